Background: an optimization exercise with open tools, aiming at small area. Do not read the settings as production practice.
At most, simulation tests tie the RTL to the original design; equivalence was not proved.
Runs are listed by start time; runs that overlapped did not see each other's results, and the first one shown may already differ from the original design.
The series may have gaps, and a smaller design here may also do less where the tests do not look.
The RTL of run 5 was laid out without a check of its function.

**design/flow/design.v**
```verilog
module counter
#(
	parameter 
		COUNTER_SIZE	= 40,
		DATA_WIDTH		= 32
)
(
	input wire 								clock_i,
	input wire 								reset_i,
	input wire 								enable_i,
	input wire 								clear_i,				 
	input wire 								loadLo_i,				 
	input wire 								loadHi_i,				 
	input wire [DATA_WIDTH-1:0]		loadData_i,
	output wire	[COUNTER_SIZE-1:0]	counterOut_o		 
);
	reg [COUNTER_SIZE-1:0] counterReg;
	always @ (posedge clock_i, posedge reset_i) begin
		if (reset_i) begin
			counterReg <= 0;
		end
		else if (clear_i) begin
			counterReg <= 0;
		end
		else if (loadLo_i | loadHi_i) begin
			if (loadLo_i) begin
				counterReg[DATA_WIDTH-1:0] <= loadData_i;
			end
			if (loadHi_i) begin
				counterReg[COUNTER_SIZE-1:DATA_WIDTH] <= loadData_i[COUNTER_SIZE-DATA_WIDTH-1:0];
			end
		end
		else if (enable_i) begin
			counterReg <= counterReg + 1;
		end
	end
	assign counterOut_o = counterReg;				 
endmodule
module ept
#(
	parameter
		COUNTER_SIZE 		= 40,
		DATA_WIDTH 			= 32,
		RAM_SIZE				= 7,									
		TASK_ID_SIZE		= RAM_SIZE + 1,
		OFFSET_SIZE			= 8
)
(
	input wire 								clock_i,
	input wire 								reset_i,
	input wire 								softReset_i,			 
	input wire 								counterLoadLo_i,
	input wire 								counterLoadHi_i,
	input wire [DATA_WIDTH-1:0]		counterLoadData_i,
	output wire [RAM_SIZE-1:0] 		ramAddress_o,
	output wire [DATA_WIDTH-1:0] 		ramWriteData_o,
	input wire [DATA_WIDTH-1:0] 		ramReadData_i,
	output wire								ramWrite_o,
	output wire								ramRead_o,
	input wire 								start_i,
	input wire 								stop_i,
	input wire [TASK_ID_SIZE-1:0]		taskID_i,				 
	input wire [OFFSET_SIZE-1:0]		offset_i,				 
	input wire 								irqAssert_i,			 
	input wire 								isrHandling_i,			 
	input wire 								contextSave_i,  		 
	input wire 								contextRestore_i,		 
	output wire [COUNTER_SIZE-1:0]	counterData_o,
	output reg 								ready_o,
	output reg								doneTick_o
);
	localparam COUNTER_ZEROS = {(COUNTER_SIZE-DATA_WIDTH){1'b0}};
	localparam RESERVED_PARAMETER_SIZE = 4;												
	localparam [RAM_SIZE-1:0] 
		RAM_ADDRESS_MAX 			= ~('b0),															 
		RAM_ADDRESS_RESERVED		= RAM_ADDRESS_MAX - RESERVED_PARAMETER_SIZE + 1;		 
	localparam FSM_SIZE = 3;
	localparam [FSM_SIZE-1:0]
		STATE_IDLE 							= 3'b000,
		STATE_WATCH							= 3'b001,
		STATE_EXCEPTION 					= 3'b010,
		STATE_SUMMARIZE					= 3'b011,
		STATE_DONE							= 3'b100,
		STATE_STORE							= 3'b101;
	reg [FSM_SIZE-1:0] stateReg, stateNextReg;
	reg [TASK_ID_SIZE-1:0] taskIDReg, taskIDNextReg;
	reg [RAM_SIZE-1:0] ramAddressReg, ramAddressNextReg, taskAddressReg;
	wire counterEnable, counterReset;
	reg counterResetReg;
	reg [COUNTER_SIZE-1:0] startTimestampReg, startTimestampNextReg, taskPartTimeReg, taskPartTimeNextReg, elapsedReg, elapsedNextReg, elapsedSumReg, elapsedSumNextReg;
	reg irqReg, irqNextReg, isrReg, isrNextReg, contextSaveReg, contextSaveNextReg, contextRestoreReg, contextRestoreNextReg, exceptionFlagReg, exceptionFlagNextReg;
	reg taskStartCCR, taskStartNextCCR, taskStopCCR, taskStopNextCCR;
	reg irqStartCCR, irqStartNextCCR, isrStartCCR, isrStartNextCCR, isrStopCCR, isrStopNextCCR, contextSaveStartCCR, contextSaveStartNextCCR,
		 contextSaveStopCCR, contextSaveStopNextCCR, contextRestoreStartCCR, contextRestoreStartNextCCR, contextRestoreStopCCR, contextRestoreStopNextCCR;
	wire taskStartTick, taskStopTick;
	wire irqStartTick, isrStartTick, isrStopTick, contextSaveStartTick, contextSaveStopTick, contextRestoreStartTick, contextRestoreStopTick;
	wire taskEnableRamAddress;
	always @ (posedge clock_i, posedge reset_i) begin
		if (reset_i) begin
			stateReg 									<= STATE_IDLE;
			taskIDReg 									<= 0;
			ramAddressReg								<= 0;
			taskAddressReg								<= 0;
			taskStartCCR								<= 0;
			taskStopCCR									<= 0;
			irqStartCCR									<= 0;
			isrStartCCR									<= 0;
			isrStopCCR									<= 0;
			contextSaveStartCCR						<= 0;
			contextSaveStopCCR						<= 0;
			contextRestoreStartCCR					<= 0;
			contextRestoreStopCCR					<= 0;
			irqReg										<= 0;
			isrReg										<= 0;
			contextSaveReg								<= 0;
			contextRestoreReg							<= 0;
			startTimestampReg							<= 0;
			taskPartTimeReg							<= 0;
			elapsedReg									<= 0;
			elapsedSumReg								<= 0;
			exceptionFlagReg							<= 0;
		end
		else if (softReset_i) begin
			stateReg 									<= STATE_IDLE;
			taskIDReg 									<= 0;
			ramAddressReg								<= 0;
			taskAddressReg								<= 0;
			taskStartCCR								<= 0;
			taskStopCCR									<= 0;
			irqStartCCR									<= 0;
			isrStartCCR									<= 0;
			isrStopCCR									<= 0;
			contextSaveStartCCR						<= 0;
			contextSaveStopCCR						<= 0;
			contextRestoreStartCCR					<= 0;
			contextRestoreStopCCR					<= 0;
			irqReg										<= 0;
			isrReg										<= 0;
			contextSaveReg								<= 0;
			contextRestoreReg							<= 0;
			startTimestampReg							<= 0;
			taskPartTimeReg							<= 0;
			elapsedReg									<= 0;
			elapsedSumReg								<= 0;
			exceptionFlagReg							<= 0;
		end
		else begin
			stateReg 									<= stateNextReg;
			taskIDReg									<= taskIDNextReg;
			ramAddressReg								<= ramAddressNextReg;
			if (taskStartTick) begin
				taskStartCCR							<= 1'b1;
				taskAddressReg							<= taskID_i[TASK_ID_SIZE-2:0];	 
			end
			else begin
				taskStartCCR							<= taskStartNextCCR;
			end
			if (taskStopTick) begin
				taskStopCCR								<= 1'b1;
			end
			else begin
				taskStopCCR								<= taskStopNextCCR;
			end
			if (irqStartTick) begin
				irqStartCCR								<= 1'b1;
			end
			else begin
				irqStartCCR								<= irqStartNextCCR;
			end
			if (isrStartTick) begin
				isrStartCCR								<= 1'b1;
			end
			else begin
				isrStartCCR								<= isrStartNextCCR;
			end
			if (isrStopTick) begin
				isrStopCCR								<= 1'b1;
			end
			else begin
				isrStopCCR								<= isrStopNextCCR;
			end
			if (contextSaveStartTick) begin
				contextSaveStartCCR					<= 1'b1;
			end
			else begin
				contextSaveStartCCR					<= contextSaveStartNextCCR;
			end
			if (contextSaveStopTick) begin
				contextSaveStopCCR					<= 1'b1;
			end
			else begin
				contextSaveStopCCR					<= contextSaveStopNextCCR;
			end
			if (contextRestoreStartTick) begin
				contextRestoreStartCCR				<= 1'b1;
			end
			else begin
				contextRestoreStartCCR				<= contextRestoreStartNextCCR;
			end
			if (contextRestoreStopTick) begin
				contextRestoreStopCCR				<= 1'b1;
			end
			else begin
				contextRestoreStopCCR				<= contextRestoreStopNextCCR;
			end
			irqReg										<= irqNextReg;
			isrReg										<= isrNextReg;
			contextSaveReg								<= contextSaveNextReg;
			contextRestoreReg							<= contextRestoreNextReg;
			startTimestampReg							<= startTimestampNextReg;
			taskPartTimeReg							<= taskPartTimeNextReg;
			elapsedReg									<= elapsedNextReg;
			elapsedSumReg								<= elapsedSumNextReg;
			exceptionFlagReg							<= exceptionFlagNextReg;
		end
	end
	always @* begin
		stateNextReg 								= stateReg;
		taskIDNextReg								= taskID_i;
		ramAddressNextReg							= ramAddressReg;
		taskStartNextCCR							= taskStopCCR;
		taskStopNextCCR							= taskStopCCR;
		irqStartNextCCR							= irqStartCCR;
		isrStartNextCCR							= isrStartCCR;
		isrStopNextCCR								= isrStopCCR;
		contextSaveStartNextCCR					= contextSaveStartCCR;
		contextSaveStopNextCCR					= contextSaveStopCCR;
		contextRestoreStartNextCCR				= contextRestoreStartCCR;
		contextRestoreStopNextCCR				= contextRestoreStopCCR;
		irqNextReg									= irqAssert_i;
		isrNextReg									= isrHandling_i;
		contextSaveNextReg						= contextSave_i;
		contextRestoreNextReg					= contextRestore_i;
		exceptionFlagNextReg						= exceptionFlagReg;
		startTimestampNextReg					= startTimestampReg;
		taskPartTimeNextReg						= taskPartTimeReg;
		elapsedNextReg								= elapsedReg;
		elapsedSumNextReg							= elapsedSumReg;
		counterResetReg								= 1'b0;
		ready_o 										= 1'b0;
		doneTick_o 									= 1'b0;
		case (stateReg)
			STATE_IDLE: begin
				ready_o 								= 1'b1;
				if (start_i) begin
					counterResetReg					= 1'b1;
					stateNextReg					= STATE_WATCH;
				end
			end
			STATE_WATCH: begin
				if (stop_i) begin
					stateNextReg		 		= STATE_DONE;					 
				end
				else begin
					if (irqStartCCR) begin
						irqStartNextCCR				= 0;																			 
						startTimestampNextReg		= counterData_o;															 
						exceptionFlagNextReg			= 1'b1;																		 
						taskPartTimeNextReg			= taskPartTimeReg + (counterData_o - startTimestampReg);		 
						stateNextReg					= STATE_EXCEPTION;														 
					end
					else begin					
						if (taskStartCCR) begin
							taskStartNextCCR			= 0;												 
							startTimestampNextReg 	= counterData_o;								 
							taskPartTimeNextReg		= 0;											 
						end
						if (taskStopCCR) begin
							taskStopNextCCR				= 0;																												 
							elapsedNextReg 				= (counterData_o - startTimestampReg) + taskPartTimeReg - {COUNTER_ZEROS, offset_i};	 
							if (taskEnableRamAddress) begin
								ramAddressNextReg 	= taskAddressReg;											
							end
							else begin
								ramAddressNextReg		= RAM_ADDRESS_RESERVED - 1;			 
							end
							stateNextReg = STATE_SUMMARIZE;
						end
					end
				end
			end
			STATE_EXCEPTION: begin
				if (contextSaveStartCCR) begin
					contextSaveStartNextCCR				= 0;																						 
					elapsedNextReg							= (counterData_o - startTimestampReg) - {COUNTER_ZEROS, offset_i};	 
					startTimestampNextReg				= counterData_o;																		 
					ramAddressNextReg						= RAM_ADDRESS_RESERVED;																 
					stateNextReg							= STATE_SUMMARIZE;
				end
				if (contextSaveStopCCR) begin
					contextSaveStopNextCCR				= 0;																						 
					taskPartTimeNextReg					= taskPartTimeReg + elapsedReg;													 
					elapsedNextReg							= (counterData_o - startTimestampReg) - {COUNTER_ZEROS, offset_i};	 
					ramAddressNextReg						= RAM_ADDRESS_RESERVED + 1;														 
					stateNextReg							= STATE_SUMMARIZE;
				end
				if (isrStartCCR) begin
					isrStartNextCCR						= 0;																						 
					startTimestampNextReg				= counterData_o;
				end
				if (isrStopCCR) begin
					isrStopNextCCR							= 0;																						 
					elapsedNextReg							= (counterData_o - startTimestampReg) - {COUNTER_ZEROS, offset_i};	 
					ramAddressNextReg						= RAM_ADDRESS_RESERVED + 2;														 
					stateNextReg							= STATE_SUMMARIZE;
				end
				if (contextRestoreStartCCR) begin
					contextRestoreStartNextCCR			= 0;																						 
					startTimestampNextReg				= counterData_o;
				end
				if (contextRestoreStopCCR) begin
					contextRestoreStopNextCCR			= 0;																						 
					elapsedNextReg							= (counterData_o - startTimestampReg) - {COUNTER_ZEROS, offset_i};	 
					ramAddressNextReg						= RAM_ADDRESS_RESERVED + 3;														 
					exceptionFlagNextReg					= 1'b0;																					 
					startTimestampNextReg				= counterData_o;																		 
					stateNextReg							= STATE_SUMMARIZE;
				end
			end
			STATE_SUMMARIZE: begin
				elapsedSumNextReg 		= elapsedReg + ramReadData_i;				 
				stateNextReg				= STATE_STORE;
			end
			STATE_STORE: begin
				if (exceptionFlagReg) begin
					stateNextReg		= STATE_EXCEPTION;
				end
				else begin
					stateNextReg		= STATE_WATCH;
				end
			end
			STATE_DONE: begin
				doneTick_o				= 1'b1;
				stateNextReg			= STATE_IDLE;
			end
			default: begin
				stateNextReg 			= STATE_IDLE;
			end
		endcase
	end
	counter #(.COUNTER_SIZE(COUNTER_SIZE), .DATA_WIDTH(DATA_WIDTH)) counter1
	(
		.clock_i(clock_i),
		.reset_i(reset_i),
		.clear_i(counterReset),
		.loadLo_i(counterLoadLo_i),
		.loadHi_i(counterLoadHi_i),
		.loadData_i(counterLoadData_i),
		.enable_i(counterEnable),
		.counterOut_o(counterData_o)		 
	);
	assign counterReset	= softReset_i | counterResetReg;
	assign counterEnable = (stateReg != STATE_IDLE);
	assign taskStartTick 				= (taskIDNextReg[TASK_ID_SIZE-1:TASK_ID_SIZE-1] > taskIDReg[TASK_ID_SIZE-1:TASK_ID_SIZE-1]);
	assign taskStopTick 					= (taskIDNextReg[TASK_ID_SIZE-1:TASK_ID_SIZE-1] < taskIDReg[TASK_ID_SIZE-1:TASK_ID_SIZE-1]);
	assign irqStartTick 					= (irqNextReg > irqReg) ? 1'b1 : 0;																		 
	assign isrStartTick 					= (isrNextReg > isrReg) ? 1'b1 : 0;																		 
	assign isrStopTick 					= (isrNextReg < isrReg) ? 1'b1 : 0;																		 
	assign contextSaveStartTick		= (contextSaveNextReg > contextSaveReg) ? 1'b1 : 0;												 
	assign contextSaveStopTick			= (contextSaveNextReg < contextSaveReg) ? 1'b1 : 0;												 
	assign contextRestoreStartTick	= (contextRestoreNextReg > contextRestoreReg) ? 1'b1 : 0;										 
	assign contextRestoreStopTick		= (contextRestoreNextReg < contextRestoreReg) ? 1'b1 : 0;										 
	assign taskEnableRamAddress		= (stateReg == STATE_WATCH) & (taskIDReg[TASK_ID_SIZE-2:0] < RAM_ADDRESS_RESERVED);		 
	assign ramRead_o					= (stateReg == STATE_SUMMARIZE);
	assign ramWrite_o 				= (stateReg == STATE_STORE);																				 
	assign ramAddress_o				= (stateReg == STATE_IDLE) ? 0 : ramAddressNextReg;														
	assign ramWriteData_o			= (stateReg == STATE_STORE) ? elapsedSumReg[DATA_WIDTH-1:0] : 0;								 
endmodule
module eptAV
#( 
	parameter
		ADDRESS_WIDTH		= 8,									
		DATA_WIDTH			= 32,
		COUNTER_SIZE		= 40
)
(
	input wire 													ept_clock,
	input wire 													ept_reset,
	input wire	[ADDRESS_WIDTH-1:0]						ept_address,
	input wire 	[DATA_WIDTH-1:0]							ept_writedata,
	output wire	[DATA_WIDTH-1:0]							ept_readdata,
	input wire 													ept_chipselect,
	input wire 													ept_write,
	input wire 													ept_irc,
	output wire 												ept_status,
	output wire	[ADDRESS_WIDTH-2:0]		 				ept_ramaddress_exp,
	output wire	[DATA_WIDTH-1:0]  						ept_ramwritedata_exp,
	input wire  [DATA_WIDTH-1:0] 							ept_ramreaddata_exp,
	output wire													ept_ramwrite_exp
);
	localparam
		RAM_ADDRESS_WIDTH 	= ADDRESS_WIDTH - 1,
		TASK_ID_SIZE			= RAM_ADDRESS_WIDTH + 1,
		OFFSET_SIZE				= 8;
	localparam [ADDRESS_WIDTH-1:0]
		MM_COUNTER_LO	= 8'h80,
		MM_COUNTER_HI	= 8'h81,
		MM_READY			= 8'h82,
		MM_START			= 8'h83,
		MM_STOP			= 8'h84,
		MM_TASK_ID		= 8'h85,
		MM_OFFSET		= 8'h86,
		MM_ISR			= 8'h87,
		MM_CTX_SAVE		= 8'h88,
		MM_CTX_RESTORE	= 8'h89,
		MM_EXECUTED		= 8'h8a,
		MM_RESET			= 8'h8b;
	wire [COUNTER_SIZE-1:0] counterData;
	wire [DATA_WIDTH-1:0] 
		counterLow = counterData[DATA_WIDTH-1:0],
		counterHigh = counterData[COUNTER_SIZE-1:DATA_WIDTH];
	wire write, ramWrite, start, stop, ready, ramDirectAccess;
	wire [RAM_ADDRESS_WIDTH-1:0] ramAddress;
	wire [DATA_WIDTH-1:0] ramWriteData;
	reg  [TASK_ID_SIZE-1:0] taskIDReg;
	reg  [OFFSET_SIZE-1:0] offsetReg;
	reg startReg, stopReg, isrHandlingReg, contextSavingReg, contextRestoringReg;
	reg executedReg;
	wire doneTick, reset, setReset, softReset, loadCounterLo, loadCounterHi;
	wire setTaskID, setOffset, isrHandling, contextSaving, contextRestoring;
	always @ (posedge ept_clock, posedge reset) begin
		if (reset) begin
			startReg						<= 0;
			stopReg						<= 0;
			taskIDReg					<= 0;
			offsetReg					<= 0;
			isrHandlingReg				<= 0;
			contextSavingReg			<= 0;
			contextRestoringReg		<= 0;
			executedReg					<= 0;
		end
		else if (softReset) begin
			startReg						<= 0;
			stopReg						<= 0;
			taskIDReg					<= 0;
			offsetReg					<= 0;
			isrHandlingReg				<= 0;
			contextSavingReg			<= 0;
			contextRestoringReg		<= 0;
			executedReg					<= 0;
		end
		else begin
			if (write) begin
				if (start) begin
					startReg					<= ept_writedata[0];							 
				end
				if (stop) begin
					stopReg					<= ept_writedata[0];							 
				end
				if (setTaskID) begin
					taskIDReg				<= ept_writedata[TASK_ID_SIZE-1:0];		 
				end
				if (setOffset) begin
					offsetReg				<= ept_writedata[OFFSET_SIZE-1:0];		 
				end
				if (isrHandling) begin
					isrHandlingReg			<= ept_writedata[0];							 
				end
				if (contextSaving) begin
					contextSavingReg		<= ept_writedata[0];							 
				end	
				if (contextRestoring) begin
					contextRestoringReg	<= ept_writedata[0];							 
				end
			end
			if (doneTick) begin
				executedReg <= executedReg + 1;
			end
		end
	end
	assign write 				= ept_write & ept_chipselect;
	assign start 				= (ept_address == MM_START);										 
	assign stop 				= (ept_address == MM_STOP);										 
	assign isrHandling		= (ept_address == MM_ISR) & write;
	assign contextSaving		= (ept_address == MM_CTX_SAVE) & write;
	assign contextRestoring	= (ept_address == MM_CTX_RESTORE) & write;					
	assign setTaskID			= (ept_address == MM_TASK_ID) & write;
	assign setOffset			= (ept_address == MM_OFFSET) & write;
	assign setReset			= (ept_address == MM_RESET) & write;
	assign loadCounterLo		= (ept_address == MM_COUNTER_LO) & write;					 
	assign loadCounterHi		= (ept_address == MM_COUNTER_HI) & write;					 
	assign reset				= ept_reset;															 
	assign softReset			= setReset & ept_writedata[0];									 
	assign ramDirectAccess				= ready & ~start & ~ept_address[ADDRESS_WIDTH-1];												 
	assign ept_ramaddress_exp			= (ramDirectAccess) ? ept_address[RAM_ADDRESS_WIDTH-1:0] : ramAddress;
	assign ept_ramwritedata_exp		= (ramDirectAccess) ? ept_writedata : ramWriteData;
	assign ept_ramwrite_exp				= (ramDirectAccess) ? write : ramWrite;
	assign ept_status						= ready;
	assign ept_readdata 					= (ramDirectAccess) ? ept_ramreaddata_exp :
												  (ept_address == MM_COUNTER_LO) ? counterLow :
												  (ept_address == MM_COUNTER_HI) ? counterHigh :
												  (ept_address == MM_READY) ? {{(DATA_WIDTH-1){1'b0}}, ready} :
												  (ept_address == MM_START) ? {{(DATA_WIDTH-1){1'b0}}, startReg} :
												  (ept_address == MM_STOP) ? {{(DATA_WIDTH-1){1'b0}}, stopReg} :
												  (ept_address == MM_TASK_ID) ? {{(DATA_WIDTH-TASK_ID_SIZE){1'b0}}, taskIDReg} :
												  (ept_address == MM_OFFSET) ? {{(DATA_WIDTH-OFFSET_SIZE){1'b0}}, offsetReg} :
												  (ept_address == MM_ISR) ? {{(DATA_WIDTH-1){1'b0}}, isrHandlingReg} :
												  (ept_address == MM_CTX_SAVE) ? {{(DATA_WIDTH-1){1'b0}}, contextSavingReg} :
												  (ept_address == MM_CTX_RESTORE) ? {{(DATA_WIDTH-TASK_ID_SIZE){1'b0}}, contextRestoringReg} :
												  (ept_address == MM_EXECUTED) ? {{(DATA_WIDTH-1){1'b0}}, executedReg} :
												  (ept_address == MM_RESET) ? {DATA_WIDTH{1'b0}} : 0;
	ept
	#(
		.COUNTER_SIZE(COUNTER_SIZE),
		.DATA_WIDTH(DATA_WIDTH),
		.RAM_SIZE(RAM_ADDRESS_WIDTH),									
		.TASK_ID_SIZE(TASK_ID_SIZE),
		.OFFSET_SIZE(OFFSET_SIZE)
	)
	ept1
	(
		.clock_i(ept_clock),
		.reset_i(reset),
		.softReset_i(softReset),
		.counterLoadLo_i(loadCounterLo),
		.counterLoadHi_i(loadCounterHi),
		.counterLoadData_i(ept_writedata),
		.ramAddress_o(ramAddress),
		.ramWriteData_o(ramWriteData),
		.ramReadData_i(ept_ramreaddata_exp),
		.ramRead_o(),
		.ramWrite_o(ramWrite),
		.start_i(startReg),
		.stop_i(stopReg),
		.taskID_i(taskIDReg),									 
		.offset_i(offsetReg),									 
		.irqAssert_i(ept_irc),							 
		.isrHandling_i(isrHandlingReg),						 
		.contextSave_i(contextSavingReg),  					 
		.contextRestore_i(contextRestoringReg),				 
		.counterData_o(counterData),
		.ready_o(ready),
		.doneTick_o(doneTick)
	);
endmodule
```
**design/flow/run.sh**
```bash
#!/bin/bash
# synth_recipe.tcl (not shown) runs the flow's synth.tcl, then flattens the netlist and writes it again
# the make line also repeats each setting of config.mk as NAME=value (left out here)
make -C /OpenROAD-flow-scripts/flow DESIGN_CONFIG=/design/flow/config.mk WORK_HOME=/design/flow/orfs CLKGATE_MAP_FILE= SYNTH_SCRIPT=/design/flow/synth_recipe.tcl finish
```
**design/flow/config.mk**
```make
export PLATFORM = sky130hd
export DESIGN_NAME = eptAV
export DESIGN_NICKNAME = eptAV
export VERILOG_FILES = /design/flow/design.v
export SDC_FILE = /design/flow/constraint.sdc
export NUM_CORES = 4
export LEC_CHECK = 0
export CAP_MARGIN = 20
export CORE_MARGIN = 2
export CORE_UTILIZATION = 40
export SLEW_MARGIN = 20
```
**design/flow/constraint.sdc**
```tcl
create_clock -name core_clock -period 8.0 [get_ports {ept_clock}]
set_input_delay 1.6000 -clock core_clock [delete_from_list [all_inputs] [get_ports {ept_clock}]]
set_output_delay 1.6000 -clock core_clock [all_outputs]
set_load 0.01 [all_outputs]
```
==> impl_metrics.toml, run 1 <==
[outcome]
status = "finished clean"

[worst_setup_path]
worstPathArrival_ns = 7.31
path_cells = "inv_1 > ha_1 > fa_1 > nor2b_1 > o21ai_0 > a2111oi_0 > or3_1 > xnor2_1 > inv_1 > ha_1 > inv_1 > nor3_1 > a2111oi_0 > a21oi_1 > a2111oi_0 > o211ai_1 > a211oi_1 > nor3_1 > nor4_1 > a311oi_1 > a221o_1"
cp-end-kind = "flip-flop"
slowest_stage = "a2111oi_0"
cpLargestDelayFamily = "compound AO/OA/AOI/OAI gates"
critPathKind = "flip-flop to flip-flop"
max_stage_delay_ns = 0.76
startpoint_type = "flip-flop"
cp_max_fo = 7
reg2reg_slack_ns = 1.18
cp_num_buf_inv = 3
required_ns = 8.49

[hold_path]
hp-class = "flip-flop to flip-flop"

[clocking]
post-cts-setup-buffers = 0
cts_max_level = 1
cts_num_sinks = 227
clockBufferDepth = 3
ctsHoldBuffers = 0
clkTransAtPathRegs_ns = 0.06
cts_buffers = 31
insertion_delay_ns = 0.61
tritoncts = "built"
clock-root-buffer = "clkbuf_16"
cts_resized = 0

[logic_synthesis]
synth_cell_types = 87
synthTopCellsByArea = "dfrtp_1 (30%), ha_1 (8.9%), nand2_1 (6.4%)"
synth_top_area_frac = 0.299
syn-cell-area_sq_um = 19000
yosysSeqAreaShare = 0.299
synthesis.instances = 2413
synthArstFlopShare = 1.00
yosysWarningCount = 3
synth-seq-cells = 227
synth_edf_count = 0
yosysTopAreaCell = "dfrtp_1"
yosysMostFrequentCell = "nand2_1"
ys_top_cells_by_count = "nand2_1 (326), a21oi_1 (235), o21ai_0 (229)"
synth_flop_cell = "dfrtp_1"
syn_area_per_cell_sq_um = 7.87
synth_fp_nets = 2630

[timing]
period_share = 0.853
slew_headroom = 0.137
slew_violations = 0
fin_skew_ns = 0.0214
tightest_slew_ns = 1.28
max_freq_ghz = 0.147
setup_viol = 0
final_hold_viol_count = 0
period_minus_slack_ns = 6.82
rsz0062_at_grt = "false"
fin_tns_setup_ns = 0

[global_routing]
grt_overflow = 0
grt_pass1_vias = 18000
grt_antenna_before_repair = 0
grt_max_degree = 120
grt_pass1_wl_um = 106000
grt.total_usage = 0.276

[layout]
finalInstanceArea_sq_um = 22100
nFillCells = 4650
stdcell_count = 3130
final_core_util = 0.473
ff_latch_area_sq_um = 5680
final_layout_size_suffix_gt1_frac = 0.0495
area_growth_pct = 16.1
diodes = 0
fin_nets = 2716
multi_input_area_sq_um = 12500

[routing]
ant_nets = 0
via_per_inst = 6.02
vias = 18800
drc = 0
wirelength_um = 69300
wl_per_cell_um = 22.1
dr.first_iter.drc_count = 1784
first_pass_iters = 6

[placement]
placed_area_sq_um = 21000
dp_cells = 3073
globalplace.congestion = 0.960
dp.final_hpwl_um = 53000
portBuffers = 149

[floorplanning]
io_pins = 150
die_area_sq_um = 49200
core_area_sq_um = 46700
chipHeight_um = 222
initial_utilization = 0.407
rows = 79
die_w_um = 222

[job]
drv_cap = 0
==> worst register-to-register path, delay by kind of cell (launching register included) <==
family,cells,cell delay [ns]
flops,1,0.44
xor+xnor,1,0.20
compound gates,9,3.42
buf+inv,3,0.35
fa+ha+maj,3,1.10
simple gates,5,1.20
==> stage by stage <==
stage	worst slack (ns)	hold slack, ns
finish	1.18	0.515
global route	0.581	0.534
CTS	1.28	0.522
detailed placement	1.32	0.506
global placement	1.55	0.490
floorplan	0.180	0.466
==> layout by cell type, fill, tap and decap left out, drive strengths merged, types with 19 or more instances in the layout <==
cell type      count
nor2             190
or3               20
a22oi             19
a31oi             25
xnor2             79
a22o              70
dfrtp            227
nor3              56
mux2i             22
o211ai            19
buf               22
a21o              57
nor2b             34
nand4             28
xor2              35
inv               94
o21ai            233
and3              39
nand2            326
and2              29
clkbuf            44
clkdlybuf4s50    149
nand2b            31
nand3             56
a21oi            236
ha               135
==> registers in the layout, indices dropped and copies added (netlist names), 3 cells and up <==
register,cells
ept1.taskIDReg,6
ept1.elapsedSumReg,32
offsetReg,8
ept1.startTimestampReg,32
ept1.taskAddressReg,7
taskIDReg,8
ept1.ramAddressReg,7
ept1.stateReg,3
ept1.counter1.counterReg,40
ept1.elapsedReg,32
ept1.taskPartTimeReg,32
==> layer usage <==
layer	vias to the layer above	GRT usage	wire [um]
met1	9106	0.366	30000
met3	137	0.0342	4030
li1	8979	-	-
met2	608	0.444	31500
met5	-	0	0
met4	0	0.136	3800
==> final timing paths <==
kind / startpoint / end / cells past startpoint
hold reg to reg: ept1.irqReg / ept1.irqStartCCR / 2
max in group asynchronous: ept_reset / ept1.ramAddressReg[3] / 3
setup / recovery: ept1.counter1.counterReg[0] / ept1.elapsedReg[30] / 21
min in group asynchronous: ept_reset / ept1.counter1.counterReg[15] / 2
hold / removal: ept1.irqReg / ept1.irqStartCCR / 2
setup reg to reg: ept1.counter1.counterReg[0] / ept1.elapsedReg[30] / 21
==> cell type report <==
class,instances,share of cell area
Multi-Input combinational cell,1976,0.567
Sequential cell,227,0.258
Timing Repair Buffer,171,0.0757
Clock buffer,44,0.0406
Tap cell,607,0.0344
Inverter,92,0.0160
Clock inverter,13,0.00862
==> logic make-up after synthesis <==
family	count (synthesis)	share of synthesized area
AND/OR/NAND/NOR	870	0.218
AO/OA/AOI/OAI	825	0.277
flip-flops	227	0.299
buffers and inverters	210	0.0447
adder cells (fa/ha/maj)	140	0.0942
XOR/XNOR	114	0.0526
multiplexers	27	0.0146
Power of run 1 is not shown: the default activity estimate is doubtful for this run.
==> run 2: changes to the inputs <==
==> design/flow/design.v (replaced) <==
module eptAV (
	input  wire        ept_clock,
	input  wire        ept_reset,
	input  wire [7:0]  ept_address,
	input  wire [31:0] ept_writedata,
	output wire [31:0] ept_readdata,
	input  wire        ept_chipselect,
	input  wire        ept_write,
	input  wire        ept_irc,
	output wire        ept_status,
	output wire [6:0]  ept_ramaddress_exp,
	output wire [31:0] ept_ramwritedata_exp,
	input  wire [31:0] ept_ramreaddata_exp,
	output wire        ept_ramwrite_exp
);
	localparam [2:0] S_IDLE = 3'd0, S_WATCH = 3'd1, S_EXC = 3'd2, S_SUM = 3'd3,
	                 S_DONE = 3'd4, S_STR = 3'd5, S_SUMX = 3'd6, S_STRX = 3'd7;
	wire write = ept_chipselect & ept_write;
	wire hi    = ept_address[7];
	wire [3:0] lo = ept_address[3:0];
	wire regsel = hi & (ept_address[6:4] == 3'b000);
	wire wr_clo   = write & regsel & (lo == 4'h0);
	wire wr_chi   = write & regsel & (lo == 4'h1);
	wire wr_start = write & regsel & (lo == 4'h3);
	wire wr_stop  = write & regsel & (lo == 4'h4);
	wire wr_task  = write & regsel & (lo == 4'h5);
	wire wr_ofs   = write & regsel & (lo == 4'h6);
	wire wr_isr   = write & regsel & (lo == 4'h7);
	wire wr_csave = write & regsel & (lo == 4'h8);
	wire wr_crest = write & regsel & (lo == 4'h9);
	wire softReset = write & regsel & (lo == 4'hb) & ept_writedata[0];
	reg        startReg, stopReg, isrHReg, csaveHReg, crestHReg, executedReg;
	reg [7:0]  taskIDReg, offsetReg;
	reg [2:0]  state;
	reg        taskActD, taskSlotOkD;                  
	reg [6:0]  ramAddressReg, taskAddressReg;
	reg        taskStartC, taskStopC, irqStartC, isrStartC, isrStopC,
	           csaveStartC, csaveStopC, crestStartC, crestStopC;
	reg        irqD, isrD, csaveD, crestD;
	reg [31:0] startTs, partTime, elapsed;
	reg [39:0] counter;
	wire idle  = (state == S_IDLE);
	wire watch = (state == S_WATCH);
	wire exc   = (state == S_EXC);
	wire store = (state == S_STR) | (state == S_STRX);
	wire done  = (state == S_DONE);
	wire taskStartTick  = taskIDReg[7] & ~taskActD;
	wire taskStopTick   = ~taskIDReg[7] & taskActD;
	wire irqStartTick   = ept_irc & ~irqD;
	wire isrStartTick   = isrHReg & ~isrD;
	wire isrStopTick    = ~isrHReg & isrD;
	wire csaveStartTick = csaveHReg & ~csaveD;
	wire csaveStopTick  = ~csaveHReg & csaveD;
	wire crestStartTick = crestHReg & ~crestD;
	wire crestStopTick  = ~crestHReg & crestD;
	wire wAct     = watch & ~stopReg;
	wire evIrq    = wAct & irqStartC;
	wire wTask    = wAct & ~irqStartC;
	wire evTStart = wTask & taskStartC;
	wire evTStop  = wTask & taskStopC;
	wire evCsS    = exc & csaveStartC;
	wire evCsE    = exc & csaveStopC;
	wire evIsS    = exc & isrStartC;
	wire evIsE    = exc & isrStopC;
	wire evCrS    = exc & crestStartC;
	wire evCrE    = exc & crestStopC;
	wire excMeas  = evCsS | evCsE | evIsE | evCrE;
	wire [31:0] since, sumP, elapsedNext, partNext, ramSum;
	wire [32:0] cSince, cSumP, cOfs;
	wire [16:0] cRam;
	wire [31:0] addend = evCsE ? elapsed : since;
	wire [31:0] beforeOfs;
	wire [31:0] ofsN = {24'hFFFFFF, ~offsetReg};
	reg         ramCarry16;                                    
	assign cSince[0] = 1'b1;
	assign cSumP[0]  = 1'b0;
	assign cOfs[0]   = 1'b1;
	assign cRam[0]   = 1'b0;
	genvar i;
	generate for (i = 0; i < 32; i = i + 1) begin : g_add
		assign since[i]    = counter[i] ^ ~startTs[i] ^ cSince[i];
		assign cSince[i+1] = (counter[i] & ~startTs[i]) | (cSince[i] & (counter[i] | ~startTs[i]));
		assign sumP[i]     = partTime[i] ^ addend[i] ^ cSumP[i];
		assign cSumP[i+1]  = (partTime[i] & addend[i]) | (cSumP[i] & (partTime[i] | addend[i]));
		assign beforeOfs[i]   = evTStop ? sumP[i] : since[i];
		assign elapsedNext[i] = beforeOfs[i] ^ ofsN[i] ^ cOfs[i];
		assign cOfs[i+1]      = (beforeOfs[i] & ofsN[i]) | (cOfs[i] & (beforeOfs[i] | ofsN[i]));
	end
	for (i = 0; i < 16; i = i + 1) begin : g_ramlo
		assign ramSum[i]  = elapsed[i] ^ ept_ramreaddata_exp[i] ^ cRam[i];
		assign cRam[i+1]  = (elapsed[i] & ept_ramreaddata_exp[i]) | (cRam[i] & (elapsed[i] | ept_ramreaddata_exp[i]));
	end
	endgenerate
	wire [16:0] cRamHi;
	assign cRamHi[0] = ramCarry16;
	generate for (i = 16; i < 32; i = i + 1) begin : g_ramhi
		assign ramSum[i]       = elapsed[i] ^ ept_ramreaddata_exp[i] ^ cRamHi[i-16];
		assign cRamHi[i-15]    = (elapsed[i] & ept_ramreaddata_exp[i]) | (cRamHi[i-16] & (elapsed[i] | ept_ramreaddata_exp[i]));
	end
	endgenerate
	assign partNext = sumP;
	always @(posedge ept_clock) ramCarry16 <= cRam[16];
	wire [40:0] cInc;
	wire [39:0] counterInc;
	assign cInc[0] = 1'b1;
	generate for (i = 0; i < 40; i = i + 1) begin : g_inc
		assign counterInc[i] = counter[i] ^ cInc[i];
		assign cInc[i+1]     = counter[i] & cInc[i];
	end
	endgenerate
	reg [6:0] ramAddressNext;
	always @* begin
		ramAddressNext = ramAddressReg;
		if (evTStop) ramAddressNext = taskSlotOkD ? taskAddressReg : 7'h7B;
		if (evCsS) ramAddressNext = 7'h7C;
		if (evCsE) ramAddressNext = 7'h7D;
		if (evIsE) ramAddressNext = 7'h7E;
		if (evCrE) ramAddressNext = 7'h7F;
	end
	reg [2:0] stateNext;
	always @* begin
		case (state)
			S_IDLE:  stateNext = startReg ? S_WATCH : S_IDLE;
			S_WATCH: stateNext = stopReg ? S_DONE : irqStartC ? S_EXC : taskStopC ? S_SUM : S_WATCH;
			S_EXC:   stateNext = evCrE ? S_SUM : excMeas ? S_SUMX : S_EXC;
			S_SUM:   stateNext = S_STR;
			S_SUMX:  stateNext = S_STRX;
			S_STR:   stateNext = S_WATCH;
			S_STRX:  stateNext = S_EXC;
			default: stateNext = S_IDLE;    
		endcase
	end
	always @(posedge ept_clock, posedge ept_reset) begin
		if (ept_reset) begin
			startReg <= 0; stopReg <= 0; isrHReg <= 0; csaveHReg <= 0; crestHReg <= 0; executedReg <= 0;
			taskIDReg <= 0; offsetReg <= 0;
			state <= S_IDLE; taskActD <= 0; taskSlotOkD <= 1'b1;
			ramAddressReg <= 0; taskAddressReg <= 0;
			taskStartC <= 0; taskStopC <= 0; irqStartC <= 0; isrStartC <= 0; isrStopC <= 0;
			csaveStartC <= 0; csaveStopC <= 0; crestStartC <= 0; crestStopC <= 0;
			irqD <= 0; isrD <= 0; csaveD <= 0; crestD <= 0;
			startTs <= 0; partTime <= 0; elapsed <= 0; counter <= 0;
		end else if (softReset) begin
			startReg <= 0; stopReg <= 0; isrHReg <= 0; csaveHReg <= 0; crestHReg <= 0; executedReg <= 0;
			taskIDReg <= 0; offsetReg <= 0;
			state <= S_IDLE; taskActD <= 0; taskSlotOkD <= 1'b1;
			ramAddressReg <= 0; taskAddressReg <= 0;
			taskStartC <= 0; taskStopC <= 0; irqStartC <= 0; isrStartC <= 0; isrStopC <= 0;
			csaveStartC <= 0; csaveStopC <= 0; crestStartC <= 0; crestStopC <= 0;
			irqD <= 0; isrD <= 0; csaveD <= 0; crestD <= 0;
			startTs <= 0; partTime <= 0; elapsed <= 0; counter <= 0;
		end else begin
			if (wr_start) startReg  <= ept_writedata[0];
			if (wr_stop)  stopReg   <= ept_writedata[0];
			if (wr_task)  taskIDReg <= ept_writedata[7:0];
			if (wr_ofs)   offsetReg <= ept_writedata[7:0];
			if (wr_isr)   isrHReg   <= ept_writedata[0];
			if (wr_csave) csaveHReg <= ept_writedata[0];
			if (wr_crest) crestHReg <= ept_writedata[0];
			if (done) executedReg <= ~executedReg;
			state <= stateNext;
			taskActD    <= taskIDReg[7];
			taskSlotOkD <= ~(&taskIDReg[6:2]);
			ramAddressReg <= ramAddressNext;
			if (taskStartTick) taskAddressReg <= taskIDReg[6:0];
			taskStartC  <= taskStartTick  | (taskStopC & ~evTStart);
			taskStopC   <= taskStopTick   | (taskStopC & ~evTStop);
			irqStartC   <= irqStartTick   | (irqStartC & ~evIrq);
			isrStartC   <= isrStartTick   | (isrStartC & ~evIsS);
			isrStopC    <= isrStopTick    | (isrStopC & ~evIsE);
			csaveStartC <= csaveStartTick | (csaveStartC & ~evCsS);
			csaveStopC  <= csaveStopTick  | (csaveStopC & ~evCsE);
			crestStartC <= crestStartTick | (crestStartC & ~evCrS);
			crestStopC  <= crestStopTick  | (crestStopC & ~evCrE);
			irqD <= ept_irc; isrD <= isrHReg; csaveD <= csaveHReg; crestD <= crestHReg;
			if (evIrq | evTStart | evCsS | evIsS | evCrS | evCrE) startTs <= counter[31:0];
			if (evTStart) partTime <= 0;
			else if (evIrq | evCsE) partTime <= partNext;
			if (evTStop | excMeas) elapsed <= elapsedNext;
			if (idle & startReg) counter <= 0;
			else if (wr_clo | wr_chi) begin
				if (wr_clo) counter[31:0]  <= ept_writedata;
				if (wr_chi) counter[39:32] <= ept_writedata[7:0];
			end else if (~idle) counter <= counterInc;
		end
	end
	wire ready = idle;
	wire direct = ready & ~hi;
	assign ept_status = ready;
	assign ept_ramaddress_exp   = direct ? ept_address[6:0] : (idle ? 7'h00 : ramAddressNext);
	assign ept_ramwrite_exp     = direct ? write : store;
	assign ept_ramwritedata_exp = ready ? ept_writedata : ramSum;
	reg [31:0] regData;
	always @* begin
		regData = 32'h0;
		if (regsel) case (lo)
			4'h0: regData = counter[31:0];
			4'h1: regData = {24'h0, counter[39:32]};
			4'h2: regData = {31'h0, ready};
			4'h3: regData = {31'h0, startReg};
			4'h4: regData = {31'h0, stopReg};
			4'h5: regData = {24'h0, taskIDReg};
			4'h6: regData = {24'h0, offsetReg};
			4'h7: regData = {31'h0, isrHReg};
			4'h8: regData = {31'h0, csaveHReg};
			4'h9: regData = {31'h0, crestHReg};
			4'ha: regData = {31'h0, executedReg};
			default: regData = 32'h0;
		endcase
	end
	assign ept_readdata = hi ? regData : (ready ? ept_ramreaddata_exp : 32'h0);
endmodule
==> run 2 against run 1 <==
The layout now fails its checks (setup timing). Fmax fell by 46%. Sequential share of layout area is 2.8 points higher. Critical path depth increased by 23. Synthesized cell count decreased by 48%. Non-clock buffer count up 65. Largest cell class unchanged.
==> impl_metrics.toml, run 2 <==
[outcome]
status = "complete, but fails checks"
check-failures = "setup timing"

[timing]
fin_ws_ns = -4.68
rsz0062_at_grt = "true"
setup_viol = 37
final_hold_viol_count = 0
tightest_slew_ns = 1.05
fin_tns_setup_ns = -74.66
fin_skew_ns = 0.0142
max_freq_ghz = 0.0789
period_minus_slack_ns = 12.68
period_share = 1.58
slew_headroom = 0.300
slew_violations = 0

[layout]
mostFrequentLayoutCell = "dfrtp_1"
multi_input_area_sq_um = 8380
final_layout_size_suffix_gt1_frac = 0.238
final_cell_mix = "dfrtp_1 (189), nand2_1 (167), clkdlybuf4s50_1 (133), nor2_1 (127), mux2i_1 (123)"
largest_register_ffs = 40
fin_nets = 1681
largest_register = "counter"
area_growth_pct = 26.8
diodes = 0
final_core_util = 0.514
nFillCells = 3039
ff_latch_area_sq_um = 4780

[clocking]
clockBufferDepth = 2
ctsHoldBuffers = 0
tritoncts = "built"
cts_buffers = 17
clock-root-buffer = "clkbuf_16"
cts_num_sinks = 191
clkTransAtPathRegs_ns = 0.07
insertion_delay_ns = 0.43
cts_max_level = 4

[routing]
drc = 0
vias = 9956
first_pass_iters = 6
dr.first_iter.drc_count = 540
via_per_inst = 5.25
wirelength_um = 34900
wl_per_cell_um = 18.4
ant_nets = 0

[global_routing]
grt_max_degree = 125
grt_pass1_vias = 10400
grt_pass1_wl_um = 56900
grt_overflow = 0
grt.total_usage = 0.212
grt_antenna_before_repair = 1

[floorplanning]
initial_utilization = 0.406
rows = 66
io_pins = 150
die_area_sq_um = 34500
core_area_sq_um = 32500
chipHeight_um = 186
die_w_um = 186

[placement]
globalplace.congestion = 0.819
dp.final_hpwl_um = 24300
portBuffers = 149

[worst_setup_path]
cp-end-kind = "flip-flop"
required_ns = 8.33
startpoint_type = "flip-flop"
max_stage_delay_ns = 0.55
critPathKind = "flip-flop to flip-flop"
reg2reg_slack_ns = -4.68
slowest_stage = "fa_2"
cp_common_cell = "fa_2"
cp_max_fo = 2
worstPathArrival_ns = 13.00

[logic_synthesis]
yosysSeqAreaShare = 0.362
synth_fp_nets = 1503
syn_area_per_cell_sq_um = 10.4
synth_top_area_frac = 0.358
synthTopCellsByArea = "dfrtp_1 (36%), fa_1 (15%), mux2i_1 (9.4%)"
yosysMostFrequentCell = "dfrtp_1"
synth_cell_types = 66
synth-seq-cells = 191
synthArstFlopShare = 0.995
syn-cell-area_sq_um = 13200
synth_flop_cell = "dfrtp_1"
synth_edf_count = 0
synthesis.instances = 1264
yosysTopAreaCell = "dfrtp_1"
yosysWarningCount = 1
ys_top_cells_by_count = "dfrtp_1 (189), nand2_1 (186), nor2_1 (130)"

[hold_path]
hp-class = "flip-flop to flip-flop"

[job]
drv_cap = 0
## run 2: final timing paths
path | from | endpoint | depth (start not counted)
setup / recovery | counter[0] | elapsed[31] | 44
hold / removal | crestStartC | crestStartC | 2
setup reg to reg | counter[0] | elapsed[31] | 44
hold reg to reg | crestStartC | crestStartC | 2
max in group asynchronous | ept_reset | partTime[14] | 3
min in group asynchronous | ept_reset | counter[7] | 2
## run 2: final cells by class
class / count / share of cell area
Timing Repair Buffer: 236 / 0.128
Tap cell: 442 / 0.0331
Sequential cell: 191 / 0.285
Inverter: 69 / 0.0165
Clock buffer: 19 / 0.0265
Multi-Input combinational cell: 927 / 0.501
Clock inverter: 12 / 0.00950
## run 2: metal layers
layer / GRT usage / vias up / routed length (um)
met3: 0.0344 / 26 / 1530
li1: - / 4742 / -
met1: 0.293 / 5007 / 15900
met4: 0.0488 / 0 / 454
met5: 0 / - / 0
met2: 0.350 / 181 / 17100
## run 2: repair_timing
action,CTS,global route
setup endpoints to repair,45,41
pin swaps,13,8
endpoints found under the hold margin,0,0
buffers inserted,3,3
resized for setup,112,27
gates cloned,0,0
## run 2: worst max-delay path, delay by kind of cell (launching register included)
kind	cells	cell delay [ns]
buffers and inverters	5	0.25
AND/OR/NAND/NOR	1	0.04
flip-flops	1	0.39
adder cells (fa/ha/maj)	33	11.35
AO/OA/AOI/OAI	3	0.39
multiplexers	2	0.17
## run 2: kinds of logic after synthesis
kind of cell,share of synthesized area
fa+ha+maj,0.209
flops,0.362
mux,0.0974
buf+inv,0.0474
compound gates,0.151
xor+xnor,0.00635
simple gates,0.127
## run 2: through the flow
stage,cell area (sq um),cells,setup slack (ns),hold slack [ns]
floorplan,13500,1264,-4.39,0.471
global placement,15800,1859,-4.68,0.500
detailed placement,15800,1859,-4.76,0.509
CTS,16600,1893,-4.74,0.529
global route,16700,1896,-5.03,0.548
finish,16700,1896,-4.68,0.523
Power of run 2 is left out: the tool's default activity adds up to more than one toggle a clock period on the data nets, which glitch-free logic cannot reach.
==> run 3: changes to the inputs <==
--- a/design/flow/design.v
+++ b/design/flow/design.v
@@ -67,43 +67,45 @@
 	wire excMeas  = evCsS | evCsE | evIsE | evCrE;
-	wire [31:0] since, sumP, elapsedNext, partNext, ramSum;
-	wire [32:0] cSince, cSumP, cOfs;
-	wire [16:0] cRam;
-	wire [31:0] addend = evCsE ? elapsed : since;
-	wire [31:0] beforeOfs;
-	wire [31:0] ofsN = {24'hFFFFFF, ~offsetReg};
-	reg         ramCarry16;                                    
-	assign cSince[0] = 1'b1;
-	assign cSumP[0]  = 1'b0;
-	assign cOfs[0]   = 1'b1;
-	assign cRam[0]   = 1'b0;
+	wire        usesP = evTStop | evIrq;
+	wire [31:0] pg    = partTime & {32{usesP}};
+	wire [7:0]  ofsN  = ~(offsetReg & {8{~evIrq}});     
+	wire [31:0] s1, c1, s2, c2;
 	genvar i;
-	generate for (i = 0; i < 32; i = i + 1) begin : g_add
-		assign since[i]    = counter[i] ^ ~startTs[i] ^ cSince[i];
-		assign cSince[i+1] = (counter[i] & ~startTs[i]) | (cSince[i] & (counter[i] | ~startTs[i]));
-		assign sumP[i]     = partTime[i] ^ addend[i] ^ cSumP[i];
-		assign cSumP[i+1]  = (partTime[i] & addend[i]) | (cSumP[i] & (partTime[i] | addend[i]));
-		assign beforeOfs[i]   = evTStop ? sumP[i] : since[i];
-		assign elapsedNext[i] = beforeOfs[i] ^ ofsN[i] ^ cOfs[i];
-		assign cOfs[i+1]      = (beforeOfs[i] & ofsN[i]) | (cOfs[i] & (beforeOfs[i] | ofsN[i]));
-	end
-	for (i = 0; i < 16; i = i + 1) begin : g_ramlo
-		assign ramSum[i]  = elapsed[i] ^ ept_ramreaddata_exp[i] ^ cRam[i];
-		assign cRam[i+1]  = (elapsed[i] & ept_ramreaddata_exp[i]) | (cRam[i] & (elapsed[i] | ept_ramreaddata_exp[i]));
+	generate for (i = 0; i < 32; i = i + 1) begin : g_csa
+		assign s1[i] = counter[i] ^ ~startTs[i] ^ pg[i];
+		assign c1[i] = (counter[i] & ~startTs[i]) | (pg[i] & (counter[i] | ~startTs[i]));
 	end
 	endgenerate
-	wire [16:0] cRamHi;
-	assign cRamHi[0] = ramCarry16;
-	generate for (i = 16; i < 32; i = i + 1) begin : g_ramhi
-		assign ramSum[i]       = elapsed[i] ^ ept_ramreaddata_exp[i] ^ cRamHi[i-16];
-		assign cRamHi[i-15]    = (elapsed[i] & ept_ramreaddata_exp[i]) | (cRamHi[i-16] & (elapsed[i] | ept_ramreaddata_exp[i]));
+	wire [31:0] a2 = s1;
+	wire [31:0] b2 = {c1[30:0], 1'b1};
+	generate for (i = 0; i < 32; i = i + 1) begin : g_csa2
+		if (i < 8) begin : f
+			assign s2[i] = a2[i] ^ b2[i] ^ ofsN[i];
+			assign c2[i] = (a2[i] & b2[i]) | (ofsN[i] & (a2[i] | b2[i]));
+		end else begin : h
+			assign s2[i] = ~(a2[i] ^ b2[i]);                
+			assign c2[i] = a2[i] | b2[i];
+		end
 	end
 	endgenerate
-	assign partNext = sumP;
-	always @(posedge ept_clock) ramCarry16 <= cRam[16];
-	wire [40:0] cInc;
+	wire [31:0] sumE, sumP;
+	bkadd32 addE (.a(s2), .b({c2[30:0], 1'b0}), .ci(1'b1), .s(sumE));
+	wire [31:0] opA = store ? ept_ramreaddata_exp : partTime;
+	bkadd32 addP (.a(opA), .b(elapsed), .ci(1'b0), .s(sumP));
+	wire [31:0] elapsedNext = sumE;
+	wire [31:0] partNext    = evIrq ? sumE : sumP;
+	wire [31:0] ramSum      = sumP;
 	wire [39:0] counterInc;
-	assign cInc[0] = 1'b1;
-	generate for (i = 0; i < 40; i = i + 1) begin : g_inc
-		assign counterInc[i] = counter[i] ^ cInc[i];
-		assign cInc[i+1]     = counter[i] & cInc[i];
+	wire [4:0]  byteOnes;
+	wire [5:0]  byteCarry;
+	assign byteCarry[0] = 1'b1;
+	generate for (i = 0; i < 5; i = i + 1) begin : g_inc
+		wire [8:0] c;
+		assign c[0] = byteCarry[i];
+		genvar k;
+		for (k = 0; k < 8; k = k + 1) begin : b
+			assign counterInc[8*i+k] = counter[8*i+k] ^ c[k];
+			assign c[k+1] = counter[8*i+k] & c[k];
+		end
+		assign byteOnes[i] = &counter[8*i+7:8*i];
+		assign byteCarry[i+1] = byteCarry[i] & byteOnes[i];
 	end
@@ -212 +214,27 @@
 endmodule
+module bkadd32 (
+	input  wire [31:0] a,
+	input  wire [31:0] b,
+	input  wire        ci,
+	output wire [31:0] s
+);
+	wire [31:0] p = a ^ b;
+	reg  [31:0] gg, pp;
+	integer i, d;
+	always @* begin
+		gg = a & b;
+		pp = p;
+		gg[0] = gg[0] | (pp[0] & ci);
+		for (d = 1; d < 32; d = d * 2)
+			for (i = 2 * d - 1; i < 32; i = i + 2 * d) begin
+				gg[i] = gg[i] | (pp[i] & gg[i-d]);
+				pp[i] = pp[i] & pp[i-d];
+			end
+		for (d = 8; d >= 1; d = d / 2)
+			for (i = 3 * d - 1; i < 32; i = i + 2 * d) begin
+				gg[i] = gg[i] | (pp[i] & gg[i-d]);
+				pp[i] = pp[i] & pp[i-d];
+			end
+	end
+	assign s = p ^ {gg[30:0], ci};
+endmodule
==> run 3 against run 2 <==
The run now finishes clean. Sequential share of layout area decreased by 0.48 points. Die area increased by 8.7%. First-iteration DRC count increased by 71%. Non-clock buffer count decreased by 65. Flip-flop and latch count decreased by 1. Cell count increased by 13%. Worst hold slack got worse by 0.032 ns. Wire length increased by 30%. Utilization decreased by 3.7 points. Cell area increased by 1.3%. Critical path depth decreased by 27. Largest cell class unchanged.
==> impl_metrics.toml, run 3 <==
[timing]
fin_skew_ns = 0.0237
period_share = 0.972
max_freq_ghz = 0.129
slew_headroom = 0.339
period_minus_slack_ns = 7.77
setup_viol = 0
rsz0062_at_grt = "false"
hold_slack_ns = 0.490
slew_violations = 0
tightest_slew_ns = 0.990
fin_tns_setup_ns = 0
final_hold_viol_count = 0

[floorplanning]
core_area_sq_um = 35500
initial_utilization = 0.405
chipHeight_um = 194
rows = 69
die_area_sq_um = 37500
io_pins = 150
die_w_um = 194

[layout]
largest_register_ffs = 40
nFillCells = 3385
mostFrequentLayoutCell = "nand2_1"
final_cell_mix = "nand2_1 (202), dfrtp_1 (189), nor2_1 (164), clkdlybuf4s50_1 (149), ha_1 (115)"
fin_nets = 1935
area_growth_pct = 17.9
final_core_util = 0.478
multi_input_area_sq_um = 8920
final_layout_size_suffix_gt1_frac = 0.0706
diodes = 0
ff_latch_area_sq_um = 4760
largest_register = "counter"

[global_routing]
grt_pass1_vias = 12400
gr-usage-met1 = 0.344
grt_pass1_wl_um = 71400
grt_busiest_layer = "met2"
grt_max_degree = 126
globalRouteMet3Util = 0.0366
met2_usage = 0.390
grt_overflow = 0
grt_antenna_before_repair = 0
grt.total_usage = 0.243

[hold_path]
hp-class = "flip-flop to flip-flop"
hold_path_end = "elapsed[1]"
hold_depth = 2
hp-start = "elapsed[1]"

[routing]
ant_nets = 0
drc = 0
via_per_inst = 5.68
wirelength_um = 45200
first_pass_iters = 5
dr.first_iter.drc_count = 924
vias = 12200
wl_per_cell_um = 21.1

[job]
drv_cap = 0

[logic_synthesis]
synth_top_area_frac = 0.329
yosysSeqAreaShare = 0.331
synth_edf_count = 0
synthesis.instances = 1569
ys_top_cells_by_count = "nand2_1 (204), dfrtp_1 (189), nor2_1 (167)"
synth_cell_types = 66
synthTopCellsByArea = "dfrtp_1 (33%), ha_1 (10%), fa_1 (9.7%)"
synth_flop_cell = "dfrtp_1"
yosysTopAreaCell = "dfrtp_1"
syn_area_per_cell_sq_um = 9.16
yosysMostFrequentCell = "nand2_1"
synth_fp_nets = 1831
syn-cell-area_sq_um = 14400
synthArstFlopShare = 1.00
synth-seq-cells = 190
yosysWarningCount = 2

[worst_setup_path]
critPathKind = "primary input to primary output"
reg2reg_slack_ns = 0.96
cp-end-kind = "primary output"
startpoint_type = "primary input"
worstPathArrival_ns = 6.17
cp_max_fo = 4
worst_r2r_path_depth = 24
reg2reg_to = "partTime[31]"
required_ns = 6.40
worstReg2RegStart = "state[2]"

[clocking]
post-cts-setup-buffers = 0
clockBufferDepth = 2
clock-root-buffer = "clkbuf_16"
cts_max_level = 4
cts_buffers = 17
cts_resized = 0
insertion_delay_ns = 0.45
clkTransAtPathRegs_ns = 0.07
cts_num_sinks = 190
ctsHoldBuffers = 0
tritoncts = "built"

[placement]
dp.final_hpwl_um = 32000
globalplace.congestion = 0.880
portBuffers = 149

[outcome]
status = "finished clean"
run 3: cell types whose count changed after synthesis, moves of 26 or more:
cell       change
o31ai_1       +35
a211oi_1      -35
nor2_1        +37
o21ai_1       +26
mux2i_1       -68
a21oi_1       +32
a22oi_1       +26
mux2_2        +35
inv_1         +39
ha_1          +50
o2bb2ai_2     -30
fa_1          -27
o21ai_0       +34
run 3: kinds of logic (layout without fill, tap and decap cells):
kind of cell / count (synthesis) / after routing / share of synthesized area
XOR/XNOR: 36 / 36 / 0.0219
flip-flops: 190 / 190 / 0.331
adder cells (fa/ha/maj): 185 / 185 / 0.198
AO/OA/AOI/OAI: 366 / 366 / 0.173
multiplexers: 91 / 91 / 0.0664
buffers and inverters: 194 / 311 / 0.0533
AND/OR/NAND/NOR: 507 / 507 / 0.158
run 3: worst max path at each step:
stage,endpoint,cells past startpoint,slack (ns),from
floorplan,counter[0],1,1.23,ept_reset
global placement,ept_ramwritedata_exp[31],17,0.30,ept_ramreaddata_exp[14]
detailed placement,ept_ramwritedata_exp[31],17,0.27,ept_ramreaddata_exp[7]
CTS,ept_ramwritedata_exp[31],17,0.24,ept_ramreaddata_exp[14]
global route,ept_ramwritedata_exp[31],19,0.05,ept_ramreaddata_exp[0]
finish,ept_ramwritedata_exp[31],17,0.23,ept_ramreaddata_exp[14]
run 3: metal layers:
metal	vias to the layer above	share of wire	wire length, um
li1	5660	-	-
met1	6113	0.47	21100
met2	389	0.47	21100
met3	40	0.051	2310
met4	0	0.016	708
met5	-	0	0
run 3: stage by stage:
step                      instance area (sq um)  setup slack (ns)  instances
after floorplan                           14400              1.23       1569
after global placement                    16300             0.299       2114
after detailed placement                  16300             0.269       2114
after CTS                                 16900             0.243       2146
after global routing                      16900            0.0492       2147
final                                     16900             0.226       2147
run 3: cell type report:
| cell class | count | share of cell area |
|---|---|---|
| Clock inverter | 12 | 0.00945 |
| Timing Repair Buffer | 171 | 0.0985 |
| Tap cell | 461 | 0.0340 |
| Clock buffer | 20 | 0.0269 |
| Sequential cell | 190 | 0.281 |
| Inverter | 108 | 0.0244 |
| Multi-Input combinational cell | 1185 | 0.526 |
run 3: critical path, cell delays in order:
cell	delay, ns
clkdlybuf4s50_1	0.46
mux2_2	0.31
ha_1	0.33
nand4_1	0.15
a2111oi_0	0.59
o21ai_1	0.30
nor2_1	0.21
nor4_1	0.07
buf_4	0.15
or4_1	0.52
nand3_1	0.14
o41a_1	0.19
fa_1	0.20
xnor2_1	0.13
xnor2_1	0.11
a21oi_1	0.16
clkdlybuf4s50_1	0.55
Power of run 3 is left out for the same reason.
==> run 4: changes to the inputs <==
--- a/design/flow/design.v
+++ b/design/flow/design.v
@@ -99,3 +99,3 @@
 	wire [5:0]  byteCarry;
-	assign byteCarry[0] = 1'b1;
+	assign byteCarry[0] = ~idle & ~(wr_clo | wr_chi);       
 	generate for (i = 0; i < 5; i = i + 1) begin : g_inc
@@ -143,3 +143,2 @@
 			irqD <= 0; isrD <= 0; csaveD <= 0; crestD <= 0;
-			startTs <= 0; partTime <= 0; elapsed <= 0; counter <= 0;
 		end else if (softReset) begin
@@ -152,3 +151,2 @@
 			irqD <= 0; isrD <= 0; csaveD <= 0; crestD <= 0;
-			startTs <= 0; partTime <= 0; elapsed <= 0; counter <= 0;
 		end else begin
@@ -177,11 +175,25 @@
 			irqD <= ept_irc; isrD <= isrHReg; csaveD <= csaveHReg; crestD <= crestHReg;
-			if (evIrq | evTStart | evCsS | evIsS | evCrS | evCrE) startTs <= counter[31:0];
-			if (evTStart) partTime <= 0;
-			else if (evIrq | evCsE) partTime <= partNext;
-			if (evTStop | excMeas) elapsed <= elapsedNext;
-			if (idle & startReg) counter <= 0;
-			else if (wr_clo | wr_chi) begin
-				if (wr_clo) counter[31:0]  <= ept_writedata;
-				if (wr_chi) counter[39:32] <= ept_writedata[7:0];
-			end else if (~idle) counter <= counterInc;
+		end
+	end
+	wire capS   = ~softReset & (evIrq | evTStart | evCsS | evIsS | evCrS | evCrE);
+	wire holdS  = ~softReset & ~(evIrq | evTStart | evCsS | evIsS | evCrS | evCrE);
+	wire ldE    = ~softReset & (evTStop | excMeas);
+	wire holdE  = ~softReset & ~(evTStop | excMeas);
+	wire ldPE   = ~softReset & evIrq;
+	wire ldPP   = ~softReset & evCsE;
+	wire holdP  = ~softReset & ~(evTStart | evIrq | evCsE);
+	wire clr    = softReset | (idle & startReg);
+	wire ldLo   = ~clr & wr_clo;
+	wire keepLo = ~clr & ~wr_clo;
+	wire ldHi   = ~clr & wr_chi;
+	wire keepHi = ~clr & ~wr_chi;
+	always @(posedge ept_clock, posedge ept_reset) begin
+		if (ept_reset) begin
+			startTs <= 0; partTime <= 0; elapsed <= 0; counter <= 0;
+		end else begin
+			startTs  <= (counter[31:0] & {32{capS}}) | (startTs & {32{holdS}});
+			elapsed  <= (sumE & {32{ldE}}) | (elapsed & {32{holdE}});
+			partTime <= (sumE & {32{ldPE}}) | (sumP & {32{ldPP}}) | (partTime & {32{holdP}});
+			counter[31:0]  <= (ept_writedata & {32{ldLo}}) | (counterInc[31:0] & {32{keepLo}});
+			counter[39:32] <= (ept_writedata[7:0] & {8{ldHi}}) | (counterInc[39:32] & {8{keepHi}});
 		end
==> run 4 against run 3 <==
Worst hold slack improved by 0.020 ns. Cell area decreased by 2.4%. Wire length decreased by 4.3%. Area after synthesis decreased by 2.5%. Register-to-register slack improved by 0.52 ns. Synthesized cell count decreased by 2.7%. Utilization increased by 0.10 points. Worst setup slack improved by 0.16 ns.
==> impl_metrics.toml, run 4 <==
[global_routing]
grt_antenna_before_repair = 0
grt_max_degree = 116
grt_overflow = 0
grt_pass1_vias = 12100
grt_pass1_wl_um = 68200
grt.total_usage = 0.245

[floorplanning]
initial_utilization = 0.406
chipHeight_um = 191
io_pins = 150
rows = 68
die_area_sq_um = 36600
die_w_um = 191
core_area_sq_um = 34500

[routing]
via_per_inst = 5.62
vias = 11800
ant_nets = 0
drc = 0
dr.first_iter.drc_count = 763
first_pass_iters = 5
wl_per_cell_um = 20.6
wirelength_um = 43300

[timing]
fin_tns_setup_ns = 0
slew_violations = 0
fin_skew_ns = 0.0129
setup_viol = 0
period_share = 0.951
tightest_slew_ns = 1.09
final_hold_viol_count = 0
slew_headroom = 0.272
rsz0062_at_grt = "false"
period_minus_slack_ns = 7.61
max_freq_ghz = 0.131

[logic_synthesis]
yosysTopAreaCell = "dfrtp_1"
synth_cell_types = 72
synth_edf_count = 0
yosysMostFrequentCell = "nand2_1"
synthTopCellsByArea = "dfrtp_1 (34%), ha_1 (10%), fa_1 (10%)"
ys_top_cells_by_count = "nand2_1 (242), dfrtp_1 (189), a21oi_1 (131)"
syn_area_per_cell_sq_um = 9.18
yosysWarningCount = 2
synth-seq-cells = 190
synthesis.instances = 1527
synth_top_area_frac = 0.337
yosysSeqAreaShare = 0.339
syn-cell-area_sq_um = 14000
synth_fp_nets = 1790
synthArstFlopShare = 1.00
synth_flop_cell = "dfrtp_1"

[clocking]
cts_max_level = 4
post-cts-setup-buffers = 0
clock-root-buffer = "clkbuf_16"
insertion_delay_ns = 0.46
tritoncts = "built"
cts_num_sinks = 190
ctsHoldBuffers = 0
cts_buffers = 17
cts_resized = 0
clkTransAtPathRegs_ns = 0.07
clockBufferDepth = 2

[layout]
largest_register = "counter"
diodes = 0
final_layout_size_suffix_gt1_frac = 0.0639
fin_nets = 1894
nFillCells = 3362
final_cell_mix = "nand2_1 (241), dfrtp_1 (189), clkdlybuf4s50_1 (149), a21oi_1 (131), inv_1 (127)"
largest_register_ffs = 40
mostFrequentLayoutCell = "nand2_1"
area_growth_pct = 18.0

[hold_path]
hp-class = "flip-flop to flip-flop"

[worst_setup_path]
required_ns = 6.40
worstPathArrival_ns = 6.01
cp-end-kind = "primary output"
critPathKind = "primary input to primary output"
cp_max_fo = 3
startpoint_type = "primary input"

[job]
drv_cap = 0

[placement]
globalplace.congestion = 0.881
portBuffers = 149
dp.final_hpwl_um = 30300

[outcome]
status = "finished clean"
-- run 4: cell types whose count changed in the layout (fill, tap and decap cells not counted), moves of 25 or more --
cell | before | now
a21oi_1 | 68 | 131
nor2_1 | 164 | 111
nand2_1 | 202 | 241
o31ai_1 | 39 | 6
a22o_1 | 67 | 38
o21ai_1 | 26 | 1
-- run 4: metal layers --
metal  wire, um  share of wire  GRT usage  up-vias
li1           -              -          -     5475
met1      19500           0.45      0.333     5876
met5          0              0          0        -
met4       1050          0.024     0.0772        0
met2      20300           0.47      0.398      376
met3       2440          0.056     0.0417       61
-- run 4: worst max-delay path, stage by stage --
cell	delay, ns
clkdlybuf4s50_1	0.47
mux2_2	0.29
ha_1	0.20
fa_1	0.44
a211oi_1	0.21
o21ai_0	0.20
o2111a_1	0.30
a211o_1	0.33
a41o_1	0.29
a221oi_1	0.41
fa_1	0.27
xnor2_1	0.13
xnor2_1	0.16
nand2_1	0.08
nand2_1	0.10
clkdlybuf4s50_1	0.54
-- run 4: path summary, 6_finish.rpt --
check | startpoint | to | slack (ns) | cells past startpoint
hold / removal | partTime[6] | partTime[6] | 0.51 | 2
min in group asynchronous | ept_reset | counter[7] | 1.71 | 2
max in group asynchronous | ept_reset | partTime[16] | 5.17 | 3
hold reg to reg | partTime[6] | partTime[6] | 0.51 | 2
setup / recovery | ept_ramreaddata_exp[0] | ept_ramwritedata_exp[31] | 0.39 | 16
setup reg to reg | state[2] | partTime[31] | 1.48 | 20
-- run 4: area by class of cell --
type	instances	area, sq um	area share
multi-input combinational	1125	8420	0.509
sequential	190	4760	0.288
timing repair buffer	168	1650	0.100
tap	455	569	0.0344
inverter	129	492	0.0297
clock buffer	21	470	0.0285
clock inverter	11	176	0.0107
-- run 4: cell families (layout without fill, tap and decap cells) --
family | count (synthesis) | in the layout | share of synthesized area
flops | 190 | 190 | 0.339
fa+ha+maj | 186 | 186 | 0.204
buf+inv | 212 | 329 | 0.0622
compound gates | 367 | 367 | 0.170
mux | 65 | 65 | 0.0509
simple gates | 465 | 465 | 0.148
xor+xnor | 42 | 42 | 0.0262
-- run 4: stage by stage --
stage	std cells	instance area, sq um	utilization	worst slack (ns)	hold WS, ns
after floorplan	1527	14000	-	1.23	0.446
after global placement	2066	15900	0.459	0.418	0.480
after detailed placement	2066	15900	0.459	0.384	0.495
after CTS	2098	16500	0.478	0.354	0.515
after global routing	2099	16500	0.479	0.108	0.533
final	2099	16500	0.479	0.389	0.510
Power of run 4 is not shown: the default activity estimate is doubtful for this run.
==> run 5: changes to the inputs <==
--- a/design/flow/design.v
+++ b/design/flow/design.v
@@ -67,21 +67,12 @@
 	wire excMeas  = evCsS | evCsE | evIsE | evCrE;
-	wire        usesP = evTStop | evIrq;
-	wire [31:0] pg    = partTime & {32{usesP}};
-	wire [7:0]  ofsN  = ~(offsetReg & {8{~evIrq}});     
-	wire [31:0] s1, c1, s2, c2;
+	wire [7:0]  ofsN = ~(offsetReg & {8{~evIrq}});      
+	wire [31:0] rs, rc;
 	genvar i;
-	generate for (i = 0; i < 32; i = i + 1) begin : g_csa
-		assign s1[i] = counter[i] ^ ~startTs[i] ^ pg[i];
-		assign c1[i] = (counter[i] & ~startTs[i]) | (pg[i] & (counter[i] | ~startTs[i]));
-	end
-	endgenerate
-	wire [31:0] a2 = s1;
-	wire [31:0] b2 = {c1[30:0], 1'b1};
-	generate for (i = 0; i < 32; i = i + 1) begin : g_csa2
+	generate for (i = 0; i < 32; i = i + 1) begin : g_row
 		if (i < 8) begin : f
-			assign s2[i] = a2[i] ^ b2[i] ^ ofsN[i];
-			assign c2[i] = (a2[i] & b2[i]) | (ofsN[i] & (a2[i] | b2[i]));
+			assign rs[i] = counter[i] ^ ~startTs[i] ^ ofsN[i];
+			assign rc[i] = (counter[i] & ~startTs[i]) | (ofsN[i] & (counter[i] | ~startTs[i]));
 		end else begin : h
-			assign s2[i] = ~(a2[i] ^ b2[i]);                
-			assign c2[i] = a2[i] | b2[i];
+			assign rs[i] = counter[i] ^ startTs[i];        
+			assign rc[i] = counter[i] | ~startTs[i];
 		end
@@ -90,8 +81,8 @@
 	wire [31:0] sumE, sumP;
-	bkadd32 addE (.a(s2), .b({c2[30:0], 1'b0}), .ci(1'b1), .s(sumE));
+	bkadd32 addE (.a(rs), .b({rc[30:0], 1'b1}), .ci(1'b1), .s(sumE));
+	reg         convS;                                    
 	wire [31:0] opA = store ? ept_ramreaddata_exp : partTime;
-	bkadd32 addP (.a(opA), .b(elapsed), .ci(1'b0), .s(sumP));
-	wire [31:0] elapsedNext = sumE;
-	wire [31:0] partNext    = evIrq ? sumE : sumP;
-	wire [31:0] ramSum      = sumP;
+	wire [31:0] opB = convS ? ~startTs : elapsed;
+	bkadd32 addP (.a(opA), .b(opB), .ci(1'b0), .s(sumP));
+	wire [31:0] ramSum = sumP;
 	wire [39:0] counterInc;
@@ -138,4 +129,4 @@
 			taskIDReg <= 0; offsetReg <= 0;
-			state <= S_IDLE; taskActD <= 0; taskSlotOkD <= 1'b1;
-			ramAddressReg <= 0; taskAddressReg <= 0;
+			state <= S_IDLE; taskActD <= 0;
+			ramAddressReg <= 0;
 			taskStartC <= 0; taskStopC <= 0; irqStartC <= 0; isrStartC <= 0; isrStopC <= 0;
@@ -146,4 +137,4 @@
 			taskIDReg <= 0; offsetReg <= 0;
-			state <= S_IDLE; taskActD <= 0; taskSlotOkD <= 1'b1;
-			ramAddressReg <= 0; taskAddressReg <= 0;
+			state <= S_IDLE; taskActD <= 0;
+			ramAddressReg <= 0;
 			taskStartC <= 0; taskStopC <= 0; irqStartC <= 0; isrStartC <= 0; isrStopC <= 0;
@@ -162,5 +153,3 @@
 			taskActD    <= taskIDReg[7];
-			taskSlotOkD <= ~(&taskIDReg[6:2]);
 			ramAddressReg <= ramAddressNext;
-			if (taskStartTick) taskAddressReg <= taskIDReg[6:0];
 			taskStartC  <= taskStartTick  | (taskStopC & ~evTStart);
@@ -177,9 +166,8 @@
 	end
-	wire capS   = ~softReset & (evIrq | evTStart | evCsS | evIsS | evCrS | evCrE);
-	wire holdS  = ~softReset & ~(evIrq | evTStart | evCsS | evIsS | evCrS | evCrE);
+	wire capSev = evIrq | evTStart | evCsS | evIsS | evCrS | evCrE;
+	wire capS   = ~softReset & capSev;
+	wire cnvS   = ~softReset & convS;
+	wire holdS  = ~softReset & ~capSev & ~convS;
 	wire ldE    = ~softReset & (evTStop | excMeas);
 	wire holdE  = ~softReset & ~(evTStop | excMeas);
-	wire ldPE   = ~softReset & evIrq;
-	wire ldPP   = ~softReset & evCsE;
-	wire holdP  = ~softReset & ~(evTStart | evIrq | evCsE);
 	wire clr    = softReset | (idle & startReg);
@@ -191,7 +179,7 @@
 		if (ept_reset) begin
-			startTs <= 0; partTime <= 0; elapsed <= 0; counter <= 0;
+			startTs <= 0; elapsed <= 0; counter <= 0; convS <= 0;
 		end else begin
-			startTs  <= (counter[31:0] & {32{capS}}) | (startTs & {32{holdS}});
+			convS    <= evCrE & ~softReset;
+			startTs  <= (counter[31:0] & {32{capS}}) | (~sumP & {32{cnvS}}) | (startTs & {32{holdS}});
 			elapsed  <= (sumE & {32{ldE}}) | (elapsed & {32{holdE}});
-			partTime <= (sumE & {32{ldPE}}) | (sumP & {32{ldPP}}) | (partTime & {32{holdP}});
 			counter[31:0]  <= (ept_writedata & {32{ldLo}}) | (counterInc[31:0] & {32{keepLo}});
@@ -199,2 +187,8 @@
 		end
+	end
+	always @(posedge ept_clock) begin
+		taskSlotOkD <= ~(&taskIDReg[6:2]);
+		if (taskStartTick) taskAddressReg <= taskIDReg[6:0];
+		if (evIrq)      partTime <= sumE;
+		else if (evCsE) partTime <= sumP;
 	end
==> design/flow/flow/run.sh (new file) <==
#!/bin/bash
# Layout flow: the standard flow (standard.sh) with port buffers of the smallest buffer
# cell (buf_1) and clock tree synthesis without dummy loads, with smaller clock buffers.
# standard.sh's output goes to standard.log, ORFS's per-step logs stay in orfs/logs.
exec > run.log 2>&1
set -x
export BUFFER_PORTS_ARGS="-buffer_cell sky130_fd_sc_hd__buf_1"
export CTS_ARGS="-sink_clustering_enable -repair_clock_nets -dont_use_dummy_load -buf_list sky130_fd_sc_hd__clkbuf_8 -root_buf sky130_fd_sc_hd__clkbuf_8 -sink_clustering_size 24"
bash standard.sh > standard.log 2>&1
echo "standard.sh exit $?"
==> design/flow/standard.sh (new file) <==
#!/bin/bash
# synth_recipe.tcl (not shown) runs the flow's synth.tcl, then flattens the netlist and writes it again
# the make line also repeats each setting of config.mk as NAME=value (left out here)
make -C /OpenROAD-flow-scripts/flow DESIGN_CONFIG=/design/flow/config.mk WORK_HOME=/design/flow/orfs CLKGATE_MAP_FILE= SYNTH_SCRIPT=/design/flow/synth_recipe.tcl "${@:-finish}"
removed: design/flow/run.sh
==> run 5 against run 4 <==
Worst hold slack worse by 0.022 ns. Cell count is 3.9% lower. First-iteration DRC count is 24% higher. Worst setup slack better by 0.31 ns. Utilization is 4.0 points lower. Synthesized cell count is 4.0% lower. Clock skew is 0.037 ns higher. Critical path depth is 1 higher. Wire length is 5.7% lower. Register-to-register slack better by 1.2 ns. Critical path type unchanged.
==> impl_metrics.toml, run 5 <==
[floorplanning]
chipHeight_um = 188
die_w_um = 188
initial_utilization = 0.404
core_area_sq_um = 33400
io_pins = 150
rows = 67
die_area_sq_um = 35300

[logic_synthesis]
syn-cell-area_sq_um = 13500
synthTopCellsByArea = "dfrtp_1 (28%), ha_1 (11%), edfxtp_1 (8.7%)"
synthArstFlopShare = 0.791
synth_cell_types = 65
synth_edf_count = 39
yosysSeqAreaShare = 0.367
synth-seq-cells = 191
synth_flop_cell = "dfrtp_1"
synthesis.instances = 1466
yosysMostFrequentCell = "a21oi_1"
ys_top_cells_by_count = "a21oi_1 (163), nor2_1 (152), dfrtp_1 (151)"
synth_top_area_frac = 0.279
syn_area_per_cell_sq_um = 9.23
yosysTopAreaCell = "dfrtp_1"
synth_fp_nets = 1698
yosysWarningCount = 2

[layout]
area_growth_pct = 8.53
largest_register = "counter"
largest_register_ffs = 40
ff_latch_area_sq_um = 4970
final_cell_mix = "a21oi_1 (163), dfrtp_1 (150), nor2_1 (149), buf_1 (149), nand2_1 (145)"
multi_input_area_sq_um = 7730
final_core_util = 0.439
final_layout_size_suffix_gt1_frac = 0.0586
stdcell_count = 2017
nFillCells = 3318
mostFrequentLayoutCell = "a21oi_1"
diodes = 0
fin_nets = 1803

[global_routing]
grt_max_degree = 84
grt_pass1_vias = 11100
grt_antenna_before_repair = 0
grt.total_usage = 0.236
grt_overflow = 0
grt_pass1_wl_um = 64300

[placement]
globalplace.congestion = 0.851
dp_cells = 2000
dp.final_hpwl_um = 29000
portBuffers = 149

[timing]
slew_headroom = 0.297
period_minus_slack_ns = 7.30
tightest_slew_ns = 1.05
fin_tns_setup_ns = 0
fin_skew_ns = 0.0497
final_hold_viol_count = 0
rsz0062_at_grt = "false"
max_freq_ghz = 0.137
period_share = 0.912
hold_slack_ns = 0.488
slew_violations = 0
setup_viol = 0

[clocking]
cts_num_sinks = 191
clockBufferDepth = 2
clock-root-buffer = "clkbuf_8"
tritoncts = "built"
insertion_delay_ns = 0.50
post-cts-setup-buffers = 0
cts_max_level = 4
cts_resized = 0
cts_buffers = 17
clkTransAtPathRegs_ns = 0.08
ctsHoldBuffers = 0

[job]
drv_cap = 0

[worst_setup_path]
critPathKind = "primary input to primary output"
cp-end-kind = "primary output"
cp_common_cell = "a21oi_1"
slowest_stage = "o31ai_1"
worstPathArrival_ns = 5.70
startpoint_type = "primary input"
max_stage_delay_ns = 0.48
path_cells = "buf_1 > mux2_2 > ha_1 > inv_1 > fa_1 > nand2b_1 > a21oi_1 > o21ai_1 > a21oi_1 > o211ai_1 > o311a_1 > o31ai_1 > fa_1 > xnor2_1 > xnor2_1 > a21oi_1 > buf_1"
required_ns = 6.40
cp_max_fo = 4

[routing]
first_pass_iters = 5
ant_nets = 0
via_per_inst = 5.58
drc = 0
wl_per_cell_um = 20.2
wirelength_um = 40800
vias = 11300
dr.first_iter.drc_count = 948

[outcome]
status = "finished clean"

[hold_path]
hp-class = "flip-flop to flip-flop"
run 5: final timing paths:
kind | slack (ns) | start | to | cells past startpoint
setup / recovery | 0.70 | ept_ramreaddata_exp[0] | ept_ramwritedata_exp[31] | 17
hold / removal | 0.49 | elapsed[1] | elapsed[1] | 2
setup reg to reg | 2.64 | state[2] | startTs[31] | 17
hold reg to reg | 0.49 | elapsed[1] | elapsed[1] | 2
max in group asynchronous | 5.24 | ept_reset | elapsed[30] | 3
min in group asynchronous | 1.25 | ept_reset | counter[4] | 2
run 5: metal layers:
layer,GRT usage,share of wire,routed length (um),up-vias
met5,0,0,0,-
met4,0.0527,0.016,645,0
met1,0.331,0.46,18700,5526
li1,-,-,-,5305
met3,0.0552,0.072,2930,34
met2,0.370,0.46,18600,386
run 5: kinds of logic after synthesis:
kind of cell	after synthesis	share of synthesized area
fa+ha+maj	155	0.165
xor+xnor	39	0.0253
flops	191	0.367
mux	72	0.0572
buf+inv	209	0.0633
simple gates	414	0.140
compound gates	386	0.182
run 5: cell type report:
class	count	area share
Sequential cell	191	0.339
Multi-Input combinational cell	1066	0.527
Tap cell	448	0.0382
Timing Repair Buffer	167	0.0473
Inverter	128	0.0331
Clock buffer	17	0.0159
run 5: worst max-delay path, delay by kind of cell:
family          cells  cell delay, ns
compound gates      7            2.12
fa+ha+maj           3            0.91
mux                 1            0.16
xor+xnor            2            0.40
simple gates        1            0.19
buf+inv             3            0.31
run 5: metrics by stage:
step	cell area, sq um	worst slack [ns]
4_1_cts	14700	0.744
3_5_place_dp	14400	0.757
5_1_grt	14700	0.494
6_report	14700	0.702
3_3_place_gp	14400	0.874
2_1_floorplan	13500	1.89
Power of run 5 is not shown: the default activity estimate is doubtful for this run.
==> run 6: changes to the inputs <==
--- a/design/flow/design.v
+++ b/design/flow/design.v
@@ -200,21 +200,13 @@
 	assign ept_ramwritedata_exp = ready ? ept_writedata : ramSum;
-	reg [31:0] regData;
-	always @* begin
-		regData = 32'h0;
-		if (regsel) case (lo)
-			4'h0: regData = counter[31:0];
-			4'h1: regData = {24'h0, counter[39:32]};
-			4'h2: regData = {31'h0, ready};
-			4'h3: regData = {31'h0, startReg};
-			4'h4: regData = {31'h0, stopReg};
-			4'h5: regData = {24'h0, taskIDReg};
-			4'h6: regData = {24'h0, offsetReg};
-			4'h7: regData = {31'h0, isrHReg};
-			4'h8: regData = {31'h0, csaveHReg};
-			4'h9: regData = {31'h0, crestHReg};
-			4'ha: regData = {31'h0, executedReg};
-			default: regData = 32'h0;
-		endcase
-	end
-	assign ept_readdata = hi ? regData : (ready ? ept_ramreaddata_exp : 32'h0);
+	wire selRam = ~hi & ready;
+	wire [10:0] sel;
+	generate for (i = 0; i < 11; i = i + 1) begin : g_sel
+		assign sel[i] = regsel & (lo == i);
+	end
+	endgenerate
+	wire [31:0] rdCounter = counter[31:0] & {32{sel[0]}};
+	wire [7:0]  rdByte    = (counter[39:32] & {8{sel[1]}}) | (taskIDReg & {8{sel[5]}}) | (offsetReg & {8{sel[6]}});
+	wire        rdFlag    = (ready & sel[2]) | (startReg & sel[3]) | (stopReg & sel[4]) | (isrHReg & sel[7]) |
+	                        (csaveHReg & sel[8]) | (crestHReg & sel[9]) | (executedReg & sel[10]);
+	assign ept_readdata = (ept_ramreaddata_exp & {32{selRam}}) | rdCounter | {24'h0, rdByte} | {31'h0, rdFlag};
 endmodule
--- a/design/flow/flow/run.sh
+++ b/design/flow/flow/run.sh
@@ -7,3 +7,3 @@
 export BUFFER_PORTS_ARGS="-buffer_cell sky130_fd_sc_hd__buf_1"
-export CTS_ARGS="-sink_clustering_enable -repair_clock_nets -dont_use_dummy_load -buf_list sky130_fd_sc_hd__clkbuf_8 -root_buf sky130_fd_sc_hd__clkbuf_8 -sink_clustering_size 24"
+export CTS_ARGS="-sink_clustering_enable -repair_clock_nets -dont_use_dummy_load -buf_list sky130_fd_sc_hd__clkbuf_8 -root_buf sky130_fd_sc_hd__clkbuf_16 -sink_clustering_size 16 -sink_clustering_max_diameter 60"
 bash standard.sh > standard.log 2>&1
==> run 6 against run 5 <==
Sequential share of layout area increased by 0.55 points. First-iteration DRC count decreased by 13%. Cell area decreased by 1.6%. Via count decreased by 3.6%. Die area decreased by 2.2%. Critical path type unchanged. Largest cell class unchanged. Highest routed layer unchanged.
==> impl_metrics.toml, run 6 <==
[logic_synthesis]
synth_edf_count = 39
yosysWarningCount = 2
synth_fp_nets = 1603
synth_top_area_frac = 0.286
synthTopCellsByArea = "dfrtp_1 (29%), ha_1 (11%), edfxtp_1 (8.9%)"
ys_top_cells_by_count = "dfrtp_1 (151), nor2_1 (133), a21oi_1 (126)"
yosysTopAreaCell = "dfrtp_1"
synthArstFlopShare = 0.791
syn_area_per_cell_sq_um = 9.65
yosysMostFrequentCell = "dfrtp_1"
synth_cell_types = 61
syn-cell-area_sq_um = 13200
synth-seq-cells = 191
synth_flop_cell = "dfrtp_1"
synthesis.instances = 1371
yosysSeqAreaShare = 0.376

[placement]
globalplace.congestion = 0.869
portBuffers = 149
dp.final_hpwl_um = 27500

[timing]
setup_viol = 0
period_share = 0.892
fin_skew_ns = 0.0333
slew_violations = 0
fin_tns_setup_ns = 0
tightest_slew_ns = 1.08
period_minus_slack_ns = 7.14
max_freq_ghz = 0.140
slew_headroom = 0.278
rsz0062_at_grt = "false"
final_hold_viol_count = 0

[hold_path]
hp-class = "flip-flop to flip-flop"
hold_depth = 2

[clocking]
tritoncts = "built"
clock-root-buffer = "clkbuf_16"
cts_num_sinks = 191
cts_buffers = 17
insertion_delay_ns = 0.40
clkTransAtPathRegs_ns = 0.08
ctsHoldBuffers = 0
cts_resized = 0
post-cts-setup-buffers = 0
cts_max_level = 4
clockBufferDepth = 2

[job]
drv_cap = 0

[layout]
largest_register = "counter"
ff_latch_area_sq_um = 4970
diodes = 0
area_growth_pct = 9.22
fin_nets = 1713
final_cell_mix = "dfrtp_1 (150), buf_1 (149), nor2_1 (129), a21oi_1 (126), inv_1 (120)"
final_layout_size_suffix_gt1_frac = 0.0683
mostFrequentLayoutCell = "dfrtp_1"
largest_register_ffs = 40
multi_input_area_sq_um = 7550
nFillCells = 3248

[worst_setup_path]
critPathKind = "primary input to primary output"
required_ns = 6.40
cp_max_fo = 4
reg2reg_to = "partTime[31]"
cp-end-kind = "primary output"
crit_path_start = "ept_ramreaddata_exp[0]"
crit_end = "ept_ramwritedata_exp[31]"
worstReg2RegStart = "state[1]"
startpoint_type = "primary input"
worst_r2r_path_depth = 18
worstPathArrival_ns = 5.54
reg2reg_slack_ns = 2.45

[routing]
via_per_inst = 5.65
drc = 0
vias = 10800
first_pass_iters = 5
wl_per_cell_um = 20.3
dr.first_iter.drc_count = 822
wirelength_um = 38900
ant_nets = 0

[global_routing]
grt_overflow = 0
grt_pass1_vias = 10700
grt_pass1_wl_um = 60800
grt.total_usage = 0.232
grt_antenna_before_repair = 0
grt_max_degree = 97

[outcome]
status = "finished clean"

[floorplanning]
initial_utilization = 0.406
die_area_sq_um = 34500
rows = 66
core_area_sq_um = 32500
io_pins = 150
chipHeight_um = 186
die_w_um = 186
run 6: cell types whose count changed after synthesis, sizes merged, moves of 8 or more:
cell | before | now
nand2 | 149 | 100
a21oi | 164 | 127
a22o | 60 | 91
nor2 | 154 | 135
buf | 39 | 25
mux2i | 39 | 26
nand3 | 10 | 23
mux2 | 32 | 43
nand2b | 11 | 22
o21ai | 58 | 48
a21o | 23 | 15
run 6: area by class of cell:
cell class / count / area share
Sequential cell: 191 / 0.344
Clock buffer: 17 / 0.0170
Multi-Input combinational cell: 987 / 0.523
Inverter: 122 / 0.0321
Tap cell: 442 / 0.0383
Timing Repair Buffer: 162 / 0.0455
run 6: metal layers:
layer | up-vias | GRT usage | wire length (um)
met4 | 0 | 0.0567 | 641
met2 | 335 | 0.381 | 18100
met1 | 5425 | 0.320 | 18200
met3 | 32 | 0.0348 | 2030
met5 | - | 0 | 0
li1 | 5056 | - | -
run 6: worst max-delay path, cell delays in order:
cell	delay, ns
buf_1	0.13
mux2_2	0.17
ha_1	0.15
inv_1	0.06
fa_1	0.47
nand2b_1	0.19
a21oi_1	0.26
o21ai_0	0.17
buf_4	0.17
o21ai_0	0.21
buf_4	0.19
a21oi_1	0.10
o21ai_0	0.46
o31a_1	0.23
fa_1	0.20
xnor2_1	0.13
xnor2_1	0.13
a21oi_1	0.32
buf_1	0.19
run 6: how the worst min path moves through the flow:
stage | startpoint | slack, ns | end
2_1_floorplan | elapsed[1] | 0.44 | elapsed[1]
6_report | elapsed[2] | 0.49 | elapsed[2]
3_3_place_gp | elapsed[1] | 0.46 | elapsed[1]
3_5_place_dp | elapsed[1] | 0.48 | elapsed[1]
5_1_grt | elapsed[1] | 0.52 | elapsed[1]
4_1_cts | elapsed[2] | 0.50 | elapsed[2]
run 6: logic make-up after synthesis:
kind of cell | share of synthesized area
AO/OA/AOI/OAI | 0.183
XOR/XNOR | 0.0258
adder cells (fa/ha/maj) | 0.169
buffers and inverters | 0.0570
flip-flops | 0.376
multiplexers | 0.0563
AND/OR/NAND/NOR | 0.134
run 6: stage by stage:
stage                      util  hold WS, ns  instance area (sq um)  instances  worst slack [ns]
after detailed placement  0.436        0.477                  14200       1904             0.857
after floorplan               -        0.445                  13200       1371              1.83
after global routing      0.444        0.519                  14400       1921             0.571
final                     0.444        0.492                  14400       1921             0.862
after CTS                 0.444        0.496                  14400       1921             0.845
after global placement    0.436        0.460                  14200       1904             0.957
Power of run 6 is not shown: the default activity estimate is doubtful for this run.
==> run 7: changes to the inputs <==
==> design/flow/flow/run.sh (replaced) <==
#!/bin/bash
# Layout flow:
#  1. the standard synthesis (standard.sh synth), unchanged;
#  2. the combinational cells of that netlist re-mapped by Yosys/ABC for area (flow/remap.abc);
#     the flip-flops (and tie cells) are kept as they are, with their names and cell types;
#  3. the rest of the standard flow (standard.sh finish) on that netlist, with port buffers
#     of the smallest buffer cell (buf_1) and clock tree synthesis without dummy loads.
# Logs: run.log (this script), standard_synth.log, remap_yosys.log, standard.log, and ORFS's
# per-step logs under orfs/logs.
exec > run.log 2>&1
set -x
export BUFFER_PORTS_ARGS="-buffer_cell sky130_fd_sc_hd__buf_1"
export CTS_ARGS="-sink_clustering_enable -repair_clock_nets -dont_use_dummy_load"
bash standard.sh synth > standard_synth.log 2>&1 || exit 1
R=orfs/results/$FLOW_PLATFORM/eptAV/base
LIB=$FLOW_HOME/platforms/sky130hd/lib/sky130_fd_sc_hd__tt_025C_1v80.lib
cp $R/1_2_yosys.v std_1_2_yosys.v
KEEP=$(grep -o "sky130_fd_sc_hd__[a-z0-9_]*" std_1_2_yosys.v | sort -u | grep -E "__(df|edf|sdf|sedf|dl|conb)" | tr '\n' ' ')
DU=$(grep -o "\-dont_use [a-z0-9_*]*" orfs/logs/$FLOW_PLATFORM/eptAV/base/1_2_yosys.log | sort -u | tr '\n' ' ')
cat > remap.ys <<EOY
read_liberty -ignore_miss_func $LIB
read_verilog std_1_2_yosys.v
hierarchy -top $FLOW_TOP
blackbox $KEEP
flatten
opt_clean
abc -liberty $LIB $DU -script flow/remap.abc
opt_clean
setundef -zero
hilomap -singleton -hicell sky130_fd_sc_hd__conb_1 HI -locell sky130_fd_sc_hd__conb_1 LO
splitnets
opt_clean -purge
insbuf -buf sky130_fd_sc_hd__buf_4 A X
stat -liberty $LIB
write_verilog -noattr -nohex -nodec remapped.v
EOY
yosys -l remap_yosys.log -s remap.ys > /dev/null 2>&1 || exit 1
cp remapped.v $R/1_2_yosys.v
rm -f $R/1_synth.odb $R/1_synth.sdc
bash standard.sh finish > standard.log 2>&1
echo "standard.sh exit $?"
==> design/flow/flow/remap.abc (new file) <==
strash
&get -n
&fraig -x
&put
scorr
dc2
strash
&get -n
&dch -f
&nf -a
&put
==> run 7 against run 6 <==
Still clean. Register-to-register slack gained 0.13 ns. First-iteration DRC count grew 23%. Count of clock-buffer cells in the layout is the same. Area after synthesis shrank 6.1%.
==> impl_metrics.toml, run 7 <==
[outcome]
status = "finished clean"

[global_routing]
grt_pass1_vias = 11400
grt_pass1_wl_um = 64000
grt.total_usage = 0.250
grt_antenna_before_repair = 0
grt_overflow = 0
grt_max_degree = 83

[timing]
fin_ws_ns = 0.217
rsz0062_at_grt = "false"
tightest_slew_ns = 1.14
slew_headroom = 0.236
fin_skew_ns = 0.0342
period_minus_slack_ns = 7.78
period_share = 0.973
final_hold_viol_count = 0
setup_viol = 0
max_freq_ghz = 0.128
slew_violations = 0

[floorplanning]
chipHeight_um = 180
io_pins = 150
core_area_sq_um = 30600
initial_utilization = 0.406
rows = 64
die_w_um = 180
die_area_sq_um = 32500

[worst_setup_path]
required_ns = 6.40
cp_max_fo = 3
critPathKind = "primary input to primary output"
startpoint_type = "primary input"
cp-end-kind = "primary output"
worstPathArrival_ns = 6.18

[routing]
route.met3.wl_um = 2240
highest_layer = "met4"
first_pass_iters = 6
ant_nets = 0
wirelength_met1_um = 18700
via_per_inst = 5.77
vias = 11800
wl_per_cell_um = 19.9
wirelength_um = 40700
drc = 0
wl_met2_um = 18500
dr.first_iter.drc_count = 1015

[clocking]
tritoncts = "built"
cts_buffers = 17
ctsHoldBuffers = 0
cts_num_sinks = 191
insertion_delay_ns = 0.45
clkTransAtPathRegs_ns = 0.06
clockBufferDepth = 2
cts_max_level = 4
clock-root-buffer = "clkbuf_16"

[layout]
nFillCells = 3048
diodes = 0
area_growth_pct = 14.6
final_cell_mix = "nand2_1 (198), nor2_1 (174), a21oi_1 (156), dfrtp_1 (150), buf_1 (149)"
final_layout_size_suffix_gt1_frac = 0.0406
largest_register = "counter"
largest_register_ffs = 40
mostFrequentLayoutCell = "nand2_1"
fin_nets = 1728
finalInstanceArea_sq_um = 14200

[placement]
dp_slack_ns = -0.0847
dp.final_hpwl_um = 27500
globalplace.congestion = 0.877
portBuffers = 149
placed_area_sq_um = 13800

[logic_synthesis]
synth_fp_nets = 1526
yosysWarningCount = 2
syn-cell-area_sq_um = 12400
synthesis.instances = 1449
syn_area_per_cell_sq_um = 8.57

[hold_path]
hp-class = "flip-flop to flip-flop"

[job]
drv_cap = 0
==> run 7: cell type report <==
| class | count | area, sq um | share of cell area |
|---|---|---|---|
| Clock buffer | 17 | 425 | 0.0299 |
| Inverter | 32 | 125 | 0.00880 |
| Multi-Input combinational cell | 1226 | 7390 | 0.520 |
| Sequential cell | 191 | 4970 | 0.350 |
| Tap cell | 396 | 495 | 0.0348 |
| Timing Repair Buffer | 183 | 815 | 0.0573 |
==> run 7: critical path: stages <==
cell       delay (ns)
buf_1            0.13
and3b_1          0.21
a2111oi_1        0.34
buf_4            0.20
maj3_1           0.23
a211oi_1         0.13
o41ai_2          0.38
buf_4            0.20
o31ai_2          0.09
o31a_1           0.36
o41a_1           0.41
nor4_2           0.26
buf_4            0.18
o2111ai_1        0.20
a211oi_2         0.31
buf_4            0.15
or3_1            0.10
a21oi_1          0.08
o31ai_1          0.29
buf_4            0.17
buf_1            0.16
==> run 7: per-stage QoR <==
stage                      util  std cells  hold WS [ns]  TNS, ns
after floorplan               -       1449         0.411        0
after global placement    0.450       2026         0.437        0
after detailed placement  0.450       2027         0.444  -0.0882
after CTS                 0.464       2044         0.455        0
after global routing      0.465       2045         0.466        0
final                     0.465       2045         0.449        0
==> run 7: final timing paths <==
path | startpoint | endpoint | slack (ns) | cells past startpoint
worst max-delay path | ept_ramreaddata_exp[0] | ept_ramwritedata_exp[30] | 0.22 | 21
worst min-delay path | irqD | irqStartC | 0.45 | 1
worst max register to register | convS | partTime[31] | 2.58 | 17
worst min register to register | irqD | irqStartC | 0.45 | 1
max in group asynchronous | ept_reset | counter[29] | 5.19 | 3
min in group asynchronous | ept_reset | taskActD | 1.34 | 2
==> run 7: repair_timing <==
item / CTS / global route
gates resized for setup: 3 / 2
buffers inserted: 0 / 1
pin swaps: 0 / 3
endpoints found under the setup margin: 2 / 2
hold endpoints to repair: 0 / 0
==> run 7: routing by layer <==
metal / vias up / GRT usage
met5: - / 0
met1: 5661 / 0.346
li1: 5657 / -
met3: 78 / 0.0335
met2: 401 / 0.398
met4: 0 / 0.0955
Power of run 7 is not shown: the default activity estimate is doubtful for this run.
==> run 8: changes to the inputs <==
--- a/design/flow/flow/run.sh
+++ b/design/flow/flow/run.sh
@@ -12,3 +12,3 @@
 export BUFFER_PORTS_ARGS="-buffer_cell sky130_fd_sc_hd__buf_1"
-export CTS_ARGS="-sink_clustering_enable -repair_clock_nets -dont_use_dummy_load"
+export CTS_ARGS="-sink_clustering_enable -repair_clock_nets -dont_use_dummy_load -buf_list sky130_fd_sc_hd__clkbuf_8 -root_buf sky130_fd_sc_hd__clkbuf_16 -sink_clustering_size 16 -sink_clustering_max_diameter 60"
 bash standard.sh synth > standard_synth.log 2>&1 || exit 1
==> design/flow/flow/remap.abc (replaced) <==
strash
&get -n
&fraig -x
&put
scorr
dc2
strash
&get -n
&dch -f
&nf -a
&put
topo
stime -c
buffer -c
upsize -c
dnsize -c
==> run 8 against run 7 <==
Area after synthesis up 3.0%. Cell area fell by 1.3%. Worst hold slack is essentially flat. Global-route usage down 0.84 points. Non-clock buffer count is 13 lower.
==> impl_metrics.toml, run 8 <==
[floorplanning]
core_area_sq_um = 31600
die_area_sq_um = 33400
io_pins = 150
initial_utilization = 0.405
rows = 65
die_w_um = 183
chipHeight_um = 183

[routing]
first_pass_iters = 5
dr.first_iter.drc_count = 830
via_per_inst = 5.72
wl_per_cell_um = 19.8
wirelength_um = 40300
ant_nets = 0
vias = 11700
drc = 0

[worst_setup_path]
cp-end-kind = "primary output"
startpoint_type = "primary input"
cp_max_fo = 4
required_ns = 6.40
cpLargestDelayFamily = "compound AO/OA/AOI/OAI gates"
critPathKind = "primary input to primary output"
path_cells = "buf_1 > and3b_1 > a2111oi_4 > maj3_4 > a211oi_2 > o41ai_4 > o31ai_2 > o31a_1 > o41a_1 > nor4_4 > o2111ai_2 > a211oi_2 > o21ai_1 > and3_1 > o31ai_1 > buf_1"
worstPathArrival_ns = 5.89
max_stage_delay_ns = 0.54
cp_num_buf_inv = 2
slowest_stage = "o41a_1"

[placement]
dp.final_hpwl_um = 27700
globalplace.congestion = 0.880
portBuffers = 149

[timing]
hold_slack_ns = 0.449
period_minus_slack_ns = 7.49
tightest_slew_ns = 1.07
rsz0062_at_grt = "false"
setup_viol = 0
max_freq_ghz = 0.134
final_hold_viol_count = 0
fin_tns_setup_ns = 0
slew_headroom = 0.284
period_share = 0.936
slew_violations = 0
fin_skew_ns = 0.0385

[clocking]
cts_max_level = 4
clock-root-buffer = "clkbuf_16"
clkTransAtPathRegs_ns = 0.09
post-cts-setup-buffers = 0
insertion_delay_ns = 0.42
cts_num_sinks = 191
tritoncts = "built"
cts_resized = 0
ctsHoldBuffers = 0
clockBufferDepth = 2
cts_buffers = 17

[global_routing]
gr-usage-met1 = 0.335
globalRouteMet3Util = 0.0276
grt_pass1_wl_um = 62500
grt_antenna_before_repair = 0
grt.total_usage = 0.242
met2_usage = 0.401
grt_overflow = 0
grt_pass1_vias = 11000
grt_max_degree = 96
grt_busiest_layer = "met2"

[job]
drv_cap = 0

[logic_synthesis]
synthesis.instances = 1512
synth_fp_nets = 1589
syn-cell-area_sq_um = 12800
yosysWarningCount = 2
syn_area_per_cell_sq_um = 8.46

[hold_path]
hp-class = "flip-flop to flip-flop"

[layout]
nFillCells = 3198
multi_input_area_sq_um = 7480
mostFrequentLayoutCell = "nand2_1"
final_layout_size_suffix_gt1_frac = 0.0520
area_growth_pct = 9.79
largest_register_ffs = 40
fin_nets = 1715
final_cell_mix = "nand2_1 (199), nor2_1 (173), a21oi_1 (156), dfrtp_1 (150), buf_1 (149)"
diodes = 0
ff_latch_area_sq_um = 4970
largest_register = "counter"

[outcome]
status = "finished clean"
[run 8: worst paths after layout]
check / from / endpoint / slack, ns / cells past startpoint
worst min register to register: irqD / irqStartC / 0.45 / 1
worst min-delay path: irqD / irqStartC / 0.45 / 1
min in group asynchronous: ept_reset / offsetReg[4] / 1.39 / 2
worst max register to register: convS / partTime[31] / 2.64 / 15
worst max-delay path: ept_ramreaddata_exp[0] / ept_ramwritedata_exp[30] / 0.51 / 16
max in group asynchronous: ept_reset / convS / 5.25 / 3
[run 8: stage by stage]
| step | utilization | std cells | setup WS (ns) | instance area, sq um |
|---|---|---|---|---|
| finish | 0.445 | 2038 | 0.510 | 14000 |
| global route | 0.445 | 2038 | 0.272 | 14000 |
| CTS | 0.445 | 2038 | 0.522 | 14000 |
| detailed placement | 0.437 | 2021 | 0.547 | 13800 |
| global placement | 0.437 | 2021 | 0.555 | 13800 |
| floorplan | - | 1512 | 1.06 | 12800 |
[run 8: layer usage]
metal	share of wire	up-vias
met2	0.47	304
met3	0.040	53
met5	0	-
met4	0.023	0
li1	-	5613
met1	0.46	5691
[run 8: final cells by class]
class | instances | share of cell area
timing repair buffer | 170 | 0.0511
clock buffer | 17 | 0.0175
inverter | 32 | 0.00891
sequential | 191 | 0.354
multi-input combinational | 1226 | 0.533
tap | 402 | 0.0358
Power of run 8 is not shown: the default activity estimate is doubtful for this run.
==> run 9: changes to the inputs <==
--- a/design/flow/flow/run.sh
+++ b/design/flow/flow/run.sh
@@ -6,3 +6,4 @@
 #  3. the rest of the standard flow (standard.sh finish) on that netlist, with port buffers
-#     of the smallest buffer cell (buf_1) and clock tree synthesis without dummy loads.
+#     of the smallest buffer cell (buf_1) and clock tree synthesis without dummy loads, with
+#     clkbuf_8 leaf buffers under a clkbuf_16 root.
 # Logs: run.log (this script), standard_synth.log, remap_yosys.log, standard.log, and ORFS's
==> run 9 against run 8 <==
Die area is the same. Highest routed layer unchanged. Area after synthesis did not move. Critical endpoint unchanged. Clock skew is the same. Register-to-register slack about the same. Via count is the same. Still clean. Count of clock-buffer cells in the layout unchanged.
==> impl_metrics.toml, run 9 <==
[outcome]
status = "finished clean"

[worst_setup_path]
worstReg2RegStart = "convS"
worst_r2r_path_depth = 15
crit_path_start = "ept_ramreaddata_exp[0]"
required_ns = 6.40
slowest_stage = "o41a_1"
worstPathArrival_ns = 5.89
cp_max_fo = 4
cp-end-kind = "primary output"
reg2reg_slack_ns = 2.64
path_cells = "buf_1 > and3b_1 > a2111oi_4 > maj3_4 > a211oi_2 > o41ai_4 > o31ai_2 > o31a_1 > o41a_1 > nor4_4 > o2111ai_2 > a211oi_2 > o21ai_1 > and3_1 > o31ai_1 > buf_1"
max_stage_delay_ns = 0.54
critPathKind = "primary input to primary output"
startpoint_type = "primary input"
reg2reg_to = "partTime[31]"

[timing]
period_minus_slack_ns = 7.49
max_freq_ghz = 0.134
slew_violations = 0
fin_tns_setup_ns = 0
slew_headroom = 0.284
setup_viol = 0
period_share = 0.936
final_hold_viol_count = 0
rsz0062_at_grt = "false"
tightest_slew_ns = 1.07
fin_skew_ns = 0.0385

[routing]
via_per_inst = 5.72
dr.first_iter.drc_count = 830
ant_nets = 0
drc = 0
first_pass_iters = 5
wl_per_cell_um = 19.8
wirelength_um = 40300
vias = 11700

[logic_synthesis]
synthesis.instances = 1512
syn-cell-area_sq_um = 12800
syn_area_per_cell_sq_um = 8.46
synth_fp_nets = 1589
yosysWarningCount = 2

[clocking]
cts_max_level = 4
clock-root-buffer = "clkbuf_16"
cts_resized = 0
clkTransAtPathRegs_ns = 0.09
insertion_delay_ns = 0.42
clockBufferDepth = 2
ctsHoldBuffers = 0
post-cts-setup-buffers = 0
cts_buffers = 17
cts_num_sinks = 191
tritoncts = "built"

[hold_path]
hold_depth = 1
hp-start = "irqD"
hp-class = "flip-flop to flip-flop"
hold_path_end = "irqStartC"

[global_routing]
grt_antenna_before_repair = 0
grt_pass1_wl_um = 62500
grt_overflow = 0
grt.total_usage = 0.242
grt_max_degree = 96
grt_pass1_vias = 11000

[layout]
area_growth_pct = 9.79
largest_register = "counter"
final_layout_size_suffix_gt1_frac = 0.0520
mostFrequentLayoutCell = "nand2_1"
fin_nets = 1715
largest_register_ffs = 40
final_cell_mix = "nand2_1 (199), nor2_1 (173), a21oi_1 (156), dfrtp_1 (150), buf_1 (149)"
diodes = 0
final_core_util = 0.445

[floorplanning]
die_w_um = 183
io_pins = 150
die_area_sq_um = 33400
initial_utilization = 0.405
rows = 65
chipHeight_um = 183
core_area_sq_um = 31600

[placement]
globalplace.congestion = 0.880
portBuffers = 149
dp.final_hpwl_um = 27700

[job]
drv_cap = 0
[run 9: cell counts in the layout (fill, tap and decap cells not counted)]
Identical to the previous run, type by type.
[run 9: how the worst max path moves through the flow]
stage	to	cells after the start
floorplan	ept_ramwritedata_exp[30]	14
global placement	ept_ramwritedata_exp[30]	16
detailed placement	ept_ramwritedata_exp[30]	16
CTS	ept_ramwritedata_exp[30]	16
global route	ept_ramwritedata_exp[30]	16
finish	ept_ramwritedata_exp[30]	16
[run 9: through the flow]
stage          hold WS (ns)  cell area, sq um  std cells  setup WS [ns]
2_1_floorplan         0.410             12800       1512           1.06
3_3_place_gp          0.433             13800       2021          0.555
3_5_place_dp          0.439             13800       2021          0.547
4_1_cts               0.447             14000       2038          0.522
5_1_grt               0.476             14000       2038          0.272
6_report              0.449             14000       2038          0.510
[run 9: cell type report]
type / instances / area (sq um)
Clock buffer: 17 / 245
Sequential cell: 191 / 4970
Multi-Input combinational cell: 1226 / 7480
Timing Repair Buffer: 170 / 717
Tap cell: 402 / 503
Inverter: 32 / 125
Fill cell: 3198 / 17500
[run 9: worst max-delay path: cells and delay by family]
kind | cells | cell delay (ns)
adder cells (fa/ha/maj) | 1 | 0.27
buffers and inverters | 2 | 0.31
AO/OA/AOI/OAI | 10 | 2.85
AND/OR/NAND/NOR | 3 | 0.84
[run 9: per-layer routing]
layer  wire, um  track usage
met2      19100        0.401
met4        942       0.0701
met5          0            0
met1      18700        0.335
met3       1600       0.0276
Power of run 9 is not shown: the default activity estimate is doubtful for this run.
==> run 10: changes to the inputs <==
==> design/flow/flow/remap.abc (replaced) <==
strash
&get -n
&fraig -x
&put
scorr
dc2
strash
dch -f
amap
topo
==> run 10 against run 9 <==
First-iteration DRC count grew 37%. Wire length shrank 1.3%. Die area down 8.7%. Synthesized cell count rose by 0.99%. Flip-flop and latch count is the same. Fmax shrank 0.26%. Still clean on timing, DRC and antenna. Largest cell class unchanged. Worst hold slack improved by 0.0018 ns. Sequential share of layout area is 1.2 points higher. Count of clock-buffer cells in the layout did not move. Via count up 6.8%.
==> impl_metrics.toml, run 10 <==
[timing]
setup_viol = 0
slew_violations = 0
fin_skew_ns = 0.0428
slew_headroom = 0.275
period_share = 0.939
max_freq_ghz = 0.133
hold_slack_ns = 0.451
final_hold_viol_count = 0
period_minus_slack_ns = 7.51
rsz0062_at_grt = "false"
tightest_slew_ns = 1.08

[layout]
final_cell_mix = "nor2_1 (289), clkinv_1 (216), nand2_1 (178), o22ai_1 (172), o21ai_0 (153)"
final_layout_size_suffix_gt1_frac = 0.0628
largest_register_ffs = 40
fin_nets = 1831
area_growth_pct = 16.6
largest_register = "counter"
multi_input_area_sq_um = 6030
ff_latch_area_sq_um = 4970
final_core_util = 0.473
nFillCells = 2984
mostFrequentLayoutCell = "nor2_1"

[hold_path]
hold_path_end = "irqStartC"
hp-class = "flip-flop to flip-flop"
hp-start = "irqD"
hold_depth = 1

[worst_setup_path]
reg2reg_to = "counter[39]"
reg2reg_slack_ns = 1.77
cp-end-kind = "primary output"
cp_max_fo = 4
required_ns = 6.40
startpoint_type = "primary input"
cp_common_cell = "nor2_1"
worst_r2r_path_depth = 44
worstReg2RegStart = "state[0]"
critPathKind = "primary input to primary output"
max_stage_delay_ns = 0.51
worstPathArrival_ns = 5.91
slowest_stage = "or4b_4"

[clocking]
insertion_delay_ns = 0.40
cts_buffers = 17
cts_max_level = 4
ctsHoldBuffers = 0
cts_num_sinks = 191
clock-root-buffer = "clkbuf_16"
clockBufferDepth = 2
tritoncts = "built"
clkTransAtPathRegs_ns = 0.07

[floorplanning]
io_pins = 150
initial_utilization = 0.406
chipHeight_um = 175
core_area_sq_um = 28700
die_area_sq_um = 30500
die_w_um = 175
rows = 62

[logic_synthesis]
yosysWarningCount = 2
synth_fp_nets = 1604
syn-cell-area_sq_um = 11600
syn_area_per_cell_sq_um = 7.63
synthesis.instances = 1527

[global_routing]
grt_pass1_vias = 11800
grt_max_degree = 104
grt.total_usage = 0.261
grt_antenna_before_repair = 0
grt_overflow = 0
grt_pass1_wl_um = 63300

[job]
drv_cap = 0

[routing]
wl_per_cell_um = 18.6
via_per_inst = 5.83
drc = 0
dr.first_iter.drc_count = 1138
vias = 12500
first_pass_iters = 8
wirelength_um = 39800
ant_nets = 0

[outcome]
status = "finished clean"

[placement]
portBuffers = 149
globalplace.congestion = 0.901
dp.final_hpwl_um = 27800
run 10: what timing repair did:
item / in CTS / in global routing
resized for setup: 4 / 24
pin swaps: 0 / 9
setup endpoints to repair: 2 / 6
buffers inserted: 0 / 4
run 10: worst max-delay path by stage:
stage	startpoint	endpoint	cells past startpoint
6_report	ept_ramreaddata_exp[0]	ept_ramwritedata_exp[31]	31
5_1_grt	ept_ramreaddata_exp[0]	ept_ramwritedata_exp[31]	31
4_1_cts	ept_ramreaddata_exp[0]	ept_ramwritedata_exp[31]	30
3_5_place_dp	ept_ramreaddata_exp[0]	ept_ramwritedata_exp[31]	31
3_3_place_gp	ept_ramreaddata_exp[0]	ept_ramwritedata_exp[31]	31
2_1_floorplan	convS	ept_ramwritedata_exp[31]	22
run 10: critical path: cells and delay by family:
family	cells	cell delay, ns
AO/OA/AOI/OAI	10	1.41
buffers and inverters	5	0.67
AND/OR/NAND/NOR	16	2.20
run 10: area by class of cell:
type	count	area share
multi-input combinational	1118	0.444
timing repair buffer	208	0.0754
inverter	218	0.0609
tap	384	0.0354
sequential	191	0.366
antenna	1	0.000184
clock buffer	17	0.0181
run 10: per-stage QoR:
stage / worst slack [ns] / instances / cell area, sq um / TNS, ns
2_1_floorplan: 0.109 / 1527 / 11600 / 0
5_1_grt: 0.0524 / 2136 / 13600 / 0
4_1_cts: 0.0272 / 2131 / 13400 / 0
3_3_place_gp: -0.154 / 2114 / 13100 / -0.257
3_5_place_dp: -0.203 / 2114 / 13100 / -0.356
6_report: 0.491 / 2137 / 13600 / 0
run 10: metal layers:
metal | vias up | part of all wire | GRT usage
li1 | 6049 | - | -
met1 | 5902 | 0.44 | 0.354
met2 | 456 | 0.48 | 0.431
met3 | 46 | 0.066 | 0.0437
met4 | 0 | 0.016 | 0.0733
met5 | - | 0 | 0
Power of run 10 is not shown: the default activity estimate is doubtful for this run.
==> run 11: changes to the inputs <==
--- a/design/flow/config.mk
+++ b/design/flow/config.mk
@@ -9,3 +9,3 @@
 export CORE_MARGIN = 2
-export CORE_UTILIZATION = 40
+export CORE_UTILIZATION = 55
 export SLEW_MARGIN = 20
==> run 11 against run 10 <==
Worst hold slack got worse by 0.014 ns. Synthesized cell count is the same. Clock skew up 0.0019 ns. Flip-flop and latch count stayed put. Still clean on timing, DRC and antenna. Die area is 27% lower. Fmax fell by 3.0%. Worst setup slack worse by 0.24 ns. Non-clock buffer count is 15 higher. Sequential share of layout area is 0.16 points higher. Cell area shrank 0.43%. Register-to-register slack got worse by 0.27 ns. Largest cell class unchanged.
==> impl_metrics.toml, run 11 <==
[clocking]
cts_buffers = 17
ctsHoldBuffers = 0
cts_num_sinks = 191
clkTransAtPathRegs_ns = 0.07
tritoncts = "built"
clockBufferDepth = 2
clock-root-buffer = "clkbuf_16"
insertion_delay_ns = 0.40
cts_max_level = 4

[routing]
first_pass_iters = 7
drc = 0
wirelength_um = 39300
dr.first_iter.drc_count = 1287
ant_nets = 0
wl_per_cell_um = 19.2
vias = 12600
via_per_inst = 6.18

[worst_setup_path]
worst_r2r_path_depth = 31
required_ns = 6.40
worstReg2RegStart = "state[1]"
cp_max_fo = 3
cp_num_buf_inv = 5
cp-end-kind = "primary output"
slowest_stage = "or4b_4"
cpLargestDelayFamily = "simple AND/OR/NAND/NOR gates"
critPathKind = "primary input to primary output"
max_stage_delay_ns = 0.51
reg2reg_to = "partTime[31]"
startpoint_type = "primary input"
reg2reg_slack_ns = 1.50
cp.depth = 31
cp_common_cell = "nor2_1"
worstPathArrival_ns = 6.14

[logic_synthesis]
synth_fp_nets = 1604
syn-cell-area_sq_um = 11600
yosysWarningCount = 2
synthesis.instances = 1527
syn_area_per_cell_sq_um = 7.63

[floorplanning]
die_w_um = 150
io_pins = 150
initial_utilization = 0.558
die_area_sq_um = 22400
core_area_sq_um = 20900
chipHeight_um = 150
rows = 53

[timing]
hold_slack_ns = 0.437
tightest_slew_ns = 1.07
max_freq_ghz = 0.129
setup_viol = 0
fin_tns_setup_ns = 0
rsz0062_at_grt = "true"
fin_skew_ns = 0.0446
period_minus_slack_ns = 7.74
slew_violations = 0
slew_headroom = 0.283
final_hold_viol_count = 0
period_share = 0.968

[global_routing]
grt.total_usage = 0.352
grt_pass1_wl_um = 61100
grt_antenna_before_repair = 0
grt_max_degree = 96
grt_pass1_vias = 11500
grt_overflow = 0

[hold_path]
hp-start = "irqD"
hp-class = "flip-flop to flip-flop"
hold_path_end = "irqStartC"
hold_depth = 1

[layout]
area_growth_pct = 16.1
final_cell_mix = "nor2_1 (290), clkinv_1 (217), nand2_1 (177), o22ai_1 (170), o21ai_0 (153)"
mostFrequentLayoutCell = "nor2_1"
largest_register_ffs = 40
fin_nets = 1846
final_layout_size_suffix_gt1_frac = 0.0702
diodes = 0
largest_register = "counter"

[placement]
dp.final_hpwl_um = 26300
portBuffers = 149
globalplace.congestion = 0.889

[outcome]
status = "finished clean"

[job]
drv_cap = 0
## run 11: final cells by class
class	instances	area, sq um
clock buffers	17	245
fillers	1875	7370
inverters	218	823
multi-input cells	1118	6020
flip-flops and latches	191	4970
well taps	275	344
repair buffers	223	1120
## run 11: metal layers
| layer | track usage | wire length, um | up-vias |
|---|---|---|---|
| met5 | 0 | 0 | - |
| met4 | 0.0895 | 795 | 0 |
| met3 | 0.0622 | 3700 | 70 |
| met2 | 0.572 | 18300 | 598 |
| met1 | 0.489 | 16500 | 5875 |
| li1 | - | - | 6071 |
## run 11: worst max path at each step
stage	start	endpoint
floorplan	convS	ept_ramwritedata_exp[31]
global placement	ept_ramreaddata_exp[0]	ept_ramwritedata_exp[31]
detailed placement	ept_ramreaddata_exp[0]	ept_ramwritedata_exp[31]
CTS	ept_ramreaddata_exp[0]	ept_ramwritedata_exp[31]
global route	ept_ramreaddata_exp[0]	ept_ramwritedata_exp[31]
finish	ept_ramreaddata_exp[0]	ept_ramwritedata_exp[31]
## run 11: worst register-to-register path: cells and delay by family, from the launching register on
family                 cells  cell delay (ns)
AND/OR/NAND/NOR           15             3.12
flip-flops                 1             0.49
buffers and inverters      3             0.26
AO/OA/AOI/OAI             13             2.34
## run 11: stage by stage
stage                     setup WS (ns)  std cells  instance area, sq um   util
after floorplan                   0.109       1527                 11600      -
after global placement           -0.247       2021                 13100  0.629
after detailed placement         -0.391       2021                 13100  0.629
after CTS                        0.0270       2038                 13400  0.642
after global routing            -0.0691       2042                 13500  0.647
final                             0.256       2042                 13500  0.647
## run 11: timing repair
action / 4_1_cts / 5_1_grt
buffers inserted: 0 / 4
resized for setup: 6 / 22
pin swaps: 1 / 11
endpoints found under the setup margin: 3 / 6
Power of run 11 is not shown: the default activity estimate is doubtful for this run.
==> run 12: changes to the inputs <==
--- a/design/flow/config.mk
+++ b/design/flow/config.mk
@@ -7,5 +7,5 @@
 export LEC_CHECK = 0
-export CAP_MARGIN = 20
+export CAP_MARGIN = 10
 export CORE_MARGIN = 2
-export CORE_UTILIZATION = 55
-export SLEW_MARGIN = 20
+export CORE_UTILIZATION = 40
+export SLEW_MARGIN = 10
==> run 12 against run 11 <==
Critical path depth did not move. Cell area grew 0.16%. Sequential share of layout area down 0.058 points. Cell count increased by 4.6%. First-iteration DRC count decreased by 17%. Largest cell class unchanged. Utilization down 18 points. Fmax rose by 3.2%.
==> impl_metrics.toml, run 12 <==
[global_routing]
grt_overflow = 0
grt_pass1_vias = 11800
grt_max_degree = 104
grt_antenna_before_repair = 0
grt_pass1_wl_um = 63300
grt.total_usage = 0.261

[placement]
dp_slack_ns = -0.203
portBuffers = 149
globalplace.congestion = 0.901
dp.final_hpwl_um = 27800

[worst_setup_path]
cp_common_cell = "nor2_1"
cp-end-kind = "primary output"
critPathKind = "primary input to primary output"
cp_max_fo = 4
required_ns = 6.40
worstPathArrival_ns = 5.91
max_stage_delay_ns = 0.51
slowest_stage = "or4b_4"
startpoint_type = "primary input"

[timing]
hold_slack_ns = 0.451
period_minus_slack_ns = 7.51
setup_viol = 0
tightest_slew_ns = 1.19
rsz0062_at_grt = "false"
fin_skew_ns = 0.0424
slew_violations = 0
period_share = 0.938
fin_ws_ns = 0.493
slew_headroom = 0.204
final_hold_viol_count = 0
max_freq_ghz = 0.133

[routing]
first_pass_iters = 7
ant_nets = 0
wirelength_um = 39700
drc = 0
vias = 12400
wl_per_cell_um = 18.6
dr.first_iter.drc_count = 1073
via_per_inst = 5.81

[floorplanning]
core_area_sq_um = 28700
die_w_um = 175
die_area_sq_um = 30500
initial_utilization = 0.406
io_pins = 150
chipHeight_um = 175
rows = 62

[clocking]
clock-root-buffer = "clkbuf_16"
cts_num_sinks = 191
tritoncts = "built"
cts_max_level = 4
insertion_delay_ns = 0.40
clockBufferDepth = 2
ctsHoldBuffers = 0
clkTransAtPathRegs_ns = 0.07
cts_buffers = 17

[job]
drv_cap = 0

[layout]
largest_register_ffs = 40
final_layout_size_suffix_gt1_frac = 0.0611
area_growth_pct = 16.3
final_cell_mix = "nor2_1 (289), clkinv_1 (216), nand2_1 (178), o22ai_1 (172), o21ai_0 (153)"
largest_register = "counter"
mostFrequentLayoutCell = "nor2_1"
fin_nets = 1830

[hold_path]
hp-class = "flip-flop to flip-flop"

[logic_synthesis]
yosysWarningCount = 2
syn-cell-area_sq_um = 11600
synth_fp_nets = 1604
synthesis.instances = 1527
syn_area_per_cell_sq_um = 7.63

[outcome]
status = "finished clean"
## run 12: path summary, 6_finish.rpt
kind	startpoint	to	slack (ns)	cells after the start
setup / recovery	ept_ramreaddata_exp[0]	ept_ramwritedata_exp[31]	0.49	31
hold / removal	irqD	irqStartC	0.45	1
setup reg to reg	state[0]	counter[39]	1.74	44
hold reg to reg	irqD	irqStartC	0.45	1
max in group asynchronous	ept_reset	elapsed[16]	5.22	3
min in group asynchronous	ept_reset	elapsed[25]	1.47	2
## run 12: what timing repair did
action	4_1_cts	5_1_grt
pin swaps	0	9
setup endpoints to repair	2	6
resized for setup	4	24
buffers inserted	0	4
## run 12: worst max-delay path: cells and delay by family
| kind | cells | cell delay [ns] |
|---|---|---|
| buffers and inverters | 5 | 0.67 |
| and+or+nand+nor | 16 | 2.19 |
| AOI/OAI and AO/OA | 10 | 1.43 |
## run 12: final cells by class
class                           count  area [sq um]
Antenna cell                        1          2.50
Timing Repair Buffer              207           997
Sequential cell                   191          4970
Multi-Input combinational cell   1118          6020
Tap cell                          384           480
Inverter                          218           827
Clock buffer                       17           245
Fill cell                        2988         15200
## run 12: per-stage QoR
step           TNS (ns)   util  area (sq um)  instances
2_1_floorplan         0      -         11600       1527
3_3_place_gp     -0.257  0.458         13100       2114
3_5_place_dp     -0.356  0.458         13100       2114
4_1_cts               0  0.467         13400       2131
5_1_grt               0  0.472         13500       2135
6_report              0  0.472         13500       2136
## run 12: metal layers
layer | track usage | up-vias | share of wire
met5 | 0 | - | 0
met4 | 0.0733 | 0 | 0.016
met3 | 0.0437 | 49 | 0.062
met2 | 0.431 | 417 | 0.48
met1 | 0.354 | 5889 | 0.44
li1 | - | 6049 | -
Power of run 12 is not shown: the default activity estimate is doubtful for this run.
==> run 13: changes to the inputs <==
--- a/design/flow/config.mk
+++ b/design/flow/config.mk
@@ -10,2 +10,3 @@
 export CORE_UTILIZATION = 40
+export GPL_TIMING_DRIVEN = 0
 export SLEW_MARGIN = 10
==> run 13 against run 12 <==
First-iteration DRC count up 12%. Via count down 0.68%. Non-clock buffer count down 24. Still clean. Global-route usage up 0.38 points. Flip-flop and latch count unchanged.
==> impl_metrics.toml, run 13 <==
[logic_synthesis]
syn-cell-area_sq_um = 11600
yosysWarningCount = 2
synth_fp_nets = 1604
synthesis.instances = 1527
syn_area_per_cell_sq_um = 7.63

[outcome]
status = "finished clean"

[worst_setup_path]
required_ns = 6.40
startpoint_type = "primary input"
worstReg2RegStart = "state[0]"
cp_max_fo = 4
critPathKind = "primary input to primary output"
worstPathArrival_ns = 6.12
max_stage_delay_ns = 0.56
reg2reg_to = "counter[39]"
slowest_stage = "or4b_4"
cp_common_cell = "nor2_1"
cp-end-kind = "primary output"
reg2reg_slack_ns = 1.00
worst_r2r_path_depth = 44

[routing]
via_per_inst = 5.84
highest_layer = "met4"
wirelength_um = 40700
vias = 12300
first_pass_iters = 7
drc = 0
wl_met2_um = 19300
route.met3.wl_um = 2580
ant_nets = 0
dr.first_iter.drc_count = 1198
wl_per_cell_um = 19.3
wirelength_met1_um = 17900

[timing]
final_hold_viol_count = 0
slew_headroom = 0.236
fin_tns_setup_ns = 0
period_share = 0.964
slew_violations = 0
period_minus_slack_ns = 7.72
setup_viol = 0
max_freq_ghz = 0.130
hold_slack_ns = 0.443
fin_skew_ns = 0.0405
tightest_slew_ns = 1.14

[placement]
dp.final_hpwl_um = 28700
dp_cells = 2080
portBuffers = 149
globalplace.congestion = 0.847

[layout]
final_layout_size_suffix_gt1_frac = 0.0643
mostFrequentLayoutCell = "nor2_1"
fin_nets = 1806
area_growth_pct = 18.6
ff_latch_area_sq_um = 4970
stdcell_count = 2111
final_cell_mix = "nor2_1 (277), clkinv_1 (211), nand2_1 (174), o22ai_1 (172), o21ai_0 (152)"
diodes = 0
nFillCells = 2926
largest_register = "counter"
largest_register_ffs = 40
multi_input_area_sq_um = 6190

[clocking]
cts_buffers = 17
cts_num_sinks = 191
clock-root-buffer = "clkbuf_16"
clkTransAtPathRegs_ns = 0.08
cts_max_level = 4
insertion_delay_ns = 0.40
ctsHoldBuffers = 0
clockBufferDepth = 2
tritoncts = "built"

[global_routing]
grt_pass1_wl_um = 63600
grt_pass1_vias = 11700
grt.total_usage = 0.265
grt_antenna_before_repair = 0
grt_overflow = 0
grt_max_degree = 60

[floorplanning]
die_area_sq_um = 30500
io_pins = 150
core_area_sq_um = 28700
rows = 62
initial_utilization = 0.406
chipHeight_um = 175
die_w_um = 175

[hold_path]
hold_path_end = "irqStartC"
hp-start = "irqD"
hp-class = "flip-flop to flip-flop"
hold_depth = 1

[job]
drv_cap = 0
==> run 13: area by class of cell <==
cell class | instances | area share
multi-input combinational | 1118 | 0.448
sequential | 191 | 0.360
tap | 384 | 0.0348
inverter | 218 | 0.0614
timing repair buffer | 183 | 0.0774
clock buffer | 17 | 0.0178
==> run 13: critical path: cells and delay by family <==
family,cells,cell delay (ns)
AO/OA/AOI/OAI,10,1.58
AND/OR/NAND/NOR,15,2.24
buffers and inverters,4,0.64
==> run 13: per-stage QoR <==
step / util / instance area [sq um] / worst slack (ns)
after CTS: 0.474 / 13600 / 0.0313
after global placement: 0.442 / 12700 / -4.69
after floorplan: - / 11600 / 0.109
after detailed placement: 0.459 / 13200 / -1.56
final: 0.481 / 13800 / 0.284
after global routing: 0.481 / 13800 / -0.0557
==> run 13: how the worst max path moves through the flow <==
stage,startpoint,to,slack (ns),depth (start not counted)
4_1_cts,ept_ramreaddata_exp[0],ept_ramwritedata_exp[31],0.03,30
2_1_floorplan,convS,ept_ramwritedata_exp[31],0.11,22
5_1_grt,ept_ramreaddata_exp[0],ept_ramwritedata_exp[30],-0.06,30
3_3_place_gp,state[1],startTs[7],-4.69,8
6_report,ept_ramreaddata_exp[1],ept_ramwritedata_exp[31],0.28,29
3_5_place_dp,ept_address[5],counter[39],-1.56,43
==> run 13: timing repair <==
action / 4_1_cts / 5_1_grt
gates resized for setup: 36 / 33
endpoints found under the setup margin: 15 / 9
pin swaps: 9 / 24
gates cloned: 0 / 0
setup buffers: 5 / 9
==> run 13: metal layers <==
layer / global-route usage / up-vias
li1: - / 5998
met1: 0.360 / 5826
met2: 0.439 / 434
met3: 0.0346 / 62
met4: 0.0868 / 0
met5: 0 / -
Power of run 13 is not shown: the default activity estimate is doubtful for this run.
==> run 14: changes to the inputs <==
--- a/design/flow/flow/run.sh
+++ b/design/flow/flow/run.sh
@@ -3,3 +3,4 @@
 #  1. the standard synthesis (standard.sh synth), unchanged;
-#  2. the combinational cells of that netlist re-mapped by Yosys/ABC for area (flow/remap.abc);
+#  2. the combinational cells of that netlist re-mapped by Yosys/ABC for area (flow/remap.abc,
+#     area-only mapping; the timing repair of the standard flow then restores timing);
 #     the flip-flops (and tie cells) are kept as they are, with their names and cell types;
--- a/design/flow/config.mk
+++ b/design/flow/config.mk
@@ -10,3 +10,2 @@
 export CORE_UTILIZATION = 40
-export GPL_TIMING_DRIVEN = 0
 export SLEW_MARGIN = 10
==> run 14 against run 13 <==
Highest routed layer unchanged. First-iteration DRC count down 10%. Critical path depth rose by 2. Count of clock-buffer cells in the layout unchanged. Critical endpoint unchanged. Clock skew increased by 0.0020 ns. Sequential share of layout area up 0.68 points. Flip-flop and latch count unchanged. Area after synthesis did not move.
==> impl_metrics.toml, run 14 <==
[outcome]
status = "finished clean"

[timing]
max_freq_ghz = 0.133
fin_ws_ns = 0.493
slew_violations = 0
period_share = 0.938
tightest_slew_ns = 1.19
period_minus_slack_ns = 7.51
final_hold_viol_count = 0
slew_headroom = 0.204
rsz0062_at_grt = "false"
fin_tns_setup_ns = 0
setup_viol = 0
fin_skew_ns = 0.0424

[global_routing]
grt_overflow = 0
grt_max_degree = 104
grt_antenna_before_repair = 0
grt_pass1_wl_um = 63300
grt_pass1_vias = 11800
grt.total_usage = 0.261

[routing]
dr.first_iter.drc_count = 1073
wirelength_um = 39700
wl_per_cell_um = 18.6
route.met3.wl_um = 2470
wirelength_met1_um = 17700
vias = 12400
wl_met2_um = 18900
via_per_inst = 5.81
drc = 0
ant_nets = 0
highest_layer = "met4"
first_pass_iters = 7

[logic_synthesis]
synth_fp_nets = 1604
synthesis.instances = 1527
syn-cell-area_sq_um = 11600
yosysWarningCount = 2
syn_area_per_cell_sq_um = 7.63

[worst_setup_path]
required_ns = 6.40
slowest_stage = "or4b_4"
cp_common_cell = "nor2_1"
cp_max_fo = 4
startpoint_type = "primary input"
cp-end-kind = "primary output"
worstPathArrival_ns = 5.91
critPathKind = "primary input to primary output"
max_stage_delay_ns = 0.51

[clocking]
cts_buffers = 17
cts_num_sinks = 191
clkTransAtPathRegs_ns = 0.07
cts_max_level = 4
tritoncts = "built"
ctsHoldBuffers = 0
insertion_delay_ns = 0.40
clockBufferDepth = 2
clock-root-buffer = "clkbuf_16"

[floorplanning]
rows = 62
die_w_um = 175
core_area_sq_um = 28700
die_area_sq_um = 30500
chipHeight_um = 175
io_pins = 150
initial_utilization = 0.406

[layout]
mostFrequentLayoutCell = "nor2_1"
final_cell_mix = "nor2_1 (289), clkinv_1 (216), nand2_1 (178), o22ai_1 (172), o21ai_0 (153)"
final_layout_size_suffix_gt1_frac = 0.0611
largest_register = "counter"
largest_register_ffs = 40
fin_nets = 1830
stdcell_count = 2136
nFillCells = 2988
area_growth_pct = 16.3

[placement]
dp.final_hpwl_um = 27800
dp_slack_ns = -0.203
globalplace.congestion = 0.901
portBuffers = 149
dp_cells = 2114

[hold_path]
hp-class = "flip-flop to flip-flop"

[job]
drv_cap = 0
-- run 14: what timing repair did --
action / CTS / global route
resized for setup: 4 / 24
buffers inserted: 0 / 4
cloned: 0 / 0
setup endpoints to repair: 2 / 6
pin swaps: 0 / 9
-- run 14: critical path: cells and delay by family --
family | cells | cell delay [ns]
simple gates | 16 | 2.19
compound gates | 10 | 1.43
buf+inv | 5 | 0.67
-- run 14: layout make-up --
class / instances / area, sq um / share of cell area
multi-input combinational: 1118 / 6020 / 0.445
sequential: 191 / 4970 / 0.367
timing repair buffer: 207 / 997 / 0.0736
inverter: 218 / 827 / 0.0611
tap: 384 / 480 / 0.0355
clock buffer: 17 / 245 / 0.0181
antenna: 1 / 2.50 / 0.000185
-- run 14: through the flow --
stage / utilization / hold WS (ns) / cell area [sq um]
after CTS: 0.467 / 0.451 / 13400
after floorplan: - / 0.415 / 11600
final: 0.472 / 0.451 / 13500
after detailed placement: 0.458 / 0.435 / 13100
after global placement: 0.458 / 0.436 / 13100
after global routing: 0.472 / 0.468 / 13500
-- run 14: metal layers --
| metal | up-vias | global-route usage |
|---|---|---|
| met5 | - | 0 |
| met4 | 0 | 0.0733 |
| met3 | 49 | 0.0437 |
| met2 | 417 | 0.431 |
| met1 | 5889 | 0.354 |
| li1 | 6049 | - |
-- run 14: path summary, 6_finish.rpt --
| check | start | endpoint | slack, ns | depth (start not counted) |
|---|---|---|---|---|
| setup / recovery | ept_ramreaddata_exp[0] | ept_ramwritedata_exp[31] | 0.49 | 31 |
| hold / removal | irqD | irqStartC | 0.45 | 1 |
| setup reg to reg | state[0] | counter[39] | 1.74 | 44 |
| hold reg to reg | irqD | irqStartC | 0.45 | 1 |
| max in group asynchronous | ept_reset | elapsed[16] | 5.22 | 3 |
| min in group asynchronous | ept_reset | elapsed[25] | 1.47 | 2 |
Power of run 14 is not shown: the default activity estimate is doubtful for this run.
==> run 15: changes to the inputs <==
--- a/design/flow/flow/run.sh
+++ b/design/flow/flow/run.sh
@@ -14,3 +14,4 @@
 export BUFFER_PORTS_ARGS="-buffer_cell sky130_fd_sc_hd__buf_1"
-export CTS_ARGS="-sink_clustering_enable -repair_clock_nets -dont_use_dummy_load -buf_list sky130_fd_sc_hd__clkbuf_8 -root_buf sky130_fd_sc_hd__clkbuf_16 -sink_clustering_size 16 -sink_clustering_max_diameter 60"
+export RECOVER_POWER=100
+export CTS_ARGS="-sink_clustering_enable -repair_clock_nets -dont_use_dummy_load -buf_list sky130_fd_sc_hd__clkbuf_8 -root_buf sky130_fd_sc_hd__clkbuf_16 -sink_clustering_size 12 -sink_clustering_max_diameter 50"
 bash standard.sh synth > standard_synth.log 2>&1 || exit 1
==> run 15 against run 14 <==
Worst hold slack about the same. Largest cell class unchanged. Cell count unchanged. Critical endpoint unchanged. Synthesized cell count unchanged. The layout now fails its checks (capacitance limit, slew limit). Register-to-register slack got worse by 0.79 ns. Fmax decreased by 0.20%. Via count increased by 0.19%. Cell area decreased by 0.62%. Non-clock buffer count unchanged. Area after synthesis unchanged.
==> impl_metrics.toml, run 15 <==
[global_routing]
grt_antenna_before_repair = 0
grt.total_usage = 0.261
grt_overflow = 0
grt_pass1_vias = 11800
grt_max_degree = 104
grt_pass1_wl_um = 63300

[timing]
final_hold_viol_count = 0
fin_skew_ns = 0.0442
fin_ws_ns = 0.477
tightest_slew_ns = 4.96
max_freq_ghz = 0.133
slew_violations = 384
slew_headroom = -2.33
setup_viol = 0
rsz0062_at_grt = "false"
period_minus_slack_ns = 7.52
period_share = 0.940

[layout]
area_growth_pct = 15.6
fin_nets = 1830
final_layout_size_suffix_gt1_frac = 0.0514
mostFrequentLayoutCell = "nor2_1"
largest_register_ffs = 40
final_core_util = 0.469
largest_register = "counter"
final_cell_mix = "nor2_1 (293), clkinv_1 (216), nand2_1 (178), o22ai_1 (172), o21ai_0 (153)"
nFillCells = 3007

[clocking]
tritoncts = "built"
clock-root-buffer = "clkbuf_16"
clkTransAtPathRegs_ns = 0.07
cts_max_level = 4
cts_buffers = 17
cts_num_sinks = 191
insertion_delay_ns = 0.40
clockBufferDepth = 2

[floorplanning]
chipHeight_um = 175
rows = 62
core_area_sq_um = 28700
die_w_um = 175
io_pins = 150
initial_utilization = 0.406
die_area_sq_um = 30500

[worst_setup_path]
cp_common_cell = "nor2_1"
max_stage_delay_ns = 0.51
critPathKind = "primary input to primary output"
cp-end-kind = "primary output"
required_ns = 6.40
slowest_stage = "or4b_4"
worstPathArrival_ns = 5.92
cp_max_fo = 4
startpoint_type = "primary input"

[routing]
wl_per_cell_um = 18.7
wirelength_um = 39900
ant_nets = 0
drc = 0
dr.first_iter.drc_count = 1240
first_pass_iters = 6
via_per_inst = 5.82
vias = 12400

[logic_synthesis]
yosysWarningCount = 2
synth_fp_nets = 1604
syn_area_per_cell_sq_um = 7.63
syn-cell-area_sq_um = 11600
synthesis.instances = 1527

[outcome]
status = "complete, but fails checks"
check-failures = "capacitance limit, slew limit"

[placement]
dp.final_hpwl_um = 27800
dp_slack_ns = -0.203
portBuffers = 149
globalplace.congestion = 0.901

[job]
drv_cap = 9

[hold_path]
hp-class = "flip-flop to flip-flop"
-- run 15: path summary, 6_finish.rpt --
| check | from | to | slack (ns) | cells after the start |
|---|---|---|---|---|
| setup / recovery | ept_ramreaddata_exp[0] | ept_ramwritedata_exp[31] | 0.48 | 31 |
| hold reg to reg | irqD | irqStartC | 0.45 | 1 |
| hold / removal | irqD | irqStartC | 0.45 | 1 |
| min in group asynchronous | ept_reset | elapsed[25] | 2.72 | 2 |
| max in group asynchronous | ept_reset | elapsed[16] | 2.37 | 3 |
| setup reg to reg | state[1] | startTs[27] | 0.95 | 11 |
-- run 15: per-layer routing --
| metal | wire [um] | vias up | GRT usage |
|---|---|---|---|
| li1 | - | 6052 | - |
| met1 | 17600 | 5866 | 0.354 |
| met2 | 18900 | 457 | 0.431 |
| met3 | 2630 | 52 | 0.0437 |
| met4 | 702 | 0 | 0.0733 |
| met5 | 0 | - | 0 |
-- run 15: what timing repair did --
action                     in CTS  in global routing
setup endpoints to repair       2                  6
hold buffers                    0                  0
buffers inserted                0                  4
pin swaps                       0                  9
resized for setup               4                 24
-- run 15: area by class of cell --
| cell class | instances | area (sq um) | area share |
|---|---|---|---|
| antenna | 1 | 2.50 | 0.000186 |
| clock buffer | 17 | 245 | 0.0182 |
| inverter | 218 | 823 | 0.0612 |
| multi-input combinational | 1118 | 5990 | 0.445 |
| sequential | 191 | 4970 | 0.369 |
| tap | 384 | 480 | 0.0357 |
| timing repair buffer | 207 | 951 | 0.0706 |
-- run 15: metrics by stage --
step / TNS, ns / hold WS [ns] / instances / instance area [sq um]
finish: 0 / 0.451 / 2136 / 13500
CTS: 0 / 0.451 / 2131 / 13400
floorplan: 0 / 0.415 / 1527 / 11600
global placement: -0.257 / 0.436 / 2114 / 13100
global route: 0 / 0.468 / 2135 / 13500
detailed placement: -0.356 / 0.435 / 2114 / 13100
-- run 15: critical path: cells and delay by family --
family                 cells  cell delay, ns
buffers and inverters      5            0.67
AOI/OAI and AO/OA         10            1.44
and+or+nand+nor           16            2.20
Power of run 15 is not shown: the default activity estimate is doubtful for this run.
==> run 16: changes to the inputs <==
--- a/design/flow/flow/run.sh
+++ b/design/flow/flow/run.sh
@@ -14,3 +14,2 @@
 export BUFFER_PORTS_ARGS="-buffer_cell sky130_fd_sc_hd__buf_1"
-export RECOVER_POWER=100
 export CTS_ARGS="-sink_clustering_enable -repair_clock_nets -dont_use_dummy_load -buf_list sky130_fd_sc_hd__clkbuf_8 -root_buf sky130_fd_sc_hd__clkbuf_16 -sink_clustering_size 12 -sink_clustering_max_diameter 50"
==> run 16 against run 15 <==
Now clean on timing, DRC and antenna. Sequential share of layout area shrank 0.23 points. Cell area grew 0.62%. Area after synthesis is the same. Critical endpoint unchanged. Count of clock-buffer cells in the layout is the same. Worst hold slack is essentially flat. Utilization grew 0.29 points. Highest routed layer unchanged. Synthesized cell count is the same. Worst setup slack gained 0.015 ns. Register-to-register slack gained 0.79 ns.
==> impl_metrics.toml, run 16 <==
[outcome]
status = "finished clean"

[layout]
largest_register = "counter"
mostFrequentLayoutCell = "nor2_1"
largest_register_ffs = 40
area_growth_pct = 16.3
final_layout_size_suffix_gt1_frac = 0.0611
finalInstanceArea_sq_um = 13500
final_cell_mix = "nor2_1 (289), clkinv_1 (216), nand2_1 (178), o22ai_1 (172), o21ai_0 (153)"
final_core_util = 0.472
fin_nets = 1830
stdcell_count = 2136

[floorplanning]
die_area_sq_um = 30500
initial_utilization = 0.406
io_pins = 150
rows = 62
core_area_sq_um = 28700
die_w_um = 175
chipHeight_um = 175

[worst_setup_path]
cp_common_cell = "nor2_1"
slowest_stage = "or4b_4"
critPathKind = "primary input to primary output"
cp-end-kind = "primary output"
worst_r2r_path_depth = 44
required_ns = 6.40
cp_max_fo = 4
max_stage_delay_ns = 0.51
startpoint_type = "primary input"
worstPathArrival_ns = 5.91

[logic_synthesis]
yosysWarningCount = 2
syn_area_per_cell_sq_um = 7.63
syn-cell-area_sq_um = 11600
synth_fp_nets = 1604
synthesis.instances = 1527

[routing]
first_pass_iters = 7
ant_nets = 0
drc = 0
vias = 12400
wirelength_um = 39700
via_per_inst = 5.81
wl_per_cell_um = 18.6
dr.first_iter.drc_count = 1073

[timing]
tightest_slew_ns = 1.19
slew_violations = 0
setup_viol = 0
slew_headroom = 0.204
period_minus_slack_ns = 7.51
fin_skew_ns = 0.0424
fin_ws_ns = 0.493
rsz0062_at_grt = "false"
final_hold_viol_count = 0
period_share = 0.938
max_freq_ghz = 0.133

[clocking]
cts_buffers = 17
tritoncts = "built"
cts_num_sinks = 191
ctsHoldBuffers = 0
clkTransAtPathRegs_ns = 0.07
insertion_delay_ns = 0.40
cts_max_level = 4
clock-root-buffer = "clkbuf_16"
clockBufferDepth = 2

[global_routing]
grt_pass1_wl_um = 63300
grt_antenna_before_repair = 0
grt_overflow = 0
grt_pass1_vias = 11800
grt.total_usage = 0.261
grt_max_degree = 104

[placement]
dp_slack_ns = -0.203
dp_cells = 2114
dp.final_hpwl_um = 27800
globalplace.congestion = 0.901
portBuffers = 149
placed_area_sq_um = 13100

[hold_path]
hold_depth = 1
hp-class = "flip-flop to flip-flop"

[job]
drv_cap = 0
[run 16: worst max-delay path: cells and delay by family]
family / cells / cell delay [ns]
simple gates: 16 / 2.19
compound gates: 10 / 1.43
buf+inv: 5 / 0.67
[run 16: path summary, 6_finish.rpt]
| kind | end | start | slack [ns] |
|---|---|---|---|
| worst max-delay path | ept_ramwritedata_exp[31] | ept_ramreaddata_exp[0] | 0.49 |
| worst min-delay path | irqStartC | irqD | 0.45 |
| worst max register to register | counter[39] | state[0] | 1.74 |
| worst min register to register | irqStartC | irqD | 0.45 |
| max in group asynchronous | elapsed[16] | ept_reset | 5.22 |
| min in group asynchronous | elapsed[25] | ept_reset | 1.47 |
[run 16: metal layers]
metal	global-route usage	wire, um	share of wire
met5	0	0	0
met4	0.0733	653	0.016
met3	0.0437	2470	0.062
met2	0.431	18900	0.48
met1	0.354	17700	0.44
[run 16: layout make-up]
class                   instances  area, sq um
multi-input cells            1118         6020
repair buffers                207          997
well taps                     384          480
diodes                          1         2.50
fillers                      2988        15200
flip-flops and latches        191         4970
clock buffers                  17          245
inverters                     218          827
[run 16: timing repair]
item / CTS / global route
endpoints found under the setup margin: 2 / 6
gates resized for setup: 4 / 24
pin swaps: 0 / 9
setup buffers: 0 / 4
[run 16: per-stage QoR]
stage               setup TNS [ns]  hold slack [ns]
floorplan                        0            0.415
global placement            -0.257            0.436
detailed placement          -0.356            0.435
CTS                              0            0.451
global route                     0            0.468
finish                           0            0.451
Power of run 16 is not shown: the default activity estimate is doubtful for this run.
==> run 17: changes to the inputs <==
--- a/design/flow/flow/run.sh
+++ b/design/flow/flow/run.sh
@@ -14,3 +14,3 @@
 export BUFFER_PORTS_ARGS="-buffer_cell sky130_fd_sc_hd__buf_1"
-export CTS_ARGS="-sink_clustering_enable -repair_clock_nets -dont_use_dummy_load -buf_list sky130_fd_sc_hd__clkbuf_8 -root_buf sky130_fd_sc_hd__clkbuf_16 -sink_clustering_size 12 -sink_clustering_max_diameter 50"
+export CTS_ARGS="-sink_clustering_enable -repair_clock_nets -dont_use_dummy_load -buf_list sky130_fd_sc_hd__clkbuf_8 -root_buf sky130_fd_sc_hd__clkbuf_16 -sink_clustering_size 16 -sink_clustering_max_diameter 60"
 bash standard.sh synth > standard_synth.log 2>&1 || exit 1
--- a/design/flow/config.mk
+++ b/design/flow/config.mk
@@ -9,3 +9,3 @@
 export CORE_MARGIN = 2
-export CORE_UTILIZATION = 40
+export CORE_UTILIZATION = 32
 export SLEW_MARGIN = 10
==> run 17 against run 16 <==
Register-to-register slack worse by 0.19 ns. Critical path depth is 2 higher. Wire length is 5.9% higher. Worst hold slack worse by 0.0015 ns. Flip-flop and latch count stayed put. Area after synthesis stayed put. Utilization is 8.6 points lower. Still clean on timing, DRC and antenna. Largest cell class unchanged. First-iteration DRC count is 30% higher. Synthesized cell count stayed put. Critical endpoint unchanged.
==> impl_metrics.toml, run 17 <==
[outcome]
status = "finished clean"

[layout]
diodes = 0
largest_register = "counter"
stdcell_count = 2227
final_layout_size_suffix_gt1_frac = 0.0725
mostFrequentLayoutCell = "nor2_1"
ff_latch_area_sq_um = 4970
nFillCells = 3721
finalInstanceArea_sq_um = 13800
final_cell_mix = "nor2_1 (286), clkinv_1 (216), nand2_1 (176), o22ai_1 (172), o21ai_0 (153)"
area_growth_pct = 18.5
fin_nets = 1845
largest_register_ffs = 40
multi_input_area_sq_um = 6070

[placement]
placed_area_sq_um = 13400
globalplace.congestion = 0.875
portBuffers = 149
dp.final_hpwl_um = 29100
dp_cells = 2207

[clocking]
cts_buffers = 17
clockBufferDepth = 2
tritoncts = "built"
clkTransAtPathRegs_ns = 0.09
ctsHoldBuffers = 0
clock-root-buffer = "clkbuf_16"
insertion_delay_ns = 0.41
cts_max_level = 4
cts_num_sinks = 191

[worst_setup_path]
startpoint_type = "primary input"
slowest_stage = "or4b_4"
worst_r2r_path_depth = 31
max_stage_delay_ns = 0.51
cp-end-kind = "primary output"
required_ns = 6.40
cp_common_cell = "nor2_1"
critPathKind = "primary input to primary output"
worstPathArrival_ns = 6.19
cp_max_fo = 3

[timing]
setup_viol = 0
slew_headroom = 0.206
tightest_slew_ns = 1.18
final_hold_viol_count = 0
fin_skew_ns = 0.0390
period_minus_slack_ns = 7.79
slew_violations = 0
period_share = 0.973
hold_slack_ns = 0.450
max_freq_ghz = 0.128

[routing]
drc = 0
first_pass_iters = 5
via_per_inst = 5.62
ant_nets = 0
dr.first_iter.drc_count = 1395
vias = 12500
wirelength_um = 42100
wl_per_cell_um = 18.9

[global_routing]
grt_pass1_vias = 11800
grt.total_usage = 0.220
grt_overflow = 0
grt_pass1_wl_um = 65900
grt_max_degree = 102
grt_antenna_before_repair = 2

[job]
drv_cap = 0

[floorplanning]
core_area_sq_um = 35700
die_w_um = 195
initial_utilization = 0.326
die_area_sq_um = 37900
rows = 69
io_pins = 150
chipHeight_um = 195

[hold_path]
hp-class = "flip-flop to flip-flop"
hold_depth = 0

[logic_synthesis]
synth_fp_nets = 1604
synthesis.instances = 1527
syn_area_per_cell_sq_um = 7.63
yosysWarningCount = 2
syn-cell-area_sq_um = 11600
==> run 17: cell types whose count changed in the layout (fill, tap and decap cells not counted), sizes merged <==
cell / change
inv: +1
clkbuf: -2
diode: -1
clkinvlp: -1
buf: +17
==> run 17: repair_timing <==
item | CTS | global route
setup buffers | 2 | 1
hold endpoints to repair | 0 | 0
resized for setup | 21 | 18
setup endpoints to repair | 3 | 6
pin swaps | 9 | 9
==> run 17: routing by layer <==
metal  vias up  share of wire  GRT usage
met4         4          0.024     0.0679
li1       6083              -          -
met5         -        0.00055          0
met2       471           0.46      0.354
met1      5890           0.45      0.307
met3        66          0.066     0.0292
==> run 17: final timing paths <==
check,start,to,slack [ns]
worst max-delay path,ept_ramreaddata_exp[0],ept_ramwritedata_exp[31],0.21
worst min-delay path,taskIDReg[5],taskAddressReg[5],0.45
worst max register to register,state[1],partTime[31],1.55
worst min register to register,taskIDReg[5],taskAddressReg[5],0.45
max in group asynchronous,ept_reset,startTs[16],5.27
min in group asynchronous,ept_reset,irqD,1.42
==> run 17: final cells by class <==
| cell class | count | share of cell area |
|---|---|---|
| clock buffers | 17 | 0.0178 |
| inverters | 218 | 0.0597 |
| repair buffers | 222 | 0.0810 |
| flip-flops and latches | 191 | 0.360 |
| well taps | 461 | 0.0418 |
| multi-input cells | 1118 | 0.440 |
==> run 17: worst max-delay path: cells and delay by family <==
family,cells,cell delay (ns)
AO/OA/AOI/OAI,10,1.30
AND/OR/NAND/NOR,16,2.29
buffers and inverters,7,1.00
==> run 17: metrics by stage <==
stage          utilization  setup TNS [ns]  setup WS, ns
6_report             0.386               0         0.213
5_1_grt              0.386         -0.0949       -0.0824
4_1_cts              0.383               0        0.0373
3_5_place_dp         0.374           -1.19        -0.616
3_3_place_gp         0.374          -0.892        -0.533
2_1_floorplan            -               0         0.109
Power of run 17 is not shown: the default activity estimate is doubtful for this run.
==> run 18: changes to the inputs <==
==> design/flow/flow/remap.abc (replaced) <==
strash
&get -n
&fraig -x
&put
scorr
dc2
strash
dch -f
amap -m -Q 0.3
topo
--- a/design/flow/config.mk
+++ b/design/flow/config.mk
@@ -9,3 +9,3 @@
 export CORE_MARGIN = 2
-export CORE_UTILIZATION = 32
+export CORE_UTILIZATION = 40
 export SLEW_MARGIN = 10
==> run 18 against run 17 <==
Still clean. Wire length is 0.64% lower. Worst setup slack better by 0.060 ns. Non-clock buffer count is 7 lower. Clock skew is 0.0052 ns higher. Register-to-register slack better by 0.10 ns. Critical path depth is 4 lower. Flip-flop and latch count stayed put. Synthesized cell count is 6.7% lower. Utilization is 9.0 points higher.
==> impl_metrics.toml, run 18 <==
[hold_path]
hold_depth = 1
hp-start = "irqD"
hold_path_end = "irqStartC"
hp-class = "flip-flop to flip-flop"

[layout]
largest_register_ffs = 40
final_cell_mix = "nor2_1 (237), clkinv_1 (214), o22ai_1 (171), dfrtp_1 (150), buf_1 (145)"
area_growth_pct = 17.3
final_layout_size_suffix_gt1_frac = 0.0743
mostFrequentLayoutCell = "nor2_1"
largest_register = "counter"
diodes = 0
fin_nets = 1735

[floorplanning]
initial_utilization = 0.406
die_area_sq_um = 30500
die_w_um = 175
rows = 62
io_pins = 150
core_area_sq_um = 28700
chipHeight_um = 175

[global_routing]
grt_overflow = 0
grt_antenna_before_repair = 0
grt.total_usage = 0.272
grt_max_degree = 90
grt_pass1_vias = 11500
grt_pass1_wl_um = 65000

[clocking]
insertion_delay_ns = 0.41
clock-root-buffer = "clkbuf_16"
clkTransAtPathRegs_ns = 0.09
cts_max_level = 4
cts_num_sinks = 191
cts_buffers = 17
tritoncts = "built"
clockBufferDepth = 2

[timing]
max_freq_ghz = 0.129
hold_slack_ns = 0.418
fin_ws_ns = 0.273
period_minus_slack_ns = 7.73
final_hold_viol_count = 0
period_share = 0.966
slew_headroom = 0.118
rsz0062_at_grt = "false"
slew_violations = 0
tightest_slew_ns = 1.32
fin_skew_ns = 0.0442
setup_viol = 0

[logic_synthesis]
syn_area_per_cell_sq_um = 8.19
yosysWarningCount = 2
synth_fp_nets = 1501
synthesis.instances = 1424
syn-cell-area_sq_um = 11700

[routing]
wirelength_um = 41800
drc = 0
first_pass_iters = 5
wl_per_cell_um = 20.5
via_per_inst = 5.98
ant_nets = 0
vias = 12200
dr.first_iter.drc_count = 1080

[placement]
dp.final_hpwl_um = 28000
portBuffers = 149
dp_slack_ns = -0.321
globalplace.congestion = 0.874

[job]
drv_cap = 0

[worst_setup_path]
cp-end-kind = "primary output"
slowest_stage = "or4_4"
cp_common_cell = "buf_4"
required_ns = 6.40
reg2reg_slack_ns = 1.65
reg2reg_to = "counter[39]"
max_stage_delay_ns = 0.49
worstPathArrival_ns = 6.13
critPathKind = "primary input to primary output"
startpoint_type = "primary input"
worstReg2RegStart = "state[2]"
cp_max_fo = 4
worst_r2r_path_depth = 42

[outcome]
status = "finished clean"
[run 18: layout make-up]
class | instances | area (sq um)
Fill cell | 2930 | 15000
Multi-Input combinational cell | 1016 | 6080
Sequential cell | 191 | 4970
Timing Repair Buffer | 215 | 1080
Inverter | 217 | 820
Tap cell | 384 | 480
Clock buffer | 17 | 245
[run 18: how the worst max path moves through the flow]
| stage | start | to | slack, ns |
|---|---|---|---|
| after floorplan | state[2] | ept_ramwritedata_exp[31] | 0.36 |
| after global placement | ept_ramreaddata_exp[0] | ept_ramwritedata_exp[31] | -0.25 |
| after detailed placement | ept_ramreaddata_exp[0] | ept_ramwritedata_exp[31] | -0.32 |
| after CTS | ept_ramreaddata_exp[0] | ept_ramwritedata_exp[31] | 0.08 |
| after global routing | ept_ramreaddata_exp[0] | ept_ramwritedata_exp[31] | 0.004 |
| final | ept_ramreaddata_exp[0] | ept_ramwritedata_exp[31] | 0.27 |
[run 18: per-layer routing]
layer / global-route usage / part of all wire / vias up
met2: 0.442 / 0.47 / 459
li1: - / - / 5851
met5: 0 / 0 / -
met3: 0.0383 / 0.067 / 50
met4: 0.0760 / 0.020 / 0
met1: 0.379 / 0.45 / 5845
[run 18: per-stage QoR]
step                instance area (sq um)  cells  TNS (ns)   util
global route                        13700   2040         0  0.476
floorplan                           11700   1424         0      -
CTS                                 13500   2037         0  0.470
global placement                    13200   2020    -0.446  0.460
finish                              13700   2040         0  0.476
detailed placement                  13200   2020    -0.606  0.460
[run 18: worst max-delay path: cells and delay by family]
kind                   cells  cell delay (ns)
AND/OR/NAND/NOR           10             1.83
buffers and inverters      7             0.95
AO/OA/AOI/OAI             12             1.74
[run 18: repair_timing]
item                       CTS  global route
pin swaps                    3            18
gates resized for setup     10            31
setup buffers                0             2
setup endpoints to repair    2             7
hold buffers                 0             0
cloned                       0             0
Power of run 18 is not shown: the default activity estimate is doubtful for this run.
==> run 19: changes to the inputs <==
==> design/flow/flow/remap.abc (replaced) <==
strash
&get -n
&fraig -x
&put
scorr
dc2
strash
dch -f
amap -F 3 -A 10
topo
--- a/design/flow/config.mk
+++ b/design/flow/config.mk
@@ -9,3 +9,3 @@
 export CORE_MARGIN = 2
-export CORE_UTILIZATION = 40
+export CORE_UTILIZATION = 45
 export SLEW_MARGIN = 10
==> run 19 against run 18 <==
Still clean on timing, DRC and antenna. Register-to-register slack lost 0.61 ns. Largest cell class unchanged. Cell area fell by 1.8%. Worst setup slack gained 0.075 ns. Critical path type unchanged.
==> impl_metrics.toml, run 19 <==
[global_routing]
grt_pass1_wl_um = 62000
grt_pass1_vias = 11600
grt.total_usage = 0.297
grt_max_degree = 83
grt_antenna_before_repair = 0
grt_overflow = 0

[logic_synthesis]
syn-cell-area_sq_um = 11600
synthesis.instances = 1515
syn_area_per_cell_sq_um = 7.65
synth_fp_nets = 1592
yosysWarningCount = 2

[routing]
ant_nets = 0
vias = 12400
drc = 0
dr.first_iter.drc_count = 1109
wl_per_cell_um = 19.2
first_pass_iters = 8
wirelength_um = 39700
via_per_inst = 6.00

[floorplanning]
rows = 58
core_area_sq_um = 25300
die_w_um = 165
initial_utilization = 0.459
die_area_sq_um = 27100
chipHeight_um = 165
io_pins = 150

[job]
drv_cap = 0

[outcome]
status = "finished clean"

[layout]
diodes = 0
area_growth_pct = 15.8
largest_register_ffs = 40
final_cell_mix = "nor2_1 (281), clkinv_1 (200), o22ai_1 (185), nand2_1 (182), o21ai_0 (170)"
fin_nets = 1820
final_core_util = 0.532
final_layout_size_suffix_gt1_frac = 0.0620
largest_register = "counter"
finalInstanceArea_sq_um = 13400
nFillCells = 2501
multi_input_area_sq_um = 6020
ff_latch_area_sq_um = 4970
mostFrequentLayoutCell = "nor2_1"

[hold_path]
hp-start = "csaveD"
hp-class = "flip-flop to flip-flop"

[clocking]
cts_max_level = 4
insertion_delay_ns = 0.40
clock-root-buffer = "clkbuf_16"
clkTransAtPathRegs_ns = 0.10
cts_num_sinks = 191
clockBufferDepth = 2
tritoncts = "built"
cts_buffers = 17

[worst_setup_path]
max_stage_delay_ns = 0.39
startpoint_type = "primary input"
required_ns = 6.40
cp-end-kind = "primary output"
slowest_stage = "a311o_1"
worstReg2RegStart = "state[0]"
cp_max_fo = 4
worstPathArrival_ns = 6.05
critPathKind = "primary input to primary output"
crit_path_start = "ept_ramreaddata_exp[0]"
cp_common_cell = "nor2_1"

[timing]
slew_violations = 0
max_freq_ghz = 0.131
period_share = 0.957
tightest_slew_ns = 1.03
fin_skew_ns = 0.0469
period_minus_slack_ns = 7.65
setup_viol = 0
final_hold_viol_count = 0
slew_headroom = 0.309

[placement]
globalplace.congestion = 0.902
placed_area_sq_um = 13100
portBuffers = 149
dp.final_hpwl_um = 27500
[run 19: cell count changes in the layout (fill, tap and decap cells not counted), moves of 10 or more]
cell	change
o22ai_1	+14
nor2_1	+44
xnor2_1	-12
o21ai_0	+80
nand2_1	+70
clkinv_1	-14
o2bb2ai_1	-50
o32ai_1	-15
a222oi_1	+10
a21oi_1	+18
a2bb2oi_1	-15
[run 19: path summary, 6_finish.rpt]
| kind | end | slack (ns) | cells past startpoint |
|---|---|---|---|
| setup reg to reg | partTime[31] | 1.04 | 30 |
| max in group asynchronous | convS | 5.07 | 3 |
| hold / removal | csaveStartC | 0.47 | 1 |
| min in group asynchronous | isrHReg | 1.35 | 2 |
| setup / recovery | ept_ramwritedata_exp[31] | 0.35 | 28 |
| hold reg to reg | csaveStartC | 0.47 | 1 |
[run 19: metal layers]
| metal | global-route usage | up-vias | share of wire |
|---|---|---|---|
| met1 | 0.413 | 5866 | 0.44 |
| met5 | 0 | - | 0 |
| met3 | 0.0575 | 56 | 0.080 |
| met2 | 0.469 | 496 | 0.45 |
| met4 | 0.0968 | 0 | 0.021 |
| li1 | - | 6013 | - |
[run 19: what timing repair did]
item,4_1_cts,5_1_grt
hold buffers,0,0
endpoints found under the hold margin,0,0
pin swaps,1,1
setup buffers,0,0
gates resized for setup,4,19
endpoints found under the setup margin,2,9
[run 19: stage by stage]
step	TNS (ns)	cells	hold WS (ns)	worst slack, ns
floorplan	0	1515	0.415	0.0285
global placement	-0.0680	2054	0.440	-0.0680
detailed placement	-0.289	2054	0.442	-0.204
CTS	0	2071	0.466	0.0201
global route	-0.00215	2071	0.515	-0.00215
finish	0	2071	0.466	0.347
[run 19: layout make-up]
class	count	share of cell area
repair buffers	209	0.0752
inverters	202	0.0568
well taps	330	0.0308
flip-flops and latches	191	0.370
multi-input cells	1122	0.449
clock buffers	17	0.0183
[run 19: worst max-delay path, delay by kind of cell]
kind,cells,cell delay [ns]
AOI/OAI and AO/OA,11,2.39
buffers and inverters,4,0.60
and+or+nand+nor,13,1.48
Power of run 19 is not shown: the default activity estimate is doubtful for this run.
==> run 20: changes to the inputs <==
--- a/design/flow/config.mk
+++ b/design/flow/config.mk
@@ -9,3 +9,3 @@
 export CORE_MARGIN = 2
-export CORE_UTILIZATION = 45
+export CORE_UTILIZATION = 40
 export SLEW_MARGIN = 10
==> run 20 against run 19 <==
Still clean. First-iteration DRC count up 10%. Worst hold slack got worse by 0.012 ns. Clock skew down 0.0091 ns. Via count fell by 0.21%. Wire length increased by 2.0%. Register-to-register slack improved by 0.18 ns. Worst setup slack got worse by 0.035 ns. Area after synthesis unchanged. Utilization is 6.1 points lower. Flip-flop and latch count unchanged. Fmax shrank 0.46%. Largest cell class unchanged. Highest routed layer unchanged.
==> impl_metrics.toml, run 20 <==
[timing]
slew_violations = 0
fin_skew_ns = 0.0378
period_share = 0.961
setup_viol = 0
fin_ws_ns = 0.312
period_minus_slack_ns = 7.69
rsz0062_at_grt = "false"
final_hold_viol_count = 0
tightest_slew_ns = 0.995
slew_headroom = 0.329
max_freq_ghz = 0.130

[clocking]
cts_max_level = 4
ctsHoldBuffers = 0
cts_buffers = 17
cts_num_sinks = 191
clock-root-buffer = "clkbuf_16"
insertion_delay_ns = 0.40
clkTransAtPathRegs_ns = 0.08
tritoncts = "built"
clockBufferDepth = 2
post-cts-setup-buffers = 0

[worst_setup_path]
critPathKind = "primary input to primary output"
cp_max_fo = 4
reg2reg_slack_ns = 1.22
worstPathArrival_ns = 6.09
cp_common_cell = "nor2_1"
reg2reg_to = "partTime[31]"
worstReg2RegStart = "state[0]"
slowest_stage = "a311o_1"
startpoint_type = "primary input"
cp-end-kind = "primary output"
cpLargestDelayFamily = "compound AO/OA/AOI/OAI gates"
cp_num_buf_inv = 5
required_ns = 6.40
max_stage_delay_ns = 0.37
worst_r2r_path_depth = 30

[layout]
diodes = 0
final_layout_size_suffix_gt1_frac = 0.0649
largest_register_ffs = 40
area_growth_pct = 16.3
final_cell_mix = "nor2_1 (276), clkinv_1 (199), o22ai_1 (185), nand2_1 (182), o21ai_0 (169)"
largest_register = "counter"
fin_nets = 1820
mostFrequentLayoutCell = "nor2_1"

[job]
drv_cap = 0

[routing]
via_per_inst = 5.84
dr.first_iter.drc_count = 1221
ant_nets = 0
drc = 0
first_pass_iters = 6
vias = 12400
wl_per_cell_um = 19.1
wirelength_um = 40500

[hold_path]
hold_path_end = "irqStartC"
hold_depth = 1
hp-class = "flip-flop to flip-flop"
hp-start = "irqD"

[logic_synthesis]
yosysWarningCount = 2
synthesis.instances = 1515
syn_area_per_cell_sq_um = 7.65
syn-cell-area_sq_um = 11600
synth_fp_nets = 1592

[global_routing]
grt_pass1_vias = 11700
grt_overflow = 0
grt_antenna_before_repair = 0
grt_pass1_wl_um = 63800
grt_max_degree = 82
grt.total_usage = 0.266

[outcome]
status = "finished clean"

[placement]
dp_slack_ns = -0.385
portBuffers = 149
dp.final_hpwl_um = 28500
globalplace.congestion = 0.883

[floorplanning]
die_w_um = 174
core_area_sq_um = 28600
io_pins = 150
die_area_sq_um = 30400
chipHeight_um = 174
initial_utilization = 0.405
rows = 62
[run 20: worst max path at each step]
stage / slack, ns / from / end / cells after the start
finish: 0.31 / ept_ramreaddata_exp[0] / ept_ramwritedata_exp[31] / 29
global route: 0.006 / ept_ramreaddata_exp[0] / ept_ramwritedata_exp[31] / 29
CTS: 0.05 / ept_ramreaddata_exp[0] / ept_ramwritedata_exp[30] / 27
detailed placement: -0.38 / ept_ramreaddata_exp[0] / ept_ramwritedata_exp[31] / 29
global placement: -0.26 / ept_ramreaddata_exp[0] / ept_ramwritedata_exp[31] / 29
floorplan: 0.03 / convS / ept_ramwritedata_exp[31] / 25
[run 20: per-layer routing]
| layer | share of wire | routed length (um) | GRT usage | vias up |
|---|---|---|---|---|
| li1 | - | - | - | 6029 |
| met4 | 0.023 | 949 | 0.0802 | 0 |
| met2 | 0.47 | 19000 | 0.434 | 466 |
| met5 | 0 | 0 | 0 | - |
| met3 | 0.064 | 2590 | 0.0273 | 61 |
| met1 | 0.44 | 18000 | 0.373 | 5849 |
[run 20: stage by stage]
stage	hold slack, ns	util	cell area (sq um)	std cells	setup TNS, ns
global placement	0.439	0.459	13100	2108	-0.483
floorplan	0.415	-	11600	1515	0
CTS	0.458	0.468	13400	2125	0
detailed placement	0.429	0.459	13100	2108	-0.746
finish	0.453	0.471	13500	2125	0
global route	0.476	0.471	13500	2125	0
[run 20: final cells by class]
| type | count | area (sq um) |
|---|---|---|
| well taps | 384 | 480 |
| multi-input cells | 1122 | 6010 |
| clock buffers | 17 | 245 |
| flip-flops and latches | 191 | 4970 |
| fillers | 2917 | 15100 |
| repair buffers | 209 | 1010 |
| inverters | 202 | 763 |
[run 20: timing repair]
action / 4_1_cts / 5_1_grt
endpoints found under the setup margin: 2 / 7
cloned: 0 / 0
resized for setup: 5 / 23
pin swaps: 1 / 3
Power of run 20 is not shown: the default activity estimate is doubtful for this run.
==> run 21: changes to the inputs <==
--- a/design/flow/flow/run.sh
+++ b/design/flow/flow/run.sh
@@ -41,3 +41,4 @@
 rm -f $R/1_synth.odb $R/1_synth.sdc
-bash standard.sh finish > standard.log 2>&1
+DUL="$(echo "$DU" | sed 's/-dont_use //g') sky130_fd_sc_hd__buf_4 sky130_fd_sc_hd__buf_6 sky130_fd_sc_hd__buf_8 sky130_fd_sc_hd__buf_12 sky130_fd_sc_hd__buf_16"
+bash standard.sh DONT_USE_CELLS="$DUL" finish > standard.log 2>&1
 echo "standard.sh exit $?"
==> run 21 against run 20 <==
Still clean. Register-to-register slack got worse by 0.20 ns. Fmax is 1.4% higher. Non-clock buffer count down 5. Cell area rose by 0.31%. Via count down 0.47%. Utilization increased by 0.14 points. Global-route usage decreased by 0.38 points. Flip-flop and latch count is the same. Sequential share of layout area down 0.11 points. Worst hold slack worse by 0.036 ns. Critical path depth decreased by 4. Critical path type unchanged.
==> impl_metrics.toml, run 21 <==
[worst_setup_path]
required_ns = 6.40
worstPathArrival_ns = 5.98
cp_max_fo = 3
critPathKind = "primary input to primary output"
cp-end-kind = "primary output"
startpoint_type = "primary input"

[global_routing]
grt_pass1_vias = 11500
grt_pass1_wl_um = 62800
grt_max_degree = 80
grt.total_usage = 0.262
grt_antenna_before_repair = 0
grt_overflow = 0

[logic_synthesis]
syn_area_per_cell_sq_um = 7.65
synthesis.instances = 1515
syn-cell-area_sq_um = 11600
yosysWarningCount = 2
synth_fp_nets = 1592

[layout]
final_core_util = 0.472
largest_register_ffs = 40
final_layout_size_suffix_gt1_frac = 0.0253
diodes = 0
fin_nets = 1815
final_cell_mix = "nor2_1 (286), clkinv_1 (200), o22ai_1 (187), nand2_1 (182), o21ai_0 (170)"
mostFrequentLayoutCell = "nor2_1"
largest_register = "counter"
nFillCells = 2902
area_growth_pct = 16.6

[clocking]
cts_buffers = 17
ctsHoldBuffers = 0
cts_num_sinks = 191
cts_max_level = 4
post-cts-setup-buffers = 0
cts_resized = 0
tritoncts = "built"
insertion_delay_ns = 0.41
clock-root-buffer = "clkbuf_16"
clockBufferDepth = 2
clkTransAtPathRegs_ns = 0.09

[timing]
slew_violations = 0
tightest_slew_ns = 1.16
rsz0062_at_grt = "false"
period_share = 0.948
slew_headroom = 0.226
period_minus_slack_ns = 7.58
setup_viol = 0
fin_ws_ns = 0.415
fin_tns_setup_ns = 0
final_hold_viol_count = 0
fin_skew_ns = 0.0448
max_freq_ghz = 0.132
hold_slack_ns = 0.418

[routing]
ant_nets = 0
wl_per_cell_um = 19.0
dr.first_iter.drc_count = 1139
wirelength_um = 40300
first_pass_iters = 8
vias = 12300
drc = 0
via_per_inst = 5.82

[floorplanning]
die_w_um = 174
core_area_sq_um = 28600
die_area_sq_um = 30400
rows = 62
io_pins = 150
chipHeight_um = 174
initial_utilization = 0.405

[placement]
portBuffers = 149
dp.final_hpwl_um = 28900
dp_slack_ns = 0.0375
globalplace.congestion = 0.894

[hold_path]
hp-class = "flip-flop to flip-flop"

[job]
drv_cap = 0

[outcome]
status = "finished clean"
==> run 21: stage by stage <==
stage	instance area [sq um]	instances
5_1_grt	13500	2120
2_1_floorplan	11600	1515
4_1_cts	13500	2120
3_5_place_dp	13200	2103
3_3_place_gp	13200	2103
6_report	13500	2120
==> run 21: metal layers <==
layer  vias to the layer above  GRT usage  wire length, um
met5                         -          0                0
met4                         0     0.0721              814
met3                        56     0.0372             2660
met2                       436      0.427            18700
met1                      5833      0.364            18000
li1                       6022          -                -
==> run 21: layout make-up <==
type                    count  area [sq um]  share of cell area
flip-flops and latches    191          4970               0.368
inverters                 202           763              0.0564
clock buffers              17           245              0.0181
repair buffers            204          1090              0.0803
multi-input cells        1122          5980               0.442
well taps                 384           480              0.0355
==> run 21: worst paths after layout <==
path	startpoint	endpoint	slack [ns]	cells after the start
hold / removal	irqD	irqStartC	0.42	1
max in group asynchronous	ept_reset	elapsed[10]	5.45	3
min in group asynchronous	ept_reset	isrD	1.28	2
setup reg to reg	state[0]	partTime[31]	1.02	29
setup / recovery	ept_ramreaddata_exp[0]	ept_ramwritedata_exp[29]	0.42	25
hold reg to reg	irqD	irqStartC	0.42	1
==> run 21: critical path, stage by stage <==
cell	delay (ns)
buf_1	0.16
o22ai_1	0.14
nor3_1	0.27
nor2_1	0.08
nor2_1	0.13
o21ai_1	0.12
nor2b_1	0.18
o41ai_2	0.27
nor2_1	0.11
nor2_1	0.10
nor2_1	0.06
nor4b_2	0.31
a31oi_2	0.16
nor2_1	0.23
a31oi_2	0.14
nor3_2	0.27
a211oi_2	0.12
nor4_2	0.26
a311o_1	0.30
dlygate4sd1_1	0.26
a21oi_1	0.09
nor2_1	0.10
a21oi_1	0.07
o22ai_1	0.25
buf_1	0.19
Power of run 21 is not shown: the default activity estimate is doubtful for this run.
==> run 22: changes to the inputs <==
--- a/design/flow/flow/run.sh
+++ b/design/flow/flow/run.sh
@@ -41,4 +41,3 @@
 rm -f $R/1_synth.odb $R/1_synth.sdc
-DUL="$(echo "$DU" | sed 's/-dont_use //g') sky130_fd_sc_hd__buf_4 sky130_fd_sc_hd__buf_6 sky130_fd_sc_hd__buf_8 sky130_fd_sc_hd__buf_12 sky130_fd_sc_hd__buf_16"
-bash standard.sh DONT_USE_CELLS="$DUL" finish > standard.log 2>&1
+bash standard.sh finish > standard.log 2>&1
 echo "standard.sh exit $?"
--- a/design/flow/config.mk
+++ b/design/flow/config.mk
@@ -7,2 +7,3 @@
 export LEC_CHECK = 0
+export ABC_AREA = 1
 export CAP_MARGIN = 10
==> run 22 against run 21 <==
Now fails the layout checks on setup timing. Critical endpoint is now ept_ramwritedata_exp[30]. Flip-flop and latch count did not move. Utilization is 1.8 points higher. Via count shrank 0.73%. Synthesized cell count shrank 4.3%. Highest routed layer unchanged.
==> impl_metrics.toml, run 22 <==
[layout]
final_layout_size_suffix_gt1_frac = 0.110
largest_register = "counter"
diodes = 0
fin_nets = 1787
mostFrequentLayoutCell = "clkinv_1"
finalInstanceArea_sq_um = 13700
largest_register_ffs = 40
final_core_util = 0.491
area_growth_pct = 20.7
final_cell_mix = "clkinv_1 (221), o22ai_1 (195), nor2_1 (189), nand2_1 (171), o21ai_0 (157)"
nFillCells = 2834

[routing]
vias = 12300
wirelength_um = 40800
ant_nets = 0
wl_per_cell_um = 19.6
drc = 0
via_per_inst = 5.88
first_pass_iters = 6
dr.first_iter.drc_count = 1219

[floorplanning]
rows = 61
die_w_um = 172
chipHeight_um = 172
core_area_sq_um = 27900
initial_utilization = 0.407
die_area_sq_um = 29700
io_pins = 150

[clocking]
ctsHoldBuffers = 0
clkTransAtPathRegs_ns = 0.09
clockBufferDepth = 2
cts_buffers = 17
insertion_delay_ns = 0.41
cts_max_level = 4
cts_num_sinks = 191
clock-root-buffer = "clkbuf_16"
tritoncts = "built"

[global_routing]
grt_busiest_layer = "met2"
grt_overflow = 0
grt_antenna_before_repair = 0
gr-usage-met1 = 0.375
grt_pass1_wl_um = 62100
grt_pass1_vias = 11300
met2_usage = 0.460
globalRouteMet3Util = 0.0341
grt_max_degree = 94
grt.total_usage = 0.275

[timing]
rsz0062_at_grt = "true"
hold_slack_ns = 0.447
slew_violations = 0
max_freq_ghz = 0.119
tightest_slew_ns = 1.12
period_minus_slack_ns = 8.38
final_hold_viol_count = 0
period_share = 1.05
fin_skew_ns = 0.0372
slew_headroom = 0.249
fin_ws_ns = -0.380
fin_tns_setup_ns = -0.776
setup_viol = 3

[worst_setup_path]
required_ns = 6.40
slowest_stage = "a31o_1"
max_stage_delay_ns = 0.26
worstPathArrival_ns = 6.78
cp_max_fo = 4
cp_common_cell = "o21ai_2"
cp-end-kind = "primary output"
startpoint_type = "primary input"
critPathKind = "primary input to primary output"

[logic_synthesis]
yosysWarningCount = 2
synthesis.instances = 1450
syn-cell-area_sq_um = 11300
syn_area_per_cell_sq_um = 7.81
synth_fp_nets = 1527

[placement]
placed_area_sq_um = 13100
dp.final_hpwl_um = 27400
globalplace.congestion = 0.875
portBuffers = 149

[outcome]
check-failures = "setup timing"
status = "complete, but fails checks"

[job]
drv_cap = 0

[hold_path]
hp-class = "flip-flop to flip-flop"
-- run 22: metal layers --
metal	vias to the layer above	wire, um	share of wire
met2	495	19000	0.47
met3	69	2900	0.071
li1	5883	-	-
met5	-	0	0
met4	0	977	0.024
met1	5810	17900	0.44
-- run 22: final cells by class --
class                   count  area [sq um]  share of cell area
inverters                 229           871              0.0637
repair buffers            241          1270              0.0928
well taps                 378           473              0.0346
multi-input cells        1030          5850               0.428
clock buffers              17           245              0.0179
flip-flops and latches    191          4970               0.363
-- run 22: metrics by stage --
stage	cells	worst slack, ns
2_1_floorplan	1450	-0.00613
4_1_cts	2080	-0.450
3_3_place_gp	2051	-0.759
3_5_place_dp	2051	-0.850
6_report	2086	-0.380
5_1_grt	2086	-0.811
-- run 22: path summary, 6_finish.rpt --
path | from | end | slack (ns) | cells past startpoint
setup / recovery | ept_ramreaddata_exp[0] | ept_ramwritedata_exp[30] | -0.38 | 38
hold / removal | irqD | irqStartC | 0.45 | 1
setup reg to reg | state[2] | partTime[31] | 0.73 | 44
hold reg to reg | irqD | irqStartC | 0.45 | 1
max in group asynchronous | ept_reset | counter[0] | 5.29 | 3
min in group asynchronous | ept_reset | crestD | 1.36 | 2
-- run 22: what timing repair did --
action / CTS / global route
endpoints found under the setup margin: 6 / 26
cloned: 0 / 0
resized for setup: 24 / 41
buffers inserted: 12 / 7
endpoints found under the hold margin: 0 / 0
pin swaps: 31 / 28
-- run 22: worst max-delay path, delay by kind of cell --
kind	cells	cell delay (ns)
AND/OR/NAND/NOR	8	1.12
buffers and inverters	5	0.48
AO/OA/AOI/OAI	25	3.58
Power of run 22 is not shown: the default activity estimate is doubtful for this run.
==> run 23: changes to the inputs <==
==> design/flow/flow/remap.abc (replaced) <==
strash
&get -n
&fraig -x
&put
scorr
dc2
strash
dch -f
amap
topo
==> run 23 against run 22 <==
The layout still fails its checks (setup timing). Die area rose by 1.4%. First-iteration DRC count fell by 14%. Utilization rose by 0.057 points. Count of clock-buffer cells in the layout did not move. Register-to-register slack got worse by 0.02 ns. Fmax fell by 0.45%. Cell area rose by 2.3%. Sequential share of layout area fell by 0.82 points. Worst hold slack improved by 0.0031 ns.
==> impl_metrics.toml, run 23 <==
[worst_setup_path]
cp_common_cell = "o21ai_2"
max_stage_delay_ns = 0.25
required_ns = 6.40
slowest_stage = "a22o_1"
cp-end-kind = "primary output"
worstPathArrival_ns = 6.82
startpoint_type = "primary input"
critPathKind = "primary input to primary output"
cp_max_fo = 4

[layout]
largest_register = "counter"
final_cell_mix = "nor2_1 (233), clkinv_1 (206), o22ai_1 (183), nand2_1 (178), dfrtp_1 (151)"
final_layout_size_suffix_gt1_frac = 0.117
final_core_util = 0.491
mostFrequentLayoutCell = "nor2_1"
fin_nets = 1844
largest_register_ffs = 40
diodes = 0
area_growth_pct = 21.8
nFillCells = 2919

[timing]
fin_skew_ns = 0.0361
hold_slack_ns = 0.450
period_share = 1.05
fin_ws_ns = -0.418
slew_headroom = 0.216
final_hold_viol_count = 0
fin_tns_setup_ns = -0.766
max_freq_ghz = 0.119
rsz0062_at_grt = "true"
period_minus_slack_ns = 8.42
tightest_slew_ns = 1.17
slew_violations = 0
setup_viol = 3

[routing]
vias = 12300
drc = 0
via_per_inst = 5.73
wirelength_um = 39800
ant_nets = 0
first_pass_iters = 5
wl_per_cell_um = 18.5
dr.first_iter.drc_count = 1048

[job]
drv_cap = 0

[clocking]
clock-root-buffer = "clkbuf_16"
cts_buffers = 17
clockBufferDepth = 2
clkTransAtPathRegs_ns = 0.10
tritoncts = "built"
insertion_delay_ns = 0.39
cts_max_level = 4
cts_num_sinks = 191

[floorplanning]
chipHeight_um = 173
io_pins = 150
die_w_um = 173
die_area_sq_um = 30100
rows = 62
initial_utilization = 0.404
core_area_sq_um = 28500

[outcome]
check-failures = "setup timing"
status = "complete, but fails checks"

[logic_synthesis]
syn_area_per_cell_sq_um = 7.72
synthesis.instances = 1489
synth_fp_nets = 1566
syn-cell-area_sq_um = 11500
yosysWarningCount = 2

[global_routing]
grt_antenna_before_repair = 0
grt_max_degree = 92
grt_pass1_wl_um = 62800
grt_pass1_vias = 11700
grt.total_usage = 0.263
grt_overflow = 0

[placement]
dp_slack_ns = -0.897
dp.final_hpwl_um = 27200
portBuffers = 149
globalplace.congestion = 0.878

[hold_path]
hp-class = "flip-flop to flip-flop"
## run 23: changes by cell type in the layout (fill, tap and decap cells not counted), moves of 7 or more
cell,previous run,this run
clkinv_1,221,206
o32ai_1,22,37
nor2b_1,11,27
nor2_1,189,233
o21ai_0,157,147
a22oi_1,3,19
buf_4,92,109
o21ai_2,20,13
a221o_1,0,19
nand2_1,171,178
a21oi_1,67,47
a222oi_1,42,1
o22ai_1,195,183
## run 23: routing by layer
layer	wire [um]	vias to the layer above	share of wire	GRT usage
met1	17500	5869	0.44	0.354
li1	-	5984	-	-
met3	2270	47	0.057	0.0373
met5	0	-	0	0
met4	784	0	0.020	0.0597
met2	19200	405	0.48	0.451
## run 23: cell type report
cell class | count | area [sq um] | area share
Clock buffer | 17 | 245 | 0.0175
Inverter | 212 | 808 | 0.0578
Multi-Input combinational cell | 1086 | 6090 | 0.435
Sequential cell | 191 | 4970 | 0.355
Tap cell | 384 | 480 | 0.0343
Timing Repair Buffer | 259 | 1400 | 0.100
## run 23: critical path: cells and delay by family
kind / cells / cell delay [ns]
compound gates: 21 / 2.50
buf+inv: 5 / 0.55
simple gates: 23 / 2.16
## run 23: final timing paths
kind / slack [ns] / depth (start not counted) / from / to
max: -0.42 / 49 / ept_ramreaddata_exp[0] / ept_ramwritedata_exp[31]
min reg2reg: 0.45 / 0 / taskIDReg[5] / taskAddressReg[5]
max in group asynchronous: 5.20 / 3 / ept_reset / elapsed[19]
max reg2reg: 0.71 / 47 / state[1] / partTime[31]
min: 0.45 / 0 / taskIDReg[5] / taskAddressReg[5]
min in group asynchronous: 1.39 / 2 / ept_reset / elapsed[31]
## run 23: per-stage QoR
| step | area, sq um | cells |
|---|---|---|
| finish | 14000 | 2149 |
| global placement | 13300 | 2107 |
| floorplan | 11600 | 1489 |
| global route | 14000 | 2149 |
| CTS | 13700 | 2135 |
| detailed placement | 13300 | 2107 |
## run 23: repair_timing
item,in CTS,in global routing
buffers inserted,11,14
pin swaps,34,9
hold buffers,0,0
endpoints found under the setup margin,10,24
gates resized for setup,30,52
Power of run 23 is not shown: the default activity estimate is doubtful for this run.
==> run 24: changes to the inputs <==
--- a/design/flow/flow/run.sh
+++ b/design/flow/flow/run.sh
@@ -6,7 +6,2 @@
 #     the flip-flops (and tie cells) are kept as they are, with their names and cell types;
-#  3. the rest of the standard flow (standard.sh finish) on that netlist, with port buffers
-#     of the smallest buffer cell (buf_1) and clock tree synthesis without dummy loads, with
-#     clkbuf_8 leaf buffers under a clkbuf_16 root.
-# Logs: run.log (this script), standard_synth.log, remap_yosys.log, standard.log, and ORFS's
-# per-step logs under orfs/logs.
 exec > run.log 2>&1
==> design/flow/flow/remap.abc (replaced) <==
strash
&get -n
&fraig -x
&put
scorr
dc2
strash
dch -f
amap -F 3 -A 10
topo
--- a/design/flow/config.mk
+++ b/design/flow/config.mk
@@ -7,3 +7,2 @@
 export LEC_CHECK = 0
-export ABC_AREA = 1
 export CAP_MARGIN = 10
==> run 24 against run 23 <==
The run now finishes clean. Via count rose by 0.81%. Flip-flop and latch count is the same. Critical path depth decreased by 20. Global-route usage grew 0.25 points. Cell area shrank 3.6%. Register-to-register slack improved by 0.51 ns. Area after synthesis up 0.89%. Count of clock-buffer cells in the layout is the same. Critical path type unchanged.
==> impl_metrics.toml, run 24 <==
[timing]
max_freq_ghz = 0.130
period_minus_slack_ns = 7.69
slew_violations = 0
fin_tns_setup_ns = 0
slew_headroom = 0.329
setup_viol = 0
tightest_slew_ns = 0.995
fin_skew_ns = 0.0378
rsz0062_at_grt = "false"
period_share = 0.961
final_hold_viol_count = 0

[floorplanning]
io_pins = 150
die_w_um = 174
initial_utilization = 0.405
rows = 62
chipHeight_um = 174
die_area_sq_um = 30400
core_area_sq_um = 28600

[worst_setup_path]
slowest_stage = "a311o_1"
cp_max_fo = 4
worstPathArrival_ns = 6.09
worstReg2RegStart = "state[0]"
reg2reg_slack_ns = 1.22
critPathKind = "primary input to primary output"
max_stage_delay_ns = 0.37
reg2reg_to = "partTime[31]"
startpoint_type = "primary input"
cp_common_cell = "nor2_1"
required_ns = 6.40
worst_r2r_path_depth = 30
cp-end-kind = "primary output"

[global_routing]
grt_max_degree = 82
grt_pass1_vias = 11700
grt_pass1_wl_um = 63800
grt.total_usage = 0.266
grt_overflow = 0
grt_antenna_before_repair = 0

[routing]
wl_per_cell_um = 19.1
route.met3.wl_um = 2590
via_per_inst = 5.84
highest_layer = "met4"
ant_nets = 0
first_pass_iters = 6
vias = 12400
dr.first_iter.drc_count = 1221
drc = 0
wirelength_met1_um = 18000
wl_met2_um = 19000
wirelength_um = 40500

[layout]
largest_register = "counter"
ff_latch_area_sq_um = 4970
area_growth_pct = 16.3
mostFrequentLayoutCell = "nor2_1"
nFillCells = 2917
diodes = 0
largest_register_ffs = 40
multi_input_area_sq_um = 6010
final_cell_mix = "nor2_1 (276), clkinv_1 (199), o22ai_1 (185), nand2_1 (182), o21ai_0 (169)"
final_layout_size_suffix_gt1_frac = 0.0649
fin_nets = 1820

[placement]
portBuffers = 149
globalplace.congestion = 0.883
dp.final_hpwl_um = 28500

[clocking]
cts_max_level = 4
clock-root-buffer = "clkbuf_16"
cts_buffers = 17
clockBufferDepth = 2
cts_num_sinks = 191
post-cts-setup-buffers = 0
tritoncts = "built"
clkTransAtPathRegs_ns = 0.08
insertion_delay_ns = 0.40
ctsHoldBuffers = 0

[outcome]
status = "finished clean"

[hold_path]
hp-class = "flip-flop to flip-flop"
hp-start = "irqD"
hold_path_end = "irqStartC"
hold_depth = 1

[logic_synthesis]
synth_fp_nets = 1592
yosysWarningCount = 2
synthesis.instances = 1515
syn-cell-area_sq_um = 11600
syn_area_per_cell_sq_um = 7.65

[job]
drv_cap = 0
-- run 24: area by class of cell --
class                   instances  share of cell area
flip-flops and latches        191               0.369
clock buffers                  17              0.0182
repair buffers                209              0.0749
inverters                     202              0.0566
multi-input cells            1122               0.446
well taps                     384              0.0356
-- run 24: timing repair --
action                                 in CTS  in global routing
setup endpoints to repair                   2                  7
gates resized for setup                     5                 23
endpoints found under the hold margin       0                  0
cloned                                      0                  0
pin swaps                                   1                  3
-- run 24: worst max-delay path: cells and delay by family --
family,cells,cell delay (ns)
buffers and inverters,5,0.79
AO/OA/AOI/OAI,11,2.29
AND/OR/NAND/NOR,13,1.41
-- run 24: metal layers --
metal,global-route usage,up-vias
li1,-,6029
met1,0.373,5849
met2,0.434,466
met3,0.0273,61
met4,0.0802,0
met5,0,-
-- run 24: worst max path at each step --
| stage | start | endpoint | slack [ns] | cells after the start |
|---|---|---|---|---|
| finish | ept_ramreaddata_exp[0] | ept_ramwritedata_exp[31] | 0.31 | 29 |
| global route | ept_ramreaddata_exp[0] | ept_ramwritedata_exp[31] | 0.006 | 29 |
| CTS | ept_ramreaddata_exp[0] | ept_ramwritedata_exp[30] | 0.05 | 27 |
| detailed placement | ept_ramreaddata_exp[0] | ept_ramwritedata_exp[31] | -0.38 | 29 |
| global placement | ept_ramreaddata_exp[0] | ept_ramwritedata_exp[31] | -0.26 | 29 |
| floorplan | convS | ept_ramwritedata_exp[31] | 0.03 | 25 |
-- run 24: through the flow --
step | setup WS, ns | utilization | cell area [sq um] | hold WS (ns) | std cells
final | 0.312 | 0.471 | 13500 | 0.453 | 2125
after global routing | 0.00632 | 0.471 | 13500 | 0.476 | 2125
after CTS | 0.0478 | 0.468 | 13400 | 0.458 | 2125
after detailed placement | -0.385 | 0.459 | 13100 | 0.429 | 2108
after global placement | -0.261 | 0.459 | 13100 | 0.439 | 2108
after floorplan | 0.0285 | - | 11600 | 0.415 | 1515
Power of run 24 is not shown: the default activity estimate is doubtful for this run.
==> run 25: changes to the inputs <==
--- a/design/flow/flow/run.sh
+++ b/design/flow/flow/run.sh
@@ -9,3 +9,3 @@
 export BUFFER_PORTS_ARGS="-buffer_cell sky130_fd_sc_hd__buf_1"
-export CTS_ARGS="-sink_clustering_enable -repair_clock_nets -dont_use_dummy_load -buf_list sky130_fd_sc_hd__clkbuf_8 -root_buf sky130_fd_sc_hd__clkbuf_16 -sink_clustering_size 16 -sink_clustering_max_diameter 60"
+export CTS_ARGS="-sink_clustering_enable -repair_clock_nets -dont_use_dummy_load -buf_list sky130_fd_sc_hd__clkbuf_16 -root_buf sky130_fd_sc_hd__clkbuf_16 -sink_clustering_size 30 -sink_clustering_max_diameter 100"
 bash standard.sh synth > standard_synth.log 2>&1 || exit 1
==> run 25 against run 24 <==
Still clean. First-iteration DRC count increased by 7.3%. Register-to-register slack about the same. Non-clock buffer count stayed put. Fmax grew 0.18%. Critical path depth is the same.
==> impl_metrics.toml, run 25 <==
[timing]
rsz0062_at_grt = "false"
max_freq_ghz = 0.130
setup_viol = 0
period_share = 0.959
tightest_slew_ns = 1.05
fin_skew_ns = 0.0248
slew_violations = 0
final_hold_viol_count = 0
period_minus_slack_ns = 7.67
hold_slack_ns = 0.452
slew_headroom = 0.295

[clocking]
clockBufferDepth = 2
clock-root-buffer = "clkbuf_16"
ctsHoldBuffers = 0
cts_buffers = 17
insertion_delay_ns = 0.44
clkTransAtPathRegs_ns = 0.06
tritoncts = "built"
cts_num_sinks = 191
cts_max_level = 4

[global_routing]
grt_busiest_layer = "met2"
grt_antenna_before_repair = 0
grt_pass1_vias = 11600
grt_overflow = 0
grt_max_degree = 82
globalRouteMet3Util = 0.0289
gr-usage-met1 = 0.373
grt.total_usage = 0.266
grt_pass1_wl_um = 63900
met2_usage = 0.433

[floorplanning]
initial_utilization = 0.405
die_area_sq_um = 30400
core_area_sq_um = 28600
chipHeight_um = 174
io_pins = 150
rows = 62
die_w_um = 174

[layout]
area_growth_pct = 17.8
final_cell_mix = "nor2_1 (276), clkinv_1 (199), o22ai_1 (185), nand2_1 (182), o21ai_0 (169)"
nFillCells = 2893
largest_register_ffs = 40
final_layout_size_suffix_gt1_frac = 0.0649
diodes = 0
mostFrequentLayoutCell = "nor2_1"
fin_nets = 1820
largest_register = "counter"

[worst_setup_path]
worstPathArrival_ns = 6.07
max_stage_delay_ns = 0.31
cp-end-kind = "primary output"
startpoint_type = "primary input"
slowest_stage = "a311o_1"
cp_max_fo = 4
cp_common_cell = "nor2_1"
required_ns = 6.40
critPathKind = "primary input to primary output"

[placement]
portBuffers = 149
globalplace.congestion = 0.883
dp.final_hpwl_um = 28500

[routing]
ant_nets = 0
wl_per_cell_um = 19.1
drc = 0
first_pass_iters = 8
via_per_inst = 5.85
wirelength_um = 40600
vias = 12400
dr.first_iter.drc_count = 1310

[hold_path]
hp-class = "flip-flop to flip-flop"

[outcome]
status = "finished clean"

[logic_synthesis]
synth_fp_nets = 1592
yosysWarningCount = 2
syn-cell-area_sq_um = 11600
syn_area_per_cell_sq_um = 7.65
synthesis.instances = 1515

[job]
drv_cap = 0
==> run 25: path summary, 6_finish.rpt <==
kind | slack (ns) | cells past startpoint | from | endpoint
max in group asynchronous | 5.15 | 3 | ept_reset | convS
worst min register to register | 0.45 | 1 | irqD | irqStartC
worst min-delay path | 0.45 | 1 | irqD | irqStartC
worst max register to register | 1.23 | 30 | state[0] | partTime[31]
min in group asynchronous | 1.33 | 2 | ept_reset | isrStartC
worst max-delay path | 0.33 | 29 | ept_ramreaddata_exp[0] | ept_ramwritedata_exp[31]
==> run 25: worst max-delay path, delay by kind of cell <==
| kind | cells | cell delay (ns) |
|---|---|---|
| and+or+nand+nor | 13 | 2.04 |
| AOI/OAI and AO/OA | 11 | 1.53 |
| buffers and inverters | 5 | 0.89 |
==> run 25: routing by layer <==
layer  vias to the layer above  share of wire
met1                      5830           0.44
met2                       493           0.47
met3                        62          0.068
li1                       6040              -
met5                         -              0
met4                         0          0.025
==> run 25: area by class of cell <==
cell class	count	area (sq um)	share of cell area
Clock buffer	17	425	0.0311
Multi-Input combinational cell	1122	6010	0.440
Tap cell	384	480	0.0352
Sequential cell	191	4970	0.364
Inverter	202	763	0.0559
Timing Repair Buffer	209	1010	0.0739
==> run 25: what timing repair did <==
action / in CTS / in global routing
setup buffers: 0 / 0
resized for setup: 5 / 23
hold endpoints to repair: 0 / 0
pin swaps: 1 / 3
setup endpoints to repair: 2 / 7
==> run 25: metrics by stage <==
step | TNS (ns) | std cells | setup slack, ns | area (sq um) | util
final | 0 | 2125 | 0.326 | 13700 | 0.477
after CTS | 0 | 2125 | 0.0478 | 13600 | 0.474
after global placement | -0.483 | 2108 | -0.261 | 13100 | 0.459
after detailed placement | -0.746 | 2108 | -0.385 | 13100 | 0.459
after floorplan | 0 | 1515 | 0.0285 | 11600 | -
after global routing | 0 | 2125 | 0.0371 | 13700 | 0.477
Power of run 25 is not shown: the default activity estimate is doubtful for this run.

==> re-timing with driven ports <==
The flow's constraints put no driver on any port. The routed layouts listed below were extracted and timed again, unchanged, in two steps. Step 1: set_driving_cell puts a clkbuf_16 on ept_clock and a buf_2 on each other input, an assumption about the parent block. Step 2 moves the port delays by t, midway between the first and last clock arrival at a register: inputs arrive t later, outputs are due t later. That takes back most of the time a late clock gives input paths. Three values: ideal, step 1, step 2; two values: the first two.
| run | t (ns) | slack for setup (ns) | pins driven straight from the clock port |
|---|---|---|---|
| run 1 | 0.652 | 1.179 / 1.179 / 1.179 | 1 |
| run 2 | 0.472 | -4.677 / -4.677 / -4.677 | 1 |
| run 3 | 0.493 | 0.226 / 0.201 / 0.201 | 1 |
| run 4 | 0.506 | 0.389 / 0.363 / 0.363 | 1 |
| run 5 | 0.517 | 0.702 / 0.659 / 0.680 | 1 |
| run 6 | 0.433 | 0.862 / 0.839 / 0.839 | 1 |
| run 7 | 0.485 | 0.217 / 0.183 / 0.183 | 1 |
| run 8 | 0.446 | 0.510 / 0.483 / 0.483 | 1 |
| run 9 | 0.446 | 0.510 / 0.483 / 0.483 | 1 |
| run 10 | 0.429 | 0.491 / 0.453 / 0.435 | 1 |
| run 11 | 0.431 | 0.256 / 0.230 / 0.230 | 1 |
| run 12 | 0.430 | 0.493 / 0.452 / 0.408 | 1 |
| run 13 | 0.429 | 0.284 / 0.253 / 0.253 | 1 |
| run 14 | 0.430 | 0.493 / 0.452 / 0.408 | 1 |
| run 15 | 0.431 | 0.477 / 0.437 / 0.407 | 1 |
| run 16 | 0.430 | 0.493 / 0.452 / 0.408 | 1 |
| run 17 | 0.444 | 0.213 / 0.184 / 0.184 | 1 |
| run 18 | 0.436 | 0.273 / 0.236 / 0.236 | 1 |
| run 19 | 0.431 | 0.347 / 0.325 / 0.325 | 1 |
| run 20 | 0.435 | 0.312 / 0.291 / 0.291 | 1 |
| run 21 | 0.440 | 0.415 / 0.392 / 0.392 | 1 |
| run 22 | 0.438 | -0.380 / -0.437 / -0.437 | 1 |
| run 23 | 0.425 | -0.418 / -0.482 / -0.482 | 1 |
| run 24 | 0.435 | 0.312 / 0.291 / 0.291 | 1 |
| run 25 | 0.478 | 0.326 / 0.302 / 0.302 | 1 |
